What follows belongs to an exercise in optimizing a design on an open flow for small area; a production flow would make more cautious choices.
In this exercise RTL edits were held to simulation tests only and were not proved equivalent to the original.
Runs are listed by start time; runs that overlapped did not see each other's results, and the first one shown may already differ from the original design.
The series may have gaps, and a smaller design here may also do less where the tests do not look.

===== flow/config.mk =====
export PLATFORM = sky130hd
export DESIGN_NAME = dct2d_top
export DESIGN_NICKNAME = dct2d_top
export VERILOG_FILES = /design/flow/design.v
export SDC_FILE = /design/flow/constraint.sdc
export NUM_CORES = 4
export LEC_CHECK = 0
export CAP_MARGIN = 20
export CORE_MARGIN = 2
export CORE_UTILIZATION = 40
export SLEW_MARGIN = 20

===== flow/constraint.sdc =====
create_clock -name core_clock -period 12.0 [get_ports {clk}]
set_input_delay 2.4000 -clock core_clock [delete_from_list [all_inputs] [get_ports {clk}]]
set_output_delay 2.4000 -clock core_clock [all_outputs]
set_load 0.01 [all_outputs]

===== flow/design.v =====
module DCT_1D(in,out);
  input [63:0] in;
  output [63:0] out;
  wire [7:0] pixel [7:0];  
  wire signed [9:0] x07, x16, x25, x34, x0_7, x1_6, x2_5, x3_4;  
  assign pixel[7] = in[7:0];
  assign pixel[6] = in[15:8];
  assign pixel[5] = in[23:16];
  assign pixel[4] = in[31:24];
  assign pixel[3] = in[39:32];
  assign pixel[2] = in[47:40];
  assign pixel[1] = in[55:48];
  assign pixel[0] = in[63:56];
  assign x07 =  pixel[0] + pixel[7];
  assign x16 =  pixel[1] +  pixel[6];
  assign x25 =  pixel[2]  +  pixel[5];
  assign x34 =  pixel[3]  +  pixel[4];
  assign x0_7 =  pixel[0]  -  pixel[7];
  assign x1_6 =  pixel[1]  -  pixel[6];
  assign x2_5 =  pixel[2]  -  pixel[5];
  assign x3_4 =  pixel[3]  -  pixel[4];  
  wire signed [10:0] b1, b2, b3, b4;
  assign b1 = x07 + x34;
  assign b2 = x16 + x25;
  assign b3 = x07 - x34;
  assign b4 = x16 - x25;
    wire signed [11:0] c1, c2;
    assign c1 = b1 + b2;
    assign c2 = b1 - b2;
    wire signed [17:0] shift6_c1, shift6_c2;
    wire signed [16:0] shift5_c1, shift5_c2;
    wire signed [13:0] shift2_c1, shift2_c2;
      assign shift6_c1 = {c1, 6'b0};
      assign shift5_c1 = {c1, 5'b0};
      assign shift2_c1 = {c1, 2'b0};
      assign shift6_c2 = {c2, 6'b0};
      assign shift5_c2 = {c2, 5'b0};
      assign shift2_c2 = {c2, 2'b0};
    wire signed [18:0] z0, z4;
      assign z0 = shift6_c1 + shift5_c1 - shift2_c1 - c1;
      assign z4 = shift6_c2 + shift5_c2 - shift2_c2 - c2;
    wire signed [17:0] shift7_b3;
    wire signed [15:0] shift5_b3, shift5_b4;
    wire signed [14:0] shift4_b3, shift4_b4;
    wire signed [13:0] shift3_b3;
    wire signed [11:0] shift1_b3;
      assign shift7_b3 = {b3, 7'b0};
      assign shift5_b3 = {b3, 5'b0};
      assign shift4_b3 = {b3, 4'b0};
      assign shift3_b3 = {b3, 3'b0};
      assign shift1_b3 = {b3, 1'b0};
      assign shift5_b4 = {b4, 5'b0};
      assign shift4_b4 = {b4, 4'b0};
    wire signed [20:0] z2;
      assign z2 = shift7_b3 - shift4_b3 - shift1_b3  + shift5_b4 + shift4_b4 + b4;
      wire signed [16:0] shift7_x0_7, shift7_x1_6, shift7_x2_5;
        assign shift7_x0_7 = {x0_7, 7'b0};
        assign shift7_x1_6 = {x1_6, 7'b0};
        assign shift7_x2_5 = {x2_5, 7'b0};
      wire signed [15:0] shift6_x0_7, shift6_x1_6, shift6_x2_5, shift6_x3_4;
        assign shift6_x0_7 = {x0_7, 6'b0};
        assign shift6_x1_6 = {x1_6, 6'b0};
        assign shift6_x2_5 = {x2_5, 6'b0};
        assign shift6_x3_4 = {x3_4, 6'b0};
      wire signed [14:0] shift5_x0_7, shift5_x1_6, shift5_x3_4;
        assign shift5_x0_7 = {x0_7, 5'b0};
        assign shift5_x1_6 = {x1_6, 5'b0};
        assign shift5_x3_4 = {x3_4, 5'b0};
      wire signed [13:0] shift4_x1_6, shift4_x2_5, shift4_x3_4;
        assign shift4_x1_6 = {x1_6, 4'b0};
        assign shift4_x2_5 = {x2_5, 4'b0};
        assign shift4_x3_4 = {x3_4, 4'b0};
      wire signed [12:0] shift3_x0_7, shift3_x1_6, shift3_x2_5, shift3_x3_4;
        assign shift3_x0_7 = {x0_7, 3'b0};
        assign shift3_x1_6 = {x1_6, 3'b0};
        assign shift3_x2_5 = {x2_5, 3'b0};
        assign shift3_x3_4 = {x3_4, 3'b0};
      wire signed [10:0] shift1_x0_7, shift1_x1_6, shift1_x2_5, shift1_x3_4;
        assign shift1_x0_7 = {x0_7, 1'b0};
        assign shift1_x1_6 = {x1_6, 1'b0};
        assign shift1_x2_5 = {x2_5, 1'b0};
        assign shift1_x3_4 = {x3_4, 1'b0};
      wire signed [19:0] sharing1, sharing2;
        assign sharing1 = shift6_x0_7 + shift3_x0_7;
        assign sharing2 = shift6_x3_4 + shift3_x3_4;
      wire signed [19:0] c1x0_7, c1x1_6, c1x2_5;
        assign c1x0_7 = shift7_x0_7 - shift1_x0_7 ;
        assign c1x1_6 = shift7_x1_6 - shift1_x1_6 ;
        assign c1x2_5 = shift7_x2_5 - shift1_x2_5 ;
      wire signed [19:0] c3x0_7, c3x1_6, c3x3_4;
         assign c3x0_7 = sharing1 + shift5_x0_7 + shift1_x0_7;
         assign c3x1_6 = shift6_x1_6 + shift5_x1_6 + shift3_x1_6 + shift1_x1_6;
         assign c3x3_4 = sharing2 + shift5_x3_4; 
      wire signed [19:0] c5x0_7, c5x2_5, c5x3_4;
         assign c5x0_7 = sharing1;
         assign c5x2_5 = shift6_x2_5 + shift3_x2_5 - x2_5;
         assign c5x3_4 = sharing2 - x3_4;
      wire signed [19:0] c7x1_6, c7x2_5, c7x3_4;
         assign c7x1_6 = shift4_x1_6 + shift3_x1_6 + x1_6;
         assign c7x2_5 = shift4_x2_5 + shift3_x2_5;
         assign c7x3_4 = shift4_x3_4 + shift3_x3_4 + x3_4;
  wire signed [20:0] z1, z3, z5;
     assign z1 = c1x0_7 + c3x1_6 + c5x2_5 + c7x3_4;
     assign z3 = c3x0_7 - c7x1_6 - c1x2_5 - c5x3_4;
     assign z5 = c5x0_7 - c1x1_6 + c7x2_5 + c3x3_4;  
  assign out={z0[18:11],z1[18:11],z2[18:11],z3[18:11],z4[18:11],z5[18:11],16'b0}; 
endmodule
module DCT_2D(in,out, count1);
  input [63:0] in;
  input [2:0] count1;
  output reg [95:0] out;
  wire signed [7:0] pixel [7:0];  
  wire signed [10:0] x07, x16, x25, x34, x0_7, x1_6, x2_5, x3_4;  
  assign pixel[7] = in[7:0];
  assign pixel[6] = in[15:8];
  assign pixel[5] = in[23:16];
  assign pixel[4] = in[31:24];
  assign pixel[3] = in[39:32];
  assign pixel[2] = in[47:40];
  assign pixel[1] = in[55:48];
  assign pixel[0] = in[63:56];
  assign x07 =  pixel[0] + pixel[7];
  assign x16 =  pixel[1] +  pixel[6];
  assign x25 =  pixel[2]  +  pixel[5];
  assign x34 =  pixel[3]  +  pixel[4];
  assign x0_7 =  pixel[0]  -  pixel[7];
  assign x1_6 =  pixel[1]  -  pixel[6];
  assign x2_5 =  pixel[2]  -  pixel[5];
  assign x3_4 =  pixel[3]  -  pixel[4];
    wire signed [11:0] b1, b2, b3, b4;
    assign b1 = x07 + x34;
    assign b2 = x16 + x25;
    assign b3 = x07 - x34;
    assign b4 = x16 - x25;
    wire signed [12:0] c1, c2;
    assign c1 = b1 + b2;
    assign c2 = b1 - b2;
    wire signed [18:0] shift6_c1, shift6_c2;
    wire signed [17:0] shift5_c1, shift5_c2;
    wire signed [14:0] shift2_c1, shift2_c2;
      assign shift6_c1 = {c1, 6'b0};
      assign shift5_c1 = {c1, 5'b0};
      assign shift2_c1 = {c1, 2'b0};
      assign shift6_c2 = {c2, 6'b0};
      assign shift5_c2 = {c2, 5'b0};
      assign shift2_c2 = {c2, 2'b0};
    wire signed [19:0] z0, z4;
      assign z0 = shift6_c1 + shift5_c1 - shift2_c1 - c1;
      assign z4 = shift6_c2 + shift5_c2 - shift2_c2 - c2;
    wire signed [18:0] shift7_b3;
    wire signed [16:0] shift5_b3, shift5_b4;
    wire signed [15:0] shift4_b3, shift4_b4;
    wire signed [14:0] shift3_b3;
    wire signed [12:0] shift1_b3;
      assign shift7_b3 = {b3, 7'b0};
      assign shift5_b3 = {b3, 5'b0};
      assign shift4_b3 = {b3, 4'b0};
      assign shift3_b3 = {b3, 3'b0};
      assign shift1_b3 = {b3, 1'b0};
      assign shift5_b4 = {b4, 5'b0};
      assign shift4_b4 = {b4, 4'b0};
    wire signed [19:0] z2;
      assign z2 = shift7_b3 - shift4_b3 - shift1_b3  + shift5_b4 + shift4_b4 + b4;
    wire signed [17:0] shift7_x0_7, shift7_x1_6, shift7_x2_5;
      assign shift7_x0_7 = {x0_7, 7'b0};
      assign shift7_x1_6 = {x1_6, 7'b0};
      assign shift7_x2_5 = {x2_5, 7'b0};
    wire signed [16:0] shift6_x0_7, shift6_x1_6, shift6_x2_5, shift6_x3_4;
      assign shift6_x0_7 = {x0_7, 6'b0};
      assign shift6_x1_6 = {x1_6, 6'b0};
      assign shift6_x2_5 = {x2_5, 6'b0};
      assign shift6_x3_4 = {x3_4, 6'b0};
    wire signed [15:0] shift5_x0_7, shift5_x1_6, shift5_x3_4;
      assign shift5_x0_7 = {x0_7, 5'b0};
      assign shift5_x1_6 = {x1_6, 5'b0};
      assign shift5_x3_4 = {x3_4, 5'b0};
    wire signed [14:0] shift4_x1_6, shift4_x2_5, shift4_x3_4;
      assign shift4_x1_6 = {x1_6, 4'b0};
      assign shift4_x2_5 = {x2_5, 4'b0};
      assign shift4_x3_4 = {x3_4, 4'b0};
    wire signed [13:0] shift3_x0_7, shift3_x1_6, shift3_x2_5, shift3_x3_4;
      assign shift3_x0_7 = {x0_7, 3'b0};
      assign shift3_x1_6 = {x1_6, 3'b0};
      assign shift3_x2_5 = {x2_5, 3'b0};
      assign shift3_x3_4 = {x3_4, 3'b0};
    wire signed [11:0] shift1_x0_7, shift1_x1_6, shift1_x2_5, shift1_x3_4;
      assign shift1_x0_7 = {x0_7, 1'b0};
      assign shift1_x1_6 = {x1_6, 1'b0};
      assign shift1_x2_5 = {x2_5, 1'b0};
      assign shift1_x3_4 = {x3_4, 1'b0};
      wire signed [19:0] sharing1, sharing2;
        assign sharing1 = shift6_x0_7 + shift3_x0_7;
        assign sharing2 = shift6_x3_4 + shift3_x3_4;
      wire signed [19:0] c1x0_7, c1x1_6, c1x2_5;
        assign c1x0_7 = shift7_x0_7 - shift1_x0_7 ;
        assign c1x1_6 = shift7_x1_6 - shift1_x1_6 ;
        assign c1x2_5 = shift7_x2_5 - shift1_x2_5 ;
      wire signed [19:0] c3x0_7, c3x1_6, c3x3_4;
         assign c3x0_7 = sharing1 + shift5_x0_7 + shift1_x0_7;
         assign c3x1_6 = shift6_x1_6 + shift5_x1_6 + shift3_x1_6 + shift1_x1_6;
         assign c3x3_4 = sharing2 + shift5_x3_4; 
      wire signed [19:0] c5x0_7, c5x2_5, c5x3_4;
         assign c5x0_7 = sharing1;
         assign c5x2_5 = shift6_x2_5 + shift3_x2_5 - x2_5;
         assign c5x3_4 = sharing2 - x3_4;
      wire signed [19:0] c7x1_6, c7x2_5, c7x3_4;
         assign c7x1_6 = shift4_x1_6 + shift3_x1_6 + x1_6;
         assign c7x2_5 = shift4_x2_5 + shift3_x2_5;
         assign c7x3_4 = shift4_x3_4 + shift3_x3_4 + x3_4;
      wire signed [19:0] z1, z3, z5;
        assign z1 = c1x0_7 + c3x1_6 + c5x2_5 + c7x3_4;
        assign z3 = c3x0_7 - c7x1_6 - c1x2_5 - c5x3_4;
        assign z5 = c5x0_7 - c1x1_6 + c7x2_5 + c3x3_4;  
       always @ (*) begin
         case (count1)
          3'b011: begin  
                      if (z1[15] != z1[14])
                        out = z1[15]?
                                    {z0[16:5],12'b1000_0000_0000,z2[14:3],z3[14:3],z4[14:3],z5[14:3],24'b0} :
                                     {z0[16:5],12'b0111_1111_1111,z2[14:3],z3[14:3],z4[14:3],z5[14:3],24'b0} ;
                      else
                        out = {z0[16:5],z1[14:3],z2[14:3],z3[14:3],z4[14:3],z5[14:3],24'b0};
                  end
          3'b100: begin  
                      if (z0[15] != z0[14])
                        out =z0[15]?
                        {12'b1000_0000_0000,z1[14:3],z2[14:3],z3[14:3],z4[14:3],z5[14:3],24'b0} :
                        {12'b0111_1111_1111,z1[14:3],z2[14:3],z3[14:3],z4[14:3],z5[14:3],24'b0};
                      else
                        out = {z0[14:3],z1[14:3],z2[14:3],z3[14:3],z4[14:3],z5[14:3],24'b0};
                  end
          default: out = {z0[14:3],z1[14:3],z2[14:3],z3[14:3],z4[14:3],z5[14:3],24'b0};
          endcase
       end
endmodule
module TPmem_1
#( parameter BW = 8 )  
(  input [8*BW-1:0]  i_data,
   input	   i_enable,
   input 	   i_clk,
   input	   i_Reset,
   output reg [8*BW-1:0] o_data,
   output reg	   o_en
);
reg [4-1:0]  counter ;
reg [6*BW-1:0] array [8-1:0];  
reg [8*BW-1:0] data_out;
wire [8*BW-1:0] col [6-1:0];  
wire [3-1:0] index = counter[3-1:0];
wire [8*BW-1:0] w_data;
wire	      w_en;
always@(posedge i_clk) begin
    if(~i_Reset) begin
    counter <= 4'b0;
    o_data <= {BW{8'b0}};
    o_en <= 1'b0;
    end
    else    begin
	o_data <= w_data ;
	o_en <= w_en ;
        if(i_enable)
        counter <= counter + 4'b1;
        else begin
            if(counter[3]==1'b1)
	    counter <= counter + 4'b1;
    	    else
    	    counter <= counter ;
    	    end
    end
end
always@(posedge i_clk) begin
    if(~i_Reset) begin
	array[7] <= {BW{6'b0}};
	array[6] <= {BW{6'b0}};
	array[5] <= {BW{6'b0}};
	array[4] <= {BW{6'b0}};
	array[3] <= {BW{6'b0}};
	array[2] <= {BW{6'b0}};
	array[1] <= {BW{6'b0}};
	array[0] <= {BW{6'b0}};
    end
    else    begin
	if(i_enable) begin
	array[index] <= i_data[8*BW-1:2*BW] ;
	end
    end
end
assign col[0] = {{array[0][6*BW-1:5*BW]},{array[1][6*BW-1:5*BW]},{array[2][6*BW-1:5*BW]},{array[3][6*BW-1:5*BW]},{array[4][6*BW-1:5*BW]},{array[5][6*BW-1:5*BW]},{array[6][6*BW-1:5*BW]},{array[7][6*BW-1:5*BW]}} ;
assign col[1] = {{array[0][5*BW-1:4*BW]},{array[1][5*BW-1:4*BW]},{array[2][5*BW-1:4*BW]},{array[3][5*BW-1:4*BW]},{array[4][5*BW-1:4*BW]},{array[5][5*BW-1:4*BW]},{array[6][5*BW-1:4*BW]},{array[7][5*BW-1:4*BW]}} ;
assign col[2] = {{array[0][4*BW-1:3*BW]},{array[1][4*BW-1:3*BW]},{array[2][4*BW-1:3*BW]},{array[3][4*BW-1:3*BW]},{array[4][4*BW-1:3*BW]},{array[5][4*BW-1:3*BW]},{array[6][4*BW-1:3*BW]},{array[7][4*BW-1:3*BW]}} ;
assign col[3] = {{array[0][3*BW-1:2*BW]},{array[1][3*BW-1:2*BW]},{array[2][3*BW-1:2*BW]},{array[3][3*BW-1:2*BW]},{array[4][3*BW-1:2*BW]},{array[5][3*BW-1:2*BW]},{array[6][3*BW-1:2*BW]},{array[7][3*BW-1:2*BW]}} ;
assign col[4] = {{array[0][2*BW-1:1*BW]},{array[1][2*BW-1:1*BW]},{array[2][2*BW-1:1*BW]},{array[3][2*BW-1:1*BW]},{array[4][2*BW-1:1*BW]},{array[5][2*BW-1:1*BW]},{array[6][2*BW-1:1*BW]},{array[7][2*BW-1:1*BW]}} ;
assign col[5] = {{array[0][1*BW-1:0*BW]},{array[1][1*BW-1:0*BW]},{array[2][1*BW-1:0*BW]},{array[3][1*BW-1:0*BW]},{array[4][1*BW-1:0*BW]},{array[5][1*BW-1:0*BW]},{array[6][1*BW-1:0*BW]},{array[7][1*BW-1:0*BW]}} ;
wire [2:0] zerotoseven;
assign zerotoseven = counter[2:0];
wire write_signal;
assign write_signal = counter[3];
always@(*) begin
    if((zerotoseven<=4'd5)&&(write_signal==1'b1)) begin    
    data_out = col[index];  
    end
    else    begin
    data_out = 63'b0;  
    end
end
assign w_en = counter[3] ;
assign w_data = data_out ;
endmodule
module TPmem_2
#( parameter BW = 12 )
(  input [8*BW-1:0]  i_data,
   input	   i_enable,
   input 	   i_clk,
   input	   i_Reset,
   output reg [8*BW-1:0] o_data,
   output reg	   o_en
);
reg [4-1:0]  counter ;
reg [8*BW-1:0] array [6-1:0];  
reg [8*BW-1:0] data_out;
wire [6*BW-1:0] col [7-1:0];   
wire [3-1:0] index = counter[3-1:0] ;
wire [8*BW-1:0] w_data;
wire	      w_en;
always@(posedge i_clk) begin
    if(~i_Reset) begin
    counter <= 4'b0;
    o_data <= {BW{8'b0}};
    o_en <= 1'b0;
    end
    else    begin
	o_data <= w_data ;
	o_en <= w_en ;
        if(i_enable)
        counter <= counter + 4'b1;
        else begin
          if(counter[3]==1'b1)
	          counter <= counter + 4'b1;
    	    else
    	      counter <= counter ;
    	  end
    end
end
always@(posedge i_clk) begin
    if(~i_Reset) begin
	array[5] <= {BW{8'b0}};
	array[4] <= {BW{8'b0}};
	array[3] <= {BW{8'b0}};
	array[2] <= {BW{8'b0}};
	array[1] <= {BW{8'b0}};
	array[0] <= {BW{8'b0}};
    end
    else    begin
	if((i_enable) && (counter<=4'd5)) begin   
	array[index] <= i_data ;
	end
    end
end
assign col[0] = {{array[0][8*BW-1:7*BW]},{array[1][8*BW-1:7*BW]},{array[2][8*BW-1:7*BW]},{array[3][8*BW-1:7*BW]},{array[4][8*BW-1:7*BW]},{array[5][8*BW-1:7*BW]}}; 
assign col[1] = {{array[0][7*BW-1:6*BW]},{array[1][7*BW-1:6*BW]},{array[2][7*BW-1:6*BW]},{array[3][7*BW-1:6*BW]},{array[4][7*BW-1:6*BW]},{array[5][7*BW-1:6*BW]}}; 
assign col[2] = {{array[0][6*BW-1:5*BW]},{array[1][6*BW-1:5*BW]},{array[2][6*BW-1:5*BW]},{array[3][6*BW-1:5*BW]},{array[4][6*BW-1:5*BW]},{array[5][6*BW-1:5*BW]}}; 
assign col[3] = {{array[0][5*BW-1:4*BW]},{array[1][5*BW-1:4*BW]},{array[2][5*BW-1:4*BW]},{array[3][5*BW-1:4*BW]},{array[4][5*BW-1:4*BW]},{array[5][5*BW-1:4*BW]}}; 
assign col[4] = {{array[0][4*BW-1:3*BW]},{array[1][4*BW-1:3*BW]},{array[2][4*BW-1:3*BW]},{array[3][4*BW-1:3*BW]},{array[4][4*BW-1:3*BW]},{array[5][4*BW-1:3*BW]}}; 
assign col[5] = {{array[0][3*BW-1:2*BW]},{array[1][3*BW-1:2*BW]},{array[2][3*BW-1:2*BW]},{array[3][3*BW-1:2*BW]},{array[4][3*BW-1:2*BW]},{array[5][3*BW-1:2*BW]}}; 
wire [2:0] zerotoseven;
assign zerotoseven = counter[2:0];
wire write_signal;
assign write_signal = counter[3];
always@(*) begin
    if((zerotoseven<=4'd5)&&(write_signal==1'b1)) begin    
    data_out = {col[index], 24'b0} ;  
    end
    else    begin
    data_out = 96'b0;  
    end
end
assign w_en = counter[3] ;
assign w_data = data_out ;
endmodule
module counter1(count,clk,reset);
  input clk,reset;
  output reg [15:0]count;
  always @(posedge clk)
  begin
    if(~reset)
      count <= 16'b0; 
    else
      count <= count + 1'b1;
  end
endmodule
module counter2(count,clk,reset);
  input clk,reset;
  output reg [4:0]count;
  always @(posedge clk)
  begin
    if(~reset)
      begin count <= 5'b11111; end
    else if (count == 5'd30)
      begin count <= count; end  
    else
      begin count <= count + 1'b1; end
  end
endmodule
module dct2d_top (clk, rst_n, pix_row, coef_row);
  input clk, rst_n;
  input  [63:0] pix_row;
  output [95:0] coef_row;
  wire reset = rst_n;
  wire [4:0]global_clk; 
  wire [15:0]address1;  
  wire [63:0]DCT1_in;  
  wire [63:0]DCT1_out_, TP1_out, TP2_out, TP1_out_pre, TP2_out_pre;  
  reg  [63:0]DCT1_out;
  wire [63:0]DCT2_in;  
  wire [95:0]DCT2_out_, TP3_out, TP4_out, TP3_out_pre, TP4_out_pre;
  reg  [95:0]DCT2_out;
  wire [95:0]OUT;
  wire en1,en3_, en3;
  wire tp1_o_en, tp2_o_en, tp3_o_en, tp4_o_en;
  assign DCT1_in = pix_row;
  assign coef_row = OUT;
  DCT_1D    DCT1(DCT1_in, DCT1_out_);
  DCT_2D    DCT2(DCT2_in, DCT2_out_,address1[2:0]);
  always @ (posedge clk) begin  
    if (!reset)
      begin
        DCT1_out <= 64'b0;
        DCT2_out <= 96'b0;
      end
    else begin
        DCT1_out <= DCT1_out_;
        DCT2_out <= DCT2_out_;
    end
  end
  wire not_en1, not_en3;
  assign not_en1 = (global_clk>5'd3) &&(global_clk<5'd31) && ~en1;
  assign not_en3 = (global_clk>5'd18) &&(global_clk<5'd31)&&~en3;
  assign en3 = (global_clk>4'd10) && en3_;
  TPmem_1 TP1(DCT1_out, en1,clk,reset,TP1_out_pre, tp1_o_en);
  TPmem_1 TP2(DCT1_out,not_en1,clk,reset,TP2_out_pre, tp2_o_en);
  TPmem_2 TP3(DCT2_out, en3,clk,reset,TP3_out_pre, tp3_o_en);
  TPmem_2 TP4(DCT2_out,not_en3,clk,reset,TP4_out_pre, tp4_o_en);
  assign TP1_out = tp1_o_en? TP1_out_pre : 64'b0;
  assign TP2_out = tp2_o_en? TP2_out_pre : 64'b0;
  assign TP3_out = tp3_o_en? TP3_out_pre : 96'b0;
  assign TP4_out = tp4_o_en? TP4_out_pre : 96'b0;
  counter1  cnt1(address1,clk,reset);  
  counter2  global_cnt(global_clk,clk,reset);
  TPcontrol tp1(global_clk,address1[3:0],en1,en3_,clk,reset);
  assign DCT2_in = tp2_o_en ? TP2_out : TP1_out;
  assign OUT =  tp4_o_en ? TP4_out : TP3_out;
endmodule
module TPcontrol(global_clk,count,en1,en3,clk,reset);
input [4:0] global_clk;
input [3:0]count;
input clk,reset;
output reg en1,en3;
  always @(posedge clk)
  begin
    if (!reset)
      begin
        en1 <=1'b0;
      end
    else if(count == 4'b0001)
      en1 <= 1'b1;
    else
      begin
        if(count[2:0] == 3'b001)
          en1 <= ~en1;
      end
  end
  always @(posedge clk)
  begin
    if (!reset)
      begin
        en3 <=1'b0;
      end
    else if((count[2:0] == 3'b011)&&(global_clk>5'b01001))
        en3<=(~en3);
  end
endmodule

===== flow/run.sh =====
#!/bin/bash
# synth_recipe.tcl (not shown) runs the flow's synth.tcl, then flattens the netlist and writes it again
# the make line also repeats each setting of config.mk as NAME=value (left out here)
make -C /OpenROAD-flow-scripts/flow DESIGN_CONFIG=/design/flow/config.mk WORK_HOME=/design/flow/orfs CLKGATE_MAP_FILE= SYNTH_SCRIPT=/design/flow/synth_recipe.tcl finish

==> results of run 1 <==
## Yosys cell counts, types with 8 or more instances
cell and number:
edfxtp_1 1632, and2_1 1280, inv_1 1041, ha_1 671, clkbuf_1 631, a21oi_1 598
fa_1 565, nor2_1 550, dfxtp_1 423, and3_1 398, o21ai_0 320, xnor2_1 314
a22oi_1 287, a222oi_1 208, a22o_1 133, o21bai_1 125, nand2_1 121, xor2_1 117
a21o_1 99, a211oi_1 76, a221oi_1 67, nor3_1 65, nand3_1 41, nand2b_1 36
nor2b_1 35, o21a_1 34, buf_1 28, buf_4 25, a31oi_1 24, or3_1 20
o31ai_1 13, mux2i_1 12, nor4_1 12, a21boi_0 10, nor3b_1 10, o211ai_1 10
buf_2 9, or2_2 8
## flip-flops by register name, summed over array words and instances, names as in the netlist, 4 cells and up
register	flops
TP4.o_data	72
cnt1.count	4
TP2.counter	4
TP3.array	432
TP1.counter	4
TP1.o_data	64
TP3.counter	4
DCT1_out	48
TP4.counter	4
TP4.array	432
TP2.o_data	64
TP1.array	384
global_cnt.count	5
DCT2_out	72
TP3.o_data	72
TP2.array	384
## how the worst min path moves through the flow
stage,slack (ps),cells after the start,endpoint,start
6_report,420,2,TP4.o_data[79],TP4.array[1][91]
5_1_grt,490,2,TP3.o_data[45],TP3.array[4][93]
4_1_cts,430,2,TP4.o_data[79],TP4.array[1][91]
3_5_place_dp,460,2,TP4.o_data[85],TP4.array[0][85]
3_3_place_gp,450,2,TP1.o_data[59],TP1.array[0][43]
2_1_floorplan,440,1,cnt1.count[0],cnt1.count[0]
## worst max-delay path: cells and delay by family
family | cells | cell delay (ps)
buf+inv | 4 | 810
compound gates | 7 | 1880
xor+xnor | 3 | 810
fa+ha+maj | 8 | 3180
mux | 1 | 300
simple gates | 9 | 1560
## per-stage QoR
step | util [%] | std cells | setup WS, ps | hold slack (ps)
final | 44.64 | 14130 | 1752 | 422.1
after global routing | 44.64 | 14130 | 1128 | 487.1
after CTS | 44.63 | 14130 | 1836 | 427.5
after detailed placement | 42.07 | 13720 | 1035 | 461.6
after global placement | 42.06 | 13720 | 968.2 | 451.1
after floorplan | - | 10220 | 2768 | 444.9
## logic make-up after synthesis
family	count (synthesis)	share of synthesized area, %
xor+xnor	435	3.314
compound gates	2107	12.35
buf+inv	1738	5.676
fa+ha+maj	1238	16.88
mux	16	0.1413
flops	2055	49.17
other cells	1	0.003208
simple gates	2605	12.46
## cell type report
class | instances | area (sq um)
antenna | 3 | 7.507
clock buffer | 304 | 6277
clock inverter | 100 | 1147
fill | 26580 | 161000
inverter | 1043 | 3920
multi-input combinational | 6426 | 53470
sequential | 2055 | 57490
tap | 3900 | 4880
timing repair buffer | 299 | 2630
## per-layer routing
layer  track usage [%]  vias to the layer above  wire length, um
met5                 0                        -               11
met4             8.436                        2            13810
met3             2.962                      536            25790
met2             40.14                     3037           170600
met1             31.49                    39610           146500
li1                  -                    35270                -
==> flow_summary.json, run 1 <==
{
  "netlist_instances": 10200,
  "drive_gt1_share_pct": 6.287,
  "fp-row-count": 198,
  "vias": 78450,
  "track_usage_pct": 23.81,
  "viasPerCell": 5.552,
  "ys_seq_area_share_pct": 49.17,
  "final_nets": 11350,
  "worstPathRequired_ps": 12720,
  "hp-class": "reg -> reg",
  "ys_ff_latch": 2055,
  "clock_sinks": 2055,
  "slew_viol_final": 0,
  "io_buffer_count": 137,
  "antenna_found_initial": 24,
  "slowest_stage": "o311ai_0",
  "start_kind": "input pin",
  "cts-resized-gates": 0,
  "yosysWarnings": 152,
  "ys_types": 94,
  "dp_hpwl_um": 232000,
  "cap_violations": 0,
  "syn_to_final_growth_pct": 11.08,
  "grt_pass1_wl_um": 525300,
  "drt_pre_antenna_iters": 7,
  "drcViolationCount": 0,
  "synth_top_area_share_pct": 41.93,
  "cts_setup_buffers": 0,
  "syn_area_sq_mm": 0.1169,
  "cts_tree": "done",
  "fin_crit_ps": 10250,
  "fmax_ghz": 0.09758,
  "place_congestion": 0.8839,
  "initialDrtViolationCount": 8098,
  "cts.root.buffer_cell": "clkbuf_16",
  "r2r-start": "TP2.o_en",
  "rsz0062_at_grt": "false",
  "critPathLaunch": "pix_row[16]",
  "grt_max_degree": 104,
  "cts_buffer_depth": 4,
  "core_area_sq_mm": 0.2908,
  "synthTopCellsByArea": "edfxtp_1 (42%), fa_1 (9.7%), dfxtp_1 (7.2%)",
  "r2r-end": "DCT2_out[82]",
  "wl_um": 356700,
  "finalSetupViolations": 0,
  "wl_per_cell_um": 25.24,
  "synth_edf_count": 1632,
  "rr_worst_depth": 34,
  "crit_type": "in -> reg",
  "max_stage_delay_ps": 730,
  "slew_headroom_pct": 20.79,
  "endpoint": "DCT1_out[39]",
  "holdBufCountCts": 0,
  "skew_ps": 121.0,
  "ant_nets": 0,
  "die_h_um": 544.6,
  "end_kind": "flop",
  "worstPathArrival_ps": 10960,
  "clk_latency_ps": 930,
  "synth.avg_cell_area_sq_um": 11.46,
  "clk_pin_slew_ps": 60,
  "fin_crit_sh_pct": 85.40,
  "die_x_um": 544.6,
  "path_max_fanout": 6,
  "status": "finished clean",
  "yosysTopAreaCell": "edfxtp_1",
  "final_cell_mix": "edfxtp_1 (1632), and2_1 (1274), inv_1 (1041)",
  "h-tree-depth": 4,
  "placed_area_sq_mm": 0.1224,
  "final_common_cell": "edfxtp_1",
  "grt_pass1_vias": 79370,
  "fin_area_sq_mm": 0.1298,
  "synth-main-ff-cell": "edfxtp_1",
  "r2r_slack_ps": 1760,
  "crit_top_cell": "fa_1",
  "ys_async_sr_fraction_pct": 0,
  "finalHoldViolations": 0,
  "tightestPinTransition_ps": 1188,
  "setup_tns_ps": 0,
  "io_pins": 162,
  "die_area_sq_mm": 0.2965,
  "initial_utilization_pct": 40.19,
  "grt-ovfl-total": 0,
  "numCtsBuffers": 219
}
Power of run 1 is not shown: the default activity estimate is doubtful for this run.
==> inputs of run 2 (changes only) <==
--- a/flow/design.v
+++ b/flow/design.v
@@ -107,5 +107,5 @@
 endmodule
-module DCT_2D(in,out, count1);
+module DCT_2D(in,out, col0, col1);
   input [63:0] in;
-  input [2:0] count1;
+  input col0, col1;  
   output reg [95:0] out;
@@ -214,4 +214,3 @@
        always @ (*) begin
-         case (count1)
-          3'b011: begin  
+         if (col0) begin  
                       if (z1[15] != z1[14])
@@ -222,4 +221,4 @@
                         out = {z0[16:5],z1[14:3],z2[14:3],z3[14:3],z4[14:3],z5[14:3],24'b0};
-                  end
-          3'b100: begin  
+         end
+         else if (col1) begin  
                       if (z0[15] != z0[14])
@@ -230,150 +229,80 @@
                         out = {z0[14:3],z1[14:3],z2[14:3],z3[14:3],z4[14:3],z5[14:3],24'b0};
-                  end
-          default: out = {z0[14:3],z1[14:3],z2[14:3],z3[14:3],z4[14:3],z5[14:3],24'b0};
-          endcase
+         end
+         else
+           out = {z0[14:3],z1[14:3],z2[14:3],z3[14:3],z4[14:3],z5[14:3],24'b0};
        end
 endmodule
-module TPmem_1
-#( parameter BW = 8 )  
-(  input [8*BW-1:0]  i_data,
-   input	   i_enable,
-   input 	   i_clk,
-   input	   i_Reset,
-   output reg [8*BW-1:0] o_data,
-   output reg	   o_en
+module TPmem_1 (
+  input             i_clk,
+  input             i_vmode,    
+  input             i_vout,     
+  input  [47:0]     i_data,     
+  output [63:0]     o_data      
 );
-reg [4-1:0]  counter ;
-reg [6*BW-1:0] array [8-1:0];  
-reg [8*BW-1:0] data_out;
-wire [8*BW-1:0] col [6-1:0];  
-wire [3-1:0] index = counter[3-1:0];
-wire [8*BW-1:0] w_data;
-wire	      w_en;
-always@(posedge i_clk) begin
-    if(~i_Reset) begin
-    counter <= 4'b0;
-    o_data <= {BW{8'b0}};
-    o_en <= 1'b0;
-    end
-    else    begin
-	o_data <= w_data ;
-	o_en <= w_en ;
-        if(i_enable)
-        counter <= counter + 4'b1;
-        else begin
-            if(counter[3]==1'b1)
-	    counter <= counter + 4'b1;
-    	    else
-    	    counter <= counter ;
-    	    end
-    end
-end
-always@(posedge i_clk) begin
-    if(~i_Reset) begin
-	array[7] <= {BW{6'b0}};
-	array[6] <= {BW{6'b0}};
-	array[5] <= {BW{6'b0}};
-	array[4] <= {BW{6'b0}};
-	array[3] <= {BW{6'b0}};
-	array[2] <= {BW{6'b0}};
-	array[1] <= {BW{6'b0}};
-	array[0] <= {BW{6'b0}};
-    end
-    else    begin
-	if(i_enable) begin
-	array[index] <= i_data[8*BW-1:2*BW] ;
-	end
-    end
-end
-assign col[0] = {{array[0][6*BW-1:5*BW]},{array[1][6*BW-1:5*BW]},{array[2][6*BW-1:5*BW]},{array[3][6*BW-1:5*BW]},{array[4][6*BW-1:5*BW]},{array[5][6*BW-1:5*BW]},{array[6][6*BW-1:5*BW]},{array[7][6*BW-1:5*BW]}} ;
-assign col[1] = {{array[0][5*BW-1:4*BW]},{array[1][5*BW-1:4*BW]},{array[2][5*BW-1:4*BW]},{array[3][5*BW-1:4*BW]},{array[4][5*BW-1:4*BW]},{array[5][5*BW-1:4*BW]},{array[6][5*BW-1:4*BW]},{array[7][5*BW-1:4*BW]}} ;
-assign col[2] = {{array[0][4*BW-1:3*BW]},{array[1][4*BW-1:3*BW]},{array[2][4*BW-1:3*BW]},{array[3][4*BW-1:3*BW]},{array[4][4*BW-1:3*BW]},{array[5][4*BW-1:3*BW]},{array[6][4*BW-1:3*BW]},{array[7][4*BW-1:3*BW]}} ;
-assign col[3] = {{array[0][3*BW-1:2*BW]},{array[1][3*BW-1:2*BW]},{array[2][3*BW-1:2*BW]},{array[3][3*BW-1:2*BW]},{array[4][3*BW-1:2*BW]},{array[5][3*BW-1:2*BW]},{array[6][3*BW-1:2*BW]},{array[7][3*BW-1:2*BW]}} ;
-assign col[4] = {{array[0][2*BW-1:1*BW]},{array[1][2*BW-1:1*BW]},{array[2][2*BW-1:1*BW]},{array[3][2*BW-1:1*BW]},{array[4][2*BW-1:1*BW]},{array[5][2*BW-1:1*BW]},{array[6][2*BW-1:1*BW]},{array[7][2*BW-1:1*BW]}} ;
-assign col[5] = {{array[0][1*BW-1:0*BW]},{array[1][1*BW-1:0*BW]},{array[2][1*BW-1:0*BW]},{array[3][1*BW-1:0*BW]},{array[4][1*BW-1:0*BW]},{array[5][1*BW-1:0*BW]},{array[6][1*BW-1:0*BW]},{array[7][1*BW-1:0*BW]}} ;
-wire [2:0] zerotoseven;
-assign zerotoseven = counter[2:0];
-wire write_signal;
-assign write_signal = counter[3];
-always@(*) begin
-    if((zerotoseven<=4'd5)&&(write_signal==1'b1)) begin    
-    data_out = col[index];  
-    end
-    else    begin
-    data_out = 63'b0;  
+  reg [511:0] a;    
+  genvar i, j;
+  generate
+    for (i = 0; i < 8; i = i + 1) begin : row
+      for (j = 0; j < 8; j = j + 1) begin : col
+        if (!(i < 2 && j < 2)) begin : cl
+          wire [7:0] vin, hin;
+          if (i == 0)
+            assign vin = i_data[47-8*(7-j) -: 8];
+          else if (i == 2 && j < 2)
+            assign vin = hin;
+          else
+            assign vin = a[(8*(i-1)+j)*8 +: 8];
+          if (j == 0)
+            assign hin = i_data[47-8*(7-i) -: 8];
+          else if (j == 2 && i < 2)
+            assign hin = vin;
+          else
+            assign hin = a[(8*i+j-1)*8 +: 8];
+          always @(posedge i_clk)
+            a[(8*i+j)*8 +: 8] <= i_vmode ? vin : hin;
+        end
+      end
     end
-end
-assign w_en = counter[3] ;
-assign w_data = data_out ;
-endmodule
-module TPmem_2
-#( parameter BW = 12 )
-(  input [8*BW-1:0]  i_data,
-   input	   i_enable,
-   input 	   i_clk,
-   input	   i_Reset,
-   output reg [8*BW-1:0] o_data,
-   output reg	   o_en
+  endgenerate
+  genvar r;
+  generate
+    for (r = 0; r < 8; r = r + 1) begin : out
+      assign o_data[63-8*r -: 8] = i_vout ? a[(8*7+7-r)*8 +: 8] : a[(8*(7-r)+7)*8 +: 8];
+    end
+  endgenerate
+endmodule
+module TPmem_2 (
+  input             i_clk,
+  input             i_en,
+  input             i_hmode,    
+  input             i_hout,     
+  input  [71:0]     i_data,     
+  output [71:0]     o_data      
 );
-reg [4-1:0]  counter ;
-reg [8*BW-1:0] array [6-1:0];  
-reg [8*BW-1:0] data_out;
-wire [6*BW-1:0] col [7-1:0];   
-wire [3-1:0] index = counter[3-1:0] ;
-wire [8*BW-1:0] w_data;
-wire	      w_en;
-always@(posedge i_clk) begin
-    if(~i_Reset) begin
-    counter <= 4'b0;
-    o_data <= {BW{8'b0}};
-    o_en <= 1'b0;
-    end
-    else    begin
-	o_data <= w_data ;
-	o_en <= w_en ;
-        if(i_enable)
-        counter <= counter + 4'b1;
-        else begin
-          if(counter[3]==1'b1)
-	          counter <= counter + 4'b1;
-    	    else
-    	      counter <= counter ;
-    	  end
-    end
-end
-always@(posedge i_clk) begin
-    if(~i_Reset) begin
-	array[5] <= {BW{8'b0}};
-	array[4] <= {BW{8'b0}};
-	array[3] <= {BW{8'b0}};
-	array[2] <= {BW{8'b0}};
-	array[1] <= {BW{8'b0}};
-	array[0] <= {BW{8'b0}};
-    end
-    else    begin
-	if((i_enable) && (counter<=4'd5)) begin   
-	array[index] <= i_data ;
-	end
-    end
-end
-assign col[0] = {{array[0][8*BW-1:7*BW]},{array[1][8*BW-1:7*BW]},{array[2][8*BW-1:7*BW]},{array[3][8*BW-1:7*BW]},{array[4][8*BW-1:7*BW]},{array[5][8*BW-1:7*BW]}}; 
-assign col[1] = {{array[0][7*BW-1:6*BW]},{array[1][7*BW-1:6*BW]},{array[2][7*BW-1:6*BW]},{array[3][7*BW-1:6*BW]},{array[4][7*BW-1:6*BW]},{array[5][7*BW-1:6*BW]}}; 
-assign col[2] = {{array[0][6*BW-1:5*BW]},{array[1][6*BW-1:5*BW]},{array[2][6*BW-1:5*BW]},{array[3][6*BW-1:5*BW]},{array[4][6*BW-1:5*BW]},{array[5][6*BW-1:5*BW]}}; 
-assign col[3] = {{array[0][5*BW-1:4*BW]},{array[1][5*BW-1:4*BW]},{array[2][5*BW-1:4*BW]},{array[3][5*BW-1:4*BW]},{array[4][5*BW-1:4*BW]},{array[5][5*BW-1:4*BW]}}; 
-assign col[4] = {{array[0][4*BW-1:3*BW]},{array[1][4*BW-1:3*BW]},{array[2][4*BW-1:3*BW]},{array[3][4*BW-1:3*BW]},{array[4][4*BW-1:3*BW]},{array[5][4*BW-1:3*BW]}}; 
-assign col[5] = {{array[0][3*BW-1:2*BW]},{array[1][3*BW-1:2*BW]},{array[2][3*BW-1:2*BW]},{array[3][3*BW-1:2*BW]},{array[4][3*BW-1:2*BW]},{array[5][3*BW-1:2*BW]}}; 
-wire [2:0] zerotoseven;
-assign zerotoseven = counter[2:0];
-wire write_signal;
-assign write_signal = counter[3];
-always@(*) begin
-    if((zerotoseven<=4'd5)&&(write_signal==1'b1)) begin    
-    data_out = {col[index], 24'b0} ;  
+  reg [431:0] a;    
+  genvar i, j;
+  generate
+    for (i = 0; i < 6; i = i + 1) begin : row
+      for (j = 0; j < 6; j = j + 1) begin : col
+        wire [11:0] vin, hin;
+        if (i == 0)
+          assign vin = i_data[71-12*(5-j) -: 12];
+        else
+          assign vin = a[(6*(i-1)+j)*12 +: 12];
+        if (j == 0)
+          assign hin = i_data[71-12*(5-i) -: 12];
+        else
+          assign hin = a[(6*i+j-1)*12 +: 12];
+        always @(posedge i_clk)
+          if (i_en)
+            a[(6*i+j)*12 +: 12] <= i_hmode ? hin : vin;
+      end
     end
-    else    begin
-    data_out = 96'b0;  
+  endgenerate
+  genvar h;
+  generate
+    for (h = 0; h < 6; h = h + 1) begin : out
+      assign o_data[71-12*h -: 12] = i_hout ? a[(6*(5-h)+5)*12 +: 12] : a[(6*5+5-h)*12 +: 12];
     end
-end
-assign w_en = counter[3] ;
-assign w_data = data_out ;
+  endgenerate
 endmodule
@@ -381,3 +310,3 @@
   input clk,reset;
-  output reg [15:0]count;
+  output reg [3:0]count;
   always @(posedge clk)
@@ -385,3 +314,3 @@
     if(~reset)
-      count <= 16'b0; 
+      count <= 4'd11;
     else
@@ -390,15 +319,2 @@
 endmodule
-module counter2(count,clk,reset);
-  input clk,reset;
-  output reg [4:0]count;
-  always @(posedge clk)
-  begin
-    if(~reset)
-      begin count <= 5'b11111; end
-    else if (count == 5'd30)
-      begin count <= count; end  
-    else
-      begin count <= count + 1'b1; end
-  end
-endmodule
 module dct2d_top (clk, rst_n, pix_row, coef_row);
@@ -407,75 +323,23 @@
   output [95:0] coef_row;
-  wire reset = rst_n;
-  wire [4:0]global_clk; 
-  wire [15:0]address1;  
-  wire [63:0]DCT1_in;  
-  wire [63:0]DCT1_out_, TP1_out, TP2_out, TP1_out_pre, TP2_out_pre;  
-  reg  [63:0]DCT1_out;
-  wire [63:0]DCT2_in;  
-  wire [95:0]DCT2_out_, TP3_out, TP4_out, TP3_out_pre, TP4_out_pre;
-  reg  [95:0]DCT2_out;
-  wire [95:0]OUT;
-  wire en1,en3_, en3;
-  wire tp1_o_en, tp2_o_en, tp3_o_en, tp4_o_en;
-  assign DCT1_in = pix_row;
-  assign coef_row = OUT;
-  DCT_1D    DCT1(DCT1_in, DCT1_out_);
-  DCT_2D    DCT2(DCT2_in, DCT2_out_,address1[2:0]);
-  always @ (posedge clk) begin  
-    if (!reset)
-      begin
-        DCT1_out <= 64'b0;
-        DCT2_out <= 96'b0;
-      end
-    else begin
-        DCT1_out <= DCT1_out_;
-        DCT2_out <= DCT2_out_;
-    end
-  end
-  wire not_en1, not_en3;
-  assign not_en1 = (global_clk>5'd3) &&(global_clk<5'd31) && ~en1;
-  assign not_en3 = (global_clk>5'd18) &&(global_clk<5'd31)&&~en3;
-  assign en3 = (global_clk>4'd10) && en3_;
-  TPmem_1 TP1(DCT1_out, en1,clk,reset,TP1_out_pre, tp1_o_en);
-  TPmem_1 TP2(DCT1_out,not_en1,clk,reset,TP2_out_pre, tp2_o_en);
-  TPmem_2 TP3(DCT2_out, en3,clk,reset,TP3_out_pre, tp3_o_en);
-  TPmem_2 TP4(DCT2_out,not_en3,clk,reset,TP4_out_pre, tp4_o_en);
-  assign TP1_out = tp1_o_en? TP1_out_pre : 64'b0;
-  assign TP2_out = tp2_o_en? TP2_out_pre : 64'b0;
-  assign TP3_out = tp3_o_en? TP3_out_pre : 96'b0;
-  assign TP4_out = tp4_o_en? TP4_out_pre : 96'b0;
-  counter1  cnt1(address1,clk,reset);  
-  counter2  global_cnt(global_clk,clk,reset);
-  TPcontrol tp1(global_clk,address1[3:0],en1,en3_,clk,reset);
-  assign DCT2_in = tp2_o_en ? TP2_out : TP1_out;
-  assign OUT =  tp4_o_en ? TP4_out : TP3_out;
-endmodule
-module TPcontrol(global_clk,count,en1,en3,clk,reset);
-input [4:0] global_clk;
-input [3:0]count;
-input clk,reset;
-output reg en1,en3;
-  always @(posedge clk)
-  begin
-    if (!reset)
-      begin
-        en1 <=1'b0;
-      end
-    else if(count == 4'b0001)
-      en1 <= 1'b1;
-    else
-      begin
-        if(count[2:0] == 3'b001)
-          en1 <= ~en1;
-      end
-  end
-  always @(posedge clk)
-  begin
-    if (!reset)
-      begin
-        en3 <=1'b0;
-      end
-    else if((count[2:0] == 3'b011)&&(global_clk>5'b01001))
-        en3<=(~en3);
+  wire [3:0]  ph;           
+  wire [63:0] DCT1_out;
+  wire [63:0] DCT2_in;
+  wire [95:0] DCT2_out;
+  wire [71:0] TP2_out;
+  counter1 cnt(ph, clk, rst_n);
+  wire q      = ph[3];
+  wire active = (ph[2:1] != 2'b11);     
+  DCT_1D DCT1(pix_row, DCT1_out);
+  reg [47:0] d1, d2, d3, d4;
+  always @(posedge clk) begin
+    d1 <= DCT1_out[63:16];
+    d2 <= d1;
+    d3 <= d2;
+    d4 <= d3;
   end
+  TPmem_1 TP1(.i_clk(clk), .i_vmode(~q), .i_vout(~q), .i_data(d4), .o_data(DCT2_in));
+  DCT_2D DCT2(DCT2_in, DCT2_out, ph[2:0] == 3'd0, ph[2:0] == 3'd1);
+  TPmem_2 TP2(.i_clk(clk), .i_en(active), .i_hmode(q), .i_hout(q),
+              .i_data(DCT2_out[95:24]), .o_data(TP2_out));
+  assign coef_row = {active ? TP2_out : 72'b0, 24'b0};
 endmodule
==> run 2 against run 1 <==
  * Still clean on timing, DRC and antenna
  * Utilization decreased by 0.16 points
  * Clock skew decreased by 45 ps
  * Count of clock-buffer cells in the layout decreased by 160
  * Fmax decreased by 1.5%
  * Synthesized area decreased by 38%
  * Worst setup slack got worse by 150 ps
  * Final area decreased by 38%
  * Critical path type is now reg -> reg
  * Critical endpoint is now TP2.a[155]
  * Largest cell class is now multi-input gates
==> flow_summary.json, run 2 <==
{
  "slew_viol_final": 0,
  "fin_crit_ps": 10400,
  "final_nets": 7787,
  "path_max_fanout": 62,
  "cts_setup_buffers": 0,
  "cts.root.buffer_cell": "clkbuf_16",
  "ant_nets": 0,
  "wl_um": 168000,
  "antenna_found_initial": 4,
  "grt-ovfl-total": 0,
  "end_kind": "flop",
  "finalHoldViolations": 0,
  "start_kind": "flop",
  "ys_ff_latch": 1092,
  "cts-resized-gates": 0,
  "clk_latency_ps": 760,
  "drive_gt1_share_pct": 15.90,
  "dp_hpwl_um": 135900,
  "syn_area_sq_mm": 0.07264,
  "syn_to_final_growth_pct": 10.56,
  "finalSetupViolations": 0,
  "vias": 44120,
  "max_stage_delay_ps": 700,
  "drt_pre_antenna_iters": 5,
  "initial_utilization_pct": 40.23,
  "synth-xor-area-share_pct": 5.352,
  "synthMuxAreaShare_pct": 13.55,
  "crit_type": "reg -> reg",
  "setup_tns_ps": 0,
  "die_x_um": 430.1,
  "largest_reg_flops": 464,
  "fp-row-count": 156,
  "slowest_stage": "a2111oi_2",
  "synth_most_common_cell": "inv_1",
  "drcViolationCount": 0,
  "die_h_um": 430.1,
  "synth-simple-area-share_pct": 4.327,
  "final_common_cell": "inv_1",
  "synth_edf_count": 432,
  "io_pins": 162,
  "numCtsBuffers": 107,
  "yosysTopAreaCell": "dfxtp_1",
  "fmax_ghz": 0.09614,
  "synth-main-ff-cell": "dfxtp_1",
  "grt_pass1_wl_um": 264000,
  "clk_pin_slew_ps": 60,
  "fin_crit_sh_pct": 86.68,
  "reg_top3": "TP1.a x464, TP2.a x432",
  "status": "finished clean",
  "synth_top_family_by_area": "adder cells",
  "final_cell_mix": "inv_1 (1028), mux2_2 (782), dfxtp_1 (659)",
  "synthTopCellsByArea": "dfxtp_1 (18%), edfxtp_1 (18%), fa_1 (16%)",
  "cts_tree": "done",
  "synth-adder-area-share_pct": 26.60,
  "grt_pass1_vias": 47230,
  "die_area_sq_mm": 0.1850,
  "worstPathRequired_ps": 12540,
  "netlist_instances": 6373,
  "yosysWarnings": 6,
  "track_usage_pct": 18.29,
  "grt_max_degree": 160,
  "synth.avg_cell_area_sq_um": 11.40,
  "viasPerCell": 4.919,
  "initialDrtViolationCount": 2144,
  "hp-class": "reg -> reg",
  "skew_ps": 75.65,
  "ys_async_sr_fraction_pct": 0,
  "slew_headroom_pct": 27.80,
  "rsz0062_at_grt": "false",
  "core_area_sq_mm": 0.1805,
  "worstPathArrival_ps": 10940,
  "ys_types": 86,
  "crit_top_cell": "fa_1",
  "place_congestion": 0.9244,
  "cts_buffer_depth": 3,
  "synthTopCellsByCount": "inv_1 (1030), mux2_2 (782), dfxtp_1 (660)",
  "synth_compound_area_share_pct": 7.645,
  "ys_seq_area_share_pct": 36.05,
  "synth_top_area_share_pct": 18.19,
  "io_buffer_count": 137,
  "tightestPinTransition_ps": 1075,
  "wl_per_cell_um": 18.73,
  "h-tree-depth": 3,
  "holdBufCountCts": 0,
  "regMostFlops": "TP1.a",
  "cap_violations": 0,
  "clock_sinks": 1092
}
run 2: layer usage:
metal	track usage, %	wire, um	vias up
met4	7.394	6989	2
met1	21.23	68710	21610
met3	2.157	5053	256
met2	33.96	87270	693
li1	-	-	21570
met5	0	13	-
run 2: area by class of cell:
class / instances / area (sq um)
fillers: 16760 / 100200
multi-input cells: 4078 / 41860
flip-flops and latches: 1092 / 26190
inverters: 1031 / 3877
clock buffers: 144 / 2969
well taps: 2370 / 2965
repair buffers: 208 / 1929
clock inverters: 43 / 508.0
diodes: 4 / 10.01
run 2: worst max-delay path, delay by kind of cell (launching register included):
family | cells | cell delay [ps]
adders and majority gates | 8 | 3740
AOI/OAI and AO/OA | 12 | 2560
buffers and inverters | 2 | 1240
xor gates and xnor gates | 3 | 1060
DFF | 1 | 670
muxes | 1 | 630
and+or+nand+nor | 1 | 200
run 2: worst paths after layout:
kind | start | end | slack (ps) | depth (start not counted)
max | cnt.count[3] | TP2.a[155] | 1600 | 27
min | d3[28] | d4[28] | 320 | 0
max reg2reg | cnt.count[3] | TP2.a[155] | 1600 | 27
min reg2reg | d3[28] | d4[28] | 320 | 0
run 2: cell families after synthesis:
kind of cell / Yosys count
buffers and inverters: 1226
AO/OA/AOI/OAI: 860
flip-flops: 1092
multiplexers: 885
AND/OR/NAND/NOR: 670
other: 1
XOR/XNOR: 436
adder cells (fa/ha/maj): 1203
run 2: metrics by stage:
step | setup slack [ps] | utilization, % | hold WS, ps | instances | area [sq um]
after global placement | 1428 | 42.55 | 310.3 | 8779 | 76820
after CTS | 1558 | 44.48 | 323.2 | 8966 | 80300
after global routing | 849.5 | 44.48 | 323.3 | 8969 | 80310
after detailed placement | 1334 | 42.55 | 312.1 | 8779 | 76820
final | 1599 | 44.48 | 322.7 | 8970 | 80310
after floorplan | 687.0 | - | 309.6 | 6396 | 72720
Power of run 2 is left out: the tool's default activity adds up to more than one toggle a clock period on the data nets, which glitch-free logic cannot reach.
==> inputs of run 3 (changes only) <==
--- a/flow/design.v
+++ b/flow/design.v
@@ -236,38 +236,25 @@
   input             i_clk,
-  input             i_vmode,    
-  input             i_vout,     
-  input  [47:0]     i_data,     
-  output [63:0]     o_data      
+  input      [7:0]  i_sel,      
+  input      [47:0] i_data,     
+  output reg [63:0] o_data      
 );
-  reg [511:0] a;    
-  genvar i, j;
-  generate
-    for (i = 0; i < 8; i = i + 1) begin : row
-      for (j = 0; j < 8; j = j + 1) begin : col
-        if (!(i < 2 && j < 2)) begin : cl
-          wire [7:0] vin, hin;
-          if (i == 0)
-            assign vin = i_data[47-8*(7-j) -: 8];
-          else if (i == 2 && j < 2)
-            assign vin = hin;
-          else
-            assign vin = a[(8*(i-1)+j)*8 +: 8];
-          if (j == 0)
-            assign hin = i_data[47-8*(7-i) -: 8];
-          else if (j == 2 && i < 2)
-            assign hin = vin;
-          else
-            assign hin = a[(8*i+j-1)*8 +: 8];
-          always @(posedge i_clk)
-            a[(8*i+j)*8 +: 8] <= i_vmode ? vin : hin;
-        end
-      end
-    end
-  endgenerate
-  genvar r;
+  genvar h;
   generate
-    for (r = 0; r < 8; r = r + 1) begin : out
-      assign o_data[63-8*r -: 8] = i_vout ? a[(8*7+7-r)*8 +: 8] : a[(8*(7-r)+7)*8 +: 8];
+    for (h = 0; h < 6; h = h + 1) begin : lane
+      reg [8*(14+h)-1:0] q;
+      always @(posedge i_clk)
+        q <= {q[8*(13+h)-1:0], i_data[47-8*h -: 8]};
     end
   endgenerate
+  integer r;
+  always @(*) begin
+    for (r = 0; r < 8; r = r + 1)
+      o_data[63-8*r -: 8] =
+          ({8{i_sel[0]}} & lane[0].q[8*(14+0-r)-1 -: 8])
+        | ({8{i_sel[1]}} & lane[1].q[8*(14+1-r)-1 -: 8])
+        | ({8{i_sel[2]}} & lane[2].q[8*(14+2-r)-1 -: 8])
+        | ({8{i_sel[3]}} & lane[3].q[8*(14+3-r)-1 -: 8])
+        | ({8{i_sel[4]}} & lane[4].q[8*(14+4-r)-1 -: 8])
+        | ({8{i_sel[5]}} & lane[5].q[8*(14+5-r)-1 -: 8]);
+  end
 endmodule
@@ -275,34 +262,25 @@
   input             i_clk,
-  input             i_en,
-  input             i_hmode,    
-  input             i_hout,     
-  input  [71:0]     i_data,     
-  output [71:0]     o_data      
+  input      [7:0]  i_sel,      
+  input      [71:0] i_data,     
+  output reg [71:0] o_data      
 );
-  reg [431:0] a;    
-  genvar i, j;
+  genvar k;
   generate
-    for (i = 0; i < 6; i = i + 1) begin : row
-      for (j = 0; j < 6; j = j + 1) begin : col
-        wire [11:0] vin, hin;
-        if (i == 0)
-          assign vin = i_data[71-12*(5-j) -: 12];
-        else
-          assign vin = a[(6*(i-1)+j)*12 +: 12];
-        if (j == 0)
-          assign hin = i_data[71-12*(5-i) -: 12];
-        else
-          assign hin = a[(6*i+j-1)*12 +: 12];
-        always @(posedge i_clk)
-          if (i_en)
-            a[(6*i+j)*12 +: 12] <= i_hmode ? hin : vin;
-      end
-    end
-  endgenerate
-  genvar h;
-  generate
-    for (h = 0; h < 6; h = h + 1) begin : out
-      assign o_data[71-12*h -: 12] = i_hout ? a[(6*(5-h)+5)*12 +: 12] : a[(6*5+5-h)*12 +: 12];
+    for (k = 0; k < 6; k = k + 1) begin : lane
+      reg [12*(6+k)-1:0] q;
+      always @(posedge i_clk)
+        q <= {q[12*(5+k)-1:0], i_data[71-12*k -: 12]};
     end
   endgenerate
+  integer h;
+  always @(*) begin
+    for (h = 0; h < 6; h = h + 1)
+      o_data[71-12*h -: 12] =
+          ({12{i_sel[0]}} & lane[0].q[12*(6+0-h)-1 -: 12])
+        | ({12{i_sel[1]}} & lane[1].q[12*(6+1-h)-1 -: 12])
+        | ({12{i_sel[2]}} & lane[2].q[12*(6+2-h)-1 -: 12])
+        | ({12{i_sel[3]}} & lane[3].q[12*(6+3-h)-1 -: 12])
+        | ({12{i_sel[4]}} & lane[4].q[12*(6+4-h)-1 -: 12])
+        | ({12{i_sel[5]}} & lane[5].q[12*(6+5-h)-1 -: 12]);
+  end
 endmodule
@@ -310,3 +288,3 @@
   input clk,reset;
-  output reg [3:0]count;
+  output reg [2:0]count;
   always @(posedge clk)
@@ -314,3 +292,3 @@
     if(~reset)
-      count <= 4'd11;
+      count <= 3'd1;
     else
@@ -323,3 +301,3 @@
   output [95:0] coef_row;
-  wire [3:0]  ph;           
+  wire [2:0]  ph;           
   wire [63:0] DCT1_out;
@@ -329,17 +307,9 @@
   counter1 cnt(ph, clk, rst_n);
-  wire q      = ph[3];
-  wire active = (ph[2:1] != 2'b11);     
+  wire [7:0] col_sel = 8'b1 << ph;                  
+  wire [7:0] row_sel = 8'b1 << (ph + 3'd2);         
   DCT_1D DCT1(pix_row, DCT1_out);
-  reg [47:0] d1, d2, d3, d4;
-  always @(posedge clk) begin
-    d1 <= DCT1_out[63:16];
-    d2 <= d1;
-    d3 <= d2;
-    d4 <= d3;
-  end
-  TPmem_1 TP1(.i_clk(clk), .i_vmode(~q), .i_vout(~q), .i_data(d4), .o_data(DCT2_in));
-  DCT_2D DCT2(DCT2_in, DCT2_out, ph[2:0] == 3'd0, ph[2:0] == 3'd1);
-  TPmem_2 TP2(.i_clk(clk), .i_en(active), .i_hmode(q), .i_hout(q),
-              .i_data(DCT2_out[95:24]), .o_data(TP2_out));
-  assign coef_row = {active ? TP2_out : 72'b0, 24'b0};
+  TPmem_1 TP1(.i_clk(clk), .i_sel(col_sel), .i_data(DCT1_out[63:16]), .o_data(DCT2_in));
+  DCT_2D DCT2(DCT2_in, DCT2_out, col_sel[0], col_sel[1]);
+  TPmem_2 TP2(.i_clk(clk), .i_sel(row_sel), .i_data(DCT2_out[95:24]), .o_data(TP2_out));
+  assign coef_row = {TP2_out, 24'b0};
 endmodule
==> run 3 against run 2 <==
  * Fmax down 5.1%
  * Worst setup slack worse by 560 ps
  * Still clean
  * Final cell count down 2.8%
  * Largest cell class unchanged
  * Final area down 4.1%
  * Highest routed layer is now met4
  * Flip-flop and latch count up 315
  * First-iteration DRC count up 5.5%
  * Count of clock-buffer cells in the layout up 36
  * Critical endpoint is now TP2.lane[1].q[1]
  * Routed wire length down 7.6%
==> flow_summary.json, run 3 <==
{
  "status": "finished clean",
  "synthTopCellsByArea": "dfxtp_1 (41%), fa_1 (17%), ha_1 (12%)",
  "ys_async_sr_fraction_pct": 0,
  "initialDrtViolationCount": 2261,
  "syn_area_sq_mm": 0.06833,
  "ys_types": 74,
  "grt_pass1_wl_um": 244800,
  "synth_top_family_by_area": "adder cells",
  "grt_pass1_vias": 43690,
  "final_nets": 7672,
  "cts_buffer_depth": 3,
  "synth.avg_cell_area_sq_um": 11.02,
  "clk_latency_ps": 770,
  "cts_tree": "done",
  "ys_seq_area_share_pct": 41.22,
  "final_common_cell": "dfxtp_1",
  "rsz0062_at_grt": "false",
  "crit_type": "reg -> reg",
  "die_x_um": 417.3,
  "cts-resized-gates": 0,
  "cap_violations": 0,
  "worstPathRequired_ps": 12670,
  "place_congestion": 0.9061,
  "synth_top_area_share_pct": 41.22,
  "drt_pre_antenna_iters": 10,
  "regMostFlops": "TP1.lane.q",
  "multi_input_area_sq_mm": 0.03561,
  "fp-row-count": 151,
  "path_max_fanout": 43,
  "h-tree-depth": 4,
  "fin_crit_ps": 10960,
  "fmax_ghz": 0.09125,
  "hp-class": "reg -> reg",
  "crit_buf_inv": 7,
  "track_usage_pct": 18.12,
  "fill_cells": 15630,
  "yosysWarnings": 5,
  "grt_max_degree": 73,
  "synth-adder-area-share_pct": 28.26,
  "reg_top3": "TP1.lane.q x792, TP2.lane.q x612, cnt.count x3",
  "drive_gt1_share_pct": 7.937,
  "drcViolationCount": 0,
  "synth-simple-area-share_pct": 5.281,
  "final_cell_mix": "dfxtp_1 (1406), inv_1 (1065), ha_1 (634)",
  "start_kind": "flop",
  "wl_per_cell_um": 17.81,
  "slew_headroom_pct": 29.41,
  "yosysTopAreaCell": "dfxtp_1",
  "clk_pin_slew_ps": 60,
  "fin_crit_sh_pct": 91.32,
  "synth_edf_count": 0,
  "io_pins": 162,
  "synthMuxAreaShare_pct": 3.089,
  "skew_ps": 41.80,
  "slowest_stage": "dfxtp_4",
  "synth_compound_area_share_pct": 9.608,
  "ant_nets": 0,
  "vias": 41670,
  "critical_path.top_delay_family": "adder cells",
  "initial_utilization_pct": 40.32,
  "max_stage_delay_ps": 750,
  "antenna_found_initial": 3,
  "io_buffer_count": 137,
  "setup_tns_ps": 0,
  "syn_to_final_growth_pct": 12.66,
  "finalHoldViolations": 0,
  "synth_most_common_cell": "dfxtp_1",
  "slew_viol_final": 0,
  "synth-main-ff-cell": "dfxtp_1",
  "end_kind": "flop",
  "holdBufCountCts": 0,
  "die_h_um": 417.3,
  "numCtsBuffers": 134,
  "synthTopCellsByCount": "dfxtp_1 (1407), inv_1 (1065), ha_1 (639)",
  "netlist_instances": 6200,
  "dp_hpwl_um": 124200,
  "viasPerCell": 4.778,
  "tightestPinTransition_ps": 1051,
  "ys_ff_latch": 1407,
  "wl_um": 155300,
  "cts.root.buffer_cell": "clkbuf_16",
  "worstPathArrival_ps": 11630,
  "grt-ovfl-total": 0,
  "core_area_sq_mm": 0.1695,
  "cts_setup_buffers": 0,
  "die_area_sq_mm": 0.1741,
  "clock_sinks": 1407,
  "synth-xor-area-share_pct": 5.640,
  "area.sequential_sq_mm": 0.02817,
  "largest_reg_flops": 792,
  "finalSetupViolations": 0
}
## run 3: changes by cell type after synthesis, moves of 23 or more
cell      change
nand2_1     +144
a222oi_1     +61
o21ai_0      -69
xnor2_1      +25
mux2_2      -599
nor2_1       -65
clkbuf_1     -32
xor2_1       -23
mux2i_1      -97
edfxtp_1    -432
a22oi_1     +156
dfxtp_1     +747
nand3_1      +63
inv_1        +35
## run 3: layout make-up
class / instances / share of cell area (%)
Tap cell: 2218 / 3.605
Clock buffer: 180 / 4.905
Sequential cell: 1407 / 36.59
Clock inverter: 55 / 1.017
Inverter: 1066 / 5.198
Timing Repair Buffer: 201 / 2.406
Antenna cell: 3 / 0.009752
Multi-Input combinational cell: 3592 / 46.26
## run 3: logic make-up (layout without fill, tap and decap cells)
kind of cell	Yosys count	after routing
compound gates	950	950
xor+xnor	436	436
fa+ha+maj	1204	1204
buf+inv	1225	1502
flops	1407	1407
mux	188	188
other cells	1	28
simple gates	789	789
## run 3: per-layer routing
metal | vias up | GRT usage (%) | routed length, um | part of all wire [%]
met5 | - | 0 | 0 | 0
met4 | 0 | 4.839 | 3515 | 2.3
met3 | 165 | 2.298 | 5020 | 3.2
met2 | 663 | 32.85 | 78990 | 51
met1 | 20410 | 22.52 | 67810 | 44
li1 | 20430 | - | - | -
## run 3: through the flow
step                instance area (sq um)  cells  setup slack [ps]  hold WS (ps)  utilization, %
global placement                    72410   8484              1231         309.6           42.72
CTS                                 76970   8719              1072         293.2           45.42
global route                        76980   8721             360.6         309.5           45.42
floorplan                           68420   6224              2080         309.6               -
detailed placement                  72410   8484              1073         312.1           42.73
finish                              76980   8722              1042         294.0           45.42
## run 3: final timing paths
path / startpoint / to / slack (ps) / cells after the start
setup / recovery: cnt.count[2] / TP2.lane[1].q[1] / 1040 / 35
hold / removal: TP2.lane[3].q[17] / TP2.lane[3].q[29] / 290 / 0
setup reg to reg: cnt.count[2] / TP2.lane[1].q[1] / 1040 / 35
hold reg to reg: TP2.lane[3].q[17] / TP2.lane[3].q[29] / 290 / 0
Power of run 3 is left out for the same reason.
--- run 4: outline of the changes from run 3 ---
flow/design.v: 315 -> 2843 lines; modules unchanged: 4
  DCT_1D: edited, 107 -> 1378 lines, shown in part
  DCT_2D: edited, 127 -> 1384 lines, not shown
==> module DCT_1D as of run 4, first 40 of 1378 lines <==
module DCT_1D(in, out);
  input  [63:0] in;
  output [63:0] out;
  wire n1 = in[56] ^ in[0];
  wire n2 = in[56] & in[0];
  wire n3 = in[57] ^ in[1] ^ n2;
  wire n4 = (in[57] & in[1]) | (in[57] & n2) | (in[1] & n2);
  wire n5 = in[58] ^ in[2] ^ n4;
  wire n6 = (in[58] & in[2]) | (in[58] & n4) | (in[2] & n4);
  wire n7 = in[59] ^ in[3] ^ n6;
  wire n8 = (in[59] & in[3]) | (in[59] & n6) | (in[3] & n6);
  wire n9 = in[60] ^ in[4] ^ n8;
  wire n10 = (in[60] & in[4]) | (in[60] & n8) | (in[4] & n8);
  wire n11 = in[61] ^ in[5] ^ n10;
  wire n12 = (in[61] & in[5]) | (in[61] & n10) | (in[5] & n10);
  wire n13 = in[62] ^ in[6] ^ n12;
  wire n14 = (in[62] & in[6]) | (in[62] & n12) | (in[6] & n12);
  wire n15 = in[63] ^ in[7] ^ n14;
  wire n16 = (in[63] & in[7]) | (in[63] & n14) | (in[7] & n14);
  wire n17 = in[48] ^ in[8];
  wire n18 = in[48] & in[8];
  wire n19 = in[49] ^ in[9] ^ n18;
  wire n20 = (in[49] & in[9]) | (in[49] & n18) | (in[9] & n18);
  wire n21 = in[50] ^ in[10] ^ n20;
  wire n22 = (in[50] & in[10]) | (in[50] & n20) | (in[10] & n20);
  wire n23 = in[51] ^ in[11] ^ n22;
  wire n24 = (in[51] & in[11]) | (in[51] & n22) | (in[11] & n22);
  wire n25 = in[52] ^ in[12] ^ n24;
  wire n26 = (in[52] & in[12]) | (in[52] & n24) | (in[12] & n24);
  wire n27 = in[53] ^ in[13] ^ n26;
  wire n28 = (in[53] & in[13]) | (in[53] & n26) | (in[13] & n26);
  wire n29 = in[54] ^ in[14] ^ n28;
  wire n30 = (in[54] & in[14]) | (in[54] & n28) | (in[14] & n28);
  wire n31 = in[55] ^ in[15] ^ n30;
  wire n32 = (in[55] & in[15]) | (in[55] & n30) | (in[15] & n30);
  wire n33 = in[40] ^ in[16];
  wire n34 = in[40] & in[16];
  wire n35 = in[41] ^ in[17] ^ n34;
  wire n36 = (in[41] & in[17]) | (in[41] & n34) | (in[17] & n34);
  wire n37 = in[42] ^ in[18] ^ n36;
==> run 4 against run 3 <==
  * First-iteration DRC count is 33% lower
  * Still clean on timing, DRC and antenna
  * Routed wire length decreased by 23%
  * Via count is 25% lower
==> flow_summary.json, run 4 <==
{
  "r2r_slack_ps": 520,
  "worstPathRequired_ps": 12630,
  "status": "finished clean",
  "synth_most_common_cell": "dfxtp_1",
  "clk_latency_ps": 750,
  "placed_cells": 6796,
  "grt-ovfl-total": 0,
  "crit_type": "in -> reg",
  "core_area_sq_mm": 0.1456,
  "final_nets": 6225,
  "viasPerCell": 4.439,
  "slew_headroom_pct": 32.69,
  "path_max_fanout": 4,
  "worstPathArrival_ps": 12350,
  "holdBufCountCts": 0,
  "vias": 31220,
  "cts.root.buffer_cell": "clkbuf_16",
  "synthTopCellsByCount": "dfxtp_1 (1340), inv_1 (1082), fa_1 (846)",
  "ys_seq_area_share_pct": 45.78,
  "clk_pin_slew_ps": 60,
  "hold_path_end": "TP2.lane[4].q[59]",
  "synth_top_area_share_pct": 45.78,
  "die_x_um": 386.7,
  "tightestPinTransition_ps": 1010,
  "ys_types": 56,
  "end_kind": "flop",
  "start_kind": "input pin",
  "fp-row-count": 140,
  "synth-main-ff-cell": "dfxtp_1",
  "die_h_um": 386.7,
  "cts_buffer_depth": 3,
  "synth.avg_cell_area_sq_um": 12.74,
  "drt_pre_antenna_iters": 6,
  "h-tree-depth": 3,
  "worstHoldStart": "TP2.lane[4].q[47]",
  "numCtsBuffers": 120,
  "clock_sinks": 1340,
  "regMostFlops": "TP1.lane.q",
  "whs_ps": 255.4,
  "yosysTopAreaCell": "dfxtp_1",
  "slowest_stage": "fa_2",
  "ys_ff_latch": 1340,
  "synth_edf_count": 0,
  "antenna_found_initial": 1,
  "r2r-start": "cnt.count[0]",
  "grt_max_degree": 73,
  "fin_crit_ps": 11730,
  "reg_top3": "TP1.lane.q x725, TP2.lane.q x612, cnt.count x3",
  "ant_nets": 0,
  "grt_pass1_vias": 34320,
  "largest_reg_flops": 725,
  "wl_um": 120100,
  "ys_async_sr_fraction_pct": 0,
  "slew_viol_final": 0,
  "cap_violations": 0,
  "yosysWarnings": 4,
  "initial_utilization_pct": 40.25,
  "crit_top_cell": "fa_2",
  "finalSetupViolations": 0,
  "pre_cts_ws_ps": -886.1,
  "place_congestion": 0.9354,
  "finalHoldViolations": 0,
  "fill_cells": 13030,
  "drcViolationCount": 0,
  "grt_pass1_wl_um": 192000,
  "syn_area_sq_mm": 0.05859,
  "cts_tree": "done",
  "skew_ps": 79.35,
  "fmax_ghz": 0.08528,
  "syn_to_final_growth_pct": 16.92,
  "final_cells": 7034,
  "wl_per_cell_um": 17.08,
  "holdPathStages": 0,
  "dp_hpwl_um": 95820,
  "r2r-end": "TP2.lane[0].q[2]",
  "initialDrtViolationCount": 1524,
  "die_area_sq_mm": 0.1496,
  "multi_input_area_sq_mm": 0.02753,
  "netlist_instances": 4598,
  "synthTopCellsByArea": "dfxtp_1 (46%), fa_1 (29%), inv_1 (6.9%)",
  "max_stage_delay_ps": 570,
  "area.sequential_sq_mm": 0.02683,
  "io_buffer_count": 137,
  "rr_worst_depth": 39,
  "hp-class": "reg -> reg",
  "track_usage_pct": 16.55,
  "fin_crit_sh_pct": 97.72,
  "drive_gt1_share_pct": 13.37,
  "final_common_cell": "dfxtp_1",
  "io_pins": 162,
  "setup_slack_ps": 274.1,
  "final_cell_mix": "dfxtp_1 (1339), inv_1 (1064), fa_1 (784)"
}
run 4: worst max-delay path by stage:
stage | slack, ps | start | depth (start not counted) | endpoint
2_1_floorplan | -100 | pix_row[16] | 34 | TP1.lane[4].q[6]
3_3_place_gp | -850 | pix_row[16] | 35 | TP1.lane[4].q[6]
3_5_place_dp | -890 | pix_row[16] | 32 | TP1.lane[0].q[6]
4_1_cts | -8 | pix_row[16] | 35 | TP1.lane[4].q[6]
5_1_grt | -0.07 | pix_row[0] | 35 | TP1.lane[4].q[6]
6_report | 270 | pix_row[56] | 35 | TP1.lane[4].q[6]
run 4: metrics by stage:
step	cell area [sq um]	setup TNS (ps)	utilization (%)
after floorplan	58760	-161.7	-
after global placement	63830	-8031	43.85
after detailed placement	63830	-9407	43.85
after CTS	68230	-7.512	46.87
after global routing	68500	-0.06573	47.06
final	68510	0	47.06
run 4: repair_timing:
item / CTS / global route
setup endpoints to repair: 2 / 24
buffers inserted: 0 / 11
gates resized for setup: 5 / 82
pin swaps: 2 / 58
endpoints found under the hold margin: 0 / 0
run 4: area by class of cell:
| class | instances | share of cell area [%] |
|---|---|---|
| multi-input cells | 2081 | 40.19 |
| flip-flops and latches | 1340 | 39.16 |
| inverters | 1082 | 5.932 |
| clock buffers | 163 | 4.940 |
| repair buffers | 387 | 4.811 |
| well taps | 1917 | 3.501 |
| clock inverters | 63 | 1.461 |
| diodes | 1 | 0.003653 |
run 4: cells by family (layout without fill, tap and decap cells):
logic type / count (synthesis) / count (layout) / share of synthesized area [%]
adder cells (fa/ha/maj): 1159 / 1159 / 35.54
buffers and inverters: 1200 / 1695 / 7.891
XOR/XNOR: 76 / 76 / 1.164
AND/OR/NAND/NOR: 309 / 309 / 2.430
multiplexers: 111 / 111 / 2.131
AO/OA/AOI/OAI: 402 / 402 / 5.055
flip-flops: 1340 / 1340 / 45.78
other: 1 / 25 / 0.006400
run 4: layer usage:
layer  global-route usage [%]  up-vias  routed length [um]  share of wire (%)
met5                        0        -                   0                  0
met3                    2.343      157                4687                3.9
li1                         -    14720                   -                  -
met1                    20.85    15680               51730                 43
met2                    29.25      661               60280                 50
met4                    5.219        0                3429                2.9
run 4: worst max-delay path: cells and delay by family:
family                   cells  cell delay (ps)
adder cells (fa/ha/maj)     23             9060
buffers and inverters        9              500
AO/OA/AOI/OAI                2              330
AND/OR/NAND/NOR              1               70
Power of run 4 is left out for the same reason.
==> inputs of run 5 (changes only) <==
--- a/flow/config.mk
+++ b/flow/config.mk
@@ -9,3 +9,4 @@
 export CORE_MARGIN = 2
-export CORE_UTILIZATION = 40
+export CORE_UTILIZATION = 60
+export CTS_BUF_LIST = sky130_fd_sc_hd__clkbuf_4
 export SLEW_MARGIN = 20
==> run 5 against run 4 <==
  * Still clean
  * Die area fell by 33%
  * Synthesized cell count did not move
  * Clock skew rose by 52 ps
  * Utilization rose by 22 points
  * Final area fell by 2.1%
  * Largest cell class unchanged
==> flow_summary.json, run 5 <==
{
  "fin_crit_ps": 11750,
  "numCtsBuffers": 330,
  "synth-xor-area-share_pct": 1.164,
  "final_nets": 6439,
  "fp-row-count": 114,
  "synthMuxAreaShare_pct": 2.131,
  "grt-ovfl-total": 0,
  "grt_pass1_wl_um": 197200,
  "cts_buffer_depth": 4,
  "initial_utilization_pct": 60.59,
  "wl_um": 125400,
  "fill_cells": 7418,
  "largest_reg_flops": 725,
  "place_congestion": 0.9426,
  "synthTopCellsByArea": "dfxtp_1 (46%), fa_1 (29%), inv_1 (6.9%)",
  "finalSetupViolations": 0,
  "slowest_stage": "fa_2",
  "synth_top_family_by_area": "adder cells",
  "synth-simple-area-share_pct": 2.430,
  "final_common_cell": "dfxtp_1",
  "slew_headroom_pct": 32.88,
  "synth_most_common_cell": "dfxtp_1",
  "grt_pass1_vias": 35930,
  "fin_area_sq_mm": 0.06704,
  "core_area_sq_mm": 0.09671,
  "path_max_fanout": 2,
  "setup_slack_ps": 252.7,
  "regMostFlops": "TP1.lane.q",
  "dp_hpwl_um": 100600,
  "fin_crit_sh_pct": 97.89,
  "initialDrtViolationCount": 1572,
  "viasPerCell": 4.860,
  "hp-class": "reg -> reg",
  "drt_pre_antenna_iters": 7,
  "synth_edf_count": 0,
  "wl_per_cell_um": 18.73,
  "yosysWarnings": 4,
  "io_buffer_count": 137,
  "syn_to_final_growth_pct": 14.43,
  "cts_tree": "done",
  "netlist_instances": 4598,
  "synth.avg_cell_area_sq_um": 12.74,
  "skew_ps": 131.5,
  "placed_area_sq_mm": 0.06309,
  "ys_async_sr_fraction_pct": 0,
  "clk_latency_ps": 1140,
  "finalHoldViolations": 0,
  "io_pins": 162,
  "final_cell_mix": "dfxtp_1 (1338), inv_1 (1079), fa_1 (815)",
  "synthTopCellsByCount": "dfxtp_1 (1340), inv_1 (1082), fa_1 (846)",
  "holdBufCountCts": 0,
  "cts.root.buffer_cell": "clkbuf_4",
  "pre_cts_ws_ps": -986.1,
  "die_h_um": 316.5,
  "die_area_sq_mm": 0.1002,
  "clock_sinks": 1340,
  "vias": 32540,
  "drive_gt1_share_pct": 16.82,
  "ant_nets": 0,
  "h-tree-depth": 5,
  "worstPathRequired_ps": 13040,
  "synth_compound_area_share_pct": 5.055,
  "worstPathArrival_ps": 12780,
  "end_kind": "flop",
  "synth-main-ff-cell": "dfxtp_1",
  "setup_tns_ps": 0,
  "tightestPinTransition_ps": 999.6,
  "syn_area_sq_mm": 0.05859,
  "clk_pin_slew_ps": 70,
  "grt_max_degree": 73,
  "ys_ff_latch": 1340,
  "whs_ps": 258.3,
  "slew_viol_final": 0,
  "reg_top3": "TP1.lane.q x725, TP2.lane.q x612, cnt.count x3",
  "cap_violations": 0,
  "antenna_found_initial": 6,
  "max_stage_delay_ps": 550,
  "crit_type": "in -> reg",
  "yosysTopAreaCell": "dfxtp_1",
  "status": "finished clean",
  "synth_top_area_share_pct": 45.78,
  "synth-adder-area-share_pct": 35.54,
  "start_kind": "input pin",
  "crit_top_cell": "fa_1",
  "ys_types": 56,
  "ys_seq_area_share_pct": 45.78,
  "fmax_ghz": 0.08513,
  "track_usage_pct": 26.44,
  "die_x_um": 316.5,
  "drcViolationCount": 0
}
run 5: area by class of cell:
class	count	area [sq um]	area share, %
Tap cell	1276	1597	2.381
Inverter	1082	4061	6.058
Timing Repair Buffer	391	3336	4.975
Antenna cell	4	10.01	0.01493
Clock buffer	468	3513	5.240
Clock inverter	53	274.0	0.4087
Multi-Input combinational cell	2081	27420	40.90
Sequential cell	1340	26830	40.02
run 5: layer usage:
layer / vias up / GRT usage [%] / routed length (um) / part of all wire (%)
met1: 16150 / 32.12 / 51000 / 41
met5: - / 0 / 13 / 0.010
met2: 823 / 46.87 / 65190 / 52
met3: 199 / 5.337 / 5792 / 4.6
met4: 2 / 9.241 / 3433 / 2.7
li1: 15360 / - / - / -
run 5: cell families after synthesis:
| logic type | count (synthesis) |
|---|---|
| adder cells (fa/ha/maj) | 1159 |
| multiplexers | 111 |
| AO/OA/AOI/OAI | 402 |
| flip-flops | 1340 |
| AND/OR/NAND/NOR | 309 |
| XOR/XNOR | 76 |
| other | 1 |
| buffers and inverters | 1200 |
run 5: worst paths after layout:
path	to	cells past startpoint	slack (ps)	from
max	TP1.lane[0].q[6]	32	250	pix_row[0]
min	TP2.lane[1].q[13]	0	260	TP2.lane[1].q[1]
max reg2reg	TP2.lane[0].q[4]	40	370	cnt.count[0]
min reg2reg	TP2.lane[1].q[13]	0	260	TP2.lane[1].q[1]
run 5: what timing repair did:
item | in CTS | in global routing
setup endpoints to repair | 1 | 21
pin swaps | 0 | 1
resized for setup | 1 | 17
setup buffers | 0 | 9
run 5: critical path: cells and delay by family:
family                   cells  cell delay, ps
adder cells (fa/ha/maj)     21            8770
AND/OR/NAND/NOR              2             240
buffers and inverters        6             730
AO/OA/AOI/OAI                3             620
run 5: per-stage QoR:
step	std cells	util [%]
3_3_place_gp	6161	65.24
5_1_grt	6693	69.32
4_1_cts	6682	69.17
2_1_floorplan	4621	-
3_5_place_dp	6161	65.24
6_report	6695	69.33
Power of run 5 is left out for the same reason.
==> inputs of run 6 (changes only) <==
--- a/flow/design.v
+++ b/flow/design.v
@@ -2762,3 +2762,3 @@
 endmodule
-module TPmem_1 (
+module TPmem_1 #(parameter D = 14) (
   input             i_clk,
@@ -2771,5 +2771,5 @@
     for (h = 0; h < 6; h = h + 1) begin : lane
-      reg [8*(14+h)-1:0] q;
+      reg [8*(D+h)-1:0] q;
       always @(posedge i_clk)
-        q <= {q[8*(13+h)-1:0], i_data[47-8*h -: 8]};
+        q <= {q[8*(D-1+h)-1:0], i_data[47-8*h -: 8]};
     end
@@ -2780,8 +2780,8 @@
       o_data[63-8*r -: 8] =
-          ({8{i_sel[0]}} & lane[0].q[8*(14+0-r)-1 -: 8])
-        | ({8{i_sel[1]}} & lane[1].q[8*(14+1-r)-1 -: 8])
-        | ({8{i_sel[2]}} & lane[2].q[8*(14+2-r)-1 -: 8])
-        | ({8{i_sel[3]}} & lane[3].q[8*(14+3-r)-1 -: 8])
-        | ({8{i_sel[4]}} & lane[4].q[8*(14+4-r)-1 -: 8])
-        | ({8{i_sel[5]}} & lane[5].q[8*(14+5-r)-1 -: 8]);
+          ({8{i_sel[0]}} & lane[0].q[8*(D+0-r)-1 -: 8])
+        | ({8{i_sel[1]}} & lane[1].q[8*(D+1-r)-1 -: 8])
+        | ({8{i_sel[2]}} & lane[2].q[8*(D+2-r)-1 -: 8])
+        | ({8{i_sel[3]}} & lane[3].q[8*(D+3-r)-1 -: 8])
+        | ({8{i_sel[4]}} & lane[4].q[8*(D+4-r)-1 -: 8])
+        | ({8{i_sel[5]}} & lane[5].q[8*(D+5-r)-1 -: 8]);
   end
@@ -2837,4 +2837,7 @@
   wire [7:0] row_sel = 8'b1 << (ph + 3'd2);         
-  DCT_1D DCT1(pix_row, DCT1_out);
-  TPmem_1 TP1(.i_clk(clk), .i_sel(col_sel), .i_data(DCT1_out[63:16]), .o_data(DCT2_in));
+  reg [63:0] pix_q;        
+  always @(posedge clk)
+    pix_q <= pix_row;
+  DCT_1D DCT1(pix_q, DCT1_out);
+  TPmem_1 #(.D(13)) TP1(.i_clk(clk), .i_sel(col_sel), .i_data(DCT1_out[63:16]), .o_data(DCT2_in));
   DCT_2D DCT2(DCT2_in, DCT2_out, col_sel[0], col_sel[1]);
--- a/flow/config.mk
+++ b/flow/config.mk
@@ -9,4 +9,3 @@
 export CORE_MARGIN = 2
-export CORE_UTILIZATION = 60
-export CTS_BUF_LIST = sky130_fd_sc_hd__clkbuf_4
+export CORE_UTILIZATION = 40
 export SLEW_MARGIN = 20
==> run 6 against run 5 <==
  * Largest cell class is now registers
  * Critical path type is now reg -> reg
  * Register-to-register slack improved by 130 ps
  * Worst setup slack better by 240 ps
  * Count of clock-buffer cells in the layout shrank 281
  * Non-clock buffer count down 176
==> flow_summary.json, run 6 <==
{
  "final_cell_mix": "dfxtp_1 (1359), inv_1 (1083), fa_1 (846)",
  "cts_buffer_depth": 3,
  "skew_ps": 47.07,
  "grt_pass1_vias": 33860,
  "synth_top_area_share_pct": 46.14,
  "tightestPinTransition_ps": 1027,
  "drcViolationCount": 0,
  "synth_edf_count": 0,
  "drt_pre_antenna_iters": 5,
  "io_buffer_count": 137,
  "fp-row-count": 140,
  "finalSetupViolations": 0,
  "synth.avg_cell_area_sq_um": 12.79,
  "initial_utilization_pct": 40.39,
  "diodes": 0,
  "crit_top_cell": "fa_1",
  "ys_types": 58,
  "initialDrtViolationCount": 1523,
  "clk_latency_ps": 760,
  "cts_tree": "done",
  "wl_per_cell_um": 17.56,
  "placed_cells": 6643,
  "wl_um": 120900,
  "ys_ff_latch": 1360,
  "worstPathRequired_ps": 12610,
  "yosysTopAreaCell": "dfxtp_1",
  "synthTopCellsByArea": "dfxtp_1 (46%), fa_1 (29%), inv_1 (6.9%)",
  "slowest_stage": "buf_4",
  "grt-ovfl-total": 0,
  "slew_viol_final": 0,
  "crit_type": "reg -> reg",
  "grt_pass1_wl_um": 191700,
  "end_kind": "flop",
  "synthTopCellsByCount": "dfxtp_1 (1360), inv_1 (1083), fa_1 (846)",
  "hp-class": "reg -> reg",
  "multi_input_area_sq_mm": 0.02722,
  "synth_most_common_cell": "dfxtp_1",
  "die_area_sq_mm": 0.1506,
  "vias": 30930,
  "ys_seq_area_share_pct": 46.14,
  "ys_async_sr_fraction_pct": 0,
  "largest_reg_flops": 681,
  "drive_gt1_share_pct": 8.169,
  "final_common_cell": "dfxtp_1",
  "syn_to_final_growth_pct": 14.29,
  "max_stage_delay_ps": 750,
  "start_kind": "flop",
  "synth-main-ff-cell": "dfxtp_1",
  "path_max_fanout": 68,
  "die_x_um": 388.1,
  "core_area_sq_mm": 0.1461,
  "status": "finished clean",
  "slew_headroom_pct": 31.52,
  "cts.root.buffer_cell": "clkbuf_16",
  "fmax_ghz": 0.08693,
  "viasPerCell": 4.490,
  "ant_nets": 0,
  "io_pins": 162,
  "clk_pin_slew_ps": 60,
  "reg_top3": "TP1.lane.q x681, TP2.lane.q x612, pix_q x64",
  "cap_violations": 0,
  "final_nets": 6080,
  "dp_hpwl_um": 95220,
  "netlist_instances": 4612,
  "numCtsBuffers": 131,
  "h-tree-depth": 4,
  "r2r_slack_ps": 500,
  "worstPathArrival_ps": 12120,
  "track_usage_pct": 16.58,
  "area.sequential_sq_mm": 0.02723,
  "syn_area_sq_mm": 0.05900,
  "final_cells": 6887,
  "holdBufCountCts": 0,
  "grt_max_degree": 73,
  "regMostFlops": "TP1.lane.q",
  "fill_cells": 13150,
  "fin_crit_sh_pct": 95.87,
  "place_congestion": 0.8935,
  "yosysWarnings": 5,
  "die_h_um": 388.1,
  "fin_crit_ps": 11500,
  "antenna_found_initial": 0,
  "clock_sinks": 1360,
  "finalHoldViolations": 0
}
==> run 6: changes by cell type in the layout (fill, tap and decap cells not counted), moves of 26 or more <==
cell	change
clkbuf_16	+131
buf_4	-176
clkbuf_1	+26
clkbuf_8	+30
clkinv_1	-37
fa_2	-31
clkbuf_4	-468
fa_1	+31
==> run 6: final timing paths <==
kind                                   startpoint                end  cells after the start
worst max register to register       cnt.count[2]   TP2.lane[1].q[7]                     32
worst min-delay path            TP1.lane[4].q[55]  TP1.lane[4].q[63]                      0
worst min register to register  TP1.lane[4].q[55]  TP1.lane[4].q[63]                      0
worst max-delay path                 cnt.count[2]   TP2.lane[1].q[7]                     32
==> run 6: metrics by stage <==
stage          setup slack, ps  hold slack (ps)  cell area (sq um)  TNS [ps]  util [%]
2_1_floorplan            865.1            309.6              59090         0         -
3_3_place_gp             339.6            309.9              62810         0     42.99
3_5_place_dp             197.8            312.1              62810         0     42.99
4_1_cts                  215.4            305.7              67350         0     46.10
5_1_grt                 -9.495            312.3              67430    -12.56     46.16
6_report                 496.1            307.8              67430         0     46.16
==> run 6: area by class of cell <==
| cell class | instances | area share [%] |
|---|---|---|
| Sequential cell | 1360 | 40.38 |
| Multi-Input combinational cell | 2076 | 40.37 |
| Inverter | 1083 | 6.028 |
| Clock buffer | 187 | 5.618 |
| Tap cell | 1917 | 3.557 |
| Timing Repair Buffer | 215 | 2.935 |
| Clock inverter | 49 | 1.113 |
==> run 6: kinds of logic (layout without fill, tap and decap cells) <==
family,count (synthesis),count (layout),share of synthesized area [%]
AND/OR/NAND/NOR,298,299,2.377
buffers and inverters,1200,1534,7.946
flip-flops,1360,1360,46.14
XOR/XNOR,73,73,1.111
adder cells (fa/ha/maj),1160,1160,35.31
other,1,24,0.006356
multiplexers,95,95,1.811
AO/OA/AOI/OAI,425,425,5.295
==> run 6: routing by layer <==
| layer | share of wire [%] | GRT usage [%] | up-vias |
|---|---|---|---|
| li1 | - | - | 14480 |
| met1 | 42 | 20.45 | 15620 |
| met2 | 50 | 29.05 | 657 |
| met3 | 4.4 | 3.004 | 173 |
| met4 | 3.3 | 5.822 | 0 |
| met5 | 0 | 0 | - |
==> run 6: critical path, delay by kind of cell, from the launching register on <==
kind / cells / cell delay, ps
fa+ha+maj: 18 / 7870
buf+inv: 6 / 1070
simple gates: 3 / 720
xor+xnor: 3 / 680
flops: 1 / 500
mux: 1 / 420
compound gates: 1 / 90
==> run 6: timing repair <==
| action | CTS | global route |
|---|---|---|
| resized for setup | 0 | 6 |
| buffers inserted | 0 | 7 |
| setup endpoints to repair | 0 | 20 |
Power of run 6 is left out for the same reason.
==> inputs of run 7 (changes only) <==
--- a/flow/config.mk
+++ b/flow/config.mk
@@ -9,3 +9,3 @@
 export CORE_MARGIN = 2
-export CORE_UTILIZATION = 40
+export CORE_UTILIZATION = 60
 export SLEW_MARGIN = 20
==> run 7 against run 6 <==
  * Sequential share of layout area increased by 0.48 points
  * Worst setup slack improved by 28 ps
  * Fmax increased by 0.24%
  * Final area decreased by 1.2%
  * Synthesized area unchanged
  * Register-to-register slack improved by 30 ps
  * Clock skew decreased by 16 ps
  * First-iteration DRC count increased by 8.5%
  * Critical path depth increased by 2
  * Critical path type unchanged
  * Largest cell class unchanged
==> flow_summary.json, run 7 <==
{
  "grt_max_degree": 73,
  "initial_utilization_pct": 60.21,
  "slowest_stage": "fa_1",
  "die_area_sq_mm": 0.1009,
  "place_congestion": 0.9091,
  "synthTopCellsByCount": "dfxtp_1 (1360), inv_1 (1083), fa_1 (846)",
  "vias": 30920,
  "crit_top_cell": "fa_1",
  "skew_ps": 31.15,
  "end_kind": "flop",
  "placed_cells": 6010,
  "holdPathStages": 0,
  "final_nets": 6075,
  "drcViolationCount": 0,
  "ant_nets": 0,
  "syn_to_final_growth_pct": 12.95,
  "die_x_um": 317.6,
  "h-tree-depth": 4,
  "cap_violations": 0,
  "antenna_found_initial": 0,
  "final_common_cell": "dfxtp_1",
  "rr_worst_depth": 34,
  "fin_crit_sh_pct": 95.63,
  "status": "finished clean",
  "holdBufCountCts": 0,
  "finalSetupViolations": 0,
  "worstPathRequired_ps": 12630,
  "placed_area_sq_mm": 0.06201,
  "finalHoldViolations": 0,
  "dp_hpwl_um": 98440,
  "track_usage_pct": 25.58,
  "numCtsBuffers": 133,
  "syn_area_sq_mm": 0.05900,
  "synth_top_area_share_pct": 46.14,
  "crit_type": "reg -> reg",
  "fill_cells": 7261,
  "synth.avg_cell_area_sq_um": 12.79,
  "yosysTopAreaCell": "dfxtp_1",
  "drt_pre_antenna_iters": 5,
  "initialDrtViolationCount": 1653,
  "core_area_sq_mm": 0.09799,
  "grt_pass1_vias": 34040,
  "grt_pass1_wl_um": 194100,
  "fmax_ghz": 0.08714,
  "fin_crit_ps": 11480,
  "slew_headroom_pct": 34.35,
  "regMostFlops": "TP1.lane.q",
  "pre_cts_ws_ps": 239.8,
  "synth_most_common_cell": "dfxtp_1",
  "setup_slack_ps": 523.9,
  "rsz0062_at_grt": "false",
  "slew_viol_final": 0,
  "reg_top3": "TP1.lane.q x681, TP2.lane.q x612, pix_q x64",
  "cts_buffer_depth": 3,
  "synth-main-ff-cell": "dfxtp_1",
  "clock_sinks": 1360,
  "path_max_fanout": 5,
  "ys_seq_area_share_pct": 46.14,
  "ys_ff_latch": 1360,
  "final_cell_mix": "dfxtp_1 (1359), inv_1 (1083), fa_1 (845)",
  "max_stage_delay_ps": 710,
  "cts.root.buffer_cell": "clkbuf_16",
  "viasPerCell": 4.945,
  "ys_async_sr_fraction_pct": 0,
  "clk_latency_ps": 730,
  "tightestPinTransition_ps": 984.8,
  "worstPathArrival_ps": 12100,
  "drive_gt1_share_pct": 8.118,
  "largest_reg_flops": 681,
  "ys_types": 58,
  "start_kind": "flop",
  "clk_pin_slew_ps": 60,
  "fin_area_sq_mm": 0.06664,
  "netlist_instances": 4612,
  "wl_um": 122900,
  "fp-row-count": 115,
  "yosysWarnings": 5,
  "io_pins": 162,
  "area.sequential_sq_mm": 0.02723,
  "multi_input_area_sq_mm": 0.02723,
  "final_cells": 6252,
  "wl_per_cell_um": 19.66,
  "synth_edf_count": 0,
  "die_h_um": 317.6,
  "cts_tree": "done",
  "synthTopCellsByArea": "dfxtp_1 (46%), fa_1 (29%), inv_1 (6.9%)",
  "io_buffer_count": 137,
  "hp-class": "reg -> reg",
  "grt-ovfl-total": 0,
  "setup_tns_ps": 0
}
-- run 7: final timing paths --
kind	to	start	slack, ps
max	TP1.lane[4].q[6]	pix_q[24]	520
min	TP1.lane[3].q[59]	TP1.lane[3].q[51]	310
max reg2reg	TP1.lane[4].q[6]	pix_q[24]	520
min reg2reg	TP1.lane[3].q[59]	TP1.lane[3].q[51]	310
-- run 7: metrics by stage --
| step | util, % | hold slack, ps |
|---|---|---|
| global placement | 63.28 | 309.5 |
| finish | 68.01 | 314.4 |
| global route | 68.01 | 313.3 |
| floorplan | - | 309.6 |
| CTS | 67.94 | 314.0 |
| detailed placement | 63.28 | 312.1 |
-- run 7: layout make-up --
type / count / share of cell area [%]
flip-flops and latches: 1360 / 40.86
multi-input cells: 2075 / 40.86
inverters: 1083 / 6.100
clock buffers: 193 / 5.909
repair buffers: 209 / 2.910
well taps: 1287 / 2.416
clock inverters: 44 / 0.9406
diodes: 1 / 0.003755
-- run 7: logic make-up (layout without fill, tap and decap cells) --
kind of cell | count (synthesis) | in the layout | synth area share [%]
AO/OA/AOI/OAI | 425 | 425 | 5.295
AND/OR/NAND/NOR | 298 | 298 | 2.377
flip-flops | 1360 | 1360 | 46.14
multiplexers | 95 | 95 | 1.811
other | 1 | 25 | 0.006356
buffers and inverters | 1200 | 1529 | 7.946
adder cells (fa/ha/maj) | 1160 | 1160 | 35.31
XOR/XNOR | 73 | 73 | 1.111
-- run 7: per-layer routing --
metal	routed length [um]	track usage [%]	up-vias
li1	-	-	14500
met1	49200	30.50	15580
met2	64790	46.59	636
met3	4315	3.636	206
met4	4601	10.24	0
met5	0	0	-
-- run 7: worst max-delay path: cells and delay by family, from the launching register on --
| kind | cells | cell delay, ps |
|---|---|---|
| adders and majority gates | 23 | 9960 |
| buffers and inverters | 8 | 600 |
| AOI/OAI and AO/OA | 2 | 360 |
| DFF | 1 | 350 |
| and+or+nand+nor | 1 | 80 |
-- run 7: what timing repair did --
action,in CTS,in global routing
resized for setup,0,12
setup buffers,0,4
endpoints found under the setup margin,0,22
Power of run 7 is left out for the same reason.
==> inputs of run 8 (changes only) <==
--- a/flow/config.mk
+++ b/flow/config.mk
@@ -9,3 +9,5 @@
 export CORE_MARGIN = 2
-export CORE_UTILIZATION = 60
+export CORE_UTILIZATION = 70
+export CTS_CLUSTER_DIAMETER = 100
+export CTS_CLUSTER_SIZE = 30
 export SLEW_MARGIN = 20
==> run 8 against run 7 <==
  * Critical path depth is the same
  * Flip-flop and latch count is the same
  * First-iteration DRC count shrank 10%
  * Count of clock-buffer cells in the layout shrank 136
  * Highest routed layer is now met5
  * Still clean on timing, DRC and antenna
  * Register-to-register slack is essentially flat
==> flow_summary.json, run 8 <==
{
  "die_x_um": 294.3,
  "clk_pin_slew_ps": 110,
  "fill_cells": 5507,
  "synth.avg_cell_area_sq_um": 12.79,
  "grt_pass1_wl_um": 185100,
  "synth_top_area_share_pct": 46.14,
  "setup_tns_ps": 0,
  "syn_area_sq_mm": 0.05900,
  "start_kind": "flop",
  "synth_edf_count": 0,
  "drcViolationCount": 0,
  "fin_crit_ps": 11490,
  "worstPathArrival_ps": 12090,
  "placed_cells": 5794,
  "slowest_stage": "fa_1",
  "final_cell_mix": "dfxtp_1 (1359), inv_1 (1083), fa_1 (845)",
  "drive_gt1_share_pct": 5.122,
  "holdPathStages": 0,
  "critical_path.top_delay_family": "adder cells",
  "vias": 30740,
  "crit_type": "reg -> reg",
  "dp_hpwl_um": 93830,
  "synth_top_family_by_area": "adder cells",
  "r2r_slack_ps": 510,
  "largest_reg_flops": 681,
  "rsz0062_at_grt": "false",
  "yosysTopAreaCell": "dfxtp_1",
  "crit_buf_inv": 8,
  "synthTopCellsByCount": "dfxtp_1 (1360), inv_1 (1083), fa_1 (846)",
  "cap_violations": 0,
  "wl_per_cell_um": 20.03,
  "core_area_sq_mm": 0.08356,
  "drt_pre_antenna_iters": 8,
  "ys_async_sr_fraction_pct": 0,
  "final_common_cell": "dfxtp_1",
  "slew_headroom_pct": 34.18,
  "crit_top_cell": "fa_1",
  "ys_ff_latch": 1360,
  "r2r-start": "pix_q[0]",
  "end_kind": "flop",
  "synthTopCellsByArea": "dfxtp_1 (46%), fa_1 (29%), inv_1 (6.9%)",
  "synth-xor-area-share_pct": 1.111,
  "finalSetupViolations": 0,
  "numCtsBuffers": 55,
  "r2r-end": "TP1.lane[4].q[6]",
  "holdBufCountCts": 0,
  "regMostFlops": "TP1.lane.q",
  "h-tree-depth": 2,
  "die_area_sq_mm": 0.08663,
  "synth_most_common_cell": "dfxtp_1",
  "syn_to_final_growth_pct": 7.361,
  "ys_types": 58,
  "synth-adder-area-share_pct": 35.31,
  "track_usage_pct": 28.53,
  "final_cells": 5864,
  "grt_pass1_vias": 33410,
  "synth_compound_area_share_pct": 5.295,
  "synthMuxAreaShare_pct": 1.811,
  "path_max_fanout": 5,
  "initialDrtViolationCount": 1480,
  "ys_seq_area_share_pct": 46.14,
  "io_pins": 162,
  "netlist_instances": 4612,
  "initial_utilization_pct": 70.61,
  "final_nets": 5985,
  "fmax_ghz": 0.08705,
  "synth-simple-area-share_pct": 2.377,
  "max_stage_delay_ps": 710,
  "grt_max_degree": 73,
  "endpoint": "TP1.lane[4].q[6]",
  "yosysWarnings": 5,
  "cts_buffer_depth": 3,
  "antenna_found_initial": 5,
  "tightestPinTransition_ps": 987.3,
  "wl_um": 117500,
  "status": "finished clean",
  "grt-ovfl-total": 0,
  "cts_tree": "done",
  "rr_worst_depth": 34,
  "fin_crit_sh_pct": 95.73,
  "cts.root.buffer_cell": "clkbuf_16",
  "worstPathRequired_ps": 12600,
  "io_buffer_count": 137,
  "ant_nets": 0,
  "clock_sinks": 1360,
  "critPathLaunch": "pix_q[0]",
  "cp.depth": 34,
  "clk_latency_ps": 680,
  "place_congestion": 0.9596,
  "hp-class": "reg -> reg",
  "viasPerCell": 5.241,
  "reg_top3": "TP1.lane.q x681, TP2.lane.q x612, pix_q x64",
  "finalHoldViolations": 0,
  "die_h_um": 294.3,
  "fp-row-count": 106,
  "skew_ps": 51.33,
  "slew_viol_final": 0,
  "synth-main-ff-cell": "dfxtp_1"
}
run 8: cell counts after synthesis:
No cell type changed its count.
run 8: worst reg2reg max path: cells and delay by family (launching register included):
kind                     cells  cell delay (ps)
adder cells (fa/ha/maj)     23            10010
flip-flops                   1              340
AND/OR/NAND/NOR              1               80
AO/OA/AOI/OAI                2              360
buffers and inverters        8              620
run 8: timing repair:
item	4_1_cts	5_1_grt
resized for setup	0	6
buffers inserted	0	1
setup endpoints to repair	0	10
run 8: cell families after synthesis:
kind of cell	after synthesis
AO/OA/AOI/OAI	425
XOR/XNOR	73
adder cells (fa/ha/maj)	1160
buffers and inverters	1200
flip-flops	1360
multiplexers	95
other	1
AND/OR/NAND/NOR	298
run 8: worst min-delay path by stage:
stage / from / end
global route: TP1.lane[3].q[10] / TP1.lane[3].q[18]
detailed placement: TP1.lane[0].q[11] / TP1.lane[0].q[19]
floorplan: TP1.lane[0].q[2] / TP1.lane[0].q[10]
global placement: TP2.lane[4].q[46] / TP2.lane[4].q[58]
CTS: TP2.lane[1].q[24] / TP2.lane[1].q[36]
finish: TP1.lane[3].q[10] / TP1.lane[3].q[18]
run 8: area by class of cell:
class | instances | area, sq um | area share [%]
multi-input combinational | 2075 | 27230 | 42.99
antenna | 1 | 2.502 | 0.003950
tap | 1080 | 1351 | 2.133
timing repair buffer | 197 | 1826 | 2.882
clock inverter | 11 | 234.0 | 0.3694
inverter | 1083 | 4065 | 6.418
sequential | 1360 | 27230 | 42.99
clock buffer | 57 | 1405 | 2.218
run 8: routing by layer:
layer	GRT usage [%]	part of all wire, %
met3	3.635	4.5
met2	52.02	53
met4	10.93	4.5
met5	0	0.034
met1	34.53	38
run 8: stage by stage:
stage	worst slack, ps	utilization, %	area, sq um	hold WS [ps]
global placement	554.1	73.81	61670	309.7
detailed placement	296.3	73.81	61670	312.1
global route	18.11	75.81	63340	305.5
CTS	303.1	75.77	63310	305.9
finish	512.8	75.81	63340	300.7
floorplan	865.1	-	59090	309.6
Power of run 8 is left out for the same reason.
==> inputs of run 9 (changes only) <==
--- a/flow/config.mk
+++ b/flow/config.mk
@@ -9,5 +9,5 @@
 export CORE_MARGIN = 2
-export CORE_UTILIZATION = 70
-export CTS_CLUSTER_DIAMETER = 100
-export CTS_CLUSTER_SIZE = 30
+export CORE_UTILIZATION = 75
+export CTS_CLUSTER_DIAMETER = 80
+export CTS_CLUSTER_SIZE = 35
 export SLEW_MARGIN = 20
==> run 9 against run 8 <==
  * The layout now fails its checks (antenna violations)
  * Worst hold slack lost 13 ps
  * Largest cell class unchanged
  * Final cell count decreased by 0.72%
  * Count of clock-buffer cells in the layout decreased by 5
  * Highest routed layer unchanged
==> flow_summary.json, run 9 <==
{
  "synth_top_family_by_area": "adder cells",
  "die_area_sq_mm": 0.08093,
  "max_stage_delay_ps": 660,
  "final_common_cell": "dfxtp_1",
  "ant_nets": 1,
  "synth_most_common_cell": "dfxtp_1",
  "clock_sinks": 1360,
  "so_faults": "antenna violations",
  "crit_top_cell": "fa_1",
  "fmax_ghz": 0.08679,
  "initialDrtViolationCount": 2086,
  "ys_ff_latch": 1360,
  "cts_buffer_depth": 3,
  "cts_tree": "done",
  "rsz0062_at_grt": "false",
  "core_area_sq_mm": 0.07772,
  "setup_slack_ps": 478.1,
  "grt_pass1_wl_um": 191600,
  "setup_tns_ps": 0,
  "skew_ps": 67.65,
  "slew_viol_final": 0,
  "ys_async_sr_fraction_pct": 0,
  "place_congestion": 0.9622,
  "grt_max_degree": 73,
  "antenna_found_initial": 3,
  "synth-simple-area-share_pct": 2.377,
  "worstPathArrival_ps": 12120,
  "fill_cells": 4374,
  "slowest_stage": "fa_2",
  "hold_path_end": "TP2.lane[5].q[17]",
  "largest_reg_flops": 681,
  "synth-adder-area-share_pct": 35.31,
  "crit_type": "reg -> reg",
  "clk_latency_ps": 680,
  "synthMuxAreaShare_pct": 1.811,
  "fp-row-count": 102,
  "drive_gt1_share_pct": 5.192,
  "rr_worst_depth": 34,
  "final_nets": 5975,
  "path_max_fanout": 33,
  "fin_crit_sh_pct": 96.02,
  "track_usage_pct": 31.42,
  "h-tree-depth": 2,
  "r2r_slack_ps": 480,
  "holdBufCountCts": 0,
  "initial_utilization_pct": 75.91,
  "grt-ovfl-total": 0,
  "slew_headroom_pct": 27.85,
  "cts.root.buffer_cell": "clkbuf_16",
  "final_cell_mix": "dfxtp_1 (1359), inv_1 (1083), fa_1 (843)",
  "vias": 31310,
  "fin_crit_ps": 11520,
  "status": "failed layout checks",
  "drt_pre_antenna_iters": 8,
  "holdPathStages": 0,
  "cap_violations": 0,
  "io_pins": 162,
  "viasPerCell": 5.378,
  "r2r-start": "cnt.count[2]",
  "finish.utilization_pct": 81.49,
  "reg_top3": "TP1.lane.q x681, TP2.lane.q x612, pix_q x64",
  "synth.avg_cell_area_sq_um": 12.79,
  "r2r-end": "TP2.lane[1].q[6]",
  "die_h_um": 284.5,
  "syn_to_final_growth_pct": 7.339,
  "numCtsBuffers": 50,
  "yosysTopAreaCell": "dfxtp_1",
  "worstPathRequired_ps": 12600,
  "finalSetupViolations": 0,
  "wl_um": 121800,
  "die_x_um": 284.5,
  "yosysWarnings": 5,
  "synth-xor-area-share_pct": 1.111,
  "critical_path.top_delay_family": "adder cells",
  "start_kind": "flop",
  "drcViolationCount": 0,
  "pre_cts_ws_ps": 271.2,
  "hp-class": "reg -> reg",
  "dp_hpwl_um": 96310,
  "finalHoldViolations": 0,
  "whs_ps": 287.7,
  "regMostFlops": "TP1.lane.q",
  "synth_compound_area_share_pct": 5.295,
  "synth-main-ff-cell": "dfxtp_1",
  "synth_edf_count": 0,
  "ys_types": 58,
  "grt_pass1_vias": 34330,
  "tightestPinTransition_ps": 1075,
  "wl_per_cell_um": 20.92,
  "netlist_instances": 4612,
  "syn_area_sq_mm": 0.05900,
  "worstHoldStart": "TP2.lane[5].q[5]",
  "synthTopCellsByCount": "dfxtp_1 (1360), inv_1 (1083), fa_1 (846)",
  "synth_top_area_share_pct": 46.14,
  "clk_pin_slew_ps": 120,
  "crit_buf_inv": 6,
  "ys_seq_area_share_pct": 46.14,
  "synthTopCellsByArea": "dfxtp_1 (46%), fa_1 (29%), inv_1 (6.9%)",
  "end_kind": "flop",
  "io_buffer_count": 137
}
run 9: cell counts after synthesis:
Identical to the previous run, type by type.
run 9: how the worst max path moves through the flow:
stage / start / slack [ps] / endpoint / cells after the start
2_1_floorplan: cnt.count[2] / 870 / TP2.lane[0].q[0] / 39
3_3_place_gp: cnt.count[0] / 560 / TP2.lane[0].q[0] / 36
3_5_place_dp: cnt.count[1] / 270 / TP2.lane[0].q[0] / 35
4_1_cts: cnt.count[0] / 190 / TP2.lane[1].q[6] / 35
5_1_grt: cnt.count[2] / 50 / TP2.lane[0].q[2] / 36
6_report: cnt.count[2] / 480 / TP2.lane[1].q[6] / 34
run 9: cell families after synthesis:
family          Yosys count
other cells               1
flops                  1360
xor+xnor                 73
mux                      95
fa+ha+maj              1160
simple gates            298
buf+inv                1200
compound gates          425
run 9: cell type report:
cell class,count,area (sq um),area share [%]
well taps,1040,1301,2.055
flip-flops and latches,1360,27230,43.00
multi-input cells,2077,27280,43.08
repair buffers,190,1827,2.884
clock inverters,15,325.3,0.5137
clock buffers,52,1290,2.037
diodes,5,12.51,0.01976
inverters,1083,4065,6.419
run 9: metal layers:
metal,track usage (%),vias to the layer above,routed length (um)
li1,-,14200,-
met1,39.29,15860,47040
met2,54.50,964,61360
met3,4.101,289,6431
met4,15.14,2,6972
met5,0,-,13
run 9: per-stage QoR:
step	std cells	cell area, sq um
3_3_place_gp	5746	61590
3_5_place_dp	5746	61590
5_1_grt	5817	63320
2_1_floorplan	4635	59090
6_report	5822	63330
4_1_cts	5813	63200
run 9: repair_timing:
| action | in CTS | in global routing |
|---|---|---|
| buffers inserted | 0 | 1 |
| setup endpoints to repair | 0 | 22 |
| gates resized for setup | 0 | 18 |
Power of run 9 is left out for the same reason.
==> inputs of run 10 (changes only) <==
--- a/flow/design.v
+++ b/flow/design.v
@@ -2,3 +2,3 @@
   input  [63:0] in;
-  output [63:0] out;
+  output [41:0] out;
   wire n1 = in[56] ^ in[0];
@@ -1348,31 +1348,30 @@
   wire n1345 = (n1272 & n1343) | (n1272 & n1342) | (n1343 & n1342);
-  wire n1346 = ~n502;
-  wire n1347 = ~n499;
-  wire n1348 = ~n496;
-  wire n1349 = ~n493;
-  wire n1350 = ~n490;
-  wire n1351 = ~n487;
-  wire n1352 = ~n484;
-  wire n1353 = ~n945;
-  wire n1354 = ~n943;
-  wire n1355 = ~n718;
-  wire n1356 = ~n716;
-  wire n1357 = ~n713;
-  wire n1358 = ~n710;
-  wire n1359 = ~n707;
-  wire n1360 = ~n704;
-  wire n1361 = ~n1169;
-  wire n1362 = ~n1166;
-  wire n1363 = ~n1163;
-  wire n1364 = ~n1160;
-  wire n1365 = ~n1157;
-  wire n1366 = ~n1154;
-  wire n1367 = ~n593;
-  wire n1368 = ~n1344;
-  wire n1369 = ~n1341;
-  wire n1370 = ~n1338;
-  wire n1371 = ~n1335;
-  wire n1372 = ~n1332;
-  wire n1373 = ~n1329;
-  assign out = {{n1346, n501, n1347, n1348, n1349, n1350, n1351, n1352}, {n946, n946, n1353, n1354, n940, n937, n934, n931}, {n719, n719, n1355, n1356, n1357, n1358, n1359, n1360}, {n1170, n1170, n1361, n1362, n1363, n1364, n1365, n1366}, {n594, n1367, n590, n588, n585, n582, n579, n576}, {n1345, n1345, n1368, n1369, n1370, n1371, n1372, n1373}, 16'b0};
+  wire n1346 = ~n499;
+  wire n1347 = ~n496;
+  wire n1348 = ~n493;
+  wire n1349 = ~n490;
+  wire n1350 = ~n487;
+  wire n1351 = ~n484;
+  wire n1352 = ~n945;
+  wire n1353 = ~n943;
+  wire n1354 = ~n718;
+  wire n1355 = ~n716;
+  wire n1356 = ~n713;
+  wire n1357 = ~n710;
+  wire n1358 = ~n707;
+  wire n1359 = ~n704;
+  wire n1360 = ~n1169;
+  wire n1361 = ~n1166;
+  wire n1362 = ~n1163;
+  wire n1363 = ~n1160;
+  wire n1364 = ~n1157;
+  wire n1365 = ~n1154;
+  wire n1366 = ~n593;
+  wire n1367 = ~n1344;
+  wire n1368 = ~n1341;
+  wire n1369 = ~n1338;
+  wire n1370 = ~n1335;
+  wire n1371 = ~n1332;
+  wire n1372 = ~n1329;
+  assign out = {{n501, n1346, n1347, n1348, n1349, n1350, n1351}, {n946, n1352, n1353, n940, n937, n934, n931}, {n719, n1354, n1355, n1356, n1357, n1358, n1359}, {n1170, n1360, n1361, n1362, n1363, n1364, n1365}, {n1366, n590, n588, n585, n582, n579, n576}, {n1345, n1367, n1368, n1369, n1370, n1371, n1372}};
 endmodule
@@ -2765,3 +2764,3 @@
   input      [7:0]  i_sel,      
-  input      [47:0] i_data,     
+  input      [41:0] i_data,     
   output reg [63:0] o_data      
@@ -2771,5 +2770,5 @@
     for (h = 0; h < 6; h = h + 1) begin : lane
-      reg [8*(D+h)-1:0] q;
+      reg [7*(D+h)-1:0] q;
       always @(posedge i_clk)
-        q <= {q[8*(D-1+h)-1:0], i_data[47-8*h -: 8]};
+        q <= {q[7*(D-1+h)-1:0], i_data[41-7*h -: 7]};
     end
@@ -2780,8 +2779,8 @@
       o_data[63-8*r -: 8] =
-          ({8{i_sel[0]}} & lane[0].q[8*(D+0-r)-1 -: 8])
-        | ({8{i_sel[1]}} & lane[1].q[8*(D+1-r)-1 -: 8])
-        | ({8{i_sel[2]}} & lane[2].q[8*(D+2-r)-1 -: 8])
-        | ({8{i_sel[3]}} & lane[3].q[8*(D+3-r)-1 -: 8])
-        | ({8{i_sel[4]}} & lane[4].q[8*(D+4-r)-1 -: 8])
-        | ({8{i_sel[5]}} & lane[5].q[8*(D+5-r)-1 -: 8]);
+          ({8{i_sel[0]}} & {1'b0, lane[0].q[7*(D+0-r)-1 -: 7]})
+        | ({8{i_sel[1]}} & {lane[1].q[7*(D+1-r)-1], lane[1].q[7*(D+1-r)-1 -: 7]})
+        | ({8{i_sel[2]}} & {lane[2].q[7*(D+2-r)-1], lane[2].q[7*(D+2-r)-1 -: 7]})
+        | ({8{i_sel[3]}} & {lane[3].q[7*(D+3-r)-1], lane[3].q[7*(D+3-r)-1 -: 7]})
+        | ({8{i_sel[4]}} & {lane[4].q[7*(D+4-r)-1], lane[4].q[7*(D+4-r)-1 -: 7]})
+        | ({8{i_sel[5]}} & {lane[5].q[7*(D+5-r)-1], lane[5].q[7*(D+5-r)-1 -: 7]});
   end
@@ -2830,3 +2829,3 @@
   wire [2:0]  ph;           
-  wire [63:0] DCT1_out;
+  wire [41:0] DCT1_out;
   wire [63:0] DCT2_in;
@@ -2841,3 +2840,3 @@
   DCT_1D DCT1(pix_q, DCT1_out);
-  TPmem_1 #(.D(13)) TP1(.i_clk(clk), .i_sel(col_sel), .i_data(DCT1_out[63:16]), .o_data(DCT2_in));
+  TPmem_1 #(.D(13)) TP1(.i_clk(clk), .i_sel(col_sel), .i_data(DCT1_out), .o_data(DCT2_in));
   DCT_2D DCT2(DCT2_in, DCT2_out, col_sel[0], col_sel[1]);
--- a/flow/config.mk
+++ b/flow/config.mk
@@ -9,5 +9,5 @@
 export CORE_MARGIN = 2
-export CORE_UTILIZATION = 75
-export CTS_CLUSTER_DIAMETER = 80
-export CTS_CLUSTER_SIZE = 35
+export CORE_UTILIZATION = 70
+export CTS_CLUSTER_DIAMETER = 100
+export CTS_CLUSTER_SIZE = 30
 export SLEW_MARGIN = 20
==> run 10 against run 9 <==
  * Utilization decreased by 5.2 points
  * Non-clock buffer count increased by 5
  * Sequential share of layout area decreased by 0.61 points
  * Worst setup slack improved by 1.2 ps
  * First-iteration DRC count decreased by 16%
  * Die area increased by 6.1%
  * Final cell count increased by 0.21%
  * Highest routed layer is now met4
  * Largest cell class unchanged
  * The run now finishes clean
  * Fmax about the same
  * Routed wire length decreased by 2.0%
  * Via count decreased by 2.4%
  * Synthesized area decreased by 0.93%
==> flow_summary.json, run 10 <==
{
  "wl_per_cell_um": 20.47,
  "ys_types": 52,
  "grt_pass1_wl_um": 188100,
  "rsz0062_at_grt": "false",
  "yosysWarnings": 5,
  "crit_top_cell": "fa_1",
  "largest_reg_flops": 651,
  "ys_ff_latch": 1330,
  "cts.root.buffer_cell": "clkbuf_16",
  "drive_gt1_share_pct": 6.447,
  "status": "finished clean",
  "core_area_sq_mm": 0.08237,
  "max_stage_delay_ps": 740,
  "track_usage_pct": 29.13,
  "fmax_ghz": 0.08680,
  "holdBufCountCts": 0,
  "synthTopCellsByCount": "dfxtp_1 (1330), inv_1 (1091), fa_1 (845)",
  "crit_buf_inv": 6,
  "slew_viol_final": 0,
  "h-tree-depth": 2,
  "reg_top3": "TP1.lane.q x651, TP2.lane.q x612, pix_q x64",
  "die_h_um": 293.0,
  "ys_async_sr_fraction_pct": 0,
  "hp-class": "reg -> reg",
  "synth_edf_count": 0,
  "grt-ovfl-total": 0,
  "netlist_instances": 4593,
  "wl_um": 119400,
  "synth-xor-area-share_pct": 1.139,
  "viasPerCell": 5.237,
  "finalHoldViolations": 0,
  "die_area_sq_mm": 0.08583,
  "syn_to_final_growth_pct": 7.501,
  "end_kind": "flop",
  "die_x_um": 293.0,
  "synth_compound_area_share_pct": 4.114,
  "synthTopCellsByArea": "dfxtp_1 (46%), fa_1 (29%), inv_1 (7.0%)",
  "dp_hpwl_um": 94870,
  "grt_max_degree": 73,
  "final_common_cell": "dfxtp_1",
  "grt_pass1_vias": 33550,
  "initial_utilization_pct": 70.96,
  "r2r_slack_ps": 480,
  "finalSetupViolations": 0,
  "crit_type": "reg -> reg",
  "synth_most_common_cell": "dfxtp_1",
  "path_max_fanout": 19,
  "syn_area_sq_mm": 0.05845,
  "yosysTopAreaCell": "dfxtp_1",
  "worstPathRequired_ps": 12580,
  "initialDrtViolationCount": 1756,
  "tightestPinTransition_ps": 1224,
  "synth.avg_cell_area_sq_um": 12.73,
  "clk_pin_slew_ps": 100,
  "synthMuxAreaShare_pct": 3.003,
  "worstPathArrival_ps": 12100,
  "slew_headroom_pct": 17.79,
  "final_nets": 5964,
  "clock_sinks": 1330,
  "skew_ps": 26.71,
  "fin_crit_ps": 11520,
  "cap_violations": 0,
  "cts_tree": "done",
  "io_pins": 162,
  "synth-adder-area-share_pct": 35.66,
  "synth-simple-area-share_pct": 2.620,
  "place_congestion": 0.9475,
  "start_kind": "flop",
  "slowest_stage": "fa_1",
  "clk_latency_ps": 670,
  "io_buffer_count": 137,
  "regMostFlops": "TP1.lane.q",
  "final_cell_mix": "dfxtp_1 (1328), inv_1 (1089), fa_1 (845)",
  "synth-main-ff-cell": "dfxtp_1",
  "cts_buffer_depth": 3,
  "numCtsBuffers": 53,
  "fp-row-count": 105,
  "vias": 30550,
  "setup_tns_ps": 0,
  "fin_crit_sh_pct": 96.01,
  "ys_seq_area_share_pct": 45.55,
  "ant_nets": 0,
  "fill_cells": 5367,
  "critical_path.top_delay_family": "adder cells",
  "synth_top_area_share_pct": 45.55,
  "antenna_found_initial": 1,
  "synth_top_family_by_area": "adder cells",
  "drcViolationCount": 0,
  "drt_pre_antenna_iters": 9
}
==> run 10: cell types whose count changed after synthesis, sizes merged, moves of 30 or more <==
| cell | delta |
|---|---|
| mux2 | +61 |
| buf | -49 |
| clkbuf | +47 |
| nand3 | -37 |
| dfxtp | -30 |
| a22oi | -132 |
| a222oi | +41 |
| nand2 | +87 |
==> run 10: cell type report <==
cell class / instances / area [sq um] / area share, %
antenna: 2 / 5.005 / 0.007965
clock buffer: 55 / 1365 / 2.172
clock inverter: 10 / 193.9 / 0.3086
inverter: 1091 / 4099 / 6.523
multi-input combinational: 2081 / 27380 / 43.58
sequential: 1330 / 26630 / 42.38
tap: 1070 / 1339 / 2.131
timing repair buffer: 195 / 1819 / 2.895
==> run 10: path summary, 6_finish.rpt <==
check,from,to,cells past startpoint
worst min-delay path,TP1.lane[2].q[8],TP1.lane[2].q[15],0
worst max register to register,cnt.count[2],TP2.lane[1].q[2],34
worst min register to register,TP1.lane[2].q[8],TP1.lane[2].q[15],0
worst max-delay path,cnt.count[2],TP2.lane[1].q[2],34
==> run 10: routing by layer <==
metal | vias up | GRT usage (%) | part of all wire, %
li1 | 14040 | - | -
met1 | 15510 | 36.54 | 40
met2 | 747 | 52.93 | 53
met3 | 251 | 2.958 | 3.8
met4 | 0 | 9.831 | 3.8
met5 | - | 0 | 0
==> run 10: repair_timing <==
action                     CTS  global route
resized for setup            0            11
setup endpoints to repair    0            22
setup buffers                0             2
==> run 10: cells by family (layout without fill, tap and decap cells) <==
family | after synthesis | count (layout)
AO/OA/AOI/OAI | 317 | 317
XOR/XNOR | 76 | 76
adder cells (fa/ha/maj) | 1162 | 1162
buffers and inverters | 1206 | 1351
flip-flops | 1330 | 1330
multiplexers | 156 | 156
other | 1 | 26
AND/OR/NAND/NOR | 345 | 346
==> run 10: through the flow <==
stage	setup slack, ps	area [sq um]	utilization (%)	hold WS [ps]	instances
final	479.3	62840	76.28	316.3	5834
after global routing	4.732	62830	76.28	322.5	5832
after CTS	149.0	62750	76.18	318.3	5828
after detailed placement	248.4	61190	74.28	312.1	5763
after global placement	438.4	61190	74.28	309.6	5763
after floorplan	594.1	58540	-	309.6	4616
Power of run 10 is left out for the same reason.
==> inputs of run 11 (changes only) <==
--- a/flow/config.mk
+++ b/flow/config.mk
@@ -9,5 +9,6 @@
 export CORE_MARGIN = 2
-export CORE_UTILIZATION = 70
-export CTS_CLUSTER_DIAMETER = 100
-export CTS_CLUSTER_SIZE = 30
+export CORE_UTILIZATION = 65
+export CTS_CLUSTER_DIAMETER = 90
+export CTS_CLUSTER_SIZE = 28
+export PLACE_DENSITY_LB_ADDON = 0.1
 export SLEW_MARGIN = 20
==> run 11 against run 10 <==
  * Routed wire length is 0.88% lower
  * Flip-flop and latch count stayed put
  * Via count is 1.1% lower
  * Non-clock buffer count is 7 lower
  * Synthesized area stayed put
  * Count of clock-buffer cells in the layout is 2 higher
  * Critical path type unchanged
  * Final area is 0.24% higher
  * Register-to-register slack better by 20 ps
  * First-iteration DRC count is 7.7% higher
==> flow_summary.json, run 11 <==
{
  "grt-ovfl-total": 0,
  "fill_cells": 6261,
  "synth-main-ff-cell": "dfxtp_1",
  "fin_crit_sh_pct": 95.80,
  "worstHoldStart": "TP2.lane[2].q[5]",
  "drcViolationCount": 0,
  "synth_compound_area_share_pct": 4.114,
  "rsz0062_at_grt": "false",
  "holdPathStages": 0,
  "ys_ff_latch": 1330,
  "holdBufCountCts": 0,
  "final_nets": 5961,
  "place_congestion": 0.9327,
  "initialDrtViolationCount": 1892,
  "critPathLaunch": "cnt.count[1]",
  "regMostFlops": "TP1.lane.q",
  "netlist_instances": 4593,
  "antenna_found_initial": 5,
  "io_pins": 162,
  "final_cell_mix": "dfxtp_1 (1329), inv_1 (1091), fa_1 (845)",
  "synth_most_common_cell": "dfxtp_1",
  "wl_um": 118400,
  "hp-class": "reg -> reg",
  "die_area_sq_mm": 0.09234,
  "worstPathArrival_ps": 12050,
  "syn_to_final_growth_pct": 7.762,
  "syn_area_sq_mm": 0.05845,
  "drive_gt1_share_pct": 6.322,
  "reg_top3": "TP1.lane.q x651, TP2.lane.q x612, pix_q x64",
  "crit_top_cell": "fa_1",
  "synthTopCellsByArea": "dfxtp_1 (46%), fa_1 (29%), inv_1 (7.0%)",
  "ant_nets": 0,
  "vias": 30210,
  "clock_sinks": 1330,
  "rr_worst_depth": 38,
  "cts_tree": "done",
  "finalSetupViolations": 0,
  "grt_pass1_wl_um": 186700,
  "crit_type": "reg -> reg",
  "synthTopCellsByCount": "dfxtp_1 (1330), inv_1 (1091), fa_1 (845)",
  "synth_top_family_by_area": "adder cells",
  "die_x_um": 303.9,
  "worstPathRequired_ps": 12550,
  "cts_buffer_depth": 3,
  "cap_violations": 0,
  "start_kind": "flop",
  "setup_tns_ps": 0,
  "max_stage_delay_ps": 610,
  "cts.root.buffer_cell": "clkbuf_16",
  "die_h_um": 303.9,
  "synth_edf_count": 0,
  "synth-adder-area-share_pct": 35.66,
  "viasPerCell": 5.092,
  "largest_reg_flops": 651,
  "grt_pass1_vias": 32970,
  "synth-xor-area-share_pct": 1.139,
  "final_common_cell": "dfxtp_1",
  "ys_types": 52,
  "synth-simple-area-share_pct": 2.620,
  "whs_ps": 296.7,
  "synthMuxAreaShare_pct": 3.003,
  "end_kind": "flop",
  "track_usage_pct": 26.59,
  "clk_pin_slew_ps": 100,
  "fmax_ghz": 0.08699,
  "slew_viol_final": 0,
  "wl_per_cell_um": 19.95,
  "ys_async_sr_fraction_pct": 0,
  "tightestPinTransition_ps": 1138,
  "area.sequential_sq_mm": 0.02663,
  "synth.avg_cell_area_sq_um": 12.73,
  "finalHoldViolations": 0,
  "yosysTopAreaCell": "dfxtp_1",
  "skew_ps": 62.14,
  "fp-row-count": 109,
  "io_buffer_count": 137,
  "h-tree-depth": 2,
  "dp_hpwl_um": 95260,
  "initial_utilization_pct": 65.84,
  "placed_cells": 5851,
  "synth_top_area_share_pct": 45.55,
  "ys_seq_area_share_pct": 45.55,
  "fin_crit_ps": 11500,
  "core_area_sq_mm": 0.08878,
  "grt_max_degree": 73,
  "yosysWarnings": 5,
  "clk_latency_ps": 700,
  "slew_headroom_pct": 23.96,
  "numCtsBuffers": 57,
  "status": "finished clean",
  "final_cells": 5933,
  "path_max_fanout": 10,
  "drt_pre_antenna_iters": 10,
  "r2r-start": "cnt.count[1]",
  "multi_input_area_sq_mm": 0.02737,
  "slowest_stage": "fa_1"
}
-- run 11: per-stage QoR --
step           area, sq um  util, %  setup WS [ps]
6_report             62990    70.95          504.2
5_1_grt              62980    70.93          11.66
4_1_cts              62920    70.87          147.6
3_5_place_dp         61270    69.01          121.9
3_3_place_gp         61270    69.01          300.4
2_1_floorplan        58540        -          594.1
-- run 11: cell families (layout without fill, tap and decap cells) --
| kind of cell | count (synthesis) | after routing |
|---|---|---|
| flops | 1330 | 1330 |
| mux | 156 | 156 |
| fa+ha+maj | 1162 | 1162 |
| compound gates | 317 | 317 |
| other cells | 1 | 31 |
| buf+inv | 1206 | 1350 |
| simple gates | 345 | 346 |
| xor+xnor | 76 | 76 |
-- run 11: layer usage --
| metal | vias up | share of wire, % | track usage, % |
|---|---|---|---|
| met1 | 15300 | 40 | 32.99 |
| met4 | 0 | 3.8 | 9.314 |
| met2 | 654 | 53 | 48.42 |
| li1 | 14060 | - | - |
| met3 | 200 | 3.6 | 2.800 |
| met5 | - | 0 | 0 |
-- run 11: critical path: cells and delay by family, from the launching register on --
family / cells / cell delay (ps)
AO/OA/AOI/OAI: 5 / 900
flip-flops: 1 / 450
adder cells (fa/ha/maj): 22 / 8960
buffers and inverters: 9 / 680
AND/OR/NAND/NOR: 1 / 220
XOR/XNOR: 1 / 190
-- run 11: path summary, 6_finish.rpt --
kind / slack (ps) / end
max: 500 / TP2.lane[0].q[0]
min: 300 / TP2.lane[2].q[17]
max reg2reg: 500 / TP2.lane[0].q[0]
min reg2reg: 300 / TP2.lane[2].q[17]
-- run 11: cell type report --
cell class | count | area share, %
Sequential cell | 1330 | 42.28
Clock buffer | 57 | 2.265
Multi-Input combinational cell | 2081 | 43.45
Antenna cell | 7 | 0.02781
Tap cell | 1165 | 2.314
Timing Repair Buffer | 188 | 2.811
Inverter | 1091 | 6.502
Clock inverter | 14 | 0.3556
-- run 11: timing repair --
action                                  CTS  global route
setup buffers                             0             3
resized for setup                         0             5
endpoints found under the setup margin    0            22
Power of run 11 is left out for the same reason.
==> inputs of run 12 (changes only) <==
--- a/flow/config.mk
+++ b/flow/config.mk
@@ -9,6 +9,6 @@
 export CORE_MARGIN = 2
-export CORE_UTILIZATION = 65
-export CTS_CLUSTER_DIAMETER = 90
-export CTS_CLUSTER_SIZE = 28
-export PLACE_DENSITY_LB_ADDON = 0.1
+export CORE_UTILIZATION = 70
+export CTS_CLUSTER_DIAMETER = 100
+export CTS_CLUSTER_SIZE = 30
+export GPL_TIMING_DRIVEN = 0
 export SLEW_MARGIN = 20
==> run 12 against run 11 <==
  * Still clean on timing, DRC and antenna
  * Worst setup slack got worse by 150 ps
  * Synthesized area did not move
  * Final cell count fell by 0.34%
  * Synthesized cell count did not move
  * Count of clock-buffer cells in the layout fell by 2
  * Clock skew fell by 32 ps
  * Sequential share of layout area fell by 0.37 points
  * Flip-flop and latch count did not move
  * First-iteration DRC count rose by 19%
  * Global-route usage rose by 5.0 points
  * Utilization rose by 6.2 points
==> flow_summary.json, run 12 <==
{
  "slowest_stage": "fa_2",
  "slew_viol_final": 0,
  "path_max_fanout": 10,
  "netlist_instances": 4593,
  "wl_per_cell_um": 22.07,
  "crit_type": "reg -> reg",
  "hp-class": "reg -> reg",
  "final_common_cell": "dfxtp_1",
  "ys_seq_area_share_pct": 45.55,
  "synth_edf_count": 0,
  "fp-row-count": 105,
  "end_kind": "flop",
  "final_cell_mix": "dfxtp_1 (1327), inv_1 (1086), fa_1 (822)",
  "synth-main-ff-cell": "dfxtp_1",
  "core_area_sq_mm": 0.08237,
  "cap_violations": 0,
  "io_buffer_count": 137,
  "yosysWarnings": 5,
  "slew_headroom_pct": 26.07,
  "grt_pass1_vias": 34330,
  "regMostFlops": "TP1.lane.q",
  "dp_hpwl_um": 102900,
  "fmax_ghz": 0.08587,
  "antenna_found_initial": 3,
  "track_usage_pct": 31.58,
  "crit_top_cell": "fa_1",
  "max_stage_delay_ps": 670,
  "synth_most_common_cell": "dfxtp_1",
  "synth-xor-area-share_pct": 1.139,
  "synth_compound_area_share_pct": 4.114,
  "status": "finished clean",
  "die_area_sq_mm": 0.08583,
  "ys_types": 52,
  "clock_sinks": 1330,
  "cts_buffer_depth": 3,
  "io_pins": 162,
  "start_kind": "flop",
  "reg_top3": "TP1.lane.q x651, TP2.lane.q x612, pix_q x64",
  "die_h_um": 293.0,
  "place_congestion": 0.9186,
  "finish.utilization_pct": 77.17,
  "crit_buf_inv": 12,
  "pre_cts_ws_ps": -1939,
  "holdBufCountCts": 0,
  "synth_top_area_share_pct": 45.55,
  "ys_ff_latch": 1330,
  "vias": 31610,
  "worstPathRequired_ps": 12510,
  "drcViolationCount": 0,
  "setup_slack_ps": 354.0,
  "tightestPinTransition_ps": 1101,
  "grt-ovfl-total": 0,
  "h-tree-depth": 2,
  "wl_um": 130500,
  "ys_async_sr_fraction_pct": 0,
  "synthTopCellsByArea": "dfxtp_1 (46%), fa_1 (29%), inv_1 (7.0%)",
  "clk_pin_slew_ps": 110,
  "grt_max_degree": 31,
  "drt_pre_antenna_iters": 7,
  "grt_pass1_wl_um": 199500,
  "finalHoldViolations": 0,
  "initialDrtViolationCount": 2256,
  "syn_to_final_growth_pct": 8.747,
  "clk_latency_ps": 660,
  "finalSetupViolations": 0,
  "final_nets": 6045,
  "worstPathArrival_ps": 12160,
  "cts.root.buffer_cell": "clkbuf_16",
  "syn_area_sq_mm": 0.05845,
  "synth-simple-area-share_pct": 2.620,
  "synthMuxAreaShare_pct": 3.003,
  "synthTopCellsByCount": "dfxtp_1 (1330), inv_1 (1091), fa_1 (845)",
  "drive_gt1_share_pct": 7.934,
  "ant_nets": 0,
  "numCtsBuffers": 54,
  "yosysTopAreaCell": "dfxtp_1",
  "viasPerCell": 5.346,
  "skew_ps": 30.04,
  "die_x_um": 293.0,
  "setup_tns_ps": 0,
  "initial_utilization_pct": 70.96,
  "fin_crit_ps": 11650,
  "synth-adder-area-share_pct": 35.66,
  "synth.avg_cell_area_sq_um": 12.73,
  "largest_reg_flops": 651,
  "fin_crit_sh_pct": 97.05,
  "synth_top_family_by_area": "adder cells",
  "cts_tree": "done",
  "critical_path.top_delay_family": "adder cells"
}
[run 12: cell counts after synthesis]
Identical to the previous run, type by type.
[run 12: per-stage QoR]
stage	hold WS, ps	instance area, sq um	cells
after floorplan	309.6	58540	4616
after global placement	310.2	61250	5823
after detailed placement	312.1	61260	5823
after CTS	321.5	63280	5896
after global routing	318.0	63560	5910
final	319.0	63560	5913
[run 12: cell families after synthesis]
family                     after synthesis
AOI/OAI and AO/OA                      317
xor gates and xnor gates                76
adders and majority gates             1162
buffers and inverters                 1206
DFF                                   1330
muxes                                  156
other                                    1
and+or+nand+nor                        345
[run 12: worst paths after layout]
kind	start	endpoint	slack [ps]	cells past startpoint
max	cnt.count[2]	TP2.lane[0].q[8]	350	38
min	TP2.lane[3].q[32]	TP2.lane[3].q[44]	320	0
max reg2reg	cnt.count[2]	TP2.lane[0].q[8]	350	38
min reg2reg	TP2.lane[3].q[32]	TP2.lane[3].q[44]	320	0
[run 12: area by class of cell]
cell class	count	area, sq um
tap	1070	1339
fill	5264	18810
clock inverter	8	219.0
antenna	3	7.507
buffer	112	691.9
clock buffer	55	1365
sequential	1330	26630
multi-input combinational	2080	27620
inverter	1091	4110
timing repair buffer	164	1574
[run 12: timing repair]
item | in CTS | in global routing
pin swaps | 11 | 16
gates resized for setup | 115 | 61
endpoints found under the setup margin | 29 | 24
setup buffers | 12 | 15
gates cloned | 0 | 0
[run 12: layer usage]
metal	vias up	GRT usage, %	routed length [um]
met2	1040	54.59	65430
met3	269	4.592	8337
li1	14190	-	-
met5	-	0	27
met4	4	12.30	5730
met1	16100	40.52	51000
Power of run 12 is left out for the same reason.
==> inputs of run 13 (changes only) <==
==> flow/flow/run.sh (new file) <==
#!/bin/bash
# Standard layout, with one netlist pass between synthesis and floorplan:
# flow/invpush.py rebuilds full adders in complemented form where that
# removes inverters (a full adder is self-dual).  Registers and the logic
# function are unchanged.
set -euo pipefail
R=orfs/results/${FLOW_PLATFORM}/dct2d_top/base
bash standard.sh synth > synth.log 2>&1
cp "$R/1_2_yosys.v" netlist_synth.v
python3 flow/invpush.py netlist_synth.v "$R/1_2_yosys.v" > invpush.log 2>&1
rm -f "$R/1_synth.odb" "$R/1_synth.sdc"
touch "$R/1_2_yosys.v"
bash standard.sh finish > layout.log 2>&1
==> flow/flow/invpush.py (new file) <==
#!/usr/bin/env python3
"""Inverter pushing on a synthesized sky130hd netlist.

A full adder is self-dual: FA(~a, ~b, ~c) = (~cout, ~sum).  So any full
adder may be built "flipped": fed the complements of its inputs, it gives
the complements of its outputs.  This script picks, for every full adder,
whether to flip it so that as few signals as possible need an inverter,
and rewrites the netlist: it removes the old inverters and adds one
inverter per signal whose complement is still needed.  The logic function
and every register are unchanged.

usage: invpush.py IN.v OUT.v
"""
import random
import re
import sys

OUT_PINS = {"X", "Y", "Q", "Q_N", "SUM", "COUT", "HI", "LO"}
INV_RE = re.compile(r"^sky130_fd_sc_hd__(inv|clkinv)_\d+$")
FA_RE = re.compile(r"^sky130_fd_sc_hd__fa_\d+$")

src = open(sys.argv[1]).read()
m = re.search(r"^module\s.*?;\n", src, re.M | re.S)
head_end = m.end()
end = src.rindex("endmodule")
body = re.sub(r"\(\*.*?\*\)", "", src[head_end:end], flags=re.S)

# split the body into statements ending with ';'
stmts = []
i = 0
inst_re = re.compile(r"\s*(sky130_fd_sc_hd__\w+)\s+(\\\S+\s|\S+)\s*\((.*)\)\s*;\s*$", re.S)
pin_re = re.compile(r"\.(\w+)\(\s*(.*?)\s*\)\s*(?:,|$)", re.S)
for st in re.findall(r"[^;]*;", body, re.S):
    mm = inst_re.match(st)
    if mm:
        typ, name, conns = mm.group(1), mm.group(2), mm.group(3)
        pins = []
        for pm in re.finditer(r"\.(\w+)\(((?:\\\S+\s)|[^()]*?)\s*\)", conns):
            pins.append((pm.group(1), pm.group(2).strip() if not pm.group(2).startswith("\\") else pm.group(2)))
        stmts.append(["inst", typ, name, pins])
    else:
        stmts.append(["text", st])
tail = body[len("".join(s[1] if s[0] == "text" else "" for s in stmts)):] if False else ""
rest = body[body.rfind(";") + 1:]


def norm(n):
    n = n.strip()
    return n


insts = [s for s in stmts if s[0] == "inst"]
text_nets = set()
for s in stmts:
    if s[0] == "text" and "assign" in s[1]:
        for tok in re.findall(r"(\\\S+|[A-Za-z_][\w$]*(?:\[\d+\])?)", s[1]):
            text_nets.add(tok)
ports = set(re.findall(r"(?:input|output)\s*(?:\[\d+:\d+\])?\s*(\w+)", src[:head_end] + body))

driver = {}
for k, s in enumerate(insts):
    for p, n in s[3]:
        if p in OUT_PINS:
            driver[norm(n)] = (k, p)


def is_port_net(n):
    base = n.split("[")[0].lstrip("\\").strip()
    return base in ports


def is_inv(k):
    return bool(INV_RE.match(insts[k][1]))


def is_fa(k):
    return bool(FA_RE.match(insts[k][1]))


def pin(k, p):
    for q, n in insts[k][3]:
        if q == p:
            return norm(n)
    return None


# removable inverters: output not a port and not used in text
removable = set()
for k in range(len(insts)):
    if is_inv(k):
        y = pin(k, "Y")
        if y not in text_nets and not is_port_net(y):
            removable.add(k)


def resolve(n):
    """(base net, parity) of net n through removable inverters."""
    par = 0
    seen = 0
    while True:
        d = driver.get(n)
        if d is None or d[0] not in removable:
            return n, par
        n = pin(d[0], "A")
        par ^= 1
        seen += 1
        assert seen < 100


# flippable FAs: their outputs are not ports and not used in text
flippable = []
for k in range(len(insts)):
    if is_fa(k):
        outs = [pin(k, "SUM"), pin(k, "COUT")]
        if all(o is not None and o not in text_nets and not is_port_net(o) for o in outs):
            flippable.append(k)
fidx = {k: j for j, k in enumerate(flippable)}

# consumers: (inst k, pin p) of every kept instance input, requiring (base, parity)
cons = []
for k, s in enumerate(insts):
    if k in removable:
        continue
    for p, n in s[3]:
        if p in OUT_PINS:
            continue
        n = norm(n)
        if n.startswith(("1'", "0'")) or re.match(r"^\d+'", n):
            continue
        b, par = resolve(n)
        cons.append((k, p, b, par))
# text references that are inverter outputs we remove are excluded above,
# so text nets always keep their physical = logical value (their drivers
# are not flipped and not removed)

base_drv_fa = {}
for b in set(c[2] for c in cons):
    d = driver.get(b)
    base_drv_fa[b] = fidx.get(d[0]) if d else None

flip = [0] * len(flippable)


def need_of(c):
    k, p, b, par = c
    fk = fidx.get(k)
    fc = flip[fk] if fk is not None else 0
    fd = base_drv_fa[b]
    fdv = flip[fd] if fd is not None else 0
    return par ^ fc ^ fdv


from collections import defaultdict
cons_of_base = defaultdict(list)
for ci, c in enumerate(cons):
    cons_of_base[c[2]].append(ci)
cons_of_fa = defaultdict(list)   # consumer indices at FA inputs
outs_of_fa = defaultdict(list)   # base nets driven by FA
for ci, c in enumerate(cons):
    if c[0] in fidx:
        cons_of_fa[fidx[c[0]]].append(ci)
for b, fd in base_drv_fa.items():
    if fd is not None:
        outs_of_fa[fd].append(b)

needcnt = defaultdict(int)
for ci, c in enumerate(cons):
    if need_of(c):
        needcnt[c[2]] += 1
cost = sum(1 for b, v in needcnt.items() if v > 0)
print("initial inverters needed:", cost, "removable inverters:", len(removable),
      "flippable FAs:", len(flippable), file=sys.stderr)


def delta_flip(j):
    # nets affected: bases consumed by FA j's inputs, and bases driven by j
    affected = {}
    for ci in cons_of_fa[j]:
        b = cons[ci][2]
        affected.setdefault(b, needcnt[b])
    for b in outs_of_fa[j]:
        affected.setdefault(b, needcnt[b])
    before = sum(1 for b, v in affected.items() if v > 0)
    newcnt = dict(affected)
    # consumer pins of FA j flip their need
    for ci in cons_of_fa[j]:
        b = cons[ci][2]
        newcnt[b] += -1 if need_of(cons[ci]) else 1
    # outputs of j: all consumers flip their need, except those at FA j
    # itself (already counted above; flipping both driver and consumer
    # keeps them unchanged)
    for b in outs_of_fa[j]:
        for ci in cons_of_base[b]:
            if fidx.get(cons[ci][0]) == j:
                # undo the change made above for this pin
                newcnt[b] -= -1 if need_of(cons[ci]) else 1
                continue
            newcnt[b] += -1 if need_of(cons[ci]) else 1
    after = sum(1 for b, v in newcnt.items() if v > 0)
    return after - before, newcnt


random.seed(1)
order = list(range(len(flippable)))
for it in range(20):
    random.shuffle(order)
    improved = 0
    for j in order:
        d, newcnt = delta_flip(j)
        if d < 0 or (d == 0 and random.random() < 0.1):
            flip[j] ^= 1
            for b, v in newcnt.items():
                needcnt[b] = v
            cost += d
            if d < 0:
                improved += 1
    if not improved and it > 5:
        break
# recount exactly
needcnt = defaultdict(int)
for c in cons:
    if need_of(c):
        needcnt[c[2]] += 1
cost = sum(1 for b, v in needcnt.items() if v > 0)
pass

# rewrite
newwires = []
cnt = [0]


def fresh():
    cnt[0] += 1
    w = "_ipush%d_" % cnt[0]
    newwires.append(w)
    return w


# physical net of each base net driven by a flipped FA gets a new name
phys = {}
for j, k in enumerate(flippable):
    if flip[j]:
        for p in ("SUM", "COUT"):
            b = pin(k, p)
            phys[b] = fresh()
inv_of = {}      # physical net -> net carrying its complement
newinvs = []


def complement(pn):
    if pn not in inv_of:
        w = fresh()
        inv_of[pn] = w
        newinvs.append((pn, w))
    return inv_of[pn]


# logical nets of flipped FA outputs that are still needed by name
for ci, c in enumerate(cons):
    k, p, b, par = c
    fk = fidx.get(k)
    fc = flip[fk] if fk is not None else 0
    fd = base_drv_fa[b]
    fdv = flip[fd] if fd is not None else 0
    pn = phys.get(b, b)               # physical net of b (value b ^ fdv)
    want = par ^ fc                   # logical parity wanted at the pin
    net = pn if (want ^ fdv) == 0 else complement(pn)
    c_new = net
    s = insts[k]
    s[3] = [(q, (c_new if (q == p) else n)) for q, n in s[3]]
# flipped FA output pins
for j, k in enumerate(flippable):
    if flip[j]:
        s = insts[k]
        s[3] = [(q, (phys[norm(n)] if q in ("SUM", "COUT") else
                     (n))) for q, n in s[3]]

# text-referenced nets driven by flipped FAs cannot occur (not flippable)


def fmt_net(n):
    n = n if isinstance(n, str) else n
    return n if not n.startswith("\\") else (n if n.endswith(" ") else n + " ")


out = [src[:head_end]]
for w in newwires:
    out.append("  wire %s;\n" % w)
ninv = 0
for s in stmts:
    if s[0] == "text":
        out.append(s[1])
        continue
    k = insts.index(s) if False else None
    out.append(None)
# rebuild instance text in order
res = [src[:head_end]]
for w in newwires:
    res.append("  wire %s;\n" % w)
kk = 0
for s in stmts:
    if s[0] == "text":
        res.append(s[1])
        continue
    k = kk
    kk += 1
    if k in removable:
        continue
    typ, name, pins = s[1], s[2], s[3]
    res.append("\n  %s %s (\n%s\n  );" % (typ, name if name.endswith(" ") or not name.startswith("\\") else name + " ",
                                        ",\n".join("    .%s(%s)" % (p, fmt_net(n)) for p, n in pins)))
for a, y in newinvs:
    ninv += 1
    res.append("\n  sky130_fd_sc_hd__inv_1 _ipinv%d_ (\n    .A(%s),\n    .Y(%s)\n  );" % (ninv, fmt_net(a), y))
res.append(rest)
res.append("\nendmodule\n")
res.append(src[end + len("endmodule"):].lstrip("\n"))
open(sys.argv[2], "w").write("".join(res))
print("removed %d inverters, added %d" % (len(removable), ninv), file=sys.stderr)
==> flow/standard.sh (new file) <==
#!/bin/bash
# synth_recipe.tcl (not shown) runs the flow's synth.tcl, then flattens the netlist and writes it again
# the make line also repeats each setting of config.mk as NAME=value (left out here)
make -C /OpenROAD-flow-scripts/flow DESIGN_CONFIG=/design/flow/config.mk WORK_HOME=/design/flow/orfs CLKGATE_MAP_FILE= SYNTH_SCRIPT=/design/flow/synth_recipe.tcl "${@:-finish}"
--- a/flow/config.mk
+++ b/flow/config.mk
@@ -12,3 +12,2 @@
 export CTS_CLUSTER_SIZE = 30
-export GPL_TIMING_DRIVEN = 0
 export SLEW_MARGIN = 20
removed: flow/run.sh
==> run 13 against run 12 <==
  * Still clean on timing, DRC and antenna
  * Synthesized cell count down 11%
  * Final cell count down 10%
  * Register-to-register slack better by 140 ps
  * Utilization down 1.2 points
  * Flip-flop and latch count unchanged
  * Fmax up 1.2%
  * Final area down 4.2%
  * Non-clock buffer count down 77
  * Global-route usage down 2.0 points
  * Critical path depth down 5
  * Sequential share of layout area up 1.8 points
  * Clock skew up 8.6 ps
  * Largest cell class unchanged
==> flow_summary.json, run 13 <==
{
  "io_buffer_count": 137,
  "crit_top_cell": "fa_1",
  "finalSetupViolations": 0,
  "final_common_cell": "dfxtp_1",
  "worstPathRequired_ps": 12590,
  "wl_um": 116800,
  "crit_buf_inv": 4,
  "cts_buffer_depth": 3,
  "dp_hpwl_um": 93110,
  "fin_area_sq_mm": 0.06090,
  "largest_reg_flops": 651,
  "skew_ps": 38.63,
  "end_kind": "flop",
  "crit_type": "reg -> reg",
  "start_kind": "flop",
  "fill_cells": 5181,
  "setup_tns_ps": 0,
  "status": "finished clean",
  "rsz0062_at_grt": "false",
  "grt_pass1_wl_um": 182300,
  "path_max_fanout": 16,
  "reg_top3": "TP1.lane.q x651, TP2.lane.q x612, pix_q x64",
  "vias": 28950,
  "worstPathArrival_ps": 12100,
  "wl_per_cell_um": 22.01,
  "regMostFlops": "TP1.lane.q",
  "ant_nets": 0,
  "final_cell_mix": "dfxtp_1 (1329), fa_1 (844), inv_1 (569)",
  "syn_to_final_growth_pct": 7.793,
  "finalHoldViolations": 0,
  "clock_sinks": 1330,
  "fmax_ghz": 0.08687,
  "clk_pin_slew_ps": 110,
  "slew_viol_final": 0,
  "syn_area_sq_mm": 0.05650,
  "fin_crit_ps": 11510,
  "cap_violations": 0,
  "initialDrtViolationCount": 1742,
  "die_area_sq_mm": 0.08300,
  "die_x_um": 288.1,
  "clk_latency_ps": 670,
  "synth.avg_cell_area_sq_um": 13.87,
  "h-tree-depth": 2,
  "final_nets": 5446,
  "slowest_stage": "or4_1",
  "die_h_um": 288.1,
  "netlist_instances": 4072,
  "slew_headroom_pct": 25.65,
  "grt_pass1_vias": 31980,
  "r2r-start": "cnt.count[1]",
  "holdPathStages": 0,
  "critical_path.top_delay_family": "adder cells",
  "initial_utilization_pct": 70.48,
  "placed_area_sq_mm": 0.05924,
  "drt_pre_antenna_iters": 7,
  "r2r-end": "TP2.lane[1].q[0]",
  "cts.root.buffer_cell": "clkbuf_16",
  "final_cells": 5306,
  "tightestPinTransition_ps": 1113,
  "max_stage_delay_ps": 600,
  "viasPerCell": 5.455,
  "fin_crit_sh_pct": 95.92,
  "drive_gt1_share_pct": 7.326,
  "place_congestion": 0.9320,
  "numCtsBuffers": 53,
  "placed_cells": 5235,
  "cts_tree": "done",
  "grt-ovfl-total": 0,
  "antenna_found_initial": 3,
  "io_pins": 162,
  "track_usage_pct": 29.56,
  "yosysWarnings": 5,
  "rr_worst_depth": 33,
  "drcViolationCount": 0,
  "fp-row-count": 104,
  "worstHoldStart": "TP2.lane[5].q[19]",
  "core_area_sq_mm": 0.08016,
  "r2r_slack_ps": 490,
  "hp-class": "reg -> reg",
  "hold_path_end": "TP2.lane[5].q[31]",
  "grt_max_degree": 73
}
[run 13: cell count changes in the layout (fill, tap and decap cells not counted), sizes merged]
cell / change
inv: -514
clkbuf: -59
buf: -17
clkinvlp: -3
clkinv: -2
diode: -2
bufinv: +1
clkdlybuf4s15: -1
[run 13: layout make-up]
class                      count  area [sq um]  share of cell area (%)
antenna                        1         2.502                0.004109
clock buffer                  55          1344                   2.207
tap                         1060          1326                   2.178
timing repair buffer         199          1864                   3.061
multi-input combinational   2080         27370                   44.95
sequential                  1330         26630                   43.73
inverter                     570          2143                   3.519
clock inverter                11         215.2                  0.3534
[run 13: worst max path at each step]
stage	depth (start not counted)	slack (ps)	to	start
3_3_place_gp	36	380	TP2.lane[0].q[4]	cnt.count[1]
2_1_floorplan	33	660	TP2.lane[0].q[4]	cnt.count[2]
3_5_place_dp	36	200	TP2.lane[0].q[5]	cnt.count[1]
4_1_cts	36	180	TP2.lane[0].q[5]	cnt.count[1]
5_1_grt	35	9	TP2.lane[0].q[5]	cnt.count[1]
6_report	33	490	TP2.lane[1].q[0]	cnt.count[1]
[run 13: stage by stage]
step | hold WS [ps] | setup WS (ps) | util, %
after CTS | 312.5 | 176.1 | 75.85
after global routing | 314.1 | 8.809 | 75.97
final | 315.9 | 489.1 | 75.97
after detailed placement | 312.1 | 201.3 | 73.91
after floorplan | 309.6 | 660.1 | -
after global placement | 309.8 | 375.4 | 73.91
[run 13: what timing repair did]
action | 4_1_cts | 5_1_grt
buffers inserted | 0 | 3
hold buffers | 0 | 0
hold endpoints to repair | 0 | 0
resized for setup | 0 | 10
endpoints found under the setup margin | 0 | 21
[run 13: layer usage]
metal	routed length (um)	track usage [%]	vias up
met2	60530	52.10	786
met1	45680	37.11	14920
met5	13	0	-
li1	-	-	13000
met3	5224	3.922	240
met4	5332	11.85	2
Power of run 13 is left out for the same reason.
==> inputs of run 14 (changes only) <==
--- a/flow/flow/run.sh
+++ b/flow/flow/run.sh
@@ -2,5 +2,5 @@
 # Standard layout, with one netlist pass between synthesis and floorplan:
-# flow/invpush.py rebuilds full adders in complemented form where that
-# removes inverters (a full adder is self-dual).  Registers and the logic
-# function are unchanged.
+# flow/invpush.py rebuilds full adders in complemented form, and half adders
+# as XOR/XNOR plus a NAND/NOR-type gate, where that removes inverters.
+# Registers and the logic function are unchanged.
 set -euo pipefail
==> flow/flow/invpush.py (replaced) <==
#!/usr/bin/env python3
"""Inverter pushing on a synthesized sky130hd netlist.

A full adder is self-dual: FA(~a, ~b, ~c) = (~cout, ~sum).  So any full
adder may be built "flipped": fed the complements of its inputs, it gives
the complements of its outputs.  A half adder can take its inputs and give
its outputs in either polarity when it is built from an XOR/XNOR gate and a
two-input AND-type gate (xor2 + nand2 or xor2 + nor2 have the half adder's
own area).  This script chooses the polarity of every full and half
adder's signals so that few inverters are needed (simulated annealing from
fixed seeds), removes the old inverters and adds one per signal whose
complement is still needed.  The logic function and every register stay as
they are.

usage: invpush.py IN.v OUT.v
"""
import math
import random
import re
import sys
from collections import defaultdict

OUT_PINS = {"X", "Y", "Q", "Q_N", "SUM", "COUT", "HI", "LO"}
INV_RE = re.compile(r"^sky130_fd_sc_hd__(inv|clkinv)_\d+$")
FA_RE = re.compile(r"^sky130_fd_sc_hd__fa_\d+$")
HA_RE = re.compile(r"^sky130_fd_sc_hd__ha_1$")
A_INV = 3.7536
A_HA = 12.512
A_X = 8.7584          # xor2 / xnor2
# carry gate of a half adder by (qa, qb, oc): input polarities and output
# polarity (1 = the complement); (cell, area, pin order)
CARRY = {
    (0, 0, 0): ("and2_1", 6.256, ("A", "B")),
    (0, 0, 1): ("nand2_1", 3.7536, ("A", "B")),
    (1, 1, 0): ("nor2_1", 3.7536, ("A", "B")),
    (1, 1, 1): ("or2_1", 6.256, ("A", "B")),
    (1, 0, 0): ("nor2b_1", 6.256, ("A", "B_N")),    # ~a' & b'
    (0, 1, 0): ("nor2b_1", 6.256, ("B_N", "A")),
    (1, 0, 1): ("nand2b_1", 6.256, ("A_N", "B")),   # a' | ~b'
    (0, 1, 1): ("nand2b_1", 6.256, ("B", "A_N")),
}


def ha_cost(qa, qb, hs, hc):
    if qa == 0 and qb == 0 and hs == 0 and hc == 0:
        return A_HA
    return A_X + CARRY[(qa, qb, hc)][1]


src = open(sys.argv[1]).read()
m = re.search(r"^module\s.*?;\n", src, re.M | re.S)
head_end = m.end()
end = src.rindex("endmodule")
body = re.sub(r"\(\*.*?\*\)", "", src[head_end:end], flags=re.S)

stmts = []
inst_re = re.compile(r"\s*(sky130_fd_sc_hd__\w+)\s+(\\\S+\s|\S+)\s*\((.*)\)\s*;\s*$", re.S)
for st in re.findall(r"[^;]*;", body, re.S):
    mm = inst_re.match(st)
    if mm:
        typ, name, conns = mm.group(1), mm.group(2), mm.group(3)
        pins = []
        for pm in re.finditer(r"\.(\w+)\(((?:\\\S+\s)|[^()]*?)\s*\)", conns):
            pins.append((pm.group(1), pm.group(2).strip()))
        stmts.append(["inst", typ, name, pins])
    else:
        stmts.append(["text", st])
rest = body[body.rfind(";") + 1:]
insts = [s for s in stmts if s[0] == "inst"]

text_nets = set()
for s in stmts:
    if s[0] == "text" and "assign" in s[1]:
        for tok in re.findall(r"(\\\S+|[A-Za-z_][\w$]*(?:\[\d+\])?)", s[1]):
            text_nets.add(tok)
ports = set(re.findall(r"(?:input|output)\s*(?:\[\d+:\d+\])?\s*(\w+)", src[:head_end] + body))


def is_port_net(n):
    return n.split("[")[0].lstrip("\\").strip() in ports


def pin(k, p):
    for q, n in insts[k][3]:
        if q == p:
            return n
    return None


driver = {}
for k, s in enumerate(insts):
    for p, n in s[3]:
        if p in OUT_PINS:
            driver[n] = (k, p)

kind = {}
for k, s in enumerate(insts):
    if INV_RE.match(s[1]):
        kind[k] = "inv"
    elif FA_RE.match(s[1]):
        kind[k] = "fa"
    elif HA_RE.match(s[1]):
        kind[k] = "ha"
    else:
        kind[k] = "other"

removable = set()
for k in range(len(insts)):
    if kind[k] == "inv":
        y = pin(k, "Y")
        if y not in text_nets and not is_port_net(y):
            removable.add(k)


def resolve(n):
    par = 0
    while True:
        d = driver.get(n)
        if d is None or d[0] not in removable:
            return n, par
        n = pin(d[0], "A")
        par ^= 1


def free_outputs(k, outs):
    return all(o is not None and o not in text_nets and not is_port_net(o) for o in outs)


# polarity variables: FA k -> one variable for both outputs and its inputs;
# HA k -> one variable per output
var_of_out = {}      # base net -> variable index
vars_ = []           # (kind, inst)
fa_var = {}
for k in range(len(insts)):
    if kind[k] == "fa" and free_outputs(k, [pin(k, "SUM"), pin(k, "COUT")]):
        v = len(vars_)
        vars_.append(("fa", k))
        fa_var[k] = v
        var_of_out[pin(k, "SUM")] = v
        var_of_out[pin(k, "COUT")] = v
ha_vars = {}
for k in range(len(insts)):
    if kind[k] == "ha" and free_outputs(k, [pin(k, "SUM"), pin(k, "COUT")]):
        vs = len(vars_)
        vars_.append(("has", k))
        vc = len(vars_)
        vars_.append(("hac", k))
        ha_vars[k] = (vs, vc)
        var_of_out[pin(k, "SUM")] = vs
        var_of_out[pin(k, "COUT")] = vc
pol = [0] * len(vars_)

# consumer pins
cons = []            # (k, p, base, par)
for k, s in enumerate(insts):
    if k in removable:
        continue
    for p, n in s[3]:
        if p in OUT_PINS:
            continue
        if re.match(r"^\d+'", n):
            continue
        b, par = resolve(n)
        cons.append((k, p, b, par))
cons_of_base = defaultdict(list)
for ci, c in enumerate(cons):
    cons_of_base[c[2]].append(ci)
cons_of_inst = defaultdict(list)
for ci, c in enumerate(cons):
    cons_of_inst[c[0]].append(ci)
outs_of_var = defaultdict(list)
for b, v in var_of_out.items():
    outs_of_var[v].append(b)


def polv(b):
    v = var_of_out.get(b)
    return pol[v] if v is not None else 0


def need(ci):
    """1 if consumer ci (not at a free HA) needs the complement of the
    physical net; None for a free HA pin."""
    k, p, b, par = cons[ci]
    if k in ha_vars:
        return None
    f = pol[fa_var[k]] if k in fa_var else 0
    return par ^ f ^ polv(b)


def q_of(ci):
    k, p, b, par = cons[ci]
    return par ^ polv(b)


def ha_q(k):
    qa = qb = 0
    for ci in cons_of_inst[k]:
        if cons[ci][1] == "A":
            qa = q_of(ci)
        elif cons[ci][1] == "B":
            qb = q_of(ci)
    return qa, qb


def cost_ha(k):
    vs, vc = ha_vars[k]
    qa, qb = ha_q(k)
    return ha_cost(qa, qb, pol[vs], pol[vc])


needcnt = defaultdict(int)
for ci in range(len(cons)):
    if need(ci):
        needcnt[cons[ci][2]] += 1


def total_cost():
    return A_INV * sum(1 for v in needcnt.values() if v > 0) + sum(cost_ha(k) for k in ha_vars)


def affected(v):
    """consumer indices whose need/q changes, and HAs whose cost changes,
    when variable v toggles."""
    kd, k = vars_[v]
    cis = set()
    if kd == "fa":
        cis.update(cons_of_inst[k])
    for b in outs_of_var[v]:
        cis.update(cons_of_base[b])
    has = set(cons[ci][0] for ci in cis if cons[ci][0] in ha_vars)
    if kd in ("has", "hac"):
        has.add(k)
    return cis, has


aff_cache = {}


def delta(v):
    if v not in aff_cache:
        aff_cache[v] = affected(v)
    cis, has = aff_cache[v]
    nets = set(cons[ci][2] for ci in cis)
    before = A_INV * sum(1 for b in nets if needcnt[b] > 0) + sum(cost_ha(k) for k in has)
    old = {ci: need(ci) for ci in cis}
    pol[v] ^= 1
    newcnt = {b: needcnt[b] for b in nets}
    for ci in cis:
        n1 = need(ci)
        if old[ci] is not None and n1 != old[ci]:
            newcnt[cons[ci][2]] += 1 if n1 else -1
    after = A_INV * sum(1 for b in nets if newcnt[b] > 0) + sum(cost_ha(k) for k in has)
    pol[v] ^= 1
    return after - before, newcnt


def apply(v, newcnt):
    pol[v] ^= 1
    for b, c in newcnt.items():
        needcnt[b] = c


init_cost = total_cost()
init_cnt = dict(needcnt)
print("initial cost %.1f um2, removable inverters %d, FAs %d, HAs %d"
      % (init_cost, len(removable), len(fa_var), len(ha_vars)), file=sys.stderr)
gbest, gpol = None, None
for seed in range(1, int(sys.argv[3]) + 1 if len(sys.argv) > 3 else 21):
    random.seed(seed)
    pol = [0] * len(vars_)
    needcnt = defaultdict(int, init_cnt)
    cost = init_cost
    best, bestpol = cost, list(pol)
    order = list(range(len(vars_)))
    T = 8.0
    for it in range(250):
        random.shuffle(order)
        for v in order:
            d, newcnt = delta(v)
            if d < -1e-9 or (T > 0.05 and random.random() < math.exp(-d / T)):
                apply(v, newcnt)
                cost += d
                if cost < best - 1e-9:
                    best, bestpol = cost, list(pol)
        T *= 0.95
    if gbest is None or best < gbest - 1e-9:
        gbest, gpol = best, bestpol
pol = gpol
needcnt = defaultdict(int)
for ci in range(len(cons)):
    if need(ci):
        needcnt[cons[ci][2]] += 1
print("final cost %.1f um2 (inverter nets %d)" % (total_cost(), sum(1 for v in needcnt.values() if v > 0)),
      file=sys.stderr)

# ---- rewrite ----
newwires = []
cnt = [0]


def fresh():
    cnt[0] += 1
    w = "_ipush%d_" % cnt[0]
    newwires.append(w)
    return w


phys = {}
for b, v in var_of_out.items():
    if pol[v]:
        phys[b] = fresh()
inv_of = {}
newinvs = []


def complement(pn):
    if pn not in inv_of:
        w = fresh()
        inv_of[pn] = w
        newinvs.append((pn, w))
    return inv_of[pn]


conn = {}            # (k, pin) -> net
for ci, (k, p, b, par) in enumerate(cons):
    pn = phys.get(b, b)
    if k in ha_vars:
        conn[(k, p)] = pn
    else:
        conn[(k, p)] = complement(pn) if need(ci) else pn
for b in var_of_out:
    k, p = driver[b]
    conn[(k, p)] = phys.get(b, b)

replaced = {}        # HA k -> list of (type, name, pins)
for k, (vs, vc) in ha_vars.items():
    qa, qb = ha_q(k)
    hs, hc = pol[vs], pol[vc]
    if (qa, qb, hs, hc) == (0, 0, 0, 0):
        continue
    a, bb = conn[(k, "A")], conn[(k, "B")]
    s_out, c_out = conn[(k, "SUM")], conn[(k, "COUT")]
    name = insts[k][2].strip()
    base = name[1:] if name.startswith("\\") else name
    sx = "xnor2_1" if (qa ^ qb ^ hs) else "xor2_1"
    cell, _, order = CARRY[(qa, qb, hc)]
    cpins = {order[0]: a, order[1]: bb}
    replaced[k] = [
        ("sky130_fd_sc_hd__" + sx, "\\%s_s " % base, [("A", a), ("B", bb), ("X" if sx == "xor2_1" else "Y", s_out)]),
        ("sky130_fd_sc_hd__" + cell, "\\%s_c " % base,
         [(pn, cpins[pn]) for pn in sorted(cpins)] + [("X" if cell in ("and2_1", "or2_1") else "Y", c_out)]),
    ]


def fmt(n):
    return n + " " if n.startswith("\\") and not n.endswith(" ") else n


def inst_text(typ, name, pins):
    name = name if name.endswith(" ") or not name.startswith("\\") else name + " "
    return "\n  %s %s (\n%s\n  );" % (typ, name, ",\n".join("    .%s(%s)" % (p, fmt(n)) for p, n in pins))


res = [src[:head_end]]
for w in newwires:
    res.append("  wire %s;\n" % w)
k = -1
for s in stmts:
    if s[0] == "text":
        res.append(s[1])
        continue
    k += 1
    if k in removable:
        continue
    if k in replaced:
        for typ, name, pins in replaced[k]:
            res.append(inst_text(typ, name, pins))
        continue
    pins = [(p, conn.get((k, p), n)) for p, n in s[3]]
    res.append(inst_text(s[1], s[2], pins))
for i, (a, y) in enumerate(newinvs):
    res.append(inst_text("sky130_fd_sc_hd__inv_1", "_ipinv%d_" % (i + 1), [("A", a), ("Y", y)]))
res.append(rest)
res.append("\nendmodule\n")
res.append(src[end + len("endmodule"):].lstrip("\n"))
open(sys.argv[2], "w").write("".join(res))
print("removed %d inverters, added %d; %d half adders rebuilt" % (len(removable), len(newinvs), len(replaced)),
      file=sys.stderr)
==> run 14 against run 13 <==
  * Final area shrank 3.2%
  * Flip-flop and latch count is the same
  * Critical path type unchanged
  * Non-clock buffer count grew 19
==> flow_summary.json, run 14 <==
{
  "fin_area_sq_mm": 0.05893,
  "final_nets": 4962,
  "syn_to_final_growth_pct": 8.142,
  "largest_reg_flops": 651,
  "clock_sinks": 1330,
  "viasPerCell": 5.683,
  "skew_ps": 28.64,
  "io_buffer_count": 137,
  "r2r-start": "cnt.count[0]",
  "multi_input_area_sq_mm": 0.02665,
  "finalSetupViolations": 0,
  "fp-row-count": 102,
  "hp-class": "reg -> reg",
  "initial_utilization_pct": 70.57,
  "area.sequential_sq_mm": 0.02663,
  "io_pins": 162,
  "setup_tns_ps": 0,
  "finalHoldViolations": 0,
  "critPathLaunch": "cnt.count[0]",
  "initialDrtViolationCount": 1950,
  "drive_gt1_share_pct": 8.047,
  "cap_violations": 0,
  "track_usage_pct": 31.33,
  "wl_per_cell_um": 24.04,
  "finish.utilization_pct": 76.32,
  "rr_worst_depth": 32,
  "crit_top_cell": "fa_1",
  "drcViolationCount": 0,
  "synth.avg_cell_area_sq_um": 14.24,
  "dp_hpwl_um": 95590,
  "h-tree-depth": 2,
  "grt_use_met2_pct": 57.14,
  "crit_type": "reg -> reg",
  "tightestPinTransition_ps": 1134,
  "slowest_stage": "fa_1",
  "fill_cells": 4717,
  "placed_area_sq_mm": 0.05737,
  "die_h_um": 283.0,
  "fmax_ghz": 0.08704,
  "placed_cells": 4984,
  "status": "finished clean",
  "grt_pass1_wl_um": 188800,
  "die_x_um": 283.0,
  "slew_headroom_pct": 24.24,
  "fin_crit_sh_pct": 95.74,
  "cts_tree": "done",
  "final_cell_mix": "dfxtp_1 (1329), fa_1 (845), inv_1 (235)",
  "netlist_instances": 3826,
  "grt-ovfl-total": 0,
  "fin_crit_ps": 11490,
  "start_kind": "flop",
  "yosysWarnings": 5,
  "grt-busiest-layer": "met2",
  "endpoint": "TP2.lane[0].q[4]",
  "reg_top3": "TP1.lane.q x651, TP2.lane.q x612, pix_q x64",
  "r2r-end": "TP2.lane[0].q[4]",
  "numCtsBuffers": 52,
  "vias": 28740,
  "clk_pin_slew_ps": 110,
  "rsz0062_at_grt": "false",
  "slew_viol_final": 0,
  "end_kind": "flop",
  "r2r_slack_ps": 510,
  "antenna_found_initial": 4,
  "worstPathArrival_ps": 12000,
  "place_congestion": 0.9618,
  "drt_pre_antenna_iters": 8,
  "clk_latency_ps": 650,
  "holdBufCountCts": 0,
  "core_area_sq_mm": 0.07721,
  "grt_max_degree": 73,
  "final_common_cell": "dfxtp_1",
  "use_met1_pct": 35.87,
  "final_cells": 5057,
  "path_max_fanout": 17,
  "syn_area_sq_mm": 0.05449,
  "max_stage_delay_ps": 680,
  "grt_pass1_vias": 32700,
  "die_area_sq_mm": 0.08009,
  "grt_use_met3_pct": 3.849,
  "cts_buffer_depth": 3,
  "worstPathRequired_ps": 12510,
  "wl_um": 121600,
  "ant_nets": 0,
  "cts.root.buffer_cell": "clkbuf_16",
  "regMostFlops": "TP1.lane.q"
}
-- run 14: changes by cell type in the layout (fill, tap and decap cells not counted), sizes merged, moves of 2 or more --
cell and delta:
inv -335, ha -256, xnor2 +102, nor2b +99, xor2 +57, nand2b +37
nor2 +33, buf +19, or2 +8, nand2 +7, and2 +2, diode +2
-- run 14: critical path: cells and delay by family, from the launching register on --
| kind | cells | cell delay (ps) |
|---|---|---|
| simple gates | 5 | 1180 |
| compound gates | 3 | 700 |
| fa+ha+maj | 20 | 8520 |
| flops | 1 | 540 |
| buf+inv | 4 | 390 |
-- run 14: metrics by stage --
step,hold slack (ps),setup slack [ps]
floorplan,309.6,522.0
global placement,309.6,489.0
detailed placement,312.1,174.6
CTS,327.3,144.0
global route,328.3,40.89
finish,326.4,510.6
-- run 14: layer usage --
metal	share of wire, %	up-vias
met5	0.011	-
met4	6.5	2
met3	4.6	327
met2	53	990
met1	36	14870
li1	-	12550
-- run 14: final cells by class --
| type | instances | share of cell area, % |
|---|---|---|
| Clock inverter | 8 | 0.2484 |
| Timing Repair Buffer | 218 | 3.387 |
| Antenna cell | 3 | 0.01274 |
| Inverter | 235 | 1.497 |
| Sequential cell | 1330 | 45.19 |
| Tap cell | 1040 | 2.208 |
| Clock buffer | 54 | 2.238 |
| Multi-Input combinational cell | 2169 | 45.22 |
-- run 14: what timing repair did --
action / in CTS / in global routing
gates resized for setup: 0 / 4
buffers inserted: 0 / 8
setup endpoints to repair: 0 / 9
-- run 14: worst min path at each step --
stage | slack (ps) | endpoint | start | cells past startpoint
finish | 330 | TP1.lane[4].q[47] | TP1.lane[4].q[40] | 0
global route | 330 | TP1.lane[4].q[62] | TP1.lane[4].q[55] | 0
global placement | 310 | TP1.lane[4].q[15] | TP1.lane[4].q[8] | 0
floorplan | 310 | TP1.lane[0].q[10] | TP1.lane[0].q[3] | 0
detailed placement | 310 | TP1.lane[3].q[41] | TP1.lane[3].q[34] | 0
CTS | 330 | TP2.lane[4].q[42] | TP2.lane[4].q[30] | 0
Power of run 14 is left out for the same reason.
==> inputs of run 15 (changes only) <==
--- a/flow/design.v
+++ b/flow/design.v
@@ -2815,3 +2815,3 @@
   input clk,reset;
-  output reg [2:0]count;
+  output reg [7:0]count;
   always @(posedge clk)
@@ -2819,5 +2819,5 @@
     if(~reset)
-      count <= 3'd1;
+      count <= 8'b0000_0010;
     else
-      count <= count + 1'b1;
+      count <= {count[6:0], count[7]};
   end
@@ -2828,3 +2828,3 @@
   output [95:0] coef_row;
-  wire [2:0]  ph;           
+  wire [7:0]  ph;           
   wire [41:0] DCT1_out;
@@ -2834,4 +2834,4 @@
   counter1 cnt(ph, clk, rst_n);
-  wire [7:0] col_sel = 8'b1 << ph;                  
-  wire [7:0] row_sel = 8'b1 << (ph + 3'd2);         
+  wire [7:0] col_sel = ph;                          
+  wire [7:0] row_sel = {ph[5:0], ph[7:6]};          
   reg [63:0] pix_q;        
==> run 15 against run 14 <==
  * Still clean
  * First-iteration DRC count fell by 6.0%
  * Non-clock buffer count fell by 26
  * Final area fell by 2.1%
  * Die area fell by 1.8%
  * Synthesized cell count fell by 2.8%
  * Worst hold slack got worse by 12 ps
  * Count of clock-buffer cells in the layout rose by 3
  * Register-to-register slack got worse by 20 ps
  * Critical endpoint is now TP2.lane[1].q[7]
==> flow_summary.json, run 15 <==
{
  "fin_crit_sh_pct": 95.91,
  "syn_area_sq_mm": 0.05351,
  "finalHoldViolations": 0,
  "worstPathRequired_ps": 12590,
  "status": "finished clean",
  "synth.avg_cell_area_sq_um": 14.40,
  "track_usage_pct": 29.81,
  "holdBufCountCts": 0,
  "m1WireLength_um": 41410,
  "initial_utilization_pct": 70.57,
  "met2WireLength_um": 60010,
  "setup_tns_ps": 0,
  "fp-row-count": 101,
  "place_congestion": 0.9341,
  "hp-class": "reg -> reg",
  "wl_met3_um": 5311,
  "slew_viol_final": 0,
  "wl_um": 112000,
  "clk_pin_slew_ps": 110,
  "io_buffer_count": 137,
  "viasPerCell": 5.677,
  "dp_hpwl_um": 87810,
  "grt-ovfl-total": 0,
  "crit_type": "reg -> reg",
  "slew_headroom_pct": 31.73,
  "reg_top3": "TP1.lane.q x651, TP2.lane.q x612, pix_q x64",
  "drcViolationCount": 0,
  "start_kind": "flop",
  "drive_gt1_share_pct": 3.657,
  "wl_per_cell_um": 23.02,
  "final_nets": 4836,
  "critical_path.top_delay_family": "adder cells",
  "fmax_ghz": 0.08689,
  "max_stage_delay_ps": 670,
  "syn_to_final_growth_pct": 7.824,
  "netlist_instances": 3717,
  "path_max_fanout": 40,
  "cts_buffer_depth": 3,
  "top_layer_used": "met4",
  "die_area_sq_mm": 0.07867,
  "crit_buf_inv": 2,
  "drt_pre_antenna_iters": 5,
  "worstPathArrival_ps": 12100,
  "placed_area_sq_mm": 0.05608,
  "regMostFlops": "TP1.lane.q",
  "clock_sinks": 1335,
  "tightestPinTransition_ps": 1017,
  "cap_violations": 0,
  "cts_setup_buffers": 0,
  "fin_area_sq_mm": 0.05770,
  "slowest_stage": "dfxtp_4",
  "clk_latency_ps": 670,
  "finalSetupViolations": 0,
  "antenna_found_initial": 1,
  "crit_top_cell": "fa_1",
  "final_cell_mix": "dfxtp_1 (1327), fa_1 (845), a22oi_1 (383)",
  "core_area_sq_mm": 0.07582,
  "rsz0062_at_grt": "false",
  "grt_max_degree": 79,
  "cts_tree": "done",
  "h-tree-depth": 2,
  "fin_crit_ps": 11510,
  "fill_cells": 4735,
  "ant_nets": 0,
  "skew_ps": 28.29,
  "vias": 27610,
  "largest_reg_flops": 651,
  "grt_pass1_wl_um": 175100,
  "initialDrtViolationCount": 1833,
  "grt_pass1_vias": 30730,
  "die_x_um": 280.5,
  "cts.root.buffer_cell": "clkbuf_16",
  "io_pins": 162,
  "numCtsBuffers": 55,
  "end_kind": "flop",
  "cts-resized-gates": 0,
  "final_common_cell": "dfxtp_1",
  "die_h_um": 280.5,
  "yosysWarnings": 5
}
-- run 15: layout make-up --
class / count / area (sq um) / share of cell area, %
Antenna cell: 3 / 7.507 / 0.01301
Inverter: 231 / 867.1 / 1.503
Timing Repair Buffer: 192 / 1784 / 3.092
Tap cell: 978 / 1224 / 2.121
Multi-Input combinational cell: 2056 / 25460 / 44.13
Clock inverter: 12 / 222.7 / 0.3860
Sequential cell: 1335 / 26750 / 46.35
Clock buffer: 57 / 1384 / 2.398
-- run 15: path summary, 6_finish.rpt --
kind | start | to | slack [ps] | cells after the start
worst min register to register | TP1.lane[3].q[49] | TP1.lane[3].q[56] | 310 | 0
worst min-delay path | TP1.lane[3].q[49] | TP1.lane[3].q[56] | 310 | 0
worst max register to register | cnt.count[0] | TP2.lane[1].q[7] | 490 | 28
worst max-delay path | cnt.count[0] | TP2.lane[1].q[7] | 490 | 28
-- run 15: stage by stage --
step	hold slack, ps	setup WS, ps	std cells	utilization (%)
after floorplan	309.6	1194	3740	-
after global placement	309.7	833.1	4792	73.97
after detailed placement	312.1	501.7	4792	73.97
after CTS	316.6	485.2	4861	76.09
after global routing	317.1	39.67	4861	76.09
final	314.4	490.8	4864	76.10
-- run 15: per-layer routing --
layer,vias up,global-route usage [%]
met5,-,0
met4,0,11.82
met3,217,3.656
met2,800,54.98
met1,14310,35.49
li1,12280,-
Power of run 15 is left out for the same reason.
## Run 16: large edit since run 15, in outline
flow/design.v: 2845 -> 2570 lines; modules unchanged: 4
  DCT_1D: edited, 1377 -> 1241 lines, shown in part
  DCT_2D: edited, 1384 -> 1245 lines, not shown
==> module DCT_1D as of run 16, first 40 of 1241 lines <==
module DCT_1D(in, out);
  input  [63:0] in;
  output [41:0] out;
  wire n1 = in[56] ^ in[0];
  wire n2 = in[56] & in[0];
  wire n3 = in[57] ^ in[1] ^ n2;
  wire n4 = (in[57] & in[1]) | (in[57] & n2) | (in[1] & n2);
  wire n5 = in[58] ^ in[2] ^ n4;
  wire n6 = (in[58] & in[2]) | (in[58] & n4) | (in[2] & n4);
  wire n7 = in[59] ^ in[3] ^ n6;
  wire n8 = (in[59] & in[3]) | (in[59] & n6) | (in[3] & n6);
  wire n9 = in[60] ^ in[4] ^ n8;
  wire n10 = (in[60] & in[4]) | (in[60] & n8) | (in[4] & n8);
  wire n11 = in[61] ^ in[5] ^ n10;
  wire n12 = (in[61] & in[5]) | (in[61] & n10) | (in[5] & n10);
  wire n13 = in[62] ^ in[6] ^ n12;
  wire n14 = (in[62] & in[6]) | (in[62] & n12) | (in[6] & n12);
  wire n15 = in[63] ^ in[7] ^ n14;
  wire n16 = (in[63] & in[7]) | (in[63] & n14) | (in[7] & n14);
  wire n17 = in[48] ^ in[8];
  wire n18 = in[48] & in[8];
  wire n19 = in[49] ^ in[9] ^ n18;
  wire n20 = (in[49] & in[9]) | (in[49] & n18) | (in[9] & n18);
  wire n21 = in[50] ^ in[10] ^ n20;
  wire n22 = (in[50] & in[10]) | (in[50] & n20) | (in[10] & n20);
  wire n23 = in[51] ^ in[11] ^ n22;
  wire n24 = (in[51] & in[11]) | (in[51] & n22) | (in[11] & n22);
  wire n25 = in[52] ^ in[12] ^ n24;
  wire n26 = (in[52] & in[12]) | (in[52] & n24) | (in[12] & n24);
  wire n27 = in[53] ^ in[13] ^ n26;
  wire n28 = (in[53] & in[13]) | (in[53] & n26) | (in[13] & n26);
  wire n29 = in[54] ^ in[14] ^ n28;
  wire n30 = (in[54] & in[14]) | (in[54] & n28) | (in[14] & n28);
  wire n31 = in[55] ^ in[15] ^ n30;
  wire n32 = (in[55] & in[15]) | (in[55] & n30) | (in[15] & n30);
  wire n33 = in[40] ^ in[16];
  wire n34 = in[40] & in[16];
  wire n35 = in[41] ^ in[17] ^ n34;
  wire n36 = (in[41] & in[17]) | (in[41] & n34) | (in[17] & n34);
  wire n37 = in[42] ^ in[18] ^ n36;
--- a/flow/flow/invpush.py
+++ b/flow/flow/invpush.py
@@ -26,2 +26,4 @@
 HA_RE = re.compile(r"^sky130_fd_sc_hd__ha_1$")
+MAJ_RE = re.compile(r"^sky130_fd_sc_hd__maj3_1$")
+XOR_RE = re.compile(r"^sky130_fd_sc_hd__x(n?)or2_1$")
 A_INV = 3.7536
@@ -103,2 +105,6 @@
         kind[k] = "ha"
+    elif MAJ_RE.match(s[1]):
+        kind[k] = "maj"
+    elif XOR_RE.match(s[1]):
+        kind[k] = "xor"
     else:
@@ -140,2 +146,17 @@
         var_of_out[pin(k, "COUT")] = v
+for k in range(len(insts)):
+    if kind[k] == "maj" and free_outputs(k, [pin(k, "X")]):
+        v = len(vars_)
+        vars_.append(("fa", k))
+        fa_var[k] = v
+        var_of_out[pin(k, "X")] = v
+xor_var = {}
+for k in range(len(insts)):
+    if kind[k] == "xor":
+        o = "X" if pin(k, "X") is not None else "Y"
+        if free_outputs(k, [pin(k, o)]):
+            v = len(vars_)
+            vars_.append(("xor", k))
+            xor_var[k] = v
+            var_of_out[pin(k, o)] = v
 ha_vars = {}
@@ -184,3 +205,3 @@
     k, p, b, par = cons[ci]
-    if k in ha_vars:
+    if k in ha_vars or k in xor_var:
         return None
@@ -327,3 +348,3 @@
     pn = phys.get(b, b)
-    if k in ha_vars:
+    if k in ha_vars or k in xor_var:
         conn[(k, p)] = pn
@@ -355,2 +376,14 @@
 
+for k, v in xor_var.items():
+    qa, qb = ha_q(k)
+    xn = 1 if "xnor" in insts[k][1] else 0
+    a, bb = conn[(k, "A")], conn[(k, "B")]
+    o = "X" if pin(k, "X") is not None else "Y"
+    out_net = conn[(k, o)]
+    if qa ^ qb ^ xn ^ pol[v]:
+        replaced[k] = [("sky130_fd_sc_hd__xnor2_1", insts[k][2], [("A", a), ("B", bb), ("Y", out_net)])]
+    else:
+        replaced[k] = [("sky130_fd_sc_hd__xor2_1", insts[k][2], [("A", a), ("B", bb), ("X", out_net)])]
+
+
 def fmt(n):
@@ -387,3 +420,3 @@
 open(sys.argv[2], "w").write("".join(res))
-print("removed %d inverters, added %d; %d half adders rebuilt" % (len(removable), len(newinvs), len(replaced)),
+print("removed %d inverters, added %d; %d half adders and xor gates rebuilt" % (len(removable), len(newinvs), len(replaced)),
       file=sys.stderr)
==> run 16 against run 15 <==
  * Sequential share of layout area grew 1.4 points
  * Final area shrank 2.8%
  * Critical endpoint is now TP2.lane[0].q[10]
  * Still clean
  * Count of clock-buffer cells in the layout shrank 1
  * Worst setup slack gained 300 ps
  * Synthesized area shrank 2.7%
  * Clock skew grew 5.9 ps
  * Utilization shrank 0.41 points
  * Global-route usage shrank 0.61 points
  * Synthesized cell count shrank 3.1%
  * Die area shrank 2.6%
  * Critical path depth grew 3
  * First-iteration DRC count shrank 2.9%
==> flow_summary.json, run 16 <==
{
  "finalSetupViolations": 0,
  "final_cell_mix": "dfxtp_1 (1327), fa_1 (832), a22oi_1 (359)",
  "fp-row-count": 100,
  "clock_sinks": 1335,
  "track_usage_pct": 29.20,
  "place_congestion": 0.9358,
  "holdBufCountCts": 0,
  "fin_crit_sh_pct": 93.43,
  "io_pins": 162,
  "synth.avg_cell_area_sq_um": 14.46,
  "cts.root.buffer_cell": "clkbuf_16",
  "regMostFlops": "TP1.lane.q",
  "drive_gt1_share_pct": 3.231,
  "worstPathArrival_ps": 11780,
  "slowest_stage": "dfxtp_4",
  "hp-class": "reg -> reg",
  "cts_tree": "done",
  "grt_pass1_vias": 30090,
  "core_area_sq_mm": 0.07407,
  "cts_setup_buffers": 0,
  "grt_max_degree": 74,
  "die_h_um": 276.7,
  "die_area_sq_mm": 0.07659,
  "finish.utilization_pct": 75.68,
  "wl_per_cell_um": 22.86,
  "wl_um": 107800,
  "fin_crit_ps": 11210,
  "fmax_ghz": 0.08920,
  "clk_latency_ps": 660,
  "yosysWarnings": 5,
  "slew_viol_final": 0,
  "drcViolationCount": 0,
  "netlist_instances": 3600,
  "h-tree-depth": 2,
  "reg_top3": "TP1.lane.q x651, TP2.lane.q x612, pix_q x64",
  "drt_pre_antenna_iters": 5,
  "syn_area_sq_mm": 0.05207,
  "final_nets": 4658,
  "status": "finished clean",
  "numCtsBuffers": 53,
  "placed_cells": 4649,
  "crit_type": "reg -> reg",
  "cts-resized-gates": 0,
  "io_buffer_count": 137,
  "largest_reg_flops": 651,
  "grt-ovfl-total": 0,
  "die_x_um": 276.7,
  "ant_nets": 0,
  "viasPerCell": 5.656,
  "setup_tns_ps": 0,
  "antenna_found_initial": 1,
  "rsz0062_at_grt": "false",
  "skew_ps": 34.22,
  "start_kind": "flop",
  "pre_cts_ws_ps": 835.2,
  "end_kind": "flop",
  "path_max_fanout": 58,
  "initialDrtViolationCount": 1779,
  "setup_slack_ps": 788.7,
  "final_common_cell": "dfxtp_1",
  "dp_hpwl_um": 83550,
  "r2r_slack_ps": 790,
  "grt_pass1_wl_um": 169000,
  "syn_to_final_growth_pct": 7.650,
  "fill_cells": 4610,
  "vias": 26670,
  "crit_top_cell": "fa_1",
  "cap_violations": 0,
  "clk_pin_slew_ps": 110,
  "finalHoldViolations": 0,
  "final_cells": 4715,
  "max_stage_delay_ps": 810,
  "tightestPinTransition_ps": 1002,
  "cts_buffer_depth": 3,
  "worstPathRequired_ps": 12570,
  "initial_utilization_pct": 70.30,
  "slew_headroom_pct": 33.23
}
run 16: final timing paths:
kind | start | end | cells past startpoint
worst max-delay path | cnt.count[3] | TP2.lane[0].q[10] | 31
worst min-delay path | TP2.lane[3].q[9] | TP2.lane[3].q[21] | 0
worst max register to register | cnt.count[3] | TP2.lane[0].q[10] | 31
worst min register to register | TP2.lane[3].q[9] | TP2.lane[3].q[21] | 0
run 16: routing by layer:
metal | vias to the layer above | global-route usage, % | part of all wire [%]
met2 | 773 | 54.52 | 55
met4 | 2 | 13.61 | 5.4
met5 | - | 0 | 0.012
met1 | 13790 | 33.64 | 36
li1 | 11880 | - | -
met3 | 222 | 3.307 | 4.0
run 16: layout make-up:
class,count,area [sq um],share of cell area (%)
antenna,1,2.502,0.004464
clock buffer,56,1359,2.424
clock inverter,9,158.9,0.2835
inverter,280,1051,1.875
multi-input combinational,1888,23860,42.56
sequential,1335,26750,47.71
tap,969,1212,2.163
timing repair buffer,177,1672,2.982
run 16: critical path, delay by kind of cell, from the launching register on:
| family | cells | cell delay [ps] |
|---|---|---|
| flip-flops | 1 | 810 |
| buffers and inverters | 2 | 150 |
| XOR/XNOR | 2 | 530 |
| AND/OR/NAND/NOR | 5 | 650 |
| adder cells (fa/ha/maj) | 19 | 8600 |
| AO/OA/AOI/OAI | 3 | 350 |
run 16: through the flow:
step | area (sq um) | hold WS [ps]
global placement | 54540 | 309.6
detailed placement | 54540 | 312.1
floorplan | 52160 | 309.6
global route | 56060 | 327.5
CTS | 56060 | 324.2
finish | 56060 | 317.8
Power of run 16 is left out for the same reason.
==> inputs of run 17 (changes only) <==
--- a/flow/config.mk
+++ b/flow/config.mk
@@ -9,3 +9,3 @@
 export CORE_MARGIN = 2
-export CORE_UTILIZATION = 70
+export CORE_UTILIZATION = 75
 export CTS_CLUSTER_DIAMETER = 100
==> run 17 against run 16 <==
  * Count of clock-buffer cells in the layout fell by 2
  * Clock skew fell by 3.2 ps
  * Critical endpoint is now TP2.lane[0].q[11]
  * Highest routed layer unchanged
  * First-iteration DRC count rose by 36%
==> flow_summary.json, run 17 <==
{
  "core_area_sq_mm": 0.06871,
  "slew_headroom_pct": 21.29,
  "path_max_fanout": 25,
  "initial_utilization_pct": 75.79,
  "yosysWarnings": 5,
  "end_kind": "flop",
  "worstPathRequired_ps": 12500,
  "rsz0062_at_grt": "false",
  "slew_viol_final": 0,
  "die_h_um": 267.5,
  "place_congestion": 0.9347,
  "antenna_found_initial": 4,
  "syn_area_sq_mm": 0.05207,
  "crit_top_cell": "fa_1",
  "fin_crit_ps": 11210,
  "slowest_stage": "dfxtp_2",
  "dp_hpwl_um": 88310,
  "largest_reg_flops": 651,
  "final_common_cell": "dfxtp_1",
  "whs_ps": 314.4,
  "initialDrtViolationCount": 2417,
  "track_usage_pct": 34.51,
  "grt_pass1_vias": 31470,
  "io_buffer_count": 137,
  "tightestPinTransition_ps": 1177,
  "reg_top3": "TP1.lane.q x651, TP2.lane.q x612, pix_q x64",
  "cts.root.buffer_cell": "clkbuf_16",
  "finish.utilization_pct": 81.31,
  "holdBufCountCts": 0,
  "worstPathArrival_ps": 11710,
  "drt_pre_antenna_iters": 8,
  "grt-ovfl-total": 0,
  "clk_latency_ps": 670,
  "cts-resized-gates": 0,
  "netlist_instances": 3600,
  "max_stage_delay_ps": 710,
  "numCtsBuffers": 52,
  "clock_sinks": 1335,
  "final_nets": 4644,
  "finalHoldViolations": 0,
  "die_area_sq_mm": 0.07156,
  "vias": 27840,
  "fp-row-count": 96,
  "regMostFlops": "TP1.lane.q",
  "ant_nets": 0,
  "finalSetupViolations": 0,
  "clk_pin_slew_ps": 110,
  "final_cell_mix": "dfxtp_1 (1327), fa_1 (832), a22oi_1 (359)",
  "drcViolationCount": 0,
  "cts_buffer_depth": 3,
  "setup_tns_ps": 0,
  "wl_per_cell_um": 25.31,
  "wl_um": 118100,
  "fmax_ghz": 0.08918,
  "syn_to_final_growth_pct": 7.283,
  "io_pins": 162,
  "status": "finished clean",
  "start_kind": "flop",
  "hp-class": "reg -> reg",
  "grt_max_degree": 85,
  "setup_slack_ps": 786.3,
  "crit_type": "reg -> reg",
  "synth.avg_cell_area_sq_um": 14.46,
  "viasPerCell": 5.968,
  "cap_violations": 0,
  "cts_tree": "done",
  "cts_setup_buffers": 0,
  "fin_crit_sh_pct": 93.45,
  "pre_cts_ws_ps": 859.7,
  "skew_ps": 31.05,
  "drive_gt1_share_pct": 2.868,
  "h-tree-depth": 2,
  "grt_pass1_wl_um": 181200,
  "die_x_um": 267.5
}
run 17: area by class of cell:
cell class	count	area [sq um]
multi-input combinational	1888	23860
fill	3601	12840
inverter	280	1051
sequential	1335	26750
clock buffer	54	1309
antenna	3	7.507
clock inverter	10	157.7
tap	931	1165
timing repair buffer	164	1574
run 17: per-layer routing:
metal / vias up / global-route usage (%) / share of wire, %
met5: - / 0 / 0.022
met4: 4 / 23.00 / 7.9
met3: 413 / 4.901 / 5.4
met2: 1224 / 62.19 / 53
met1: 14350 / 38.09 / 34
li1: 11850 / - / -
run 17: metrics by stage:
step	cells	instance area, sq um
floorplan	3623	52160
CTS	4662	55860
finish	4665	55870
detailed placement	4598	54390
global route	4665	55870
global placement	4598	54390
run 17: worst paths after layout:
path	from	end	slack, ps	cells after the start
hold reg to reg	TP2.lane[5].q[8]	TP2.lane[5].q[20]	310	0
setup / recovery	cnt.count[4]	TP2.lane[0].q[11]	790	30
setup reg to reg	cnt.count[4]	TP2.lane[0].q[11]	790	30
hold / removal	TP2.lane[5].q[8]	TP2.lane[5].q[20]	310	0
run 17: critical path, delay by kind of cell (launching register included):
| family | cells | cell delay, ps |
|---|---|---|
| and+or+nand+nor | 4 | 680 |
| DFF | 1 | 710 |
| buffers and inverters | 2 | 160 |
| AOI/OAI and AO/OA | 3 | 340 |
| xor gates and xnor gates | 2 | 540 |
| adders and majority gates | 19 | 8590 |
Power of run 17 is left out for the same reason.
==> inputs of run 18 (changes only) <==
--- a/flow/config.mk
+++ b/flow/config.mk
@@ -7,5 +7,6 @@
 export LEC_CHECK = 0
+export ABC_AREA = 1
 export CAP_MARGIN = 20
 export CORE_MARGIN = 2
-export CORE_UTILIZATION = 75
+export CORE_UTILIZATION = 70
 export CTS_CLUSTER_DIAMETER = 100
==> run 18 against run 17 <==
  * Routed wire length down 7.0%
  * Utilization down 5.0 points
  * Final cell count up 12%
  * Non-clock buffer count up 10
  * Sequential share of layout area down 1.0 points
  * Flip-flop and latch count unchanged
  * Synthesized cell count up 14%
  * First-iteration DRC count down 31%
  * Register-to-register slack worse by 60 ps
  * Via count up 0.55%
  * Critical path type unchanged
  * Critical endpoint is now TP2.lane[0].q[5]
  * Largest cell class unchanged
==> flow_summary.json, run 18 <==
{
  "status": "finished clean",
  "die_x_um": 279.4,
  "final_common_cell": "dfxtp_1",
  "ant_nets": 0,
  "fmax_ghz": 0.08870,
  "final_cells": 5205,
  "clk_pin_slew_ps": 110,
  "grt_use_met3_pct": 3.645,
  "reg_top3": "TP1.lane.q x651, TP2.lane.q x612, pix_q x64",
  "synth.avg_cell_area_sq_um": 12.99,
  "h-tree-depth": 2,
  "cap_violations": 0,
  "critPathLaunch": "cnt.count[1]",
  "fin_area_sq_mm": 0.05708,
  "finalSetupViolations": 0,
  "skew_ps": 37.10,
  "placed_area_sq_mm": 0.05550,
  "vias": 27990,
  "crit_top_cell": "fa_1",
  "dp_hpwl_um": 86130,
  "wl_per_cell_um": 21.09,
  "viasPerCell": 5.378,
  "initialDrtViolationCount": 1677,
  "drt_pre_antenna_iters": 5,
  "max_stage_delay_ps": 650,
  "r2r-end": "TP2.lane[0].q[5]",
  "clock_sinks": 1335,
  "finalHoldViolations": 0,
  "cts.root.buffer_cell": "clkbuf_16",
  "fp-row-count": 100,
  "regMostFlops": "TP1.lane.q",
  "end_kind": "flop",
  "grt-busiest-layer": "met2",
  "holdBufCountCts": 0,
  "grt_pass1_vias": 30280,
  "grt-ovfl-total": 0,
  "track_usage_pct": 29.46,
  "path_max_fanout": 38,
  "hp-class": "reg -> reg",
  "core_area_sq_mm": 0.07482,
  "die_h_um": 279.4,
  "io_buffer_count": 137,
  "placed_cells": 5136,
  "endpoint": "TP2.lane[0].q[5]",
  "fin_crit_sh_pct": 93.95,
  "initial_utilization_pct": 70.96,
  "worstPathRequired_ps": 12580,
  "grt_pass1_wl_um": 171200,
  "antenna_found_initial": 5,
  "cts_tree": "done",
  "start_kind": "flop",
  "final_cell_mix": "dfxtp_1 (1327), fa_1 (832), nand2_1 (728)",
  "wl_um": 109800,
  "setup_tns_ps": 0,
  "fin_crit_ps": 11270,
  "rsz0062_at_grt": "false",
  "use_met1_pct": 36.35,
  "cts_buffer_depth": 3,
  "largest_reg_flops": 651,
  "syn_to_final_growth_pct": 7.508,
  "io_pins": 162,
  "drive_gt1_share_pct": 3.519,
  "final_nets": 5156,
  "numCtsBuffers": 53,
  "finish.utilization_pct": 76.29,
  "grt_use_met2_pct": 51.33,
  "yosysWarnings": 5,
  "syn_area_sq_mm": 0.05310,
  "r2r_slack_ps": 730,
  "rr_worst_depth": 35,
  "place_congestion": 0.9263,
  "die_area_sq_mm": 0.07807,
  "crit_type": "reg -> reg",
  "r2r-start": "cnt.count[1]",
  "clk_latency_ps": 670,
  "grt_max_degree": 74,
  "worstPathArrival_ps": 11850,
  "slew_viol_final": 0,
  "slew_headroom_pct": 34.41,
  "tightestPinTransition_ps": 983.9,
  "slowest_stage": "dfxtp_4",
  "netlist_instances": 4087,
  "drcViolationCount": 0
}
[run 18: cell count changes in the layout (fill, tap and decap cells not counted), sizes merged, moves of 11 or more]
| cell | previous run | this run |
|---|---|---|
| nand2b | 26 | 8 |
| nor2 | 82 | 57 |
| a22o | 1 | 33 |
| nand2 | 64 | 734 |
| a22oi | 359 | 17 |
| nand4 | 0 | 11 |
| a2bb2oi | 11 | 0 |
| and3 | 11 | 0 |
| inv | 284 | 401 |
| nand3 | 103 | 121 |
| maj3 | 18 | 2 |
| or2 | 8 | 22 |
| a221oi | 15 | 97 |
| xor2 | 87 | 63 |
[run 18: worst min path at each step]
stage / startpoint / to / depth (start not counted)
after floorplan: TP1.lane[0].q[3] / TP1.lane[0].q[10] / 0
after global placement: TP1.lane[4].q[32] / TP1.lane[4].q[39] / 0
after detailed placement: TP1.lane[0].q[6] / TP1.lane[0].q[13] / 0
after CTS: TP1.lane[2].q[12] / TP1.lane[2].q[19] / 0
after global routing: TP1.lane[2].q[12] / TP1.lane[2].q[19] / 0
final: TP1.lane[0].q[29] / TP1.lane[0].q[36] / 0
[run 18: layout make-up]
cell class	instances	area (sq um)
Clock buffer	56	1359
Sequential cell	1335	26750
Timing Repair Buffer	174	1662
Fill cell	4703	17740
Multi-Input combinational cell	2262	24420
Tap cell	969	1212
Inverter	397	1490
Antenna cell	2	5.005
Clock inverter	10	188.9
[run 18: stage by stage]
step / hold slack, ps / worst slack [ps]
final: 315.9 / 725.9
after detailed placement: 312.1 / 554.4
after CTS: 315.2 / 490.2
after global placement: 309.6 / 826.4
after global routing: 309.2 / 25.55
after floorplan: 309.6 / 830.6
[run 18: worst max-delay path: cells and delay by family, from the launching register on]
kind	cells	cell delay, ps
flops	1	650
buf+inv	6	620
fa+ha+maj	19	8160
simple gates	4	640
compound gates	4	600
xor+xnor	2	500
[run 18: timing repair]
item,4_1_cts,5_1_grt
endpoints found under the setup margin,0,9
buffers inserted,0,1
gates resized for setup,0,1
[run 18: metal layers]
layer	up-vias	wire length [um]
li1	12810	-
met1	14130	41750
met2	757	56050
met3	290	5077
met4	2	6895
met5	-	13
Power of run 18 is left out for the same reason.
==> inputs of run 19 (changes only) <==
==> flow/flow/run.sh (replaced) <==
#!/bin/bash
# Standard layout, with two netlist passes between synthesis and floorplan.
# flow/invpush.py builds full adders and majority gates in complemented form,
# and half adders and XOR gates in whichever polarity suits their neighbours,
# where that removes inverters.  flow/muxmap.py rebuilds six-input AND-OR
# selects (nand3 of three a22oi) as nand2 of two a222oi.  Registers and the
# logic function are unchanged; each tool writes its own log here.
set -euo pipefail
R=orfs/results/${FLOW_PLATFORM}/dct2d_top/base
bash standard.sh synth > synth.log 2>&1
cp "$R/1_2_yosys.v" netlist_synth.v
python3 flow/invpush.py netlist_synth.v netlist_invpush.v > invpush.log 2>&1
python3 flow/muxmap.py netlist_invpush.v "$R/1_2_yosys.v" > muxmap.log 2>&1
rm -f "$R/1_synth.odb" "$R/1_synth.sdc"
touch "$R/1_2_yosys.v"
bash standard.sh finish > layout.log 2>&1
==> flow/flow/muxmap.py (new file) <==
#!/usr/bin/env python3
"""Rebuilds six-input AND-OR selects in a sky130hd netlist with fewer cells.

nand3(a22oi(p1, p2), a22oi(p3, p4), a22oi(p5, p6)) is the OR of six
two-input products; so is nand2(a222oi(p1, p2, p3), a222oi(p4, p5, p6)),
which is smaller (2 x 10.0 + 3.75 um2 against 3 x 7.5 + 5.0 um2).  Only
AND-OR trees whose inner gates feed nothing else are rebuilt; the function
is unchanged.

usage: muxmap.py IN.v OUT.v
"""
import re
import sys
from collections import defaultdict

src = open(sys.argv[1]).read()
m = re.search(r"^module\s.*?;\n", src, re.M | re.S)
head_end = m.end()
end = src.rindex("endmodule")
body = re.sub(r"\(\*.*?\*\)", "", src[head_end:end], flags=re.S)
inst_re = re.compile(r"\s*(sky130_fd_sc_hd__\w+)\s+(\\\S+\s|\S+)\s*\((.*)\)\s*;\s*$", re.S)
stmts = []
for st in re.findall(r"[^;]*;", body, re.S):
    mm = inst_re.match(st)
    if mm:
        pins = [(pm.group(1), pm.group(2).strip())
                for pm in re.finditer(r"\.(\w+)\(((?:\\\S+\s)|[^()]*?)\s*\)", mm.group(3))]
        stmts.append(["inst", mm.group(1), mm.group(2), pins])
    else:
        stmts.append(["text", st])
rest = body[body.rfind(";") + 1:]
insts = [s for s in stmts if s[0] == "inst"]
OUT_PINS = {"X", "Y", "Q", "Q_N", "SUM", "COUT", "HI", "LO"}
text = "".join(s[1] for s in stmts if s[0] == "text" and "assign" in s[1])
ports = set(re.findall(r"(?:input|output)\s*(?:\[\d+:\d+\])?\s*(\w+)", src[:head_end] + body))

driver = {}
nload = defaultdict(int)
for k, s in enumerate(insts):
    for p, n in s[3]:
        if p in OUT_PINS:
            driver[n] = k
        else:
            nload[n] += 1


def pins(k):
    return dict(insts[k][3])


def private(n):
    """net n feeds exactly one pin and is not a port or used in text"""
    base = n.split("[")[0].lstrip("\\").strip()
    return nload[n] == 1 and base not in ports and not re.search(r"(?<![\w\\$.])" + re.escape(n.strip()) + r"(?![\w$\[])", text)


drop = set()
new = {}
for k, s in enumerate(insts):
    if s[1] != "sky130_fd_sc_hd__nand3_1":
        continue
    p = pins(k)
    ins = [p["A"], p["B"], p["C"]]
    srcs = [driver.get(n) for n in ins]
    if any(d is None or insts[d][1] != "sky130_fd_sc_hd__a22oi_1" or d in drop for d in srcs):
        continue
    if len(set(srcs)) != 3 or not all(private(n) for n in ins):
        continue
    pairs = []
    for d in srcs:
        q = pins(d)
        pairs += [(q["A1"], q["A2"]), (q["B1"], q["B2"])]
    g1, g2, g3 = srcs
    y1, y2 = ins[0], ins[1]
    new[g1] = ("sky130_fd_sc_hd__a222oi_1", insts[g1][2],
               [("A1", pairs[0][0]), ("A2", pairs[0][1]), ("B1", pairs[1][0]), ("B2", pairs[1][1]),
                ("C1", pairs[2][0]), ("C2", pairs[2][1]), ("Y", y1)])
    new[g2] = ("sky130_fd_sc_hd__a222oi_1", insts[g2][2],
               [("A1", pairs[3][0]), ("A2", pairs[3][1]), ("B1", pairs[4][0]), ("B2", pairs[4][1]),
                ("C1", pairs[5][0]), ("C2", pairs[5][1]), ("Y", y2)])
    new[k] = ("sky130_fd_sc_hd__nand2_1", s[2], [("A", y1), ("B", y2), ("Y", p["Y"])])
    drop.update([g1, g2, g3])
    drop.discard(g1)
    drop.discard(g2)
    drop.add(g3)


def fmt(n):
    return n + " " if n.startswith("\\") and not n.endswith(" ") else n


def inst_text(typ, name, pl):
    name = name if name.endswith(" ") or not name.startswith("\\") else name + " "
    return "\n  %s %s (\n%s\n  );" % (typ, name, ",\n".join("    .%s(%s)" % (p, fmt(n)) for p, n in pl))


res = [src[:head_end]]
k = -1
count = 0
for s in stmts:
    if s[0] == "text":
        res.append(s[1])
        continue
    k += 1
    if k in new:
        res.append(inst_text(*new[k]))
        continue
    if k in drop:
        continue
    res.append(inst_text(s[1], s[2], s[3]))
res.append(rest)
res.append("\nendmodule\n")
res.append(src[end + len("endmodule"):].lstrip("\n"))
open(sys.argv[2], "w").write("".join(res))
print("rebuilt %d six-input selects" % (len(new) // 3), file=sys.stderr)
--- a/flow/config.mk
+++ b/flow/config.mk
@@ -7,6 +7,5 @@
 export LEC_CHECK = 0
-export ABC_AREA = 1
 export CAP_MARGIN = 20
 export CORE_MARGIN = 2
-export CORE_UTILIZATION = 70
+export CORE_UTILIZATION = 75
 export CTS_CLUSTER_DIAMETER = 100
==> run 19 against run 18 <==
  * Routed wire length grew 6.8%
  * Worst setup slack lost 200 ps
  * Final area shrank 2.7%
  * Flip-flop and latch count is the same
  * Via count shrank 0.86%
  * Synthesized area shrank 2.6%
  * First-iteration DRC count grew 80%
  * Register-to-register slack lost 200 ps
  * Die area shrank 9.0%
==> flow_summary.json, run 19 <==
{
  "endpoint": "TP2.lane[0].q[9]",
  "fmax_ghz": 0.08719,
  "skew_ps": 38.54,
  "slew_viol_final": 0,
  "setup_slack_ps": 530.8,
  "end_kind": "flop",
  "finalSetupViolations": 0,
  "grt_pass1_vias": 31110,
  "h-tree-depth": 2,
  "cts_tree": "done",
  "initial_utilization_pct": 75.51,
  "final_common_cell": "dfxtp_1",
  "wl_um": 117200,
  "drive_gt1_share_pct": 2.999,
  "status": "finished clean",
  "numCtsBuffers": 54,
  "start_kind": "flop",
  "use_met1_pct": 37.57,
  "wl_per_cell_um": 25.95,
  "drcViolationCount": 0,
  "ant_nets": 0,
  "worstPathArrival_ps": 12050,
  "synth.avg_cell_area_sq_um": 14.77,
  "grt-ovfl-total": 0,
  "regMostFlops": "TP1.lane.q",
  "antenna_found_initial": 3,
  "cap_violations": 0,
  "setup_tns_ps": 0,
  "reg_top3": "TP1.lane.q x651, TP2.lane.q x612, pix_q x64",
  "fin_crit_ps": 11470,
  "pre_cts_ws_ps": 647.5,
  "slowest_stage": "dfxtp_2",
  "cts-resized-gates": 0,
  "drt_pre_antenna_iters": 11,
  "rr_worst_depth": 32,
  "r2r_slack_ps": 530,
  "grt_use_met2_pct": 60.11,
  "io_buffer_count": 137,
  "final_nets": 4543,
  "syn_area_sq_mm": 0.05170,
  "die_area_sq_mm": 0.07105,
  "final_cell_mix": "dfxtp_1 (1327), fa_1 (832), inv_1 (280)",
  "crit_top_cell": "fa_1",
  "r2r-end": "TP2.lane[0].q[9]",
  "vias": 27750,
  "fin_crit_sh_pct": 95.58,
  "clk_pin_slew_ps": 110,
  "io_pins": 162,
  "worstPathRequired_ps": 12580,
  "place_congestion": 0.9184,
  "cts.root.buffer_cell": "clkbuf_16",
  "largest_reg_flops": 651,
  "worstHoldStart": "TP2.lane[2].q[5]",
  "die_x_um": 266.5,
  "cts_buffer_depth": 3,
  "fp-row-count": 96,
  "hp-class": "reg -> reg",
  "whs_ps": 305.6,
  "fill_cells": 3594,
  "netlist_instances": 3500,
  "critPathLaunch": "cnt.count[4]",
  "max_stage_delay_ps": 730,
  "clock_sinks": 1335,
  "clk_latency_ps": 680,
  "grt_max_degree": 79,
  "r2r-start": "cnt.count[4]",
  "finalHoldViolations": 0,
  "die_h_um": 266.5,
  "grt_use_met3_pct": 5.563,
  "syn_to_final_growth_pct": 7.389,
  "holdBufCountCts": 0,
  "dp_hpwl_um": 87410,
  "core_area_sq_mm": 0.06847,
  "tightestPinTransition_ps": 1020,
  "slew_headroom_pct": 32.02,
  "crit_type": "reg -> reg",
  "path_max_fanout": 33,
  "grt-busiest-layer": "met2",
  "cts_setup_buffers": 0,
  "initialDrtViolationCount": 3015,
  "track_usage_pct": 34.25,
  "rsz0062_at_grt": "false",
  "grt_pass1_wl_um": 179300,
  "yosysWarnings": 5,
  "viasPerCell": 6.143
}
## run 19: worst min path at each step
stage | endpoint | depth (start not counted) | slack [ps]
after floorplan | TP1.lane[0].q[10] | 0 | 310
after global placement | TP2.lane[5].q[45] | 0 | 310
after detailed placement | TP1.lane[2].q[20] | 0 | 310
after CTS | TP1.lane[4].q[48] | 0 | 300
after global routing | TP2.lane[2].q[17] | 0 | 300
final | TP2.lane[2].q[17] | 0 | 310
## run 19: routing by layer
layer,up-vias,wire length (um)
met1,14310,38900
met4,2,10330
met5,-,13
met3,478,7124
li1,11640,-
met2,1324,60870
## run 19: stage by stage
step | util, % | std cells | area, sq um
CTS | 81.08 | 4516 | 55510
global placement | 78.77 | 4446 | 53930
floorplan | - | 3523 | 51780
finish | 81.09 | 4518 | 55520
detailed placement | 78.77 | 4446 | 53930
global route | 81.08 | 4516 | 55510
## run 19: critical path, delay by kind of cell (launching register included)
kind	cells	cell delay [ps]
buf+inv	5	850
simple gates	2	420
compound gates	3	470
xor+xnor	4	1030
flops	1	730
fa+ha+maj	18	7860
## run 19: final cells by class
class                   instances  area [sq um]  area share, %
multi-input cells            1788         23480          42.29
clock buffers                  57          1363          2.454
flip-flops and latches       1335         26750          48.17
inverters                     280          1051          1.893
diodes                          2         5.005       0.009015
well taps                     882          1104          1.988
clock inverters                13         217.7         0.3921
repair buffers                161          1551          2.795
Power of run 19 is left out for the same reason.
==> inputs of run 20 (changes only) <==
--- a/flow/config.mk
+++ b/flow/config.mk
@@ -9,3 +9,3 @@
 export CORE_MARGIN = 2
-export CORE_UTILIZATION = 75
+export CORE_UTILIZATION = 78
 export CTS_CLUSTER_DIAMETER = 100
==> run 20 against run 19 <==
  * Non-clock buffer count is 6 higher
  * Register-to-register slack got worse by 40 ps
  * Final area shrank 0.13%
  * Highest routed layer unchanged
==> flow_summary.json, run 20 <==
{
  "fin_crit_sh_pct": 95.91,
  "cts-resized-gates": 0,
  "wl_per_cell_um": 25.76,
  "place_congestion": 0.9658,
  "wl_um": 115900,
  "critPathLaunch": "cnt.count[0]",
  "worstPathArrival_ps": 12090,
  "die_x_um": 261.5,
  "vias": 27720,
  "rsz0062_at_grt": "false",
  "final_nets": 4548,
  "die_area_sq_mm": 0.06836,
  "cts_tree": "done",
  "regMostFlops": "TP1.lane.q",
  "fmax_ghz": 0.08688,
  "cts.root.buffer_cell": "clkbuf_16",
  "endpoint": "TP2.lane[0].q[4]",
  "tightestPinTransition_ps": 1063,
  "netlist_instances": 3500,
  "holdBufCountCts": 0,
  "grt_pass1_wl_um": 176400,
  "setup_tns_ps": 0,
  "track_usage_pct": 35.14,
  "drive_gt1_share_pct": 3.026,
  "crit_type": "reg -> reg",
  "cts_setup_buffers": 0,
  "grt_pass1_vias": 30910,
  "end_kind": "flop",
  "path_max_fanout": 64,
  "diodes": 0,
  "fin_crit_ps": 11510,
  "skew_ps": 39.56,
  "cts_buffer_depth": 3,
  "finalSetupViolations": 0,
  "core_area_sq_mm": 0.06575,
  "yosysWarnings": 5,
  "finish.utilization_pct": 84.34,
  "final_cell_mix": "dfxtp_1 (1327), fa_1 (832), inv_1 (280)",
  "fp-row-count": 94,
  "r2r-start": "cnt.count[0]",
  "slew_viol_final": 0,
  "r2r_slack_ps": 490,
  "io_buffer_count": 137,
  "grt_max_degree": 90,
  "initial_utilization_pct": 78.63,
  "slew_headroom_pct": 29.12,
  "clock_sinks": 1335,
  "final_cells": 4499,
  "max_stage_delay_ps": 900,
  "reg_top3": "TP1.lane.q x651, TP2.lane.q x612, pix_q x64",
  "viasPerCell": 6.161,
  "ant_nets": 0,
  "worstPathRequired_ps": 12580,
  "synth.avg_cell_area_sq_um": 14.77,
  "whs_ps": 315.1,
  "placed_cells": 4434,
  "r2r-end": "TP2.lane[0].q[4]",
  "hp-class": "reg -> reg",
  "cap_violations": 0,
  "syn_to_final_growth_pct": 7.251,
  "numCtsBuffers": 53,
  "grt-ovfl-total": 0,
  "multi_input_area_sq_mm": 0.02347,
  "fill_cells": 3174,
  "initialDrtViolationCount": 2896,
  "die_h_um": 261.5,
  "final_common_cell": "dfxtp_1",
  "rr_worst_depth": 29,
  "syn_area_sq_mm": 0.05170,
  "antenna_found_initial": 2,
  "largest_reg_flops": 651,
  "start_kind": "flop",
  "finalHoldViolations": 0,
  "crit_top_cell": "fa_1",
  "dp_hpwl_um": 86400,
  "slowest_stage": "dfxtp_4",
  "area.sequential_sq_mm": 0.02675,
  "h-tree-depth": 2,
  "drt_pre_antenna_iters": 9,
  "clk_pin_slew_ps": 120,
  "drcViolationCount": 0,
  "clk_latency_ps": 680,
  "io_pins": 162,
  "status": "finished clean"
}
==> run 20: worst min path at each step <==
stage	slack [ps]	start	depth (start not counted)	to
after floorplan	310	TP1.lane[0].q[3]	0	TP1.lane[0].q[10]
after global placement	310	TP1.lane[3].q[38]	0	TP1.lane[3].q[45]
after detailed placement	310	TP1.lane[1].q[28]	0	TP1.lane[1].q[35]
after CTS	320	TP1.lane[4].q[18]	0	TP1.lane[4].q[25]
after global routing	320	TP1.lane[4].q[18]	0	TP1.lane[4].q[25]
final	320	TP1.lane[4].q[10]	0	TP1.lane[4].q[17]
==> run 20: area by class of cell <==
class / instances / area share [%]
inverters: 280 / 1.896
clock buffers: 56 / 2.451
flip-flops and latches: 1335 / 48.24
well taps: 864 / 1.950
clock inverters: 9 / 0.2527
repair buffers: 167 / 2.879
multi-input cells: 1788 / 42.34
==> run 20: critical path: cells and delay by family (launching register included) <==
kind | cells | cell delay, ps
adders and majority gates | 19 | 8690
DFF | 1 | 900
AOI/OAI and AO/OA | 4 | 780
xor gates and xnor gates | 2 | 550
and+or+nand+nor | 2 | 220
buffers and inverters | 2 | 150
==> run 20: metrics by stage <==
stage / instance area (sq um) / setup slack (ps)
after CTS: 55450 / 565.7
after global placement: 53950 / 917.0
after floorplan: 51780 / 1226
final: 55450 / 490.4
after detailed placement: 53950 / 611.6
after global routing: 55450 / 40.17
==> run 20: metal layers <==
metal / global-route usage (%) / vias to the layer above / share of wire [%]
li1: - / 11650 / -
met1: 38.72 / 14120 / 32
met2: 61.20 / 1436 / 51
met3: 5.652 / 513 / 6.8
met4: 27.24 / 2 / 9.4
met5: 0 / - / 0.016
Power of run 20 is left out for the same reason.

afterwards: timing with drivers on the ports:
No port has a modelled driver above. Below, the same layouts with a new extraction and two added sets of constraints.
Step 1 assumes that a clkbuf_16 drives the clock port and a buf_2 every other input.
Step 2 adds t to the input delays and takes it off the output delays; t is the mean of the earliest and latest rising clock arrival at the registers after step 1. Input paths then give back, and output paths get back, about the clock's delay inside the block.
a / b / c = ideal / step 1 / step 2; a / b = the first two.
run | t, ns | setup WS [ns] | hold slack, ns
run 1 | 0.963 | 1.752 / 1.763 / 0.864 | 0.422 / 0.422 / 0.422
run 2 | 0.805 | 1.599 / 1.599 / 1.336 | 0.323 / 0.323 / 0.323
run 3 | 0.824 | 1.042 / 1.042 / 1.042 | 0.294 / 0.294 / 0.294
run 4 | 0.777 | 0.274 / 0.326 / -0.451 | 0.255 / 0.255 / 0.255
run 5 | 1.155 | 0.253 / 0.302 / -0.853 | 0.258 / 0.258 / 0.258
run 6 | 0.808 | 0.496 / 0.496 / 0.496 | 0.308 / 0.308 / 0.308
run 7 | 0.795 | 0.524 / 0.524 / 0.524 | 0.314 / 0.314 / 0.314
run 8 | 0.732 | 0.513 / 0.513 / 0.513 | 0.301 / 0.301 / 0.301
run 9 | 0.713 | 0.478 / 0.478 / 0.478 | 0.288 / 0.288 / 0.288
run 10 | 0.720 | 0.479 / 0.479 / 0.479 | 0.316 / 0.316 / 0.316
run 11 | 0.730 | 0.504 / 0.504 / 0.504 | 0.297 / 0.297 / 0.297
run 12 | 0.732 | 0.354 / 0.354 / 0.354 | 0.319 / 0.319 / 0.319
run 13 | 0.713 | 0.489 / 0.489 / 0.489 | 0.316 / 0.316 / 0.316
run 14 | 0.710 | 0.511 / 0.511 / 0.511 | 0.326 / 0.326 / 0.326
run 15 | 0.724 | 0.491 / 0.491 / 0.491 | 0.314 / 0.314 / 0.314
run 16 | 0.706 | 0.789 / 0.789 / 0.789 | 0.318 / 0.318 / 0.318
run 17 | 0.712 | 0.786 / 0.786 / 0.786 | 0.314 / 0.314 / 0.314
run 18 | 0.720 | 0.726 / 0.726 / 0.726 | 0.316 / 0.316 / 0.316
run 19 | 0.733 | 0.531 / 0.531 / 0.531 | 0.306 / 0.306 / 0.306
run 20 | 0.722 | 0.490 / 0.490 / 0.490 | 0.315 / 0.315 / 0.315
Met with ideal ports but missed after step 2: setup timing in run 4 and run 5. For run 5, which loses most, drivers alone change the setup slack by +0.049 ns; drivers and shift together by -1.106 ns.
